This is an optimization exercise on Yosys and OpenROAD, whose aim is small area and a short achievable clock period, not a production implementation.
At most, simulation tests tie the RTL to the original design; equivalence was not proved.
Order is by start time. A run may have started before the one above it ended, and the first run may already hold edits.
Not every run is shown, and edits may drop behaviour that the tests do not exercise.
Function not checked in runs 1, 5, 6 and 8: the RTL went through the layout flow alone.
Power is estimated from default activity; no workload was simulated.

==> design/flow/design.v <==
module Adder_Subtractor8 (
    output       Cout,
    output [7:0] Sum,
    input  [7:0] A,
    input  [7:0] B,
    input        Cin
);
    wire C1, C2, C3, C4, C5, C6, C7;
    FullAdder F0 (
        C1,
        Sum[0],
        A[0],
        B[0] ^ Cin,
        Cin
    );
    FullAdder F1 (
        C2,
        Sum[1],
        A[1],
        B[1] ^ Cin,
        C1
    );
    FullAdder F2 (
        C3,
        Sum[2],
        A[2],
        B[2] ^ Cin,
        C2
    );
    FullAdder F3 (
        C4,
        Sum[3],
        A[3],
        B[3] ^ Cin,
        C3
    );
    FullAdder F4 (
        C5,
        Sum[4],
        A[4],
        B[4] ^ Cin,
        C4
    );
    FullAdder F5 (
        C6,
        Sum[5],
        A[5],
        B[5] ^ Cin,
        C5
    );
    FullAdder F6 (
        C7,
        Sum[6],
        A[6],
        B[6] ^ Cin,
        C6
    );
    FullAdder F7 (
        Cout,
        Sum[7],
        A[7],
        B[7] ^ Cin,
        C7
    );
endmodule
module Adder_Subtractor25 (
    output        Cout,
    output [24:0] Sum,
    input  [24:0] A,
    B,
    input         Cin
);
    wire C1, C2, C3, C4, C5, C6, C7, C8, C9, C10, C11, C12, C13, 
		C14, C15, C16, C17, C18, C19, C20, C21, C22, C23, C24;
    FullAdder F0 (
        C1,
        Sum[0],
        A[0],
        B[0] ^ Cin,
        Cin
    );
    FullAdder F1 (
        C2,
        Sum[1],
        A[1],
        B[1] ^ Cin,
        C1
    );
    FullAdder F2 (
        C3,
        Sum[2],
        A[2],
        B[2] ^ Cin,
        C2
    );
    FullAdder F3 (
        C4,
        Sum[3],
        A[3],
        B[3] ^ Cin,
        C3
    );
    FullAdder F4 (
        C5,
        Sum[4],
        A[4],
        B[4] ^ Cin,
        C4
    );
    FullAdder F5 (
        C6,
        Sum[5],
        A[5],
        B[5] ^ Cin,
        C5
    );
    FullAdder F6 (
        C7,
        Sum[6],
        A[6],
        B[6] ^ Cin,
        C6
    );
    FullAdder F7 (
        C8,
        Sum[7],
        A[7],
        B[7] ^ Cin,
        C7
    );
    FullAdder F8 (
        C9,
        Sum[8],
        A[8],
        B[8] ^ Cin,
        C8
    );
    FullAdder F9 (
        C10,
        Sum[9],
        A[9],
        B[9] ^ Cin,
        C9
    );
    FullAdder F10 (
        C11,
        Sum[10],
        A[10],
        B[10] ^ Cin,
        C10
    );
    FullAdder F11 (
        C12,
        Sum[11],
        A[11],
        B[11] ^ Cin,
        C11
    );
    FullAdder F12 (
        C13,
        Sum[12],
        A[12],
        B[12] ^ Cin,
        C12
    );
    FullAdder F13 (
        C14,
        Sum[13],
        A[13],
        B[13] ^ Cin,
        C13
    );
    FullAdder F14 (
        C15,
        Sum[14],
        A[14],
        B[14] ^ Cin,
        C14
    );
    FullAdder F15 (
        C16,
        Sum[15],
        A[15],
        B[15] ^ Cin,
        C15
    );
    FullAdder F16 (
        C17,
        Sum[16],
        A[16],
        B[16] ^ Cin,
        C16
    );
    FullAdder F17 (
        C18,
        Sum[17],
        A[17],
        B[17] ^ Cin,
        C17
    );
    FullAdder F18 (
        C19,
        Sum[18],
        A[18],
        B[18] ^ Cin,
        C18
    );
    FullAdder F19 (
        C20,
        Sum[19],
        A[19],
        B[19] ^ Cin,
        C19
    );
    FullAdder F20 (
        C21,
        Sum[20],
        A[20],
        B[20] ^ Cin,
        C20
    );
    FullAdder F21 (
        C22,
        Sum[21],
        A[21],
        B[21] ^ Cin,
        C21
    );
    FullAdder F22 (
        C23,
        Sum[22],
        A[22],
        B[22] ^ Cin,
        C22
    );
    FullAdder F23 (
        C24,
        Sum[23],
        A[23],
        B[23] ^ Cin,
        C23
    );
    FullAdder F24 (
        Cout,
        Sum[24],
        A[24],
        B[24] ^ Cin,
        C24
    );
endmodule
module CarryLookaheadAdder #(
    parameter WIDTH = 32
) (
    output [WIDTH-1 : 0] Sum,
    output               Cout,
    input  [WIDTH-1 : 0] A,
    B,
    input                Cin
);
    wire [WIDTH:0] C;
    assign C[0] = Cin;
    genvar i;
    generate
        for (i = 0; i < WIDTH; i = i + 1) begin
            FullAdder FA (
                C[i+1],
                Sum[i],
                A[i],
                B[i],
                C[i]
            );
        end
    endgenerate
    assign Cout = C[WIDTH];
endmodule
module FullAdder (
    output Cout,
    Sum,
    input  A,
    B,
    Cin
);
    assign Cout = (A & B) | (A & Cin) | (B & Cin);
    assign Sum  = A ^ B ^ Cin;
endmodule
module Int_Multiplier (
    input  [23:0] a,
    input  [23:0] b,
    output [47:0] product
);
    wire [47:0] s00, c00, s01, c01, s02, c02, s03, c03, s04, c04, s05, c05, s06, c06, s07, c07;
    wire [47:0] s10, c10, s11, c11, s12, c12, s13, c13, s14, c14;
    wire [47:0] s20, c20, s21, c21, s22, c22;
    wire [47:0] s30, c30, s31, c31;
    wire [47:0] s40, c40, s41, c41;
    wire [47:0] s50, c50;
    wire [47:0] s60, c60;
    wire [47:0] 
        p0, p1, p2, p3, p4, p5, p6, p7, p8, p9, 
        p10, p11, p12, p13, p14, p15, p16, p17, p18, p19, 
        p20, p21, p22, p23;
    assign p0  = a & {24{b[0]}};
    assign p1  = a & {24{b[1]}};
    assign p2  = a & {24{b[2]}};
    assign p3  = a & {24{b[3]}};
    assign p4  = a & {24{b[4]}};
    assign p5  = a & {24{b[5]}};
    assign p6  = a & {24{b[6]}};
    assign p7  = a & {24{b[7]}};
    assign p8  = a & {24{b[8]}};
    assign p9  = a & {24{b[9]}};
    assign p10 = a & {24{b[10]}};
    assign p11 = a & {24{b[11]}};
    assign p12 = a & {24{b[12]}};
    assign p13 = a & {24{b[13]}};
    assign p14 = a & {24{b[14]}};
    assign p15 = a & {24{b[15]}};
    assign p16 = a & {24{b[16]}};
    assign p17 = a & {24{b[17]}};
    assign p18 = a & {24{b[18]}};
    assign p19 = a & {24{b[19]}};
    assign p20 = a & {24{b[20]}};
    assign p21 = a & {24{b[21]}};
    assign p22 = a & {24{b[22]}};
    assign p23 = a & {24{b[23]}};
    CarrySaveAdder48 add_00 (
        p0,
        p1 << 1,
        p2 << 2,
        s00,
        c00
    );
    CarrySaveAdder48 add_01 (
        p3 << 3,
        p4 << 4,
        p5 << 5,
        s01,
        c01
    );
    CarrySaveAdder48 add_02 (
        p6 << 6,
        p7 << 7,
        p8 << 8,
        s02,
        c02
    );
    CarrySaveAdder48 add_03 (
        p9 << 9,
        p10 << 10,
        p11 << 11,
        s03,
        c03
    );
    CarrySaveAdder48 add_04 (
        p12 << 12,
        p13 << 13,
        p14 << 14,
        s04,
        c04
    );
    CarrySaveAdder48 add_05 (
        p15 << 15,
        p16 << 16,
        p17 << 17,
        s05,
        c05
    );
    CarrySaveAdder48 add_06 (
        p18 << 18,
        p19 << 19,
        p20 << 20,
        s06,
        c06
    );
    CarrySaveAdder48 add_07 (
        p21 << 21,
        p22 << 22,
        p23 << 23,
        s07,
        c07
    );
    CarrySaveAdder48 add_10 (
        s00,
        c00 << 1,
        s01,
        s10,
        c10
    );
    CarrySaveAdder48 add_11 (
        c01 << 1,
        s02,
        c02 << 1,
        s11,
        c11
    );
    CarrySaveAdder48 add_12 (
        s03,
        c03 << 1,
        s04,
        s12,
        c12
    );
    CarrySaveAdder48 add_13 (
        c04 << 1,
        s05,
        c05 << 1,
        s13,
        c13
    );
    CarrySaveAdder48 add_14 (
        s06,
        c06 << 1,
        s07,
        s14,
        c14
    );   
    CarrySaveAdder48 add_20 (
        s10,
        c10 << 1,
        s11,
        s20,
        c20
    );
    CarrySaveAdder48 add_21 (
        c11 << 1,
        s12,
        c12 << 1,
        s21,
        c21
    );
    CarrySaveAdder48 add_22 (
        s13,
        c13 << 1,
        s14,
        s22,
        c22
    );   
    CarrySaveAdder48 add_30 (
        s20,
        c20 << 1,
        s21,
        s30,
        c30
    );
    CarrySaveAdder48 add_31 (
        c21 << 1,
        s22,
        c22 << 1,
        s31,
        c31
    );
    CarrySaveAdder48 add_40 (
        s30,
        c30 << 1,
        s31,
        s40,
        c40
    );
    CarrySaveAdder48 add_41 (
        c31 << 1,
        c07 << 1,
        c14 << 1,
        s41,
        c41
    );
    CarrySaveAdder48 add_50 (
        s40,
        c40 << 1,
        s41,
        s50,
        c50
    );   
    CarrySaveAdder48 add_60 (
        s50,
        c50 << 1,
        c41 << 1,
        s60,
        c60
    );
    CarryLookaheadAdder #(48) cla (
        product
        ,,
        s60,
        c60 << 1,
        1'b0
    );
endmodule
module CarrySaveAdder48 (
    input  [47:0] a,
    input  [47:0] b,
    input  [47:0] c,
    output [47:0] Sum,
    output [47:0] Cout
);
    assign Sum  = a ^ b ^ c;
    assign Cout = a & b | b & c | a & c;
endmodule
module LZDetector48 (
    output [ 5:0] s,
    input  [47:0] q
);
    wire result32, result16_0, result16_1;
    wire m_result04, m_result08, m_result16, m_result32;
    wire [ 3:0] r04;
    wire [ 7:0] r08;
    wire [15:0] r16;
    wire [31:0] r32;
    wire [ 5:0] s_temp;
    assign result32 = ~(|q[47:16]);
    assign result16_0 = ~(|q[47:32]);
    assign result16_1 = ~(|q[15:0]);
    assign r04 = {1'b0, ~(|q[15:8]), ~(|q[31:24]), ~(|q[47:40])};
    assign r08 = {
        2'b0, ~(|q[7:4]), ~(|q[15:12]), ~(|q[23:20]), ~(|q[31:28]), ~(|q[39:36]), ~(|q[47:44])
    };
    assign r16 = {
        4'b0,
        ~(|q[3:2]),
        ~(|q[7:6]),
        ~(|q[11:10]),
        ~(|q[15:14]),
        ~(|q[19:18]),
        ~(|q[23:22]),
        ~(|q[27:26]),
        ~(|q[31:30]),
        ~(|q[35:34]),
        ~(|q[39:38]),
        ~(|q[43:42]),
        ~(|q[47:46])
    };
    assign r32 = {
        8'b0,
        ~q[1],
        ~q[3],
        ~q[5],
        ~q[7],
        ~q[9],
        ~q[11],
        ~q[13],
        ~q[15],
        ~q[17],
        ~q[19],
        ~q[21],
        ~q[23],
        ~q[25],
        ~q[27],
        ~q[29],
        ~q[31],
        ~q[33],
        ~q[35],
        ~q[37],
        ~q[39],
        ~q[41],
        ~q[43],
        ~q[45],
        ~q[47]
    };
    assign m_result04 = r04[s_temp[5:4]];
    assign m_result08 = r08[s_temp[5:3]];
    assign m_result16 = r16[s_temp[5:2]];
    assign m_result32 = r32[s_temp[5:1]];
    assign s_temp = {
        result32,
        (s_temp[5]) ? result16_1 : result16_0,
        m_result04,
        m_result08,
        m_result16,
        m_result32
    };
    assign s = s_temp + 6'b1;
endmodule
module FP_Multiplier (
    input  [31:0] A,
    input  [31:0] B,
    output [31:0] Out
);
    wire [ 7:0] Exp_temp;
    wire [ 7:0] Exp_sum;
    wire [47:0] Mts_temp;
    wire [ 5:0] Shift_amount;
    wire [47:0] Mts_shifted;
    assign Out[31] = A[31] ^ B[31];
    Adder_Subtractor8 Sub (
        ,
        Exp_temp,
        B[30:23],
        8'd125,
        1'b1
    );
    Adder_Subtractor8 Add (
        ,
        Exp_sum,
        A[30:23],
        Exp_temp,
        1'b0
    );
    Int_Multiplier W0 (
        {1'b1, A[22:0]},
        {1'b1, B[22:0]},
        Mts_temp
    );
    LZDetector48 LZD (
        Shift_amount,
        Mts_temp
    );
    Adder_Subtractor8 NORM (
        ,
        Out[30:23],
        Exp_sum,
        {2'b0, Shift_amount},
        1'b1
    );
    assign Mts_shifted = Mts_temp << Shift_amount;
    assign Out[22 : 0] = Mts_shifted[47 : 25];
endmodule
module FP_Adder_Subtractor32 #(
    parameter EXP_IEEE754 = 8,   
    parameter MTS_IEEE754 = 23   
) (
    output [                         31:0] Out,
    output                                 isZero,
    input  [EXP_IEEE754 + MTS_IEEE754 : 0] A,
    input  [EXP_IEEE754 + MTS_IEEE754 : 0] B
);
    wire                       sign_o;
    wire [EXP_IEEE754 - 1 : 0] exp_o;
    wire [MTS_IEEE754 - 1 : 0] mts_o;
    wire [EXP_IEEE754 - 1 : 0] exp_A;
    wire [EXP_IEEE754 - 1 : 0] exp_B;
    wire                       A_greater_than_B;
    assign exp_A            = A[MTS_IEEE754+EXP_IEEE754-1 : MTS_IEEE754];
    assign exp_B            = B[MTS_IEEE754+EXP_IEEE754-1 : MTS_IEEE754];
    assign A_greater_than_B = (exp_A >= exp_B);
    wire                       sign_X;
    wire                       sign_Y;
    wire [EXP_IEEE754 - 1 : 0] exp_X;
    wire [EXP_IEEE754 - 1 : 0] exp_Y;
    wire [MTS_IEEE754 + 1 : 0] mts_X;
    wire [MTS_IEEE754 + 1 : 0] mts_Y;
    assign  sign_X = 
            (A[EXP_IEEE754 + MTS_IEEE754] & A_greater_than_B) |
            (B[EXP_IEEE754 + MTS_IEEE754] & ~A_greater_than_B);
    assign  sign_Y = 
            (A[EXP_IEEE754 + MTS_IEEE754] & ~A_greater_than_B)|
            (B[EXP_IEEE754 + MTS_IEEE754] & A_greater_than_B) ;
    assign  exp_X = 
            (A[MTS_IEEE754 + EXP_IEEE754 - 1 : MTS_IEEE754] & {8{A_greater_than_B}}) |
            (B[MTS_IEEE754 + EXP_IEEE754 - 1 : MTS_IEEE754] & {8{~A_greater_than_B}});
    assign  exp_Y = 
            (A[MTS_IEEE754 + EXP_IEEE754 - 1 : MTS_IEEE754] & {8{~A_greater_than_B}})|
            (B[MTS_IEEE754 + EXP_IEEE754 - 1 : MTS_IEEE754] & {8{A_greater_than_B}}) ;
    assign  mts_X = 
            ({2'b1, A[MTS_IEEE754 - 1 : 0]} & {25{A_greater_than_B}}) |
            ({2'b1, B[MTS_IEEE754 - 1 : 0]} & {25{~A_greater_than_B}});
    assign  mts_Y = 
            ({2'b1, A[MTS_IEEE754 - 1 : 0]} & {25{~A_greater_than_B}})|
            ({2'b1, B[MTS_IEEE754 - 1 : 0]} & {25{A_greater_than_B}}) ;
    wire [EXP_IEEE754 - 1 : 0] exp_added;
    wire [MTS_IEEE754 + 1 : 0] mts_added;
    wire                       negative;
    FP_Adder32 FPADD (
        .exp_o   (exp_added),
        .mts_o   (mts_added),
        .negative(negative),
        .sign_X  (sign_X),
        .exp_X   (exp_X),
        .mts_X   (mts_X),
        .sign_Y  (sign_Y),
        .exp_Y   (exp_Y),
        .mts_Y   (mts_Y)
    );
    wire [              5 : 0] Shift_amount;
    wire [              5 : 0] Shift_real;
    wire [MTS_IEEE754 + 1 : 0] mts_shift;
    LZDetector48 LZD (
        Shift_amount,
        {23'b0, mts_added}
    );
    assign Shift_real = Shift_amount - 5'd23;
    assign mts_shift  = mts_added << Shift_real;
    assign mts_o      = mts_shift[24:2];
    assign isZero     = ~(|mts_added);
    assign exp_o      = exp_added - Shift_real + 2;
    assign sign_o     = ((sign_X ^ sign_Y) & negative) | (sign_X & sign_Y);
    assign Out        = {sign_o, exp_o, mts_o};
endmodule
module FP_Adder32 #(
    parameter EXP_IEEE754 = 8,   
    parameter MTS_IEEE754 = 23   
) (
    output                       negative,
    output [EXP_IEEE754 - 1 : 0] exp_o,
    output [  MTS_IEEE754 + 1:0] mts_o,
    input                        sign_X,
    input  [EXP_IEEE754 - 1 : 0] exp_X,
    input  [MTS_IEEE754 + 1 : 0] mts_X,
    input                        sign_Y,
    input  [EXP_IEEE754 - 1 : 0] exp_Y,
    input  [MTS_IEEE754 + 1 : 0] mts_Y
);
    wire [EXP_IEEE754 - 1 : 0] exp_diff;
    Adder_Subtractor8 ExpSubtract (
        .Sum(exp_diff),
        .A  (exp_X),
        .B  (exp_Y),
        .Cin(1'b1)
    );
    wire [MTS_IEEE754 + 1 : 0] mts_Y_new;
    assign mts_Y_new = mts_Y >> exp_diff;
    wire [MTS_IEEE754 + 1 : 0] mts_X_compl;
    Adder_Subtractor25 Complement2_X (
        .Sum(mts_X_compl),
        .A  (25'b0),
        .B  (mts_X),
        .Cin((sign_X ^ sign_Y) & sign_X)
    );
    wire [MTS_IEEE754 + 1 : 0] mts_Y_compl;
    Adder_Subtractor25 Complement2_Y (
        .Sum(mts_Y_compl),
        .A  (25'b0),
        .B  (mts_Y_new),
        .Cin((sign_X ^ sign_Y) & sign_Y)
    );
    wire [MTS_IEEE754 + 1 : 0] mts_pre_ovf;
    Adder_Subtractor25 MTSAdd (
        .Sum(mts_pre_ovf),
        .A  (mts_X_compl),
        .B  (mts_Y_compl),
        .Cin(1'b0)
    );
    assign negative = (sign_X ^ sign_Y) & mts_pre_ovf[24];
    Adder_Subtractor25 Complement2_MTS (
        .Sum(mts_o),
        .A  (25'b0),
        .B  (mts_pre_ovf),
        .Cin(negative)
    );
    assign exp_o = exp_X;
endmodule
module P_Element (
    output reg [31:0] out,
    output     [31:0] bottom_o,
    output     [31:0] right_o,
    input      [31:0] top_i,
    input      [31:0] left_i,
    input             clk,        
    input             rst_n       
);
    reg  [31:0] REG_TOP;   
    reg  [31:0] REG_LEFT;   
    reg  [31:0] REG_MUL;   
    reg  [31:0] REG_ADD;   
    reg  [31:0] PRE_ADD;   
    wire [31:0] RESULT_MUL;
    wire [31:0] RESULT_ADD;
    wire        RESULT_isZero;
    always @(posedge clk) begin
        if (rst_n == 1'b0) begin
            REG_TOP  <= 32'b0;
            REG_LEFT <= 32'b0;
        end else begin
            REG_TOP  <= top_i;
            REG_LEFT <= left_i;
        end
    end
    assign bottom_o = REG_TOP;
    assign right_o  = REG_LEFT;
    FP_Multiplier MUL (
        REG_TOP,
        REG_LEFT,
        RESULT_MUL
    );
    always @(posedge clk) begin
        if (rst_n == 1'b0) begin
            REG_MUL <= 32'b0;
        end else if (~(|REG_TOP) | ~(|REG_LEFT)) REG_MUL <= 32'b0;
        else REG_MUL <= RESULT_MUL;
    end
    FP_Adder_Subtractor32 ADD (
        .Out   (RESULT_ADD),
        .isZero(RESULT_isZero),
        .A     (REG_MUL),
        .B     (PRE_ADD)
    );
    always @(posedge clk) begin
        if (rst_n == 1'b0) begin
            REG_ADD <= 32'b0;
            PRE_ADD <= 32'b0;
        end   
        else if ((~(|PRE_ADD) & ~(|REG_MUL)) | RESULT_isZero) begin
            REG_ADD <= 32'b0;
            PRE_ADD <= 32'b0;
        end   
        else if (~|PRE_ADD) begin
            REG_ADD <= REG_MUL;
            PRE_ADD <= REG_MUL;
        end   
        else if (~|REG_MUL) begin
            REG_ADD <= PRE_ADD;
            PRE_ADD <= PRE_ADD;
        end else begin
            REG_ADD <= RESULT_ADD;
            PRE_ADD <= RESULT_ADD;
        end
    end
    always @(posedge clk) begin
        if (rst_n == 1'b0) begin
            out <= 32'b0;
        end else begin
            out <= REG_ADD;
        end
    end
endmodule
module SystolicArray (
	output [31:0] out0_0,
	output [31:0] out0_1,
	output [31:0] out0_2,
	output [31:0] out0_3,
	output [31:0] out1_0,
	output [31:0] out1_1,
	output [31:0] out1_2,
	output [31:0] out1_3,
	output [31:0] out2_0,
	output [31:0] out2_1,
	output [31:0] out2_2,
	output [31:0] out2_3,
	output [31:0] out3_0,
	output [31:0] out3_1,
	output [31:0] out3_2,
	output [31:0] out3_3,
	input [31:0]	 W0_i,
	input [31:0]	 W1_i,
	input [31:0]	 W2_i,
	input [31:0]	 W3_i,
	input [31:0]	 N0_i,
	input [31:0]	 N1_i,
	input [31:0]	 N2_i,
	input [31:0]	 N3_i,
	input clk,
	input reset
);
	wire [31:0]
		ROW00_00, ROW00_01, ROW00_02, ROW00_03,
		ROW01_00, ROW01_01, ROW01_02, ROW01_03,
		ROW02_00, ROW02_01, ROW02_02, ROW02_03,
		ROW03_00, ROW03_01, ROW03_02, ROW03_03;
	wire [31:0]
		COL00_00, COL00_01, COL00_02, COL00_03,
		COL01_00, COL01_01, COL01_02, COL01_03,
		COL02_00, COL02_01, COL02_02, COL02_03,
		COL03_00, COL03_01, COL03_02, COL03_03;
	P_Element PE_00_00 (
		.out(out0_0),	.right_o(ROW00_00),	.bottom_o(COL00_00),
		.left_i(W0_i),	.top_i(N0_i),
		.clk(clk),	.rst_n(reset)
	);
	P_Element PE_00_01 (
		.out(out0_1),	.right_o(ROW00_01),	.bottom_o(COL00_01),
		.left_i(ROW00_00),	.top_i(N1_i),
		.clk(clk),	.rst_n(reset)
	);
	P_Element PE_00_02 (
		.out(out0_2),	.right_o(ROW00_02),	.bottom_o(COL00_02),
		.left_i(ROW00_01),	.top_i(N2_i),
		.clk(clk),	.rst_n(reset)
	);
	P_Element PE_00_03 (
		.out(out0_3),	.right_o(ROW00_03),	.bottom_o(COL00_03),
		.left_i(ROW00_02),	.top_i(N3_i),
		.clk(clk),	.rst_n(reset)
	);
	P_Element PE_01_00 (
		.out(out1_0),	.right_o(ROW01_00),	.bottom_o(COL01_00),
		.left_i(W1_i),	.top_i(COL00_00),
		.clk(clk),	.rst_n(reset)
	);
	P_Element PE_01_01 (
		.out(out1_1),	.right_o(ROW01_01),	.bottom_o(COL01_01),
		.left_i(ROW01_00),	.top_i(COL00_01),
		.clk(clk),	.rst_n(reset)
	);
	P_Element PE_01_02 (
		.out(out1_2),	.right_o(ROW01_02),	.bottom_o(COL01_02),
		.left_i(ROW01_01),	.top_i(COL00_02),
		.clk(clk),	.rst_n(reset)
	);
	P_Element PE_01_03 (
		.out(out1_3),	.right_o(ROW01_03),	.bottom_o(COL01_03),
		.left_i(ROW01_02),	.top_i(COL00_03),
		.clk(clk),	.rst_n(reset)
	);
	P_Element PE_02_00 (
		.out(out2_0),	.right_o(ROW02_00),	.bottom_o(COL02_00),
		.left_i(W2_i),	.top_i(COL01_00),
		.clk(clk),	.rst_n(reset)
	);
	P_Element PE_02_01 (
		.out(out2_1),	.right_o(ROW02_01),	.bottom_o(COL02_01),
		.left_i(ROW02_00),	.top_i(COL01_01),
		.clk(clk),	.rst_n(reset)
	);
	P_Element PE_02_02 (
		.out(out2_2),	.right_o(ROW02_02),	.bottom_o(COL02_02),
		.left_i(ROW02_01),	.top_i(COL01_02),
		.clk(clk),	.rst_n(reset)
	);
	P_Element PE_02_03 (
		.out(out2_3),	.right_o(ROW02_03),	.bottom_o(COL02_03),
		.left_i(ROW02_02),	.top_i(COL01_03),
		.clk(clk),	.rst_n(reset)
	);
	P_Element PE_03_00 (
		.out(out3_0),	.right_o(ROW03_00),	.bottom_o(COL03_00),
		.left_i(W3_i),	.top_i(COL02_00),
		.clk(clk),	.rst_n(reset)
	);
	P_Element PE_03_01 (
		.out(out3_1),	.right_o(ROW03_01),	.bottom_o(COL03_01),
		.left_i(ROW03_00),	.top_i(COL02_01),
		.clk(clk),	.rst_n(reset)
	);
	P_Element PE_03_02 (
		.out(out3_2),	.right_o(ROW03_02),	.bottom_o(COL03_02),
		.left_i(ROW03_01),	.top_i(COL02_02),
		.clk(clk),	.rst_n(reset)
	);
	P_Element PE_03_03 (
		.out(out3_3),	.right_o(ROW03_03),	.bottom_o(COL03_03),
		.left_i(ROW03_02),	.top_i(COL02_03),
		.clk(clk),	.rst_n(reset)
	);
endmodule
==> design/flow/run.sh <==
#!/bin/bash
# synth_recipe.tcl (not shown) runs the flow's synth.tcl, then flattens the netlist and writes it again
# the make line also repeats each setting of config.mk as NAME=value (left out here)
make -C /OpenROAD-flow-scripts/flow DESIGN_CONFIG=/design/flow/config.mk WORK_HOME=/design/flow/orfs CLKGATE_MAP_FILE= SYNTH_SCRIPT=/design/flow/synth_recipe.tcl finish
==> design/flow/config.mk <==
export PLATFORM = sky130hd
export DESIGN_NAME = SystolicArray
export DESIGN_NICKNAME = SystolicArray
export VERILOG_FILES = /design/flow/design.v
export SDC_FILE = /design/flow/constraint.sdc
export NUM_CORES = 8
export LEC_CHECK = 0
export CAP_MARGIN = 20
export CORE_MARGIN = 2
export CORE_UTILIZATION = 40
export SLEW_MARGIN = 20
==> design/flow/constraint.sdc <==
create_clock -name core_clock -period 25.0 [get_ports {clk}]
set_input_delay 5.0000 -clock core_clock [delete_from_list [all_inputs] [get_ports {clk}]]
set_output_delay 5.0000 -clock core_clock [all_outputs]
set_load 0.01 [all_outputs]
==> results by group, run 1 <==
Status
  – Status: no timing/DRC/antenna violations

Timing
  – Max Fclk: 0.0416 GHz
  – Final number of setup-violating endpoints: 0
  – Final Hold Fails: 0
  – Final period util: 96.1%
  – Max-slew violations: 0
  – Worst-margin pin slew: 1.24 ns
  – Fin crit period: 24.03 ns
  – Clock skew: 0.129 ns
  – WHS: 0.434 ns
  – Slew HR: 17.5%

Setup path
  – Crit path max fanout: 15
  – Setup Crit Path Kind: reg -> reg
  – R2r setup slk: 0.97 ns
  – RR Startpoint: PE_01_00.REG_MUL[30]$_SDFF_PP0_
  – Required time worst endpoint: 26.04 ns
  – Setup crit start: PE_01_00.REG_MUL[30]$_SDFF_PP0_
  – Slowest stage delay, CP: 0.48 ns
  – Crit-path slowest cell: fa_1
  – Terminus of the critical flop-to-flop path: PE_01_00.REG_ADD[30]$_SDFFE_PP0P_
  – Most frequent CP cell: ha_1
  – Worst Setup End Kind: flop
  – Critical Path Source Type: flop
  – WP data arrival: 25.07 ns
  – Worst r2r path cells: 95

Place
  – Post-DP HPWL: 1500 mm
  – Placed instance count: 77082
  – GPL Wtd Cong: 0.972
  – PortBufs: 769
  – Post-DP Area: 555000 um^2

Drt
  – # DRC: 0
  – 1st-pass router iterations: 10
  – Via count: 426011
  – Drt via density: 5.43
  – Per-cell routed wire length: 24.0 um
  – Total wire length: 1880 mm
  – Post-DRT Antenna Nets: 0
  – Initial DRC Count: 36983

Global route
  – Total global routing overflow: 0
  – Met2 Track Usage GR: 44.7%
  – First-pass GRT wire length: 2820 mm
  – GRT busiest layer: met2
  – M3 GR Usage: 5.90%
  – Pin count of the biggest net entering global routing: 128
  – Met1 usage: 36.9%
  – Vias in the first global route: 436188
  – Initial antenna violation count: 252
  – All-Layer GR Usage: 28.4%

Floorplanning
  – Core Region: 1290000 um^2
  – Die height: 1.14 mm
  – Initial Utilization: 40.1%
  – Die width: 1.14 mm
  – Die footprint: 1310000 um^2
  – IO Pins: 770
  – Std-Cell Rows: 418

Yosys
  – Cells after Synth: 60058
  – Post-Syn Nets: 72524
  – Asr flop ratio synth: 0%
  – Library cells used by synthesis: 137
  – Yosys Warn Count: 1
  – EDFF count, synth: 0
  – Post-synth top flop: dfxtp_1
  – Synth Area per Inst: 8.64 um^2
  – Flops & latches, synth: 2560
  – Post-Syn Area: 519000 um^2
  – Seq/Total Area, Yosys: 9.88%

Cells and area
  – Nets: 72964
  – Share of cells above drive strength 1: 8.73%
  – Post-route cell area: 576000 um^2
  – Final std cells w/o fill: 78387
  – Area growth syn-to-layout: 11.0%

Clock tree
  – Sink Count: 2560
  – CTS max path bufs: 5
  – Worst skew pair latency: 1.18 ns
  – CTS H-tree lvls: 5
  – Worst-path clk slew: 0.07 ns
  – CTS tree: built
  – CTS Root Cell: clkbuf_16
  – TritonCTS buffer count: 348

Power and ir drop
  – Tot Pwr: 59.0 mW
  – Leak Pwr: 252 nW
  – Peak VDD IR: 257 uV
  – Pwr/cell area: 102 nW/um^2

Min path
  – Hold crit path type: reg -> reg
  – Hold Path Depth: 1
  – Hold wc startpoint: PE_01_01.REG_LEFT[18]$_SDFF_PN0_
  – Hold path endpoint: PE_01_02.REG_LEFT[18]$_SDFF_PN0_

Job
  – Max cap viols: 0
## Yosys cell counts, drive strengths merged, types with 191 or more instances
library cell	number	area, um^2
a211oi	482	3670
a21oi	1818	9120
a22oi	409	3070
a31oi	284	1810
and2	7872	49200
and3	191	1190
buf	464	2110
clkbuf	2919	11000
dfxtp	2560	51200
fa	8976	180000
ha	3232	40400
inv	10595	39800
mux2	289	3250
mux2i	2883	28900
nand2	5265	19800
nand2b	253	1580
nand3	504	2530
nand4	221	1380
nor2	3218	12100
nor3	563	2850
nor4	709	4460
o211ai	350	2640
o21ai	1435	7220
o22ai	387	2440
xnor2	1025	9010
xor2	547	4800
## where the power goes
group	leakage, nW	switching [mW]	internal (mW)
sequential	21.1	0.889	4.76
clock	5.96	2.39	3.20
combinational	225	29.0	18.7
## kinds of logic after synthesis
kind of cell             after synthesis  share of synthesized area, %
AO/OA/AOI/OAI                       6786                          8.50
XOR/XNOR                            1572                          2.66
adder cells (fa/ha/maj)            12256                          42.5
buffers and inverters              14031                          10.2
flip-flops                          2560                          9.88
multiplexers                        3306                          6.78
AND/OR/NAND/NOR                    19547                          19.4
## metrics by stage
| stage | utilization [%] | setup slack, ns | setup TNS [ns] |
|---|---|---|---|
| finish | 44.5 | 0.970 | 0 |
| floorplan | - | -0.134 | -0.134 |
| global route | 44.5 | -0.122 | -1.32 |
| global placement | 42.9 | -0.0636 | -0.163 |
| CTS | 43.9 | -0.0609 | -0.0609 |
| detailed placement | 42.9 | -0.341 | -1.99 |
## worst max-delay path by stage
stage                                   endpoint  slack, ns  cells after the start
2_1_floorplan  PE_03_00.PRE_ADD[30]$_SDFFE_PP0P_      -0.13                    100
3_3_place_gp     PE_00_02.REG_MUL[30]$_SDFF_PP0_      -0.06                    105
3_5_place_dp   PE_03_00.PRE_ADD[30]$_SDFFE_PP0P_      -0.34                    100
4_1_cts        PE_03_00.PRE_ADD[30]$_SDFFE_PP0P_      -0.06                    100
5_1_grt        PE_03_00.PRE_ADD[30]$_SDFFE_PP0P_      -0.12                    104
6_report       PE_01_00.REG_ADD[30]$_SDFFE_PP0P_       0.97                     95
## what timing repair did
action,in CTS,in global routing
hold endpoints to repair,0,0
hold buffers,0,0
gates resized for setup,42,1338
gates cloned,0,29
setup buffers,6,251
setup endpoints to repair,25,905
pin swaps,8,311
## placed cells by master (no fill, tap or decap), types with 282 or more instances in the layout
cell type and instances:
inv_1 10478, fa_1 8671, and2_1 7855, nand2_1 5231, ha_1 3184, nor2_1 3138
mux2i_1 2813, buf_4 2550, dfxtp_1 2388, a21oi_1 1749, o21ai_0 1296, xnor2_1 946
clkdlybuf4s50_1 767, nor4_1 682, nor3_1 531, xor2_1 513, nand3_1 495, a211oi_1 419
a22oi_1 400, diode_2 389, clkbuf_16 372, o22ai_1 371, o211ai_1 348, fa_2 305
mux2_2 282
## layout make-up
| cell class | count | area [um^2] |
|---|---|---|
| fillers | 128258 | 718000 |
| multi-input cells | 43473 | 420000 |
| flip-flops and latches | 2560 | 51500 |
| inverters | 10647 | 40000 |
| repair buffers | 3467 | 29300 |
| well taps | 17220 | 21500 |
| clock buffers | 434 | 9640 |
| clock inverters | 196 | 2670 |
| diodes | 389 | 973 |
| repair inverters | 1 | 7.51 |
## routing by layer
metal	wire length, um	vias to the layer above
met3	151000	3606
met4	114000	150
met1	767000	214679
li1	-	190511
met2	848000	17065
met5	1010	-
## worst max-delay path, delay by kind of cell (launching register included)
kind | cells | cell delay [ns]
mux | 1 | 0.13
simple gates | 14 | 1.79
flops | 1 | 0.41
buf+inv | 5 | 0.65
compound gates | 18 | 3.49
xor+xnor | 5 | 0.80
fa+ha+maj | 52 | 16.54
--- run 2: outline of the changes from run 1 ---
design/flow/design.v: 932 -> 3048 lines; modules unchanged: 0
  PE_Mul: new, 1398 lines, shown in part
  PE_Acc: new, 1505 lines, not shown
  C_A222OI: new, 3 lines
  C_A22O: new, 3 lines
  C_AOI21: new, 3 lines
  C_FA: new, 4 lines
  C_HA: new, 4 lines
  C_INV: new, 3 lines
  C_MUX2I: new, 3 lines
  C_NAND2: new, 3 lines
  C_NAND2B: new, 3 lines
  C_NOR2: new, 3 lines
  C_O21AI: new, 3 lines
  C_O22A: new, 3 lines
  C_O22AI: new, 3 lines
  C_OR2: new, 3 lines
  C_XNOR2: new, 3 lines
  C_XOR2: new, 3 lines
  SystolicArray: edited, 119 -> 41 lines
  BoothEnc: new, 19 lines
  P_Element: edited, 74 -> 35 lines
  removed: Adder_Subtractor8, Adder_Subtractor25, CarryLookaheadAdder, FullAdder, Int_Multiplier, CarrySaveAdder48, LZDetector48, FP_Multiplier, FP_Adder_Subtractor32, FP_Adder32
==> module PE_Mul as of run 2, first 27 of 1398 lines <==
module PE_Mul (
    input [11:0] onen,
    input [11:0] twon,
    input [10:0] neg,
    input [22:0] xn,
    input [7:0] ea,
    input [7:0] eb,
    input sa,
    input sb,
    output [31:0] r
);
  wire n1, n2, n3, n4, n5, n6, n7, n8, n9, n10, n11, n12, n13, n14, n15, n16;
  wire n17, n18, n19, n20, n21, n22, n23, n24, n25, n26, n27, n28, n29, n30, n31, n32;
  wire n33, n34, n35, n36, n37, n38, n39, n40, n41, n42, n43, n44, n45, n46, n47, n48;
  wire n49, n50, n51, n52, n53, n54, n55, n56, n57, n58, n59, n60, n61, n62, n63, n64;
  wire n65, n66, n67, n68, n69, n70, n71, n72, n73, n74, n75, n76, n77, n78, n79, n80;
  wire n81, n82, n83, n84, n85, n86, n87, n88, n89, n90, n91, n92, n93, n94, n95, n96;
  wire n97, n98, n99, n100, n101, n102, n103, n104, n105, n106, n107, n108, n109, n110, n111, n112;
  wire n113, n114, n115, n116, n117, n118, n119, n120, n121, n122, n123, n124, n125, n126, n127, n128;
  wire n129, n130, n131, n132, n133, n134, n135, n136, n137, n138, n139, n140, n141, n142, n143, n144;
  wire n145, n146, n147, n148, n149, n150, n151, n152, n153, n154, n155, n156, n157, n158, n159, n160;
  wire n161, n162, n163, n164, n165, n166, n167, n168, n169, n170, n171, n172, n173, n174, n175, n176;
  wire n177, n178, n179, n180, n181, n182, n183, n184, n185, n186, n187, n188, n189, n190, n191, n192;
  wire n193, n194, n195, n196, n197, n198, n199, n200, n201, n202, n203, n204, n205, n206, n207, n208;
  wire n209, n210, n211, n212, n213, n214, n215, n216, n217, n218, n219, n220, n221, n222, n223, n224;
  wire n225, n226, n227, n228, n229, n230, n231, n232, n233, n234, n235, n236, n237, n238, n239, n240;
  wire n241, n242, n243, n244, n245, n246, n247, n248, n249, n250, n251, n252, n253, n254, n255, n256;
==> module C_A222OI as of run 2 <==
module C_A222OI (input a1, input a2, input b1, input b2, input c1, input c2, output y);
  assign y = ~((a1 & a2) | (b1 & b2) | (c1 & c2));
endmodule
==> module C_A22O as of run 2 <==
module C_A22O (input a1, input a2, input b1, input b2, output y);
  assign y = (a1 & a2) | (b1 & b2);
endmodule
==> module C_AOI21 as of run 2 <==
module C_AOI21 (input a1, input a2, input b, output y);
  assign y = ~((a1 & a2) | b);
endmodule
==> module C_FA as of run 2 <==
module C_FA (input a, input b, input c, output s, output co);
  assign s = a ^ b ^ c;
  assign co = (a & b) | (a & c) | (b & c);
endmodule
==> module C_HA as of run 2 <==
module C_HA (input a, input b, output s, output co);
  assign s = a ^ b;
  assign co = a & b;
endmodule
==> module C_INV as of run 2 <==
module C_INV (input a, output y);
  assign y = ~a;
endmodule
==> module C_MUX2I as of run 2 <==
module C_MUX2I (input a0, input a1, input s, output y);
  assign y = ~(s ? a1 : a0);
endmodule
==> module C_NAND2 as of run 2 <==
module C_NAND2 (input a, input b, output y);
  assign y = ~(a & b);
endmodule
==> module C_NAND2B as of run 2 <==
module C_NAND2B (input an, input b, output y);
  assign y = ~(~an & b);
endmodule
==> module C_NOR2 as of run 2 <==
module C_NOR2 (input a, input b, output y);
  assign y = ~(a | b);
endmodule
==> module C_O21AI as of run 2 <==
module C_O21AI (input a1, input a2, input b, output y);
  assign y = ~((a1 | a2) & b);
endmodule
==> module C_O22A as of run 2 <==
module C_O22A (input a1, input a2, input b1, input b2, output y);
  assign y = (a1 | a2) & (b1 | b2);
endmodule
==> module C_O22AI as of run 2 <==
module C_O22AI (input a1, input a2, input b1, input b2, output y);
  assign y = ~((a1 | a2) & (b1 | b2));
endmodule
==> module C_OR2 as of run 2 <==
module C_OR2 (input a, input b, output y);
  assign y = a | b;
endmodule
==> module C_XNOR2 as of run 2 <==
module C_XNOR2 (input a, input b, output y);
  assign y = ~(a ^ b);
endmodule
==> module C_XOR2 as of run 2 <==
module C_XOR2 (input a, input b, output y);
  assign y = a ^ b;
endmodule
==> module SystolicArray as of run 2 <==
module SystolicArray (
    output [31:0] out0_0, output [31:0] out0_1, output [31:0] out0_2, output [31:0] out0_3,
    output [31:0] out1_0, output [31:0] out1_1, output [31:0] out1_2, output [31:0] out1_3,
    output [31:0] out2_0, output [31:0] out2_1, output [31:0] out2_2, output [31:0] out2_3,
    output [31:0] out3_0, output [31:0] out3_1, output [31:0] out3_2, output [31:0] out3_3,
    input  [31:0] W0_i, input [31:0] W1_i, input [31:0] W2_i, input [31:0] W3_i,
    input  [31:0] N0_i, input [31:0] N1_i, input [31:0] N2_i, input [31:0] N3_i,
    input clk, input reset
);
    wire [44:0] v [0:4][0:3];    
    wire [32:0] h [0:3][0:4];    
    wire [31:0] o [0:3][0:3];
    wire [31:0] N [0:3];
    wire [31:0] W [0:3];
    assign N[0] = N0_i; assign N[1] = N1_i; assign N[2] = N2_i; assign N[3] = N3_i;
    assign W[0] = W0_i; assign W[1] = W1_i; assign W[2] = W2_i; assign W[3] = W3_i;
    genvar i, j;
    generate
        for (j = 0; j < 4; j = j + 1) begin : edg
            wire [11:0] onen, twon;
            wire [10:0] neg;
            BoothEnc enc (.m(N[j][22:0]), .onen(onen), .twon(twon), .neg(neg));
            assign v[0][j] = {~|N[j], N[j][31:23], neg, twon, onen};
            assign h[j][0] = {~|W[j], W[j][31:23], ~W[j][22:0]};
        end
        for (i = 0; i < 4; i = i + 1) begin : row
            for (j = 0; j < 4; j = j + 1) begin : col
                P_Element pe (
                    .clk(clk), .reset(reset),
                    .top_i(v[i][j]), .left_i(h[i][j]),
                    .bottom_o(v[i+1][j]), .right_o(h[i][j+1]),
                    .out(o[i][j])
                );
            end
        end
    endgenerate
    assign out0_0 = o[0][0]; assign out0_1 = o[0][1]; assign out0_2 = o[0][2]; assign out0_3 = o[0][3];
    assign out1_0 = o[1][0]; assign out1_1 = o[1][1]; assign out1_2 = o[1][2]; assign out1_3 = o[1][3];
    assign out2_0 = o[2][0]; assign out2_1 = o[2][1]; assign out2_2 = o[2][2]; assign out2_3 = o[2][3];
    assign out3_0 = o[3][0]; assign out3_1 = o[3][1]; assign out3_2 = o[3][2]; assign out3_3 = o[3][3];
endmodule
==> module BoothEnc as of run 2 <==
module BoothEnc (
    input  [22:0] m,
    output [11:0] onen,      
    output [11:0] twon,      
    output [10:0] neg        
);
    wire [25:0] b = {2'b01, m, 1'b0};    
    genvar k;
    generate
        for (k = 0; k < 12; k = k + 1) begin : dig
            wire b2 = b[2*k+2], b1 = b[2*k+1], b0 = b[2*k];
            assign onen[k] = ~(b1 ^ b0);
            assign twon[k] = ~((b2 & ~b1 & ~b0) | (~b2 & b1 & b0));
            if (k < 11) begin : s
                assign neg[k] = b2;
            end
        end
    endgenerate
endmodule
==> module P_Element as of run 2 <==
module P_Element (
    input             clk,
    input             reset,       
    input      [44:0] top_i,
    input      [32:0] left_i,
    output     [44:0] bottom_o,
    output     [32:0] right_o,
    output reg [31:0] out
);
    reg [43:0] tr;     
    reg        tz;
    reg [31:0] lr;     
    reg        lz;
    reg [31:0] p;      
    reg        pz;
    reg [31:0] s;      
    wire [31:0] prod, sum;
    always @(posedge clk) begin
        tr <= top_i[43:0];
        tz <= ~reset | top_i[44];
        lr <= left_i[31:0];
        lz <= ~reset | left_i[32];
        p  <= prod;
        pz <= ~reset | tz | lz;
        s  <= sum;
        out <= reset ? s : 32'd0;
    end
    assign bottom_o = {tz, tr};
    assign right_o  = {lz, lr};
    PE_Mul mul (
        .onen(tr[11:0]), .twon(tr[23:12]), .neg(tr[34:24]), .xn(lr[22:0]),
        .ea(tr[42:35]), .eb(lr[30:23]), .sa(tr[43]), .sb(lr[31]), .r(prod)
    );
    PE_Acc acc (.p(p), .pzf(pz), .s(s), .rst_n(reset), .r(sum));
endmodule
removed: design/flow/run.sh
==> design/flow/flow/run.sh (new file) <==
#!/bin/bash
# Standard ORFS layout, asking the timing repair steps (after CTS and after global routing)
# for extra setup margin, so that the achieved period is optimised and not just the 25 ns.
set -o pipefail
bash standard.sh SETUP_SLACK_MARGIN=18 finish 2>&1 | tee standard.log
==> design/flow/standard.sh (new file) <==
#!/bin/bash
# synth_recipe.tcl (not shown) runs the flow's synth.tcl, then flattens the netlist and writes it again
# the make line also repeats each setting of config.mk as NAME=value (left out here)
make -C /OpenROAD-flow-scripts/flow DESIGN_CONFIG=/design/flow/config.mk WORK_HOME=/design/flow/orfs CLKGATE_MAP_FILE= SYNTH_SCRIPT=/design/flow/synth_recipe.tcl "${@:-finish}"
--- a/design/flow/config.mk
+++ b/design/flow/config.mk
@@ -9,3 +9,4 @@
 export CORE_MARGIN = 2
 export CORE_UTILIZATION = 40
 export SLEW_MARGIN = 20
+export SYNTH_HIERARCHICAL = 1
==> results by group, run 2 <==
Timing
  – Max Fclk: 0.144 GHz (+250%)
  – RSZ-0062 raised after global routing: yes
  – Final number of setup-violating endpoints: 0 (unchanged)
  – Slew HR: 11.7% (-5.8 points)
  – Fin crit period: 6.94 ns (-17.09 ns)
  – Final Hold Fails: 0 (unchanged)
  – Max-slew violations: 0 (unchanged)
  – Total Negative Setup Slacks: 0 ns (unchanged)
  – Worst-margin pin slew: 1.32 ns (+0.0868 ns)
  – Final period util: 27.7% (-68 points)
  – Clock skew: 0.150 ns (+0.0203 ns)

Cells and area
  – Largest register FFs: 704
  – Largest register by flop count: row.col.pe.tr
  – Fin util: 46.6% (+2.1 points)
  – Most frequent cells in the layout: xor2_1 (7776), inv_1 (5292), mux2i_1 (5133), fa_1 (4208), o22ai_1 (3872)
  – Final std cells w/o fill: 64888 (-17%)
  – Area growth syn-to-layout: 16.4%
  – Number of fill cells: 102730 (-20%)
  – Share of cells above drive strength 1: 14.2% (+5.5 points)
  – Commonest non-fill, non-tap cell in the layout: xor2_1
  – Nets: 56754 (-22%)

Setup path
  – Setup Crit Path Kind: reg -> out
  – Worst r2r path cells: 31 (-67%)
  – CP Buf/Inv Count: 1 (-4)
  – Critical Path Source Type: flop
  – Terminus of the critical flop-to-flop path: row[1].col[1].pe.s[27]$_DFF_P_
  – Crit path max fanout: 1 (-14)
  – Critical path cell sequence: clkdlybuf4s50_1
  – WP data arrival: 1.94 ns (-23.13 ns)
  – Worst Setup End Kind: output pin
  – Crit-path slowest cell: clkdlybuf4s50_1
  – Required time worst endpoint: 20.00 ns (-6.04 ns)
  – Slowest stage delay, CP: 0.53 ns (+0.05 ns)
  – R2r setup slk: 18.08 ns (+17.11 ns)
  – RR Startpoint: row[1].col[1].pe.s[23]$_DFF_P_
  – Delay-heaviest family, CP: buffers and inverters

Yosys
  – Post-Syn Nets: 53338 (-26%)
  – Cells after Synth: 46948 (-22%)
  – Post-Syn Area: 426000 um^2 (-18%)
  – Yosys Warn Count: 8 (+7)
  – Synth Area per Inst: 9.08 um^2 (+5.2%)

Clock tree
  – CTS Hold Bufs: 0 (unchanged)
  – CTS max path bufs: 5 (unchanged)
  – Worst-path clk slew: 0.06 ns (about the same)
  – CTS tree: built
  – Worst skew pair latency: 1.17 ns (about the same)
  – Sink Count: 2800 (+9.4%)
  – TritonCTS buffer count: 370 (+6.3%)
  – CTS H-tree lvls: 5 (unchanged)
  – CTS Root Cell: clkbuf_16

Min path
  – Hold wc startpoint: row[1].col[1].pe.lr[27]$_DFF_P_
  – Hold Path Depth: 0 (-1)
  – Hold path endpoint: row[1].col[2].pe.lr[27]$_DFF_P_
  – Hold crit path type: reg -> reg

Floorplanning
  – Initial Utilization: 40.1% (about the same)
  – Std-Cell Rows: 379 (-9.3%)
  – IO Pins: 770 (unchanged)
  – Die width: 1.04 mm (-9.3%)
  – Die footprint: 1070000 um^2 (-18%)
  – Core Region: 1060000 um^2 (-18%)
  – Die height: 1.04 mm (-9.3%)

Global route
  – M3 GR Usage: 7.36% (+1.5 points)
  – Met1 usage: 37.5% (+0.61 points)
  – GRT busiest layer: met2
  – First-pass GRT wire length: 2380 mm (-16%)
  – Vias in the first global route: 373678 (-14%)
  – Met2 Track Usage GR: 43.1% (-1.6 points)
  – Initial antenna violation count: 152 (-40%)
  – Pin count of the biggest net entering global routing: 95 (-26%)
  – All-Layer GR Usage: 28.5% (+0.082 points)
  – Total global routing overflow: 0 (unchanged)

Drt
  – Total wire length: 1620 mm (-14%)
  – 1st-pass router iterations: 20 (+10)
  – Initial DRC Count: 49291 (+33%)
  – Post-DRT Antenna Nets: 0 (unchanged)
  – Via count: 382485 (-10%)
  – Drt via density: 5.89 (+8.5%)
  – Per-cell routed wire length: 25.0 um (+4.1%)
  – # DRC: 0 (unchanged)

Job
  – Max cap viols: 0 (unchanged)

Place
  – Post-DP HPWL: 1110 mm (-26%)
  – GPL Wtd Cong: 0.950 (-2.3%)
  – PortBufs: 769 (unchanged)
  – Placed instance count: 62782 (-19%)

Status
  – Status: no timing/DRC/antenna violations
run 2: layout make-up:
class | count | area, um^2 | share of cell area (%)
flip-flops and latches | 2800 | 56600 | 11.4
clock buffers | 465 | 10300 | 2.08
multi-input cells | 38727 | 361000 | 72.8
inverters | 5440 | 20800 | 4.20
repair inverters | 117 | 861 | 0.173
diodes | 132 | 330 | 0.0666
clock inverters | 202 | 2450 | 0.495
repair buffers | 2908 | 26000 | 5.25
well taps | 14097 | 17600 | 3.55
run 2: layer usage:
| layer | wire [um] | vias up |
|---|---|---|
| met3 | 173000 | 3749 |
| met1 | 662000 | 186588 |
| met4 | 93100 | 80 |
| li1 | - | 171160 |
| met5 | 543 | - |
| met2 | 693000 | 20908 |
run 2: worst max-delay path by stage:
stage | startpoint | cells after the start | endpoint
finish | row[0].col[3].pe.out[5]$_SDFF_PN0_ | 1 | out0_3[5]
global route | row[1].col[1].pe.p[23]$_DFF_P_ | 35 | row[1].col[1].pe.s[4]$_DFF_P_
CTS | row[1].col[1].pe.s[24]$_DFF_P_ | 34 | row[1].col[1].pe.s[28]$_DFF_P_
floorplan | row[0].col[0].pe.s[23]$_DFF_P_ | 26 | row[0].col[0].pe.s[28]$_DFF_P_
detailed placement | row[1].col[1].pe.p[23]$_DFF_P_ | 30 | row[1].col[1].pe.s[28]$_DFF_P_
global placement | row[2].col[0].pe.p[23]$_DFF_P_ | 30 | row[2].col[0].pe.s[30]$_DFF_P_
run 2: what timing repair did:
item	4_1_cts	5_1_grt
setup endpoints to repair	958	696
resized for setup	1086	1108
setup buffers	446	559
pin swaps	181	388
endpoints found under the hold margin	0	0
gates cloned	200	71
run 2: metrics by stage:
step                      hold WS (ns)  worst slack [ns]  area [um^2]
after floorplan                  0.334             17.03       430000
after global placement           0.343             15.69       464000
after detailed placement         0.343             15.51       464000
after CTS                        0.343             18.00       485000
after global routing             0.345             17.85       496000
final                            0.346             18.06       496000
Power of run 2 is left out: the tool's default activity adds up to more than one toggle a clock period on the data nets, which glitch-free logic cannot reach.
==> inputs of run 3 (changes only) <==
==> design/flow/flow/run.sh (replaced) <==
#!/bin/bash
# Standard ORFS layout, asking the timing repair steps (after CTS and after global routing)
# for extra setup margin, so that the achieved period is optimised and not just the 25 ns.
set -o pipefail
bash standard.sh SETUP_SLACK_MARGIN=18.7 finish 2>&1 | tee standard.log
==> results by group, run 3 <==
Floorplanning
  – Core Region: 1060000 um^2 (unchanged)
  – Die height: 1.04 mm (unchanged)
  – Die width: 1.04 mm (unchanged)
  – Initial Utilization: 40.1% (unchanged)
  – IO Pins: 770 (unchanged)
  – Std-Cell Rows: 379 (unchanged)
  – Die footprint: 1070000 um^2 (unchanged)

Min path
  – Hold crit path type: reg -> reg
  – Hold wc startpoint: row[1].col[1].pe.lr[31]$_DFF_P_

Timing
  – Max Fclk: 0.149 GHz (+3.2%)
  – Worst-margin pin slew: 1.35 ns (+0.0279 ns)
  – Worst Slack Setup Final: 18.28 ns (+0.216 ns)
  – Final period util: 26.9% (-0.86 points)
  – Fin crit period: 6.72 ns (-0.216 ns)
  – Clock skew: 0.169 ns (+0.0198 ns)
  – Final Hold Fails: 0 (unchanged)
  – Final number of setup-violating endpoints: 0 (unchanged)
  – Slew HR: 9.93% (-1.7 points)
  – RSZ-0062 raised after global routing: yes
  – Max-slew violations: 0 (unchanged)
  – Total Negative Setup Slacks: 0 ns (unchanged)

Setup path
  – Critical Path Source Type: flop
  – Setup Crit Path Kind: reg -> out
  – Delay-heaviest family, CP: flip-flops
  – Slowest stage delay, CP: 0.42 ns (-0.11 ns)
  – CP Buf/Inv Count: 1 (unchanged)
  – Crit path max fanout: 1 (unchanged)
  – Setup crit start: row[2].col[1].pe.out[3]$_SDFF_PN0_
  – Required time worst endpoint: 20.00 ns (about the same)
  – Crit-path slowest cell: dfxtp_4
  – Critical path cell sequence: buf_6
  – Worst Setup End Kind: output pin
  – WP data arrival: 1.72 ns (-0.22 ns)
  – RR Startpoint: row[2].col[1].pe.s[23]$_DFF_P_

Global route
  – Initial antenna violation count: 148 (-2.6%)
  – GRT busiest layer: met2
  – M3 GR Usage: 6.87% (-0.49 points)
  – Met1 usage: 37.4% (-0.12 points)
  – Vias in the first global route: 380352 (+1.8%)
  – Met2 Track Usage GR: 44.0% (+0.94 points)
  – First-pass GRT wire length: 2400 mm (+0.77%)
  – All-Layer GR Usage: 28.6% (+0.12 points)
  – Pin count of the biggest net entering global routing: 101 (+6.3%)
  – Total global routing overflow: 0 (unchanged)

Clock tree
  – TritonCTS buffer count: 373 (+0.81%)
  – Worst skew pair latency: 1.18 ns (about the same)
  – Worst-path clk slew: 0.06 ns (about the same)
  – CTS tree: built
  – CTS Root Cell: clkbuf_16
  – CTS Hold Bufs: 0 (unchanged)
  – CTS max path bufs: 5 (unchanged)
  – Sink Count: 2800 (unchanged)
  – CTS H-tree lvls: 5 (unchanged)

Drt
  – Total wire length: 1670 mm (+2.7%)
  – # DRC: 0 (unchanged)
  – Post-DRT Antenna Nets: 0 (unchanged)
  – 1st-pass router iterations: 15 (-25%)
  – Drt via density: 5.91 (+0.34%)
  – Per-cell routed wire length: 25.0 um (+0.15%)
  – Initial DRC Count: 50133 (+1.7%)
  – Via count: 393388 (+2.9%)

Cells and area
  – Nets: 58371 (+2.8%)
  – Most frequent cells in the layout: xor2_1 (7529), inv_1 (5162), mux2i_1 (4692), fa_1 (4208), o22ai_1 (3872)
  – Commonest non-fill, non-tap cell in the layout: xor2_1
  – Largest register FFs: 704 (unchanged)
  – Final std cells w/o fill: 66513 (+2.5%)
  – Largest register by flop count: row.col.pe.tr
  – Area growth syn-to-layout: 23.4%
  – Share of cells above drive strength 1: 21.4% (+7.2 points)
  – Number of fill cells: 98255 (-4.4%)

Yosys
  – Cells after Synth: 46948 (unchanged)
  – Post-Syn Area: 426000 um^2 (unchanged)
  – Synth Area per Inst: 9.08 um^2 (unchanged)
  – Yosys Warn Count: 8 (unchanged)
  – Post-Syn Nets: 53338 (unchanged)

Place
  – Dpl ws: 15.56 ns (+0.0432 ns)
  – Placed instance count: 62760 (-0.035%)
  – PortBufs: 769 (unchanged)
  – GPL Wtd Cong: 0.938 (-1.2%)
  – Post-DP HPWL: 1100 mm (-1.1%)

Job
  – Max cap viols: 0 (unchanged)

Status
  – Status: no timing/DRC/antenna violations
==> run 3: area by class of cell <==
type	instances	area, um^2	share of cell area [%]
tap	14097	17600	3.35
antenna	127	318	0.0604
clock inverter	224	3080	0.585
sequential	2800	57500	10.9
clock buffer	459	10200	1.93
timing repair buffer	4478	43900	8.34
multi-input combinational	38733	371000	70.6
timing repair inverter	155	1090	0.207
inverter	5440	20900	3.98
==> run 3: worst paths after layout <==
check | slack, ns | cells after the start | to
max | 18.28 | 1 | out2_1[3]
min | 0.31 | 0 | row[1].col[2].pe.lr[31]$_DFF_P_
max reg2reg | 18.44 | 30 | row[2].col[1].pe.s[21]$_DFF_P_
min reg2reg | 0.31 | 0 | row[1].col[2].pe.lr[31]$_DFF_P_
==> run 3: routing by layer <==
layer / vias to the layer above / part of all wire, %
met5: - / 0.062
met2: 21900 / 44
met3: 4230 / 10
met4: 98 / 6.0
met1: 192842 / 40
li1: 174318 / -
==> run 3: metrics by stage <==
stage / util [%] / area [um^2] / hold slack [ns]
floorplan: - / 431000 / 0.334
global placement: 43.6 / 464000 / 0.350
detailed placement: 43.6 / 464000 / 0.350
CTS: 46.8 / 498000 / 0.306
global route: 49.4 / 526000 / 0.308
finish: 49.5 / 526000 / 0.311
==> run 3: worst reg2reg max path: cells and delay by family (launching register included) <==
kind                       cells  cell delay [ns]
buffers and inverters          5             0.75
muxes                          5             1.32
and+or+nand+nor               10             1.21
xor gates and xnor gates       3             0.77
DFF                            1             0.41
adders and majority gates      1             0.22
AOI/OAI and AO/OA              6             1.76
==> run 3: timing repair <==
item                       in CTS  in global routing
gates cloned                  281                114
gates resized for setup      4880               2777
setup endpoints to repair    1662               1472
setup buffers                1102               1405
pin swaps                     641               1551
Power of run 3 is left out for the same reason.
==> run 4: too many edits to list; what changed since run 3 <==
design/flow/design.v: 3048 -> 2926 lines; modules unchanged: 18
  PE_Mul: edited, 1398 -> 1328 lines, shown in part
  PE_Acc: edited, 1505 -> 1446 lines, not shown
  C_AND2: new, 3 lines
  C_MUX2: new, 3 lines
  P_Element: edited, 35 -> 36 lines
==> module PE_Mul as of run 4, first 27 of 1328 lines <==
module PE_Mul (
    input [11:0] onen,
    input [11:0] twon,
    input [10:0] neg,
    input [22:0] xn,
    input [7:0] ea,
    input [7:0] eb,
    input sa,
    input sb,
    output [33:0] r
);
  wire n1, n2, n3, n4, n5, n6, n7, n8, n9, n10, n11, n12, n13, n14, n15, n16;
  wire n17, n18, n19, n20, n21, n22, n23, n24, n25, n26, n27, n28, n29, n30, n31, n32;
  wire n33, n34, n35, n36, n37, n38, n39, n40, n41, n42, n43, n44, n45, n46, n47, n48;
  wire n49, n50, n51, n52, n53, n54, n55, n56, n57, n58, n59, n60, n61, n62, n63, n64;
  wire n65, n66, n67, n68, n69, n70, n71, n72, n73, n74, n75, n76, n77, n78, n79, n80;
  wire n81, n82, n83, n84, n85, n86, n87, n88, n89, n90, n91, n92, n93, n94, n95, n97;
  wire n98, n99, n100, n101, n102, n103, n104, n105, n106, n107, n108, n109, n110, n111, n112, n113;
  wire n114, n115, n116, n117, n118, n119, n120, n121, n122, n123, n124, n125, n126, n127, n128, n129;
  wire n130, n131, n132, n133, n134, n135, n136, n137, n138, n139, n140, n141, n142, n143, n144, n145;
  wire n146, n147, n148, n149, n151, n152, n153, n154, n155, n156, n157, n158, n159, n160, n161, n162;
  wire n163, n164, n165, n166, n167, n168, n169, n170, n171, n172, n173, n174, n175, n176, n177, n178;
  wire n179, n180, n181, n182, n183, n184, n185, n186, n187, n188, n189, n190, n191, n192, n193, n194;
  wire n195, n196, n197, n198, n199, n201, n202, n203, n204, n205, n206, n207, n208, n209, n210, n211;
  wire n212, n213, n214, n215, n216, n217, n218, n219, n220, n221, n222, n223, n224, n225, n226, n227;
  wire n228, n229, n230, n231, n232, n233, n234, n235, n236, n237, n238, n239, n240, n241, n242, n243;
  wire n244, n245, n246, n247, n248, n249, n251, n252, n253, n254, n255, n256, n257, n258, n259, n260;
==> module C_AND2 as of run 4 <==
module C_AND2 (input a, input b, output y);
  assign y = a & b;
endmodule
==> module C_MUX2 as of run 4 <==
module C_MUX2 (input a0, input a1, input s, input sn, output y);
  assign y = (a1 & s) | (a0 & sn);
endmodule
==> module P_Element, changes in run 4 <==
@@ -11,10 +11,11 @@
     reg        tz;
     reg [31:0] lr;     
     reg        lz;
-    reg [31:0] p;      
+    reg [33:0] p;      
     reg        pz;
     reg [31:0] s;      
-    wire [31:0] prod, sum;
+    wire [33:0] prod;
+    wire [31:0] sum;
     always @(posedge clk) begin
         tr <= top_i[43:0];
         tz <= ~reset | top_i[44];
==> design/flow/flow/run.sh (replaced) <==
#!/bin/bash
# Standard ORFS layout with two changes: the timing repair steps (after CTS and after global
# routing) are asked for extra setup margin, so that the achieved period is optimised and not
# just the 25 ns; and the port buffers are plain buffers (buf_2) instead of the delay cells that
# buffer_ports picks by default.
set -o pipefail
bash standard.sh SETUP_SLACK_MARGIN=18.6 "BUFFER_PORTS_ARGS=-buffer_cell sky130_fd_sc_hd__buf_2" finish 2>&1 | tee standard.log
--- a/design/flow/config.mk
+++ b/design/flow/config.mk
@@ -8,5 +8,6 @@
 export CAP_MARGIN = 20
 export CORE_MARGIN = 2
 export CORE_UTILIZATION = 40
+export CTS_CLUSTER_SIZE = 20
 export SLEW_MARGIN = 20
 export SYNTH_HIERARCHICAL = 1
==> results by group, run 4 <==
Status
  – Status: no timing/DRC/antenna violations

Cells and area
  – Final std cells w/o fill: 64397 (-3.2%)
  – Most frequent cells in the layout: xor2_1 (6923), fa_1 (4208), o22ai_1 (3888), mux2i_1 (3499), inv_1 (3263)
  – Fin util: 48.8% (-0.64 points)
  – Nets: 56311 (-3.5%)
  – Share of cells above drive strength 1: 21.1% (-0.30 points)
  – Largest register FFs: 704 (unchanged)
  – Largest register by flop count: row.col.pe.tr
  – Area growth syn-to-layout: 21.7%
  – Biggest regs: row.col.pe.tr x704, row.col.pe.p x544
  – Commonest non-fill, non-tap cell in the layout: xor2_1
  – Number of fill cells: 96626 (-1.7%)

Setup path
  – Crit. path cell count: 1 (unchanged)
  – CP Buf/Inv Count: 1 (unchanged)
  – Crit-path slowest cell: dfxtp_4
  – WP data arrival: 1.79 ns (+0.07 ns)
  – Slowest stage delay, CP: 0.51 ns (+0.09 ns)
  – Crit path max fanout: 1 (unchanged)
  – Worst r2r path cells: 31 (+3.3%)
  – Critical path cell sequence: buf_6
  – Delay-heaviest family, CP: flip-flops
  – Worst Setup End Kind: output pin
  – Setup Crit Path Kind: reg -> out
  – Critical Path Source Type: flop
  – Required time worst endpoint: 20.00 ns (about the same)

Timing
  – Final Hold Fails: 0 (unchanged)
  – Final period util: 27.2% (+0.29 points)
  – Clock skew: 0.0928 ns (-0.0766 ns)
  – Max Fclk: 0.147 GHz (-1.1%)
  – Slew HR: 8.74% (-1.2 points)
  – Worst-margin pin slew: 1.36 ns (+0.0133 ns)
  – Max-slew violations: 0 (unchanged)
  – RSZ-0062 raised after global routing: yes
  – WHS: 0.350 ns (+0.0385 ns)
  – Fin crit period: 6.79 ns (+0.0724 ns)
  – Final number of setup-violating endpoints: 0 (unchanged)
  – Total Negative Setup Slacks: 0 ns (unchanged)

Global route
  – Total global routing overflow: 0 (unchanged)
  – Vias in the first global route: 400937 (+5.4%)
  – Initial antenna violation count: 159 (+7.4%)
  – All-Layer GR Usage: 30.6% (+2.0 points)
  – Pin count of the biggest net entering global routing: 101 (unchanged)
  – First-pass GRT wire length: 2510 mm (+4.5%)

Clock tree
  – Sink Count: 2832 (+1.1%)
  – CTS H-tree lvls: 5 (unchanged)
  – CTS Root Cell: clkbuf_16
  – TritonCTS buffer count: 385 (+3.2%)
  – CTS tree: built
  – CTS max path bufs: 5 (unchanged)
  – Worst-path clk slew: 0.07 ns (about the same)
  – CTS Hold Bufs: 0 (unchanged)
  – Worst skew pair latency: 1.17 ns (about the same)

Yosys
  – Post-Syn Area: 418000 um^2 (-1.9%)
  – Yosys Warn Count: 8 (unchanged)
  – Post-Syn Nets: 51434 (-3.6%)
  – Cells after Synth: 45044 (-4.1%)
  – Synth Area per Inst: 9.28 um^2 (+2.2%)

Floorplanning
  – Die footprint: 1050000 um^2 (-1.9%)
  – Core Region: 1040000 um^2 (-2.0%)
  – Initial Utilization: 40.1% (about the same)
  – Die width: 1.03 mm (-0.97%)
  – Die height: 1.03 mm (-0.97%)
  – Std-Cell Rows: 375 (-1.1%)
  – IO Pins: 770 (unchanged)

Drt
  – Per-cell routed wire length: 27.0 um (+7.8%)
  – Post-DRT Antenna Nets: 0 (unchanged)
  – # DRC: 0 (unchanged)
  – Initial DRC Count: 53121 (+6.0%)
  – Via count: 398531 (+1.3%)
  – Total wire length: 1740 mm (+4.4%)
  – 1st-pass router iterations: 22 (+7)
  – Drt via density: 6.19 (+4.6%)

Place
  – Post-DP HPWL: 1150 mm (+4.8%)
  – GPL Wtd Cong: 0.953 (+1.6%)
  – Placed instance count: 60713 (-3.3%)
  – PortBufs: 769 (unchanged)

Min path
  – Hold crit path type: reg -> reg
  – Hold Path Depth: 0 (unchanged)

Job
  – Max cap viols: 0 (unchanged)
==> run 4: metrics by stage <==
stage / cell area (um^2) / setup slack [ns]
global route: 509000 / 18.17
finish: 509000 / 18.21
floorplan: 421000 / 16.62
detailed placement: 451000 / 14.73
CTS: 486000 / 18.15
global placement: 451000 / 14.85
==> run 4: area by class of cell <==
type / instances / area [um^2] / share of cell area (%)
Multi-Input combinational cell: 38751 / 365000 / 71.8
Sequential cell: 2832 / 58100 / 11.4
Timing Repair Buffer: 4258 / 38900 / 7.64
Tap cell: 13949 / 17500 / 3.43
Inverter: 3504 / 13800 / 2.70
Clock buffer: 464 / 10500 / 2.06
Clock inverter: 240 / 2960 / 0.582
Timing Repair inverter: 189 / 1380 / 0.272
Antenna cell: 210 / 526 / 0.103
==> run 4: what timing repair did <==
| item | CTS | global route |
|---|---|---|
| endpoints found under the setup margin | 1258 | 1159 |
| resized for setup | 2409 | 2157 |
| buffers inserted | 1053 | 1296 |
| endpoints found under the hold margin | 0 | 0 |
| gates cloned | 303 | 114 |
| pin swaps | 528 | 932 |
==> run 4: worst paths after layout <==
check,slack [ns],end,startpoint
setup / recovery,18.21,out1_3[20],row[1].col[3].pe.out[20]$_SDFF_PN0_
hold / removal,0.35,row[2].col[3].pe.lr[16]$_DFF_P_,row[2].col[2].pe.lr[16]$_DFF_P_
setup reg to reg,18.42,row[1].col[2].pe.s[12]$_DFF_P_,row[1].col[2].pe.p[26]$_DFF_P_
hold reg to reg,0.35,row[2].col[3].pe.lr[16]$_DFF_P_,row[2].col[2].pe.lr[16]$_DFF_P_
==> run 4: routing by layer <==
metal  up-vias  GRT usage [%]  wire, um
met4        90           17.7    115000
met3      5289           7.28    184000
met5         -              0       615
met2     24635           47.4    761000
met1    196616           39.0    678000
li1     171901              -         -
Power of run 4 is left out for the same reason.
==> run 5: too many edits to list; what changed since run 4 <==
design/flow/design.v: 2926 -> 2944 lines; modules unchanged: 21
  PE_Mul: edited, 1328 -> 1350 lines, not shown
  PE_Acc: edited, 1446 -> 1436 lines, shown in part
  C_A21O: new, 3 lines
  C_O21A: new, 3 lines
==> module PE_Acc as of run 5, first 24 of 1436 lines <==
module PE_Acc (
    input [33:0] p,
    input pzf,
    input [31:0] s,
    input rst_n,
    output [31:0] r
);
  wire n1, n2, n3, n4, n5, n6, n7, n8, n9, n10, n11, n12, n13, n14, n15, n16;
  wire n17, n18, n19, n20, n21, n22, n23, n24, n25, n26, n27, n28, n29, n30, n31, n32;
  wire n33, n34, n35, n36, n37, n38, n39, n40, n41, n42, n43, n44, n45, n46, n47, n48;
  wire n49, n50, n51, n52, n53, n54, n55, n56, n57, n58, n59, n60, n61, n62, n63, n64;
  wire n65, n66, n67, n68, n69, n70, n71, n72, n73, n74, n75, n76, n77, n78, n79, n80;
  wire n81, n82, n83, n84, n85, n86, n87, n88, n89, n90, n91, n92, n93, n94, n95, n96;
  wire n97, n98, n99, n100, n101, n102, n103, n104, n105, n106, n107, n108, n109, n110, n111, n112;
  wire n113, n114, n115, n116, n117, n118, n119, n120, n121, n122, n123, n124, n125, n126, n127, n128;
  wire n129, n130, n131, n132, n133, n134, n135, n136, n137, n138, n139, n140, n141, n142, n143, n144;
  wire n145, n146, n147, n148, n149, n150, n151, n153, n154, n155, n156, n157, n158, n159, n162, n163;
  wire n164, n165, n166, n167, n170, n171, n172, n173, n174, n176, n177, n178, n179, n180, n181, n182;
  wire n183, n184, n185, n186, n187, n188, n189, n190, n191, n192, n193, n194, n195, n196, n197, n198;
  wire n199, n200, n201, n202, n203, n204, n205, n206, n207, n208, n209, n210, n211, n212, n213, n214;
  wire n215, n216, n217, n218, n219, n220, n221, n222, n223, n224, n225, n226, n227, n228, n229, n230;
  wire n231, n232, n233, n234, n235, n236, n237, n238, n239, n240, n241, n242, n243, n244, n246, n247;
  wire n248, n249, n250, n251, n252, n253, n254, n255, n256, n257, n258, n259, n260, n261, n262, n263;
  wire n264, n265, n266, n267, n268, n269, n270, n271, n272, n273, n274, n275, n276, n277, n278, n279;
==> module C_A21O as of run 5 <==
module C_A21O (input a1, input a2, input b, output y);
  assign y = (a1 & a2) | b;
endmodule
==> module C_O21A as of run 5 <==
module C_O21A (input a1, input a2, input b, output y);
  assign y = (a1 | a2) & b;
endmodule
==> design/flow/flow/run.sh (replaced) <==
#!/bin/bash
# Standard ORFS layout with three changes:
#  - the timing repair steps are asked for extra setup margin, so that the achieved period is
#    optimised and not just the 25 ns clock;
#  - the port buffers are plain buffers (buf_2) instead of the delay cells buffer_ports picks;
#  - after placement, each output's flip-flop and port buffer are moved next to the output pin
#    (then legalised), so the register-to-output paths are short.
set -o pipefail
ARGS=(SETUP_SLACK_MARGIN=18.4 "BUFFER_PORTS_ARGS=-buffer_cell sky130_fd_sc_hd__buf_2")
bash standard.sh "${ARGS[@]}" place 2>&1 | tee standard_place.log || exit 1
RESDIR=$PWD/orfs/results/sky130hd/SystolicArray/base openroad -no_init -exit flow/move_out.tcl 2>&1 | tee move_out.log || exit 1
bash standard.sh "${ARGS[@]}" finish 2>&1 | tee standard_finish.log
==> design/flow/flow/move_out.tcl (new file) <==
# Move each output port's buffer, and the flip-flop that drives it, next to the port's pin.
proc move_output_flops {} {
  set block [ord::get_db_block]
  set core [$block getCoreArea]
  set cx0 [$core xMin]; set cy0 [$core yMin]; set cx1 [$core xMax]; set cy1 [$core yMax]
  set moved 0
  foreach bterm [$block getBTerms] {
    if {[$bterm getIoType] ne "OUTPUT"} continue
    set net [$bterm getNet]
    if {$net eq "NULL"} continue
    set buf ""
    foreach it [$net getITerms] { if {[$it isOutputSignal]} { set buf [$it getInst] } }
    if {$buf eq ""} continue
    set src ""
    foreach it [$buf getITerms] {
      if {[$it isInputSignal]} {
        set n2 [$it getNet]
        if {$n2 ne "NULL"} { foreach it2 [$n2 getITerms] { if {[$it2 isOutputSignal]} { set src [$it2 getInst] } } }
      }
    }
    if {$src eq ""} continue
    if {![string match "*df*" [[$src getMaster] getName]]} continue
    set bb [$bterm getBBox]
    set px [expr {([$bb xMin] + [$bb xMax]) / 2}]
    set py [expr {([$bb yMin] + [$bb yMax]) / 2}]
    set px [expr {max($cx0, min($cx1 - 20000, $px))}]
    set py [expr {max($cy0, min($cy1 - 5440, $py))}]
    $buf setLocation $px $py
    $buf setPlacementStatus PLACED
    $src setLocation $px $py
    $src setPlacementStatus PLACED
    incr moved
  }
  puts "moved $moved output flip-flops"
}

# run on the placed design, between the place and cts steps of the standard flow
set R $::env(RESDIR)
read_db $R/3_place.odb
move_output_flops
detailed_placement
check_placement
write_db $R/3_place.odb
--- a/design/flow/config.mk
+++ b/design/flow/config.mk
@@ -8,6 +8,5 @@
 export CAP_MARGIN = 20
 export CORE_MARGIN = 2
 export CORE_UTILIZATION = 40
-export CTS_CLUSTER_SIZE = 20
 export SLEW_MARGIN = 20
 export SYNTH_HIERARCHICAL = 1
==> results by group, run 5 <==
Yosys
  – Post-Syn Area: 417000 um^2 (-0.20%)
  – Post-Syn Nets: 50986 (-0.87%)
  – Synth Area per Inst: 9.22 um^2 (-0.66%)
  – Cells after Synth: 45252 (+0.46%)
  – Yosys Warn Count: 8 (unchanged)

Drt
  – Via count: 399075 (+0.14%)
  – Total wire length: 1750 mm (+0.51%)
  – 1st-pass router iterations: 19 (-14%)
  – # DRC: 0 (unchanged)
  – Per-cell routed wire length: 27.4 um (+1.5%)
  – Post-DRT Antenna Nets: 0 (unchanged)
  – Drt via density: 6.26 (+1.1%)
  – Initial DRC Count: 54293 (+2.2%)

Floorplanning
  – Initial Utilization: 40.1% (about the same)
  – Core Region: 1040000 um^2 (-0.14%)
  – Std-Cell Rows: 375 (unchanged)
  – Die footprint: 1050000 um^2 (-0.20%)
  – Die width: 1.03 mm (about the same)
  – IO Pins: 770 (unchanged)
  – Die height: 1.03 mm (about the same)

Timing
  – Final Hold Fails: 0 (unchanged)
  – Final number of setup-violating endpoints: 0 (unchanged)
  – Slew HR: 18.9% (+10 points)
  – Total Negative Setup Slacks: 0 ns (unchanged)
  – Max-slew violations: 0 (unchanged)
  – Worst-margin pin slew: 1.21 ns (-0.152 ns)
  – Max Fclk: 0.147 GHz (-0.39%)
  – Final period util: 27.3% (+0.10 points)
  – RSZ-0062 raised after global routing: yes
  – Fin crit period: 6.82 ns (+0.0262 ns)
  – Clock skew: 0.113 ns (+0.0197 ns)

Cells and area
  – Number of fill cells: 97434 (+0.84%)
  – Area growth syn-to-layout: 17.8%
  – Nets: 54966 (-2.4%)
  – Most frequent cells in the layout: xor2_1 (7395), mux2i_1 (4281), fa_1 (4208), o22ai_1 (3888), nor2_1 (3397)
  – Largest register FFs: 704 (unchanged)
  – Commonest non-fill, non-tap cell in the layout: xor2_1
  – Largest register by flop count: row.col.pe.tr
  – Biggest regs: row.col.pe.tr x704, row.col.pe.p x544
  – Share of cells above drive strength 1: 17.1% (-3.9 points)

Setup path
  – Crit path max fanout: 76 (+75)
  – RR Startpoint: row[0].col[1].pe.p[25]$_DFF_P_
  – R2r setup slk: 18.38 ns (-0.04 ns)
  – Setup Crit Path Kind: in -> reg
  – WP data arrival: 7.80 ns (+6.01 ns)
  – Worst Setup End Kind: flop
  – Setup crit start: reset
  – Required time worst endpoint: 25.98 ns (+5.98 ns)
  – Worst r2r path cells: 31 (unchanged)
  – Critical Path Source Type: input pin

Place
  – Post-DP HPWL: 1170 mm (+2.0%)
  – PortBufs: 769 (unchanged)
  – GPL Wtd Cong: 0.952 (-0.13%)

Clock tree
  – Worst skew pair latency: 1.17 ns (about the same)
  – CTS max path bufs: 5 (unchanged)
  – CTS H-tree lvls: 5 (unchanged)
  – TritonCTS buffer count: 369 (-4.2%)
  – Worst-path clk slew: 0.08 ns (about the same)
  – CTS tree: built
  – Sink Count: 2832 (unchanged)
  – CTS Hold Bufs: 0 (unchanged)
  – CTS Root Cell: clkbuf_16

Global route
  – Pin count of the biggest net entering global routing: 97 (-4.0%)
  – Vias in the first global route: 397299 (-0.91%)
  – Total global routing overflow: 0 (unchanged)
  – Initial antenna violation count: 223 (+40%)
  – First-pass GRT wire length: 2530 mm (+0.95%)
  – All-Layer GR Usage: 31.0% (+0.41 points)

Job
  – Max cap viols: 0 (unchanged)

Min path
  – Hold crit path type: reg -> reg
  – Hold wc startpoint: row[3].col[0].pe.lr[30]$_DFF_P_
  – Hold Path Depth: 0 (unchanged)

Status
  – Status: no timing/DRC/antenna violations
run 5: changes by cell type in the layout (fill, tap and decap cells not counted), sizes merged, moves of 294 or more:
cell    delta
xor2     +544
a21oi    -336
inv      -789
mux2i    +295
diode    +294
nor2     +590
nand2b   +512
ha       -656
buf      -809
run 5: worst paths after layout:
path | end
worst min-delay path | row[3].col[1].pe.lr[30]$_DFF_P_
worst min register to register | row[3].col[1].pe.lr[30]$_DFF_P_
worst max register to register | row[0].col[1].pe.s[27]$_DFF_P_
worst max-delay path | row[3].col[0].pe.s[3]$_DFF_P_
run 5: timing repair:
action	in CTS	in global routing
resized for setup	1424	1518
setup buffers	508	1002
gates cloned	247	92
endpoints found under the setup margin	968	766
pin swaps	281	678
run 5: worst max-delay path: stages:
cell and delay, ns:
buf_16 0.20, buf_8 0.42, buf_8 0.25, nand2b_4 0.32, nand2b_1 0.27, clkinvlp_4 0.15, buf_12 0.16, a222oi_1 0.39
nand2_1 0.08
run 5: stage by stage:
step / utilization [%] / area (um^2) / std cells / setup WS (ns) / hold slack, ns
6_report: 47.2 / 492000 / 63790 / 18.18 / 0.331
5_1_grt: 47.2 / 491000 / 63674 / 18.20 / 0.328
4_1_cts: 45.6 / 475000 / 62186 / 18.31 / 0.328
3_5_place_dp: 43.2 / 449000 / 60766 / 15.18 / 0.362
3_3_place_gp: 43.1 / 449000 / 60759 / 15.26 / 0.352
2_1_floorplan: - / 419000 / 45252 / 17.05 / 0.334
run 5: area by class of cell:
cell class | count | area [um^2] | area share, %
diodes | 504 | 1260 | 0.257
clock buffers | 460 | 10100 | 2.06
repair inverters | 178 | 1290 | 0.263
inverters | 2720 | 10800 | 2.20
clock inverters | 205 | 2510 | 0.510
well taps | 13760 | 17200 | 3.50
repair buffers | 3430 | 28800 | 5.85
multi-input cells | 39701 | 362000 | 73.6
flip-flops and latches | 2832 | 57700 | 11.7
run 5: per-layer routing:
metal  part of all wire [%]  track usage, %  vias to the layer above
met4                    6.7            18.7                       98
met5                  0.039               0                        -
li1                       -               -                   171456
met3                     11            7.43                     5270
met2                     44            47.9                    24659
met1                     39            39.3                   197592
Power of run 5 is left out for the same reason.
==> inputs of run 6 (changes only) <==
--- a/design/flow/design.v
+++ b/design/flow/design.v
@@ -1409,36 +1409,30 @@
   wire n841, n842, n843, n844, n845, n846, n847, n848, n849, n850, n851, n852, n853, n854, n855, n856;
   wire n857, n858, n859, n860, n861, n862, n863, n864, n865, n866, n867, n868, n869, n870, n871, n872;
   wire n873, n874, n875, n876, n877, n878, n879, n880, n881, n882, n883, n884, n885, n886, n887, n888;
-  wire n889, n890, n891, n892, n893, n894, n895, n896, n897, n898, n899, n900, n901, n902, n903, n904;
-  wire n905, n906, n907, n908, n909, n910, n911, n912, n913, n914, n915, n916, n917, n918, n919, n920;
-  wire n921, n922, n923, n924, n925, n926, n927, n928, n929, n930, n931, n932, n933, n934, n935, n936;
-  wire n937, n938, n939, n940, n941, n942, n943, n944, n945, n946, n947, n948, n949, n950, n951, n952;
-  wire n953, n954, n955, n956, n957, n958, n959, n960, n962, n963, n964, n965, n966, n967, n968, n969;
-  wire n970, n971, n972, n973, n974, n975, n976, n977, n978, n979, n980, n981, n982, n983, n984, n985;
-  wire n986, n987, n988, n989, n990, n991, n992, n993, n994, n996, n997, n999, n1000, n1001, n1002, n1003;
-  wire n1004, n1005, n1006, n1007, n1008, n1009, n1010, n1011, n1012, n1013, n1014, n1015, n1017, n1018, n1020, n1021;
-  wire n1022, n1023, n1024, n1025, n1026, n1027, n1028, n1029, n1030, n1031, n1032, n1033, n1034, n1035, n1036, n1037;
-  wire n1040, n1043, n1044, n1045, n1046, n1047, n1048, n1049, n1050, n1051, n1054, n1055, n1057, n1058, n1059, n1060;
-  wire n1061, n1062, n1065, n1067, n1068, n1070, n1071, n1072, n1073, n1074, n1075, n1076, n1079, n1080, n1081, n1082;
-  wire n1083, n1084, n1085, n1086, n1088, n1089, n1090, n1091, n1092, n1093, n1094, n1095, n1096, n1097, n1098, n1099;
-  wire n1100, n1101, n1102, n1103, n1104, n1105, n1106, n1107, n1108, n1109, n1110, n1112, n1113, n1114, n1115, n1116;
-  wire n1117, n1118, n1119, n1120, n1121, n1122, n1123, n1124, n1125, n1126, n1127, n1128, n1129, n1130, n1131, n1132;
-  wire n1133, n1134, n1136, n1137, n1138, n1139, n1140, n1141, n1142, n1143, n1144, n1145, n1146, n1147, n1148, n1149;
-  wire n1150, n1151, n1152, n1153, n1154, n1155, n1156, n1157, n1158, n1160, n1161, n1162, n1163, n1164, n1165, n1166;
-  wire n1167, n1168, n1169, n1170, n1171, n1172, n1173, n1174, n1175, n1176, n1177, n1178, n1179, n1180, n1181, n1182;
-  wire n1184, n1185, n1186, n1187, n1188, n1189, n1190, n1191, n1192, n1193, n1194, n1195, n1196, n1197, n1198, n1199;
-  wire n1200, n1201, n1202, n1203, n1204, n1205, n1206, n1208, n1209, n1210, n1211, n1212, n1213, n1214, n1215, n1216;
-  wire n1217, n1218, n1219, n1220, n1221, n1222, n1223, n1224, n1225, n1226, n1229, n1230, n1231, n1232, n1233, n1234;
-  wire n1235, n1236, n1237, n1238, n1239, n1240, n1241, n1242, n1243, n1246, n1247, n1248, n1249, n1250, n1251, n1253;
-  wire n1255, n1256, n1257, n1258, n1259, n1260, n1261, n1262, n1264, n1265, n1267, n1268, n1269, n1270, n1271, n1272;
-  wire n1273, n1274, n1275, n1276, n1277, n1278, n1279, n1280, n1281, n1282, n1283, n1284, n1285, n1286, n1287, n1288;
-  wire n1289, n1291, n1292, n1293, n1295, n1296, n1297, n1299, n1300, n1302, n1303, n1304, n1306, n1307, n1309, n1310;
-  wire n1312, n1313, n1314, n1316, n1317, n1318, n1320, n1321, n1323, n1324, n1326, n1327, n1328, n1330, n1331, n1333;
-  wire n1334, n1335, n1337, n1338, n1339, n1341, n1342, n1344, n1345, n1346, n1348, n1349, n1351, n1352, n1354, n1355;
-  wire n1356, n1358, n1359, n1361, n1362, n1363, n1365, n1366, n1367, n1369, n1370, n1371, n1372, n1374, n1375, n1376;
-  wire n1377, n1378, n1380, n1381, n1382, n1383, n1384, n1386, n1387, n1388, n1390, n1391, n1392, n1393, n1395, n1396;
-  wire n1397, n1399, n1400, n1401, n1402, n1403, n1405, n1406, n1407, n1409, n1410, n1411, n1412, n1414, n1415, n1416;
-  wire n1417, n1418, n1419, n1420, n1421, n1422;
+  wire n889, n891, n892, n893, n894, n895, n897, n898, n899, n900, n901, n902, n903, n904, n905, n906;
+  wire n907, n908, n909, n911, n913, n914, n915, n917, n918, n919, n920, n921, n923, n924, n925, n926;
+  wire n927, n928, n929, n930, n931, n932, n933, n934, n935, n936, n938, n939, n941, n942, n943, n944;
+  wire n945, n946, n947, n948, n949, n950, n951, n952, n953, n954, n955, n956, n957, n958, n959, n960;
+  wire n961, n962, n963, n964, n965, n966, n967, n968, n969, n970, n971, n972, n973, n974, n975, n976;
+  wire n977, n978, n979, n980, n981, n982, n983, n984, n985, n986, n987, n988, n989, n990, n991, n992;
+  wire n993, n994, n995, n996, n997, n998, n999, n1000, n1001, n1002, n1003, n1004, n1005, n1006, n1007, n1008;
+  wire n1009, n1010, n1011, n1012, n1013, n1014, n1015, n1017, n1018, n1019, n1020, n1021, n1022, n1023, n1024, n1025;
+  wire n1026, n1027, n1028, n1029, n1030, n1031, n1032, n1033, n1034, n1035, n1036, n1037, n1038, n1039, n1041, n1042;
+  wire n1043, n1044, n1045, n1046, n1047, n1048, n1049, n1050, n1051, n1052, n1053, n1054, n1055, n1056, n1057, n1058;
+  wire n1059, n1060, n1061, n1062, n1063, n1065, n1066, n1067, n1068, n1069, n1070, n1071, n1072, n1073, n1074, n1075;
+  wire n1076, n1077, n1078, n1079, n1080, n1081, n1082, n1083, n1084, n1085, n1086, n1087, n1089, n1090, n1091, n1092;
+  wire n1093, n1094, n1095, n1096, n1097, n1098, n1099, n1100, n1101, n1102, n1103, n1104, n1105, n1106, n1107, n1108;
+  wire n1109, n1110, n1111, n1113, n1114, n1115, n1116, n1117, n1118, n1119, n1120, n1121, n1122, n1123, n1124, n1125;
+  wire n1126, n1127, n1128, n1129, n1130, n1131, n1132, n1133, n1134, n1135, n1136, n1137, n1138, n1139, n1143, n1144;
+  wire n1145, n1146, n1147, n1148, n1149, n1153, n1154, n1155, n1156, n1162, n1166, n1168, n1169, n1170, n1171, n1172;
+  wire n1173, n1174, n1175, n1176, n1177, n1178, n1179, n1180, n1181, n1182, n1183, n1184, n1185, n1186, n1187, n1188;
+  wire n1189, n1190, n1192, n1193, n1194, n1196, n1197, n1198, n1200, n1201, n1203, n1204, n1205, n1207, n1208, n1210;
+  wire n1211, n1213, n1214, n1215, n1217, n1218, n1219, n1221, n1222, n1224, n1225, n1227, n1228, n1229, n1231, n1232;
+  wire n1234, n1235, n1236, n1238, n1239, n1240, n1242, n1243, n1245, n1246, n1247, n1249, n1250, n1252, n1253, n1255;
+  wire n1256, n1257, n1259, n1260, n1262, n1263, n1264, n1266, n1267, n1268, n1270, n1271, n1272, n1273, n1275, n1276;
+  wire n1277, n1278, n1279, n1281, n1282, n1283, n1284, n1285, n1287, n1288, n1289, n1290, n1292, n1293, n1294, n1295;
+  wire n1297, n1298, n1299, n1300, n1302, n1303, n1304, n1305, n1306, n1308, n1309, n1310, n1311, n1313, n1314, n1315;
+  wire n1316, n1318, n1319;
   C_INV c0 (p[24], n1);
   C_MUX2 c1 (p[0], p[1], p[24], n1, n2);
   C_MUX2 c2 (p[1], p[2], p[24], n1, n3);
@@ -1568,7 +1562,7 @@
   C_INV c126 (n121, n127);
   C_AOI21 c127 (n127, n125, n120, n128);
   C_O21AI c128 (n123, n118, n122, n129);
-  C_INV c129 (n129, n1421);
+  C_INV c129 (n129, n1318);
   C_XOR2 c130 (n93, n107, n130);
   C_XOR2 c131 (n95, n109, n131);
   C_XOR2 c132 (n97, n117, n132);
@@ -1678,7 +1672,7 @@
   C_MUX2I c236 (s[28], p[30], n129, n242);
   C_MUX2I c237 (s[29], p[31], n129, n243);
   C_MUX2I c238 (s[30], p[32], n129, n244);
-  C_MUX2 c239 (s[31], p[33], n129, n1421, n1409);
+  C_MUX2 c239 (s[31], p[33], n129, n1318, n1313);
   C_XOR2 c240 (n2, n25, n246);
   C_XOR2 c241 (n3, n25, n247);
   C_XOR2 c242 (n4, n25, n248);
@@ -2024,46 +2018,46 @@
   C_INV c582 (n567, n589);
   C_AOI21 c583 (n589, n578, n566, n590);
   C_XOR2 c584 (n443, n25, n591);
-  C_XNOR2 c585 (n445, n489, n1284);
-  C_XNOR2 c586 (n447, n491, n1291);
-  C_XNOR2 c587 (n449, n517, n1295);
+  C_XNOR2 c585 (n445, n489, n1185);
+  C_XNOR2 c586 (n447, n491, n1192);
+  C_XNOR2 c587 (n449, n517, n1196);
   C_XOR2 c588 (n451, n518, n595);
-  C_XNOR2 c589 (n453, n545, n1302);
+  C_XNOR2 c589 (n453, n545, n1203);
   C_XOR2 c590 (n455, n547, n597);
   C_XOR2 c591 (n457, n548, n598);
-  C_XNOR2 c592 (n459, n549, n1312);
-  C_XNOR2 c593 (n461, n569, n1316);
+  C_XNOR2 c592 (n459, n549, n1213);
+  C_XNOR2 c593 (n461, n569, n1217);
   C_XOR2 c594 (n463, n570, n601);
   C_XOR2 c595 (n465, n571, n602);
-  C_XNOR2 c596 (n467, n572, n1326);
+  C_XNOR2 c596 (n467, n572, n1227);
   C_XOR2 c597 (n469, n573, n604);
-  C_XNOR2 c598 (n471, n575, n1333);
-  C_XNOR2 c599 (n473, n577, n1337);
+  C_XNOR2 c598 (n471, n575, n1234);
+  C_XNOR2 c599 (n473, n577, n1238);
   C_XOR2 c600 (n475, n578, n607);
-  C_XNOR2 c601 (n477, n579, n1344);
+  C_XNOR2 c601 (n477, n579, n1245);
   C_XOR2 c602 (n479, n581, n609);
   C_XOR2 c603 (n481, n582, n610);
-  C_XNOR2 c604 (n483, n583, n1354);
+  C_XNOR2 c604 (n483, n583, n1255);
   C_XOR2 c605 (n485, n584, n612);
-  C_XNOR2 c606 (n487, n586, n1361);
+  C_XNOR2 c606 (n487, n586, n1262);
   C_XOR2 c607 (n442, n588, n614);
   C_NOR2 c608 (n25, n590, n615);
   C_NAND2 c609 (n25, n614, n616);
   C_NAND2B c610 (n615, n616, n617);
   C_XOR2 c611 (n238, n237, n618);
   C_NOR2 c612 (n237, n238, n619);
-  C_XNOR2 c613 (n239, n619, n1380);
+  C_XNOR2 c613 (n239, n619, n1281);
   C_NAND2B c614 (n239, n619, n621);
   C_XOR2 c615 (n240, n621, n622);
   C_NOR2 c616 (n621, n240, n623);
-  C_XNOR2 c617 (n241, n623, n1390);
+  C_XNOR2 c617 (n241, n623, n1292);
   C_NAND2B c618 (n241, n623, n625);
   C_XOR2 c619 (n242, n625, n626);
   C_NOR2 c620 (n625, n242, n627);
-  C_XNOR2 c621 (n243, n627, n1399);
+  C_XNOR2 c621 (n243, n627, n1302);
   C_NAND2B c622 (n243, n627, n629);
   C_XOR2 c623 (n244, n629, n630);
-  C_XNOR2 c624 (n238, n237, n1375);
+  C_XNOR2 c624 (n238, n237, n1276);
   C_NAND2 c625 (n237, n238, n632);
   C_XOR2 c626 (n239, n632, n633);
   C_NAND2B c627 (n632, n239, n634);
@@ -2080,7 +2074,7 @@
   C_XOR2 c638 (p[26], s[24], n645);
   C_XOR2 c639 (n645, s[23], n646);
   C_NAND2B c640 (n646, n644, n647);
-  C_NAND2 c641 (n644, n646, n648);
+  C_NAND2 c641 (n644, n647, n648);
   C_INV c642 (n648, n649);
   C_MUX2 c643 (n2, s[0], n649, n648, n650);
   C_MUX2 c644 (n3, s[1], n649, n648, n651);
@@ -2299,490 +2293,391 @@
   C_NAND2B c857 (n860, n861, n886);
   C_NAND2B c858 (n862, n863, n887);
   C_NOR2 c859 (n644, n887, n888);
-  C_INV c860 (n888, n1419);
-  C_XOR2 c861 (n702, n864, n889);
-  C_XOR2 c862 (n704, n865, n890);
-  C_XOR2 c863 (n706, n866, n891);
-  C_XOR2 c864 (n708, n867, n892);
-  C_XOR2 c865 (n710, n868, n893);
-  C_XOR2 c866 (n712, n869, n894);
-  C_XOR2 c867 (n714, n870, n895);
-  C_XOR2 c868 (n716, n871, n896);
-  C_XOR2 c869 (n718, n872, n897);
-  C_XOR2 c870 (n720, n873, n898);
-  C_XOR2 c871 (n722, n874, n899);
-  C_XOR2 c872 (n724, n875, n900);
-  C_XOR2 c873 (n726, n876, n901);
-  C_XOR2 c874 (n728, n877, n902);
-  C_XOR2 c875 (n730, n878, n903);
-  C_XOR2 c876 (n732, n879, n904);
-  C_XOR2 c877 (n734, n880, n905);
-  C_XOR2 c878 (n736, n881, n906);
-  C_XOR2 c879 (n738, n882, n907);
-  C_XOR2 c880 (n740, n883, n908);
-  C_XOR2 c881 (n742, n884, n909);
-  C_XOR2 c882 (n744, n885, n910);
-  C_XOR2 c883 (n644, n886, n911);
-  C_XOR2 c884 (n702, n701, n912);
-  C_XOR2 c885 (n704, n746, n913);
-  C_XOR2 c886 (n706, n772, n914);
-  C_XOR2 c887 (n708, n774, n915);
-  C_XOR2 c888 (n710, n800, n916);
-  C_XOR2 c889 (n712, n803, n917);
-  C_XOR2 c890 (n714, n805, n918);
-  C_XOR2 c891 (n716, n807, n919);
-  C_XOR2 c892 (n718, n828, n920);
-  C_XOR2 c893 (n720, n830, n921);
-  C_XOR2 c894 (n722, n832, n922);
-  C_XOR2 c895 (n724, n834, n923);
-  C_XOR2 c896 (n726, n836, n924);
-  C_XOR2 c897 (n728, n839, n925);
-  C_XOR2 c898 (n730, n842, n926);
-  C_XOR2 c899 (n732, n844, n927);
-  C_XOR2 c900 (n734, n846, n928);
-  C_XOR2 c901 (n736, n849, n929);
-  C_XOR2 c902 (n738, n851, n930);
-  C_XOR2 c903 (n740, n853, n931);
-  C_XOR2 c904 (n742, n855, n932);
-  C_XOR2 c905 (n744, n858, n933);
-  C_XOR2 c906 (n644, n860, n934);
-  C_NAND2 c907 (n911, n910, n935);
-  C_NOR2 c908 (n909, n908, n936);
-  C_NAND2B c909 (n935, n936, n937);
-  C_INV c910 (n911, n938);
-  C_MUX2I c911 (n909, n938, n935, n939);
-  C_NOR2 c912 (n907, n906, n940);
-  C_NAND2B c913 (n905, n904, n941);
-  C_NAND2B c914 (n941, n940, n942);
-  C_MUX2I c915 (n907, n905, n940, n943);
-  C_NOR2 c916 (n937, n942, n944);
-  C_MUX2I c917 (n943, n939, n937, n945);
-  C_INV c918 (n935, n946);
-  C_MUX2I c919 (n940, n946, n937, n947);
-  C_NOR2 c920 (n903, n902, n948);
-  C_NAND2B c921 (n900, n901, n949);
-  C_NAND2B c922 (n949, n948, n950);
-  C_INV c923 (n950, n1414);
-  C_INV c924 (n901, n951);
-  C_MUX2I c925 (n903, n951, n948, n952);
-  C_NAND2 c926 (n899, n898, n953);
-  C_NOR2 c927 (n897, n896, n954);
-  C_NAND2B c928 (n953, n954, n955);
-  C_INV c929 (n899, n956);
-  C_MUX2I c930 (n897, n956, n953, n957);
-  C_NOR2 c931 (n950, n955, n958);
-  C_MUX2I c932 (n957, n952, n950, n959);
-  C_INV c933 (n948, n960);
-  C_MUX2 c934 (n953, n960, n950, n1414, n964);
-  C_NAND2 c935 (n944, n958, n962);
-  C_MUX2I c936 (n945, n959, n944, n963);
-  C_MUX2I c937 (n947, n964, n944, n965);
-  C_MUX2I c938 (n937, n950, n944, n966);
-  C_NOR2 c939 (n895, n894, n967);
-  C_NAND2B c940 (n893, n892, n968);
-  C_NAND2B c941 (n968, n967, n969);
-  C_MUX2I c942 (n895, n893, n967, n970);
-  C_NOR2 c943 (n891, n890, n971);
-  C_NAND2 c944 (n889, n700, n972);
-  C_NAND2B c945 (n972, n971, n973);
-  C_INV c946 (n889, n974);
-  C_MUX2I c947 (n891, n974, n971, n975);
-  C_NOR2 c948 (n969, n973, n976);
-  C_MUX2I c949 (n975, n970, n969, n977);
-  C_MUX2I c950 (n971, n967, n969, n978);
-  C_NOR2 c951 (n976, n977, n979);
-  C_NOR2 c952 (n976, n978, n980);
-  C_NOR2 c953 (n976, n969, n981);
-  C_MUX2I c954 (n979, n963, n962, n982);
-  C_MUX2I c955 (n980, n965, n962, n983);
-  C_MUX2I c956 (n981, n966, n962, n984);
-  C_MUX2I c957 (n976, n944, n962, n985);
-  C_NAND2B c958 (n934, n933, n986);
-  C_NAND2B c959 (n931, n932, n987);
-  C_NOR2 c960 (n986, n987, n988);
-  C_INV c961 (n988, n1416);
-  C_INV c962 (n934, n989);
-  C_MUX2I c963 (n932, n989, n986, n990);
-  C_NAND2 c964 (n930, n929, n991);
-  C_INV c965 (n991, n1415);
-  C_NAND2B c966 (n928, n927, n992);
-  C_NOR2 c967 (n991, n992, n993);
-  C_INV c968 (n930, n994);
-  C_MUX2 c969 (n928, n994, n991, n1415, n997);
-  C_NAND2 c970 (n988, n993, n996);
-  C_INV c971 (n996, n1417);
-  C_MUX2 c972 (n990, n997, n988, n1416, n1015);
-  C_MUX2I c973 (n986, n991, n988, n999);
-  C_NOR2 c974 (n926, n925, n1000);
-  C_NAND2B c975 (n923, n924, n1001);
-  C_NAND2B c976 (n1001, n1000, n1002);
-  C_INV c977 (n924, n1003);
-  C_MUX2I c978 (n926, n1003, n1000, n1004);
-  C_NAND2 c979 (n922, n921, n1005);
-  C_NOR2 c980 (n920, n919, n1006);
-  C_NAND2B c981 (n1005, n1006, n1007);
-  C_INV c982 (n922, n1008);
-  C_MUX2I c983 (n920, n1008, n1005, n1009);
-  C_NOR2 c984 (n1002, n1007, n1010);
-  C_MUX2I c985 (n1009, n1004, n1002, n1011);
-  C_INV c986 (n1000, n1012);
-  C_MUX2I c987 (n1005, n1012, n1002, n1013);
-  C_NAND2B c988 (n996, n1010, n1014);
-  C_INV c989 (n1014, n1418);
-  C_MUX2 c990 (n1011, n1015, n996, n1417, n1037);
-  C_MUX2I c991 (n1013, n999, n996, n1017);
-  C_INV c992 (n988, n1018);
-  C_MUX2 c993 (n1002, n1018, n996, n1417, n1040);
-  C_NAND2 c994 (n918, n917, n1020);
-  C_NAND2B c995 (n916, n915, n1021);
-  C_NOR2 c996 (n1020, n1021, n1022);
-  C_INV c997 (n918, n1023);
-  C_MUX2I c998 (n916, n1023, n1020, n1024);
-  C_NOR2 c999 (n914, n913, n1025);
-  C_NAND2 c1000 (n912, n700, n1026);
-  C_NAND2B c1001 (n1026, n1025, n1027);
-  C_INV c1002 (n912, n1028);
-  C_MUX2I c1003 (n914, n1028, n1025, n1029);
-  C_NAND2B c1004 (n1027, n1022, n1030);
-  C_MUX2I c1005 (n1024, n1029, n1022, n1031);
-  C_INV c1006 (n1025, n1032);
-  C_MUX2I c1007 (n1020, n1032, n1022, n1033);
-  C_NAND2B c1008 (n1031, n1030, n1034);
-  C_NAND2 c1009 (n1030, n1033, n1035);
-  C_NAND2 c1010 (n1030, n1022, n1036);
-  C_MUX2 c1011 (n1034, n1037, n1014, n1418, n1043);
-  C_MUX2 c1012 (n1035, n1017, n1014, n1418, n1045);
-  C_MUX2 c1013 (n1036, n1040, n1014, n1418, n1047);
-  C_MUX2 c1014 (n1030, n996, n1014, n1418, n1049);
-  C_MUX2I c1015 (n982, n1043, n888, n1044);
-  C_MUX2I c1016 (n983, n1045, n888, n1046);
-  C_MUX2I c1017 (n984, n1047, n888, n1048);
-  C_MUX2I c1018 (n985, n1049, n888, n1050);
-  C_MUX2I c1019 (n962, n1014, n888, n1051);
-  C_MUX2 c1020 (n700, n700, n888, n1419, n1079);
-  C_MUX2 c1021 (n889, n912, n888, n1419, n1080);
-  C_MUX2I c1022 (n890, n913, n888, n1054);
-  C_MUX2I c1023 (n891, n914, n888, n1055);
-  C_MUX2 c1024 (n892, n915, n888, n1419, n1081);
-  C_MUX2I c1025 (n893, n916, n888, n1057);
-  C_INV c1026 (n917, n1058);
-  C_MUX2I c1027 (n894, n1058, n888, n1059);
-  C_MUX2I c1028 (n895, n1023, n888, n1060);
-  C_MUX2I c1029 (n896, n919, n888, n1061);
-  C_MUX2I c1030 (n897, n920, n888, n1062);
-  C_MUX2 c1031 (n898, n921, n888, n1419, n1082);
-  C_MUX2 c1032 (n899, n922, n888, n1419, n1083);
-  C_MUX2I c1033 (n900, n923, n888, n1065);
-  C_MUX2 c1034 (n901, n924, n888, n1419, n1084);
-  C_MUX2I c1035 (n902, n925, n888, n1067);
-  C_MUX2I c1036 (n903, n926, n888, n1068);
-  C_MUX2 c1037 (n904, n927, n888, n1419, n1085);
-  C_MUX2I c1038 (n905, n928, n888, n1070);
-  C_INV c1039 (n929, n1071);
-  C_MUX2I c1040 (n906, n1071, n888, n1072);
-  C_MUX2I c1041 (n907, n994, n888, n1073);
-  C_MUX2I c1042 (n908, n931, n888, n1074);
-  C_INV c1043 (n932, n1075);
-  C_MUX2I c1044 (n909, n1075, n888, n1076);
-  C_MUX2 c1045 (n910, n933, n888, n1419, n1086);
-  C_NOR2 c1046 (n1051, n1079, n1088);
-  C_NOR2 c1047 (n1051, n1080, n1089);
-  C_NOR2 c1048 (n1051, n1054, n1090);
-  C_NOR2 c1049 (n1051, n1055, n1091);
-  C_NOR2 c1050 (n1051, n1081, n1092);
-  C_NOR2 c1051 (n1051, n1057, n1093);
-  C_NOR2 c1052 (n1051, n1059, n1094);
-  C_NOR2 c1053 (n1051, n1060, n1095);
-  C_NOR2 c1054 (n1051, n1061, n1096);
-  C_NOR2 c1055 (n1051, n1062, n1097);
-  C_NOR2 c1056 (n1051, n1082, n1098);
-  C_NOR2 c1057 (n1051, n1083, n1099);
-  C_NOR2 c1058 (n1051, n1065, n1100);
-  C_NOR2 c1059 (n1051, n1084, n1101);
-  C_NOR2 c1060 (n1051, n1067, n1102);
-  C_NOR2 c1061 (n1051, n1068, n1103);
-  C_MUX2I c1062 (n1085, n1079, n1051, n1104);
-  C_MUX2I c1063 (n1070, n1080, n1051, n1105);
-  C_MUX2I c1064 (n1072, n1054, n1051, n1106);
-  C_MUX2I c1065 (n1073, n1055, n1051, n1107);
-  C_MUX2I c1066 (n1074, n1081, n1051, n1108);
-  C_MUX2I c1067 (n1076, n1057, n1051, n1109);
-  C_MUX2I c1068 (n1086, n1059, n1051, n1110);
-  C_NAND2B c1069 (n1050, n1088, n1112);
-  C_NAND2B c1070 (n1050, n1089, n1113);
-  C_NAND2B c1071 (n1050, n1090, n1114);
-  C_NAND2B c1072 (n1050, n1091, n1115);
-  C_NAND2B c1073 (n1050, n1092, n1116);
-  C_NAND2B c1074 (n1050, n1093, n1117);
-  C_NAND2B c1075 (n1050, n1094, n1118);
-  C_NAND2B c1076 (n1050, n1095, n1119);
-  C_MUX2I c1077 (n1096, n1088, n1050, n1120);
-  C_MUX2I c1078 (n1097, n1089, n1050, n1121);
-  C_MUX2I c1079 (n1098, n1090, n1050, n1122);
-  C_MUX2I c1080 (n1099, n1091, n1050, n1123);
-  C_MUX2I c1081 (n1100, n1092, n1050, n1124);
-  C_MUX2I c1082 (n1101, n1093, n1050, n1125);
-  C_MUX2I c1083 (n1102, n1094, n1050, n1126);
-  C_MUX2I c1084 (n1103, n1095, n1050, n1127);
-  C_MUX2I c1085 (n1104, n1096, n1050, n1128);
-  C_MUX2I c1086 (n1105, n1097, n1050, n1129);
-  C_MUX2I c1087 (n1106, n1098, n1050, n1130);
-  C_MUX2I c1088 (n1107, n1099, n1050, n1131);
-  C_MUX2I c1089 (n1108, n1100, n1050, n1132);
-  C_MUX2I c1090 (n1109, n1101, n1050, n1133);
-  C_MUX2I c1091 (n1110, n1102, n1050, n1134);
-  C_NOR2 c1092 (n1048, n1112, n1136);
-  C_NOR2 c1093 (n1048, n1113, n1137);
-  C_NOR2 c1094 (n1048, n1114, n1138);
-  C_NOR2 c1095 (n1048, n1115, n1139);
-  C_MUX2I c1096 (n1116, n1112, n1048, n1140);
-  C_MUX2I c1097 (n1117, n1113, n1048, n1141);
-  C_MUX2I c1098 (n1118, n1114, n1048, n1142);
-  C_MUX2I c1099 (n1119, n1115, n1048, n1143);
-  C_MUX2I c1100 (n1120, n1116, n1048, n1144);
-  C_MUX2I c1101 (n1121, n1117, n1048, n1145);
-  C_MUX2I c1102 (n1122, n1118, n1048, n1146);
-  C_MUX2I c1103 (n1123, n1119, n1048, n1147);
-  C_MUX2I c1104 (n1124, n1120, n1048, n1148);
-  C_MUX2I c1105 (n1125, n1121, n1048, n1149);
-  C_MUX2I c1106 (n1126, n1122, n1048, n1150);
-  C_MUX2I c1107 (n1127, n1123, n1048, n1151);
-  C_MUX2I c1108 (n1128, n1124, n1048, n1152);
-  C_MUX2I c1109 (n1129, n1125, n1048, n1153);
-  C_MUX2I c1110 (n1130, n1126, n1048, n1154);
-  C_MUX2I c1111 (n1131, n1127, n1048, n1155);
-  C_MUX2I c1112 (n1132, n1128, n1048, n1156);
-  C_MUX2I c1113 (n1133, n1129, n1048, n1157);
-  C_MUX2I c1114 (n1134, n1130, n1048, n1158);
-  C_NAND2B c1115 (n1046, n1136, n1160);
-  C_NAND2B c1116 (n1046, n1137, n1161);
-  C_MUX2I c1117 (n1138, n1136, n1046, n1162);
-  C_MUX2I c1118 (n1139, n1137, n1046, n1163);
-  C_MUX2I c1119 (n1140, n1138, n1046, n1164);
-  C_MUX2I c1120 (n1141, n1139, n1046, n1165);
-  C_MUX2I c1121 (n1142, n1140, n1046, n1166);
-  C_MUX2I c1122 (n1143, n1141, n1046, n1167);
-  C_MUX2I c1123 (n1144, n1142, n1046, n1168);
-  C_MUX2I c1124 (n1145, n1143, n1046, n1169);
-  C_MUX2I c1125 (n1146, n1144, n1046, n1170);
-  C_MUX2I c1126 (n1147, n1145, n1046, n1171);
-  C_MUX2I c1127 (n1148, n1146, n1046, n1172);
-  C_MUX2I c1128 (n1149, n1147, n1046, n1173);
-  C_MUX2I c1129 (n1150, n1148, n1046, n1174);
-  C_MUX2I c1130 (n1151, n1149, n1046, n1175);
-  C_MUX2I c1131 (n1152, n1150, n1046, n1176);
-  C_MUX2I c1132 (n1153, n1151, n1046, n1177);
-  C_MUX2I c1133 (n1154, n1152, n1046, n1178);
-  C_MUX2I c1134 (n1155, n1153, n1046, n1179);
-  C_MUX2I c1135 (n1156, n1154, n1046, n1180);
-  C_MUX2I c1136 (n1157, n1155, n1046, n1181);
-  C_MUX2I c1137 (n1158, n1156, n1046, n1182);
-  C_NOR2 c1138 (n1044, n1160, n1184);
-  C_MUX2I c1139 (n1161, n1160, n1044, n1185);
-  C_MUX2I c1140 (n1162, n1161, n1044, n1186);
-  C_MUX2I c1141 (n1163, n1162, n1044, n1187);
-  C_MUX2I c1142 (n1164, n1163, n1044, n1188);
-  C_MUX2I c1143 (n1165, n1164, n1044, n1189);
-  C_MUX2I c1144 (n1166, n1165, n1044, n1190);
-  C_MUX2I c1145 (n1167, n1166, n1044, n1191);
-  C_MUX2I c1146 (n1168, n1167, n1044, n1192);
-  C_MUX2I c1147 (n1169, n1168, n1044, n1193);
-  C_MUX2I c1148 (n1170, n1169, n1044, n1194);
-  C_MUX2I c1149 (n1171, n1170, n1044, n1195);
-  C_MUX2I c1150 (n1172, n1171, n1044, n1196);
-  C_MUX2I c1151 (n1173, n1172, n1044, n1197);
-  C_MUX2I c1152 (n1174, n1173, n1044, n1198);
-  C_MUX2I c1153 (n1175, n1174, n1044, n1199);
-  C_MUX2I c1154 (n1176, n1175, n1044, n1200);
-  C_MUX2I c1155 (n1177, n1176, n1044, n1201);
-  C_MUX2I c1156 (n1178, n1177, n1044, n1202);
-  C_MUX2I c1157 (n1179, n1178, n1044, n1203);
-  C_MUX2I c1158 (n1180, n1179, n1044, n1204);
-  C_MUX2I c1159 (n1181, n1180, n1044, n1205);
-  C_MUX2I c1160 (n1182, n1181, n1044, n1206);
-  C_MUX2I c1161 (s[23], p[25], n648, n1208);
-  C_MUX2I c1162 (s[24], p[26], n648, n1209);
-  C_MUX2I c1163 (s[25], p[27], n648, n1210);
-  C_MUX2I c1164 (s[26], p[28], n648, n1211);
-  C_MUX2I c1165 (s[27], p[29], n648, n1212);
-  C_MUX2I c1166 (s[28], p[30], n648, n1213);
-  C_MUX2I c1167 (s[29], p[31], n648, n1214);
-  C_MUX2I c1168 (s[30], p[32], n648, n1215);
-  C_XOR2 c1169 (n1208, n1044, n1216);
-  C_NOR2 c1170 (n1208, n1044, n1217);
-  C_XOR2 c1171 (n1209, n1046, n1218);
-  C_NOR2 c1172 (n1209, n1046, n1219);
-  C_XOR2 c1173 (n1210, n1048, n1220);
-  C_NOR2 c1174 (n1210, n1048, n1221);
-  C_NOR2 c1175 (n1217, n1216, n1222);
-  C_INV c1176 (n1222, n1223);
-  C_AOI21 c1177 (n1218, n1223, n1219, n1224);
-  C_INV c1178 (n1224, n1225);
-  C_AOI21 c1179 (n1220, n1225, n1221, n1226);
-  C_INV c1180 (n1226, n1420);
-  C_XNOR2 c1181 (n1218, n1222, n1377);
-  C_XNOR2 c1182 (n1220, n1224, n1383);
-  C_XOR2 c1183 (n1211, n1050, n1229);
-  C_NOR2 c1184 (n1211, n1050, n1230);
-  C_XOR2 c1185 (n1212, n1051, n1231);
-  C_NOR2 c1186 (n1212, n1051, n1232);
-  C_NOR2 c1187 (n1230, n1229, n1233);
-  C_INV c1188 (n1233, n1234);
-  C_AOI21 c1189 (n1231, n1234, n1232, n1235);
-  C_INV c1190 (n1214, n1236);
-  C_O21AI c1191 (n1236, n1213, n1214, n1237);
-  C_NAND2B c1192 (n1236, n1213, n1238);
-  C_INV c1193 (n1213, n1239);
-  C_O21AI c1194 (n1239, n1235, n1213, n1240);
-  C_INV c1195 (n1235, n1241);
-  C_INV c1196 (n1238, n1242);
-  C_AOI21 c1197 (n1242, n1241, n1237, n1243);
-  C_XOR2 c1198 (n1231, n1233, n1246);
-  C_XOR2 c1199 (n1213, n1235, n1247);
-  C_XOR2 c1200 (n1214, n1240, n1248);
-  C_XOR2 c1201 (n1215, n1243, n1249);
-  C_XOR2 c1202 (n1246, n1229, n1250);
-  C_NAND2 c1203 (n1229, n1246, n1251);
-  C_XNOR2 c1204 (n1247, n1251, n1260);
-  C_NAND2B c1205 (n1251, n1247, n1253);
-  C_XNOR2 c1206 (n1248, n1253, n1262);
-  C_NOR2 c1207 (n1253, n1248, n1255);
-  C_XOR2 c1208 (n1249, n1255, n1256);
-  C_INV c1209 (n1229, n1257);
-  C_MUX2I c1210 (n1229, n1257, n1226, n1258);
-  C_MUX2I c1211 (n1246, n1250, n1226, n1259);
-  C_MUX2I c1212 (n1247, n1260, n1226, n1261);
-  C_MUX2 c1213 (n1248, n1262, n1226, n1420, n1402);
-  C_MUX2I c1214 (n1249, n1256, n1226, n1264);
-  C_NAND2B c1215 (n888, n648, n1265);
-  C_INV c1216 (n1265, n1422);
-  C_MUX2 c1217 (p[33], s[31], n1265, n1422, n1411);
-  C_NAND2B c1218 (n87, n88, n1267);
-  C_NAND2B c1219 (n1267, n207, n1268);
-  C_NAND2B c1220 (n1268, rst_n, n1269);
-  C_NOR2 c1221 (n644, n863, n1270);
-  C_NOR2 c1222 (n207, n1270, n1271);
-  C_NAND2B c1223 (n1267, n1271, n1272);
-  C_NAND2B c1224 (n1272, rst_n, n1273);
-  C_NOR2 c1225 (n87, n88, n1274);
-  C_NAND2 c1226 (n1274, n89, n1275);
-  C_NAND2B c1227 (n1275, rst_n, n1276);
-  C_NAND2 c1228 (n87, n88, n1277);
-  C_NAND2B c1229 (n1277, n90, n1278);
-  C_NAND2B c1230 (n1278, rst_n, n1279);
-  C_NAND2B c1231 (n1269, n615, n1280);
-  C_NOR2 c1232 (n1269, n617, n1281);
-  C_NOR2 c1233 (n1269, n616, n1282);
-  C_INV c1234 (n1280, n1283);
-  C_A22O c1235 (n1283, n1284, n1281, n591, n1285);
-  C_INV c1236 (n1273, n1286);
-  C_INV c1237 (n1276, n1287);
-  C_INV c1238 (n1279, n1288);
-  C_A222OI c1239 (n1286, n1184, n1287, n2, n1288, s[0], n1289);
-  C_NAND2B c1240 (n1285, n1289, r[0]);
-  C_A222OI c1241 (n1283, n1291, n1281, n1284, n1282, n591, n1292);
-  C_A222OI c1242 (n1286, n1185, n1287, n3, n1288, s[1], n1293);
-  C_NAND2 c1243 (n1292, n1293, r[1]);
-  C_A222OI c1244 (n1283, n1295, n1281, n1291, n1282, n1284, n1296);
-  C_A222OI c1245 (n1286, n1186, n1287, n4, n1288, s[2], n1297);
-  C_NAND2 c1246 (n1296, n1297, r[2]);
-  C_A222OI c1247 (n1283, n595, n1281, n1295, n1282, n1291, n1299);
-  C_A222OI c1248 (n1286, n1187, n1287, n5, n1288, s[3], n1300);
-  C_NAND2 c1249 (n1299, n1300, r[3]);
-  C_A222OI c1250 (n1283, n1302, n1281, n595, n1282, n1295, n1303);
-  C_A222OI c1251 (n1286, n1188, n1287, n6, n1288, s[4], n1304);
-  C_NAND2 c1252 (n1303, n1304, r[4]);
-  C_A222OI c1253 (n1283, n597, n1281, n1302, n1282, n595, n1306);
-  C_A222OI c1254 (n1286, n1189, n1287, n7, n1288, s[5], n1307);
-  C_NAND2 c1255 (n1306, n1307, r[5]);
-  C_A222OI c1256 (n1283, n598, n1281, n597, n1282, n1302, n1309);
-  C_A222OI c1257 (n1286, n1190, n1287, n8, n1288, s[6], n1310);
-  C_NAND2 c1258 (n1309, n1310, r[6]);
-  C_A222OI c1259 (n1283, n1312, n1281, n598, n1282, n597, n1313);
-  C_A222OI c1260 (n1286, n1191, n1287, n9, n1288, s[7], n1314);
-  C_NAND2 c1261 (n1313, n1314, r[7]);
-  C_A222OI c1262 (n1283, n1316, n1281, n1312, n1282, n598, n1317);
-  C_A222OI c1263 (n1286, n1192, n1287, n10, n1288, s[8], n1318);
-  C_NAND2 c1264 (n1317, n1318, r[8]);
-  C_A222OI c1265 (n1283, n601, n1281, n1316, n1282, n1312, n1320);
-  C_A222OI c1266 (n1286, n1193, n1287, n11, n1288, s[9], n1321);
-  C_NAND2 c1267 (n1320, n1321, r[9]);
-  C_A222OI c1268 (n1283, n602, n1281, n601, n1282, n1316, n1323);
-  C_A222OI c1269 (n1286, n1194, n1287, n12, n1288, s[10], n1324);
-  C_NAND2 c1270 (n1323, n1324, r[10]);
-  C_A222OI c1271 (n1283, n1326, n1281, n602, n1282, n601, n1327);
-  C_A222OI c1272 (n1286, n1195, n1287, n13, n1288, s[11], n1328);
-  C_NAND2 c1273 (n1327, n1328, r[11]);
-  C_A222OI c1274 (n1283, n604, n1281, n1326, n1282, n602, n1330);
-  C_A222OI c1275 (n1286, n1196, n1287, n14, n1288, s[12], n1331);
-  C_NAND2 c1276 (n1330, n1331, r[12]);
-  C_A222OI c1277 (n1283, n1333, n1281, n604, n1282, n1326, n1334);
-  C_A222OI c1278 (n1286, n1197, n1287, n15, n1288, s[13], n1335);
-  C_NAND2 c1279 (n1334, n1335, r[13]);
-  C_A222OI c1280 (n1283, n1337, n1281, n1333, n1282, n604, n1338);
-  C_A222OI c1281 (n1286, n1198, n1287, n16, n1288, s[14], n1339);
-  C_NAND2 c1282 (n1338, n1339, r[14]);
-  C_A222OI c1283 (n1283, n607, n1281, n1337, n1282, n1333, n1341);
-  C_A222OI c1284 (n1286, n1199, n1287, n17, n1288, s[15], n1342);
-  C_NAND2 c1285 (n1341, n1342, r[15]);
-  C_A222OI c1286 (n1283, n1344, n1281, n607, n1282, n1337, n1345);
-  C_A222OI c1287 (n1286, n1200, n1287, n18, n1288, s[16], n1346);
-  C_NAND2 c1288 (n1345, n1346, r[16]);
-  C_A222OI c1289 (n1283, n609, n1281, n1344, n1282, n607, n1348);
-  C_A222OI c1290 (n1286, n1201, n1287, n19, n1288, s[17], n1349);
-  C_NAND2 c1291 (n1348, n1349, r[17]);
-  C_A222OI c1292 (n1283, n610, n1281, n609, n1282, n1344, n1351);
-  C_A222OI c1293 (n1286, n1202, n1287, n20, n1288, s[18], n1352);
-  C_NAND2 c1294 (n1351, n1352, r[18]);
-  C_A222OI c1295 (n1283, n1354, n1281, n610, n1282, n609, n1355);
-  C_A222OI c1296 (n1286, n1203, n1287, n21, n1288, s[19], n1356);
-  C_NAND2 c1297 (n1355, n1356, r[19]);
-  C_A222OI c1298 (n1283, n612, n1281, n1354, n1282, n610, n1358);
-  C_A222OI c1299 (n1286, n1204, n1287, n22, n1288, s[20], n1359);
-  C_NAND2 c1300 (n1358, n1359, r[20]);
-  C_A222OI c1301 (n1283, n1361, n1281, n612, n1282, n1354, n1362);
-  C_A222OI c1302 (n1286, n1205, n1287, n23, n1288, s[21], n1363);
-  C_NAND2 c1303 (n1362, n1363, r[21]);
-  C_INV c1304 (n614, n1365);
-  C_A222OI c1305 (n1283, n1365, n1281, n1361, n1282, n612, n1366);
-  C_A222OI c1306 (n1286, n1206, n1287, n24, n1288, s[22], n1367);
-  C_NAND2 c1307 (n1366, n1367, r[22]);
-  C_INV c1308 (n237, n1369);
-  C_A222OI c1309 (n1283, n237, n1281, n1369, n1282, n237, n1370);
-  C_INV c1310 (n1216, n1371);
-  C_A222OI c1311 (n1286, n1371, n1287, p[25], n1288, s[23], n1372);
-  C_NAND2 c1312 (n1370, n1372, r[23]);
-  C_INV c1313 (n238, n1374);
-  C_A222OI c1314 (n1283, n618, n1281, n1374, n1282, n1375, n1376);
-  C_A222OI c1315 (n1286, n1377, n1287, p[26], n1288, s[24], n1378);
-  C_NAND2 c1316 (n1376, n1378, r[24]);
-  C_INV c1317 (n239, n1381);
-  C_A222OI c1318 (n1283, n1380, n1281, n1381, n1282, n633, n1382);
-  C_A222OI c1319 (n1286, n1383, n1287, p[27], n1288, s[25], n1384);
-  C_NAND2 c1320 (n1382, n1384, r[25]);
-  C_INV c1321 (n240, n1386);
-  C_A222OI c1322 (n1283, n622, n1281, n1386, n1282, n635, n1387);
-  C_A222OI c1323 (n1286, n1258, n1287, p[28], n1288, s[26], n1388);
-  C_NAND2 c1324 (n1387, n1388, r[26]);
-  C_INV c1325 (n241, n1391);
-  C_A222OI c1326 (n1283, n1390, n1281, n1391, n1282, n637, n1392);
-  C_A222OI c1327 (n1286, n1259, n1287, p[29], n1288, s[27], n1393);
-  C_NAND2 c1328 (n1392, n1393, r[27]);
-  C_INV c1329 (n242, n1395);
-  C_A222OI c1330 (n1283, n626, n1281, n1395, n1282, n639, n1396);
-  C_A222OI c1331 (n1286, n1261, n1287, p[30], n1288, s[28], n1397);
-  C_NAND2 c1332 (n1396, n1397, r[28]);
-  C_INV c1333 (n243, n1400);
-  C_A222OI c1334 (n1283, n1399, n1281, n1400, n1282, n641, n1401);
-  C_A222OI c1335 (n1286, n1402, n1287, p[31], n1288, s[29], n1403);
-  C_NAND2 c1336 (n1401, n1403, r[29]);
-  C_INV c1337 (n244, n1405);
-  C_A222OI c1338 (n1283, n630, n1281, n1405, n1282, n643, n1406);
-  C_A222OI c1339 (n1286, n1264, n1287, p[32], n1288, s[30], n1407);
-  C_NAND2 c1340 (n1406, n1407, r[30]);
-  C_A222OI c1341 (n1283, n1409, n1281, n1409, n1282, n1409, n1410);
-  C_A222OI c1342 (n1286, n1411, n1287, p[33], n1288, s[31], n1412);
-  C_NAND2 c1343 (n1410, n1412, r[31]);
+  C_MUX2I c860 (n864, n701, n888, n889);
+  C_XNOR2 c861 (n702, n889, n941);
+  C_MUX2I c862 (n865, n746, n888, n891);
+  C_XOR2 c863 (n704, n891, n892);
+  C_MUX2I c864 (n866, n772, n888, n893);
+  C_XOR2 c865 (n706, n893, n894);
+  C_MUX2I c866 (n867, n774, n888, n895);
+  C_XNOR2 c867 (n708, n895, n942);
+  C_MUX2I c868 (n868, n800, n888, n897);
+  C_XOR2 c869 (n710, n897, n898);
+  C_INV c870 (n803, n899);
+  C_MUX2I c871 (n869, n899, n888, n900);
+  C_XOR2 c872 (n712, n900, n901);
+  C_INV c873 (n805, n902);
+  C_MUX2I c874 (n870, n902, n888, n903);
+  C_XOR2 c875 (n714, n903, n904);
+  C_MUX2I c876 (n871, n807, n888, n905);
+  C_XOR2 c877 (n716, n905, n906);
+  C_MUX2I c878 (n872, n828, n888, n907);
+  C_XOR2 c879 (n718, n907, n908);
+  C_MUX2I c880 (n873, n830, n888, n909);
+  C_XNOR2 c881 (n720, n909, n943);
+  C_MUX2I c882 (n874, n832, n888, n911);
+  C_XNOR2 c883 (n722, n911, n944);
+  C_MUX2I c884 (n875, n834, n888, n913);
+  C_XOR2 c885 (n724, n913, n914);
+  C_MUX2I c886 (n876, n836, n888, n915);
+  C_XNOR2 c887 (n726, n915, n945);
+  C_MUX2I c888 (n877, n839, n888, n917);
+  C_XOR2 c889 (n728, n917, n918);
+  C_MUX2I c890 (n878, n842, n888, n919);
+  C_XOR2 c891 (n730, n919, n920);
+  C_MUX2I c892 (n879, n844, n888, n921);
+  C_XNOR2 c893 (n732, n921, n946);
+  C_MUX2I c894 (n880, n846, n888, n923);
+  C_XOR2 c895 (n734, n923, n924);
+  C_INV c896 (n849, n925);
+  C_MUX2I c897 (n881, n925, n888, n926);
+  C_XOR2 c898 (n736, n926, n927);
+  C_INV c899 (n851, n928);
+  C_MUX2I c900 (n882, n928, n888, n929);
+  C_XOR2 c901 (n738, n929, n930);
+  C_MUX2I c902 (n883, n853, n888, n931);
+  C_XOR2 c903 (n740, n931, n932);
+  C_INV c904 (n855, n933);
+  C_MUX2I c905 (n884, n933, n888, n934);
+  C_XOR2 c906 (n742, n934, n935);
+  C_MUX2I c907 (n885, n858, n888, n936);
+  C_XNOR2 c908 (n744, n936, n947);
+  C_INV c909 (n860, n938);
+  C_MUX2I c910 (n886, n938, n888, n939);
+  C_XNOR2 c911 (n644, n939, n948);
+  C_NAND2 c912 (n948, n947, n949);
+  C_NAND2 c913 (n935, n932, n950);
+  C_NOR2 c914 (n949, n950, n951);
+  C_MUX2I c915 (n935, n948, n949, n952);
+  C_NAND2 c916 (n930, n927, n953);
+  C_NAND2 c917 (n924, n946, n954);
+  C_NOR2 c918 (n953, n954, n955);
+  C_MUX2I c919 (n924, n930, n953, n956);
+  C_NAND2 c920 (n951, n955, n957);
+  C_MUX2I c921 (n952, n956, n951, n958);
+  C_MUX2I c922 (n949, n953, n951, n959);
+  C_NAND2 c923 (n920, n918, n960);
+  C_NAND2 c924 (n945, n914, n961);
+  C_NOR2 c925 (n960, n961, n962);
+  C_MUX2I c926 (n945, n920, n960, n963);
+  C_NAND2 c927 (n944, n943, n964);
+  C_NAND2 c928 (n908, n906, n965);
+  C_NOR2 c929 (n964, n965, n966);
+  C_MUX2I c930 (n908, n944, n964, n967);
+  C_NAND2 c931 (n962, n966, n968);
+  C_MUX2I c932 (n963, n967, n962, n969);
+  C_MUX2I c933 (n960, n964, n962, n970);
+  C_NOR2 c934 (n957, n968, n971);
+  C_MUX2I c935 (n969, n958, n957, n972);
+  C_MUX2I c936 (n970, n959, n957, n973);
+  C_MUX2I c937 (n962, n951, n957, n974);
+  C_NAND2 c938 (n904, n901, n975);
+  C_NAND2 c939 (n898, n942, n976);
+  C_NOR2 c940 (n975, n976, n977);
+  C_MUX2I c941 (n898, n904, n975, n978);
+  C_NAND2 c942 (n894, n892, n979);
+  C_NAND2 c943 (n941, n700, n980);
+  C_NOR2 c944 (n979, n980, n981);
+  C_MUX2I c945 (n941, n894, n979, n982);
+  C_NAND2 c946 (n977, n981, n983);
+  C_MUX2I c947 (n978, n982, n977, n984);
+  C_MUX2I c948 (n975, n979, n977, n985);
+  C_NAND2 c949 (n983, n984, n986);
+  C_NAND2 c950 (n983, n985, n987);
+  C_NAND2 c951 (n983, n977, n988);
+  C_MUX2I c952 (n972, n986, n971, n989);
+  C_MUX2I c953 (n973, n987, n971, n990);
+  C_MUX2I c954 (n974, n988, n971, n991);
+  C_MUX2I c955 (n957, n983, n971, n992);
+  C_NOR2 c956 (n971, n700, n993);
+  C_NOR2 c957 (n971, n941, n994);
+  C_NOR2 c958 (n971, n892, n995);
+  C_NOR2 c959 (n971, n894, n996);
+  C_NOR2 c960 (n971, n942, n997);
+  C_NOR2 c961 (n971, n898, n998);
+  C_NOR2 c962 (n971, n901, n999);
+  C_NOR2 c963 (n971, n904, n1000);
+  C_NOR2 c964 (n971, n906, n1001);
+  C_NOR2 c965 (n971, n908, n1002);
+  C_NOR2 c966 (n971, n943, n1003);
+  C_NOR2 c967 (n971, n944, n1004);
+  C_NOR2 c968 (n971, n914, n1005);
+  C_NOR2 c969 (n971, n945, n1006);
+  C_NOR2 c970 (n971, n918, n1007);
+  C_NOR2 c971 (n971, n920, n1008);
+  C_MUX2I c972 (n946, n700, n971, n1009);
+  C_MUX2I c973 (n924, n941, n971, n1010);
+  C_MUX2I c974 (n927, n892, n971, n1011);
+  C_MUX2I c975 (n930, n894, n971, n1012);
+  C_MUX2I c976 (n932, n942, n971, n1013);
+  C_MUX2I c977 (n935, n898, n971, n1014);
+  C_MUX2I c978 (n947, n901, n971, n1015);
+  C_NAND2B c979 (n992, n993, n1017);
+  C_NAND2B c980 (n992, n994, n1018);
+  C_NAND2B c981 (n992, n995, n1019);
+  C_NAND2B c982 (n992, n996, n1020);
+  C_NAND2B c983 (n992, n997, n1021);
+  C_NAND2B c984 (n992, n998, n1022);
+  C_NAND2B c985 (n992, n999, n1023);
+  C_NAND2B c986 (n992, n1000, n1024);
+  C_MUX2I c987 (n1001, n993, n992, n1025);
+  C_MUX2I c988 (n1002, n994, n992, n1026);
+  C_MUX2I c989 (n1003, n995, n992, n1027);
+  C_MUX2I c990 (n1004, n996, n992, n1028);
+  C_MUX2I c991 (n1005, n997, n992, n1029);
+  C_MUX2I c992 (n1006, n998, n992, n1030);
+  C_MUX2I c993 (n1007, n999, n992, n1031);
+  C_MUX2I c994 (n1008, n1000, n992, n1032);
+  C_MUX2I c995 (n1009, n1001, n992, n1033);
+  C_MUX2I c996 (n1010, n1002, n992, n1034);
+  C_MUX2I c997 (n1011, n1003, n992, n1035);
+  C_MUX2I c998 (n1012, n1004, n992, n1036);
+  C_MUX2I c999 (n1013, n1005, n992, n1037);
+  C_MUX2I c1000 (n1014, n1006, n992, n1038);
+  C_MUX2I c1001 (n1015, n1007, n992, n1039);
+  C_NOR2 c1002 (n991, n1017, n1041);
+  C_NOR2 c1003 (n991, n1018, n1042);
+  C_NOR2 c1004 (n991, n1019, n1043);
+  C_NOR2 c1005 (n991, n1020, n1044);
+  C_MUX2I c1006 (n1021, n1017, n991, n1045);
+  C_MUX2I c1007 (n1022, n1018, n991, n1046);
+  C_MUX2I c1008 (n1023, n1019, n991, n1047);
+  C_MUX2I c1009 (n1024, n1020, n991, n1048);
+  C_MUX2I c1010 (n1025, n1021, n991, n1049);
+  C_MUX2I c1011 (n1026, n1022, n991, n1050);
+  C_MUX2I c1012 (n1027, n1023, n991, n1051);
+  C_MUX2I c1013 (n1028, n1024, n991, n1052);
+  C_MUX2I c1014 (n1029, n1025, n991, n1053);
+  C_MUX2I c1015 (n1030, n1026, n991, n1054);
+  C_MUX2I c1016 (n1031, n1027, n991, n1055);
+  C_MUX2I c1017 (n1032, n1028, n991, n1056);
+  C_MUX2I c1018 (n1033, n1029, n991, n1057);
+  C_MUX2I c1019 (n1034, n1030, n991, n1058);
+  C_MUX2I c1020 (n1035, n1031, n991, n1059);
+  C_MUX2I c1021 (n1036, n1032, n991, n1060);
+  C_MUX2I c1022 (n1037, n1033, n991, n1061);
+  C_MUX2I c1023 (n1038, n1034, n991, n1062);
+  C_MUX2I c1024 (n1039, n1035, n991, n1063);
+  C_NAND2B c1025 (n990, n1041, n1065);
+  C_NAND2B c1026 (n990, n1042, n1066);
+  C_MUX2I c1027 (n1043, n1041, n990, n1067);
+  C_MUX2I c1028 (n1044, n1042, n990, n1068);
+  C_MUX2I c1029 (n1045, n1043, n990, n1069);
+  C_MUX2I c1030 (n1046, n1044, n990, n1070);
+  C_MUX2I c1031 (n1047, n1045, n990, n1071);
+  C_MUX2I c1032 (n1048, n1046, n990, n1072);
+  C_MUX2I c1033 (n1049, n1047, n990, n1073);
+  C_MUX2I c1034 (n1050, n1048, n990, n1074);
+  C_MUX2I c1035 (n1051, n1049, n990, n1075);
+  C_MUX2I c1036 (n1052, n1050, n990, n1076);
+  C_MUX2I c1037 (n1053, n1051, n990, n1077);
+  C_MUX2I c1038 (n1054, n1052, n990, n1078);
+  C_MUX2I c1039 (n1055, n1053, n990, n1079);
+  C_MUX2I c1040 (n1056, n1054, n990, n1080);
+  C_MUX2I c1041 (n1057, n1055, n990, n1081);
+  C_MUX2I c1042 (n1058, n1056, n990, n1082);
+  C_MUX2I c1043 (n1059, n1057, n990, n1083);
+  C_MUX2I c1044 (n1060, n1058, n990, n1084);
+  C_MUX2I c1045 (n1061, n1059, n990, n1085);
+  C_MUX2I c1046 (n1062, n1060, n990, n1086);
+  C_MUX2I c1047 (n1063, n1061, n990, n1087);
+  C_NOR2 c1048 (n989, n1065, n1089);
+  C_MUX2I c1049 (n1066, n1065, n989, n1090);
+  C_MUX2I c1050 (n1067, n1066, n989, n1091);
+  C_MUX2I c1051 (n1068, n1067, n989, n1092);
+  C_MUX2I c1052 (n1069, n1068, n989, n1093);
+  C_MUX2I c1053 (n1070, n1069, n989, n1094);
+  C_MUX2I c1054 (n1071, n1070, n989, n1095);
+  C_MUX2I c1055 (n1072, n1071, n989, n1096);
+  C_MUX2I c1056 (n1073, n1072, n989, n1097);
+  C_MUX2I c1057 (n1074, n1073, n989, n1098);
+  C_MUX2I c1058 (n1075, n1074, n989, n1099);
+  C_MUX2I c1059 (n1076, n1075, n989, n1100);
+  C_MUX2I c1060 (n1077, n1076, n989, n1101);
+  C_MUX2I c1061 (n1078, n1077, n989, n1102);
+  C_MUX2I c1062 (n1079, n1078, n989, n1103);
+  C_MUX2I c1063 (n1080, n1079, n989, n1104);
+  C_MUX2I c1064 (n1081, n1080, n989, n1105);
+  C_MUX2I c1065 (n1082, n1081, n989, n1106);
+  C_MUX2I c1066 (n1083, n1082, n989, n1107);
+  C_MUX2I c1067 (n1084, n1083, n989, n1108);
+  C_MUX2I c1068 (n1085, n1084, n989, n1109);
+  C_MUX2I c1069 (n1086, n1085, n989, n1110);
+  C_MUX2I c1070 (n1087, n1086, n989, n1111);
+  C_MUX2I c1071 (s[23], p[25], n648, n1113);
+  C_MUX2I c1072 (s[24], p[26], n648, n1114);
+  C_MUX2I c1073 (s[25], p[27], n648, n1115);
+  C_MUX2I c1074 (s[26], p[28], n648, n1116);
+  C_MUX2I c1075 (s[27], p[29], n648, n1117);
+  C_MUX2I c1076 (s[28], p[30], n648, n1118);
+  C_MUX2I c1077 (s[29], p[31], n648, n1119);
+  C_MUX2I c1078 (s[30], p[32], n648, n1120);
+  C_XOR2 c1079 (n1113, n989, n1121);
+  C_NOR2 c1080 (n1113, n989, n1122);
+  C_XOR2 c1081 (n1114, n990, n1123);
+  C_NOR2 c1082 (n1114, n990, n1124);
+  C_XOR2 c1083 (n1115, n991, n1125);
+  C_NOR2 c1084 (n1115, n991, n1126);
+  C_XOR2 c1085 (n1116, n992, n1127);
+  C_NOR2 c1086 (n1116, n992, n1128);
+  C_XOR2 c1087 (n1117, n971, n1129);
+  C_NOR2 c1088 (n1117, n971, n1130);
+  C_NOR2 c1089 (n1122, n1121, n1131);
+  C_INV c1090 (n1131, n1132);
+  C_AOI21 c1091 (n1123, n1132, n1124, n1133);
+  C_AOI21 c1092 (n1127, n1126, n1128, n1134);
+  C_NAND2 c1093 (n1127, n1125, n1135);
+  C_INV c1094 (n1130, n1136);
+  C_INV c1095 (n1118, n1137);
+  C_O21AI c1096 (n1137, n1136, n1118, n1138);
+  C_NAND2B c1097 (n1137, n1129, n1139);
+  C_INV c1098 (n1133, n1143);
+  C_AOI21 c1099 (n1125, n1143, n1126, n1144);
+  C_O21AI c1100 (n1135, n1133, n1134, n1145);
+  C_INV c1101 (n1138, n1146);
+  C_INV c1102 (n1119, n1147);
+  C_O21AI c1103 (n1147, n1146, n1119, n1148);
+  C_NOR2 c1104 (n1147, n1139, n1149);
+  C_AOI21 c1105 (n1129, n1145, n1130, n1153);
+  C_INV c1106 (n1139, n1154);
+  C_AOI21 c1107 (n1154, n1145, n1138, n1155);
+  C_AOI21 c1108 (n1149, n1145, n1148, n1156);
+  C_XNOR2 c1109 (n1123, n1131, n1278);
+  C_XNOR2 c1110 (n1125, n1133, n1284);
+  C_XNOR2 c1111 (n1127, n1144, n1289);
+  C_XOR2 c1112 (n1129, n1145, n1162);
+  C_XNOR2 c1113 (n1118, n1153, n1299);
+  C_XNOR2 c1114 (n1119, n1155, n1305);
+  C_XNOR2 c1115 (n1120, n1156, n1310);
+  C_NAND2B c1116 (n888, n648, n1166);
+  C_INV c1117 (n1166, n1319);
+  C_MUX2 c1118 (p[33], s[31], n1166, n1319, n1315);
+  C_NAND2B c1119 (n87, n88, n1168);
+  C_NAND2B c1120 (n1168, n207, n1169);
+  C_NAND2B c1121 (n1169, rst_n, n1170);
+  C_NOR2 c1122 (n644, n863, n1171);
+  C_NOR2 c1123 (n207, n1171, n1172);
+  C_NAND2B c1124 (n1168, n1172, n1173);
+  C_NAND2B c1125 (n1173, rst_n, n1174);
+  C_NOR2 c1126 (n87, n88, n1175);
+  C_NAND2 c1127 (n1175, n89, n1176);
+  C_NAND2B c1128 (n1176, rst_n, n1177);
+  C_NAND2 c1129 (n87, n88, n1178);
+  C_NAND2B c1130 (n1178, n90, n1179);
+  C_NAND2B c1131 (n1179, rst_n, n1180);
+  C_NAND2B c1132 (n1170, n615, n1181);
+  C_NOR2 c1133 (n1170, n617, n1182);
+  C_NOR2 c1134 (n1170, n616, n1183);
+  C_INV c1135 (n1181, n1184);
+  C_A22O c1136 (n1184, n1185, n1182, n591, n1186);
+  C_INV c1137 (n1174, n1187);
+  C_INV c1138 (n1177, n1188);
+  C_INV c1139 (n1180, n1189);
+  C_A222OI c1140 (n1187, n1089, n1188, n2, n1189, s[0], n1190);
+  C_NAND2B c1141 (n1186, n1190, r[0]);
+  C_A222OI c1142 (n1184, n1192, n1182, n1185, n1183, n591, n1193);
+  C_A222OI c1143 (n1187, n1090, n1188, n3, n1189, s[1], n1194);
+  C_NAND2 c1144 (n1193, n1194, r[1]);
+  C_A222OI c1145 (n1184, n1196, n1182, n1192, n1183, n1185, n1197);
+  C_A222OI c1146 (n1187, n1091, n1188, n4, n1189, s[2], n1198);
+  C_NAND2 c1147 (n1197, n1198, r[2]);
+  C_A222OI c1148 (n1184, n595, n1182, n1196, n1183, n1192, n1200);
+  C_A222OI c1149 (n1187, n1092, n1188, n5, n1189, s[3], n1201);
+  C_NAND2 c1150 (n1200, n1201, r[3]);
+  C_A222OI c1151 (n1184, n1203, n1182, n595, n1183, n1196, n1204);
+  C_A222OI c1152 (n1187, n1093, n1188, n6, n1189, s[4], n1205);
+  C_NAND2 c1153 (n1204, n1205, r[4]);
+  C_A222OI c1154 (n1184, n597, n1182, n1203, n1183, n595, n1207);
+  C_A222OI c1155 (n1187, n1094, n1188, n7, n1189, s[5], n1208);
+  C_NAND2 c1156 (n1207, n1208, r[5]);
+  C_A222OI c1157 (n1184, n598, n1182, n597, n1183, n1203, n1210);
+  C_A222OI c1158 (n1187, n1095, n1188, n8, n1189, s[6], n1211);
+  C_NAND2 c1159 (n1210, n1211, r[6]);
+  C_A222OI c1160 (n1184, n1213, n1182, n598, n1183, n597, n1214);
+  C_A222OI c1161 (n1187, n1096, n1188, n9, n1189, s[7], n1215);
+  C_NAND2 c1162 (n1214, n1215, r[7]);
+  C_A222OI c1163 (n1184, n1217, n1182, n1213, n1183, n598, n1218);
+  C_A222OI c1164 (n1187, n1097, n1188, n10, n1189, s[8], n1219);
+  C_NAND2 c1165 (n1218, n1219, r[8]);
+  C_A222OI c1166 (n1184, n601, n1182, n1217, n1183, n1213, n1221);
+  C_A222OI c1167 (n1187, n1098, n1188, n11, n1189, s[9], n1222);
+  C_NAND2 c1168 (n1221, n1222, r[9]);
+  C_A222OI c1169 (n1184, n602, n1182, n601, n1183, n1217, n1224);
+  C_A222OI c1170 (n1187, n1099, n1188, n12, n1189, s[10], n1225);
+  C_NAND2 c1171 (n1224, n1225, r[10]);
+  C_A222OI c1172 (n1184, n1227, n1182, n602, n1183, n601, n1228);
+  C_A222OI c1173 (n1187, n1100, n1188, n13, n1189, s[11], n1229);
+  C_NAND2 c1174 (n1228, n1229, r[11]);
+  C_A222OI c1175 (n1184, n604, n1182, n1227, n1183, n602, n1231);
+  C_A222OI c1176 (n1187, n1101, n1188, n14, n1189, s[12], n1232);
+  C_NAND2 c1177 (n1231, n1232, r[12]);
+  C_A222OI c1178 (n1184, n1234, n1182, n604, n1183, n1227, n1235);
+  C_A222OI c1179 (n1187, n1102, n1188, n15, n1189, s[13], n1236);
+  C_NAND2 c1180 (n1235, n1236, r[13]);
+  C_A222OI c1181 (n1184, n1238, n1182, n1234, n1183, n604, n1239);
+  C_A222OI c1182 (n1187, n1103, n1188, n16, n1189, s[14], n1240);
+  C_NAND2 c1183 (n1239, n1240, r[14]);
+  C_A222OI c1184 (n1184, n607, n1182, n1238, n1183, n1234, n1242);
+  C_A222OI c1185 (n1187, n1104, n1188, n17, n1189, s[15], n1243);
+  C_NAND2 c1186 (n1242, n1243, r[15]);
+  C_A222OI c1187 (n1184, n1245, n1182, n607, n1183, n1238, n1246);
+  C_A222OI c1188 (n1187, n1105, n1188, n18, n1189, s[16], n1247);
+  C_NAND2 c1189 (n1246, n1247, r[16]);
+  C_A222OI c1190 (n1184, n609, n1182, n1245, n1183, n607, n1249);
+  C_A222OI c1191 (n1187, n1106, n1188, n19, n1189, s[17], n1250);
+  C_NAND2 c1192 (n1249, n1250, r[17]);
+  C_A222OI c1193 (n1184, n610, n1182, n609, n1183, n1245, n1252);
+  C_A222OI c1194 (n1187, n1107, n1188, n20, n1189, s[18], n1253);
+  C_NAND2 c1195 (n1252, n1253, r[18]);
+  C_A222OI c1196 (n1184, n1255, n1182, n610, n1183, n609, n1256);
+  C_A222OI c1197 (n1187, n1108, n1188, n21, n1189, s[19], n1257);
+  C_NAND2 c1198 (n1256, n1257, r[19]);
+  C_A222OI c1199 (n1184, n612, n1182, n1255, n1183, n610, n1259);
+  C_A222OI c1200 (n1187, n1109, n1188, n22, n1189, s[20], n1260);
+  C_NAND2 c1201 (n1259, n1260, r[20]);
+  C_A222OI c1202 (n1184, n1262, n1182, n612, n1183, n1255, n1263);
+  C_A222OI c1203 (n1187, n1110, n1188, n23, n1189, s[21], n1264);
+  C_NAND2 c1204 (n1263, n1264, r[21]);
+  C_INV c1205 (n614, n1266);
+  C_A222OI c1206 (n1184, n1266, n1182, n1262, n1183, n612, n1267);
+  C_A222OI c1207 (n1187, n1111, n1188, n24, n1189, s[22], n1268);
+  C_NAND2 c1208 (n1267, n1268, r[22]);
+  C_INV c1209 (n237, n1270);
+  C_A222OI c1210 (n1184, n237, n1182, n1270, n1183, n237, n1271);
+  C_INV c1211 (n1121, n1272);
+  C_A222OI c1212 (n1187, n1272, n1188, p[25], n1189, s[23], n1273);
+  C_NAND2 c1213 (n1271, n1273, r[23]);
+  C_INV c1214 (n238, n1275);
+  C_A222OI c1215 (n1184, n618, n1182, n1275, n1183, n1276, n1277);
+  C_A222OI c1216 (n1187, n1278, n1188, p[26], n1189, s[24], n1279);
+  C_NAND2 c1217 (n1277, n1279, r[24]);
+  C_INV c1218 (n239, n1282);
+  C_A222OI c1219 (n1184, n1281, n1182, n1282, n1183, n633, n1283);
+  C_A222OI c1220 (n1187, n1284, n1188, p[27], n1189, s[25], n1285);
+  C_NAND2 c1221 (n1283, n1285, r[25]);
+  C_INV c1222 (n240, n1287);
+  C_A222OI c1223 (n1184, n622, n1182, n1287, n1183, n635, n1288);
+  C_A222OI c1224 (n1187, n1289, n1188, p[28], n1189, s[26], n1290);
+  C_NAND2 c1225 (n1288, n1290, r[26]);
+  C_INV c1226 (n241, n1293);
+  C_A222OI c1227 (n1184, n1292, n1182, n1293, n1183, n637, n1294);
+  C_A222OI c1228 (n1187, n1162, n1188, p[29], n1189, s[27], n1295);
+  C_NAND2 c1229 (n1294, n1295, r[27]);
+  C_INV c1230 (n242, n1297);
+  C_A222OI c1231 (n1184, n626, n1182, n1297, n1183, n639, n1298);
+  C_A222OI c1232 (n1187, n1299, n1188, p[30], n1189, s[28], n1300);
+  C_NAND2 c1233 (n1298, n1300, r[28]);
+  C_INV c1234 (n243, n1303);
+  C_A222OI c1235 (n1184, n1302, n1182, n1303, n1183, n641, n1304);
+  C_A222OI c1236 (n1187, n1305, n1188, p[31], n1189, s[29], n1306);
+  C_NAND2 c1237 (n1304, n1306, r[29]);
+  C_INV c1238 (n244, n1308);
+  C_A222OI c1239 (n1184, n630, n1182, n1308, n1183, n643, n1309);
+  C_A222OI c1240 (n1187, n1310, n1188, p[32], n1189, s[30], n1311);
+  C_NAND2 c1241 (n1309, n1311, r[30]);
+  C_A222OI c1242 (n1184, n1313, n1182, n1313, n1183, n1313, n1314);
+  C_A222OI c1243 (n1187, n1315, n1188, p[33], n1189, s[31], n1316);
+  C_NAND2 c1244 (n1314, n1316, r[31]);
 endmodule
 module C_A21O (input a1, input a2, input b, output y);
   assign y = (a1 & a2) | b;
==> results by group, run 6 <==
Status
  – Status: no timing/DRC/antenna violations

Clock tree
  – CTS Root Cell: clkbuf_16
  – CTS max path bufs: 5 (unchanged)
  – TritonCTS buffer count: 372 (+0.81%)
  – Worst-path clk slew: 0.06 ns (-0.02 ns)
  – Sink Count: 2832 (unchanged)
  – CTS tree: built
  – CTS H-tree lvls: 5 (unchanged)
  – Worst skew pair latency: 1.17 ns (about the same)

Drt
  – # DRC: 0 (unchanged)
  – Total wire length: 1730 mm (-1.1%)
  – Drt via density: 6.26 (about the same)
  – Per-cell routed wire length: 27.6 um (+0.88%)
  – Initial DRC Count: 52789 (-2.8%)
  – Post-DRT Antenna Nets: 0 (unchanged)
  – Via count: 391138 (-2.0%)
  – 1st-pass router iterations: 28 (+9)

Cells and area
  – Most frequent cells in the layout: xor2_1 (6822), fa_1 (4208), o22ai_1 (3887), mux2i_1 (3826), nor2_1 (3211)
  – Fin util: 48.3% (+1.1 points)
  – Area growth syn-to-layout: 20.6%
  – Largest register by flop count: row.col.pe.tr
  – Nets: 54004 (-1.8%)
  – Share of cells above drive strength 1: 19.5% (+2.3 points)
  – Biggest regs: row.col.pe.tr x704, row.col.pe.p x544
  – Commonest non-fill, non-tap cell in the layout: xor2_1
  – Post-route cell area: 490000 um^2 (-0.35%)
  – Largest register FFs: 704 (unchanged)

Place
  – Post-DP Area: 438000 um^2 (-2.4%)
  – PortBufs: 769 (unchanged)
  – GPL Wtd Cong: 0.966 (+1.5%)
  – Post-DP HPWL: 1140 mm (-2.6%)

Timing
  – Total Negative Setup Slacks: 0 ns (unchanged)
  – Clock skew: 0.139 ns (+0.0261 ns)
  – Max Fclk: 0.144 GHz (-2.1%)
  – Final Hold Fails: 0 (unchanged)
  – Fin crit period: 6.96 ns (+0.144 ns)
  – Slew HR: 12.8% (-6.1 points)
  – Final number of setup-violating endpoints: 0 (unchanged)
  – RSZ-0062 raised after global routing: yes
  – Worst-margin pin slew: 1.30 ns (+0.0866 ns)
  – Max-slew violations: 0 (unchanged)
  – Final period util: 27.9% (+0.58 points)

Global route
  – M3 GR Usage: 7.60% (+0.17 points)
  – Pin count of the biggest net entering global routing: 94 (-3.1%)
  – GRT busiest layer: met2
  – Total global routing overflow: 0 (unchanged)
  – Vias in the first global route: 386768 (-2.7%)
  – Met1 usage: 40.0% (+0.68 points)
  – All-Layer GR Usage: 31.3% (+0.28 points)
  – Initial antenna violation count: 240 (+7.6%)
  – First-pass GRT wire length: 2490 mm (-1.9%)
  – Met2 Track Usage GR: 48.4% (+0.49 points)

Setup path
  – Worst Setup End Kind: flop
  – Required time worst endpoint: 26.01 ns (+0.03 ns)
  – Crit path max fanout: 93 (+22%)
  – Worst r2r path cells: 33 (+6.5%)
  – R2r setup slk: 18.28 ns (-0.10 ns)
  – Critical Path Source Type: input pin
  – WP data arrival: 7.97 ns (+0.17 ns)
  – Setup Crit Path Kind: in -> reg

Min path
  – Hold Path Depth: 0 (unchanged)
  – Hold crit path type: reg -> reg

Floorplanning
  – Die footprint: 1020000 um^2 (-2.7%)
  – IO Pins: 770 (unchanged)
  – Core Region: 1010000 um^2 (-2.7%)
  – Initial Utilization: 40.1% (about the same)
  – Die height: 1.01 mm (-1.3%)
  – Std-Cell Rows: 370 (-1.3%)
  – Die width: 1.01 mm (-1.3%)

Job
  – Max cap viols: 0 (unchanged)

Yosys
  – Post-Syn Area: 406000 um^2 (-2.7%)
  – Yosys Warn Count: 8 (unchanged)
  – Post-Syn Nets: 49402 (-3.1%)
  – Cells after Synth: 43668 (-3.5%)
  – Synth Area per Inst: 9.30 um^2 (+0.84%)
-- run 6: per-layer routing --
metal	vias to the layer above	part of all wire, %
met3	5069	11
met1	193522	39
met5	-	0.032
met4	88	6.4
li1	167707	-
met2	24752	44
-- run 6: worst paths after layout --
kind / to / from
worst max-delay path: row[0].col[0].pe.s[29]$_DFF_P_ / reset
worst min register to register: row[1].col[2].pe.tr[41]$_DFF_P_ / row[0].col[2].pe.tr[41]$_DFF_P_
worst min-delay path: row[1].col[2].pe.tr[41]$_DFF_P_ / row[0].col[2].pe.tr[41]$_DFF_P_
worst max register to register: row[2].col[0].pe.s[29]$_DFF_P_ / row[2].col[0].pe.p[26]$_DFF_P_
-- run 6: critical path: stages --
cell,delay (ns)
buf_12,0.15
buf_16,0.27
buf_16,0.18
buf_16,0.31
buf_16,0.22
nand2b_1,0.34
clkinvlp_4,0.49
a222oi_1,0.51
nand2_1,0.11
-- run 6: what timing repair did --
item / CTS / global route
pin swaps: 404 / 969
setup buffers: 832 / 1240
resized for setup: 1624 / 1770
hold buffers: 0 / 0
endpoints found under the setup margin: 1161 / 834
cloned: 321 / 105
-- run 6: metrics by stage --
step                setup slack, ns  instances  hold WS, ns
CTS                           18.28      60614        0.353
floorplan                     17.05      43668        0.334
global placement              15.47      58772        0.354
detailed placement            15.28      58781        0.349
finish                        18.04      62511        0.346
global route                  17.99      62450        0.349
-- run 6: layout make-up --
type / instances / area (um^2)
Inverter: 2400 / 9520
Clock inverter: 241 / 2850
Sequential cell: 2832 / 57800
Timing Repair Buffer: 3989 / 35600
Antenna cell: 543 / 1360
Tap cell: 13392 / 16800
Multi-Input combinational cell: 38492 / 355000
Fill cell: 93754 / 523000
Clock buffer: 439 / 10000
Timing Repair inverter: 183 / 1320
Power of run 6 is left out for the same reason.
==> inputs of run 7 (changes only) <==
==> design/flow/design.v: back to that of run 4 <==
==> results by group, run 7 <==
Global route
  – Pin count of the biggest net entering global routing: 101 (+7.4%)
  – All-Layer GR Usage: 30.5% (-0.81 points)
  – Vias in the first global route: 397632 (+2.8%)
  – First-pass GRT wire length: 2500 mm (+0.60%)
  – Total global routing overflow: 0 (unchanged)
  – Initial antenna violation count: 185 (-23%)

Setup path
  – Slowest stage delay, CP: 0.31 ns (-0.20 ns)
  – Critical path cell sequence: buf_2
  – Required time worst endpoint: 20.00 ns (-6.01 ns)
  – Critical Path Source Type: flop
  – Crit-path slowest cell: dfxtp_1
  – Crit path max fanout: 1 (-99%)
  – Worst Setup End Kind: output pin
  – WP data arrival: 1.62 ns (-6.35 ns)
  – Delay-heaviest family, CP: flip-flops
  – CP Buf/Inv Count: 1 (-5)
  – Setup Crit Path Kind: reg -> out

Drt
  – Via count: 395134 (+1.0%)
  – 1st-pass router iterations: 25 (-11%)
  – Initial DRC Count: 52202 (-1.1%)
  – Post-DRT Antenna Nets: 0 (unchanged)
  – Per-cell routed wire length: 27.0 um (-2.4%)
  – Drt via density: 6.19 (-1.0%)
  – Total wire length: 1720 mm (-0.45%)
  – # DRC: 0 (unchanged)

Timing
  – Slew HR: 16.5% (+3.7 points)
  – Total Negative Setup Slacks: 0 ns (unchanged)
  – Final period util: 26.5% (-1.4 points)
  – Worst Slack Setup Final: 18.38 ns (+0.348 ns)
  – Max-slew violations: 0 (unchanged)
  – Final number of setup-violating endpoints: 0 (unchanged)
  – RSZ-0062 raised after global routing: yes
  – Max Fclk: 0.151 GHz (+5.3%)
  – Worst-margin pin slew: 1.25 ns (-0.0464 ns)
  – Clock skew: 0.101 ns (-0.0377 ns)
  – Fin crit period: 6.62 ns (-0.348 ns)
  – Final Hold Fails: 0 (unchanged)

Place
  – GPL Wtd Cong: 0.953 (-1.3%)
  – Post-DP HPWL: 1150 mm (+0.66%)
  – Placed instance count: 60713 (+3.3%)
  – PortBufs: 769 (unchanged)
  – Dpl ws: 14.73 ns (-0.556 ns)

Cells and area
  – Fin util: 47.6% (-0.70 points)
  – Commonest non-fill, non-tap cell in the layout: xor2_1
  – Number of fill cells: 97735 (+4.2%)
  – Final std cells w/o fill: 63785 (+2.0%)
  – Multi-input gate area: 362000 um^2 (+1.9%)
  – Seq. cell area: 57700 um^2 (-0.15%)
  – Nets: 55583 (+2.9%)
  – Share of cells above drive strength 1: 18.7% (-0.80 points)
  – Most frequent cells in the layout: xor2_1 (7009), fa_1 (4208), o22ai_1 (3888), mux2i_1 (3685), inv_1 (3293)
  – Largest register by flop count: row.col.pe.tr
  – Biggest regs: row.col.pe.tr x704, row.col.pe.p x544
  – Largest register FFs: 704 (unchanged)
  – Area growth syn-to-layout: 18.8%

Yosys
  – Yosys Warn Count: 8 (unchanged)
  – Post-Syn Nets: 51434 (+4.1%)
  – Cells after Synth: 45044 (+3.2%)
  – Synth Area per Inst: 9.28 um^2 (-0.18%)
  – Post-Syn Area: 418000 um^2 (+3.0%)

Clock tree
  – Sink Count: 2832 (unchanged)
  – CTS H-tree lvls: 5 (unchanged)
  – Worst-path clk slew: 0.06 ns (about the same)
  – TritonCTS buffer count: 378 (+1.6%)
  – CTS Root Cell: clkbuf_16
  – CTS max path bufs: 5 (unchanged)
  – CTS tree: built
  – Worst skew pair latency: 1.16 ns (about the same)
  – CTS Hold Bufs: 0 (unchanged)

Floorplanning
  – Die height: 1.03 mm (+1.5%)
  – Initial Utilization: 40.1% (about the same)
  – IO Pins: 770 (unchanged)
  – Std-Cell Rows: 375 (+1.4%)
  – Die width: 1.03 mm (+1.5%)
  – Core Region: 1040000 um^2 (+2.9%)
  – Die footprint: 1050000 um^2 (+3.0%)

Job
  – Max cap viols: 0 (unchanged)

Min path
  – Hold crit path type: reg -> reg

Status
  – Status: no timing/DRC/antenna violations
-- run 7: layer usage --
layer / wire, um / vias up / share of wire, % / GRT usage (%)
met5: 979 / - / 0.057 / 0
met4: 107000 / 110 / 6.2 / 17.3
met3: 183000 / 5166 / 11 / 7.43
met2: 756000 / 24394 / 44 / 47.2
met1: 672000 / 194967 / 39 / 38.9
li1: - / 170497 / - / -
-- run 7: final cells by class --
cell class,count,area share [%]
flip-flops and latches,2832,11.6
well taps,13949,3.51
repair buffers,3564,6.22
repair inverters,159,0.233
clock inverters,235,0.645
diodes,335,0.169
inverters,3504,2.76
clock buffers,453,2.06
multi-input cells,38754,72.8
-- run 7: stage by stage --
step	hold WS, ns	cell area [um^2]
floorplan	0.334	421000
global placement	0.336	451000
detailed placement	0.336	451000
CTS	0.350	480000
global route	0.354	497000
finish	0.348	497000
-- run 7: timing repair --
item                        CTS  global route
setup endpoints to repair  1075           783
gates resized for setup    1571          1559
pin swaps                   302           670
gates cloned                259           107
buffers inserted            751           927
-- run 7: final timing paths --
check | startpoint | end | slack, ns | cells past startpoint
max | row[2].col[3].pe.out[24]$_SDFF_PN0_ | out2_3[24] | 18.38 | 1
min | row[0].col[0].pe.tr[32]$_DFF_P_ | row[1].col[0].pe.tr[32]$_DFF_P_ | 0.35 | 0
max reg2reg | row[1].col[0].pe.s[23]$_DFF_P_ | row[1].col[0].pe.s[26]$_DFF_P_ | 18.48 | 35
min reg2reg | row[0].col[0].pe.tr[32]$_DFF_P_ | row[1].col[0].pe.tr[32]$_DFF_P_ | 0.35 | 0
Power of run 7 is left out for the same reason.
## Run 8: large edit since run 7, in outline
design/flow/design.v: 2926 -> 2984 lines; modules unchanged: 21
  PE_Mul: edited, 1328 -> 1373 lines, not shown
  PE_Acc: edited, 1446 -> 1453 lines, shown in part
  C_A21O: new, 3 lines
  C_O21A: new, 3 lines
==> module PE_Acc as of run 8, first 24 of 1453 lines <==
module PE_Acc (
    input [33:0] p,
    input pzf,
    input [31:0] s,
    input rst_n,
    output [31:0] r
);
  wire n1, n2, n3, n4, n5, n6, n7, n8, n9, n10, n11, n12, n13, n14, n15, n16;
  wire n17, n18, n19, n20, n21, n22, n23, n24, n25, n26, n27, n28, n29, n30, n31, n32;
  wire n33, n34, n35, n36, n37, n38, n39, n40, n41, n42, n43, n44, n45, n46, n47, n48;
  wire n49, n50, n51, n52, n53, n54, n55, n56, n57, n58, n59, n60, n61, n62, n63, n64;
  wire n65, n66, n67, n68, n69, n70, n71, n72, n73, n74, n75, n76, n77, n78, n79, n80;
  wire n81, n82, n83, n84, n85, n86, n87, n88, n89, n90, n91, n92, n93, n94, n95, n96;
  wire n97, n98, n99, n100, n101, n102, n103, n104, n105, n106, n107, n108, n109, n110, n111, n112;
  wire n113, n114, n115, n116, n117, n118, n119, n120, n121, n122, n123, n124, n125, n126, n127, n128;
  wire n129, n130, n131, n132, n133, n134, n135, n136, n137, n138, n139, n140, n141, n142, n143, n144;
  wire n145, n146, n147, n148, n149, n150, n151, n153, n154, n155, n156, n157, n158, n159, n162, n163;
  wire n164, n165, n166, n167, n170, n171, n172, n173, n174, n176, n177, n178, n179, n180, n181, n182;
  wire n183, n184, n185, n186, n187, n188, n189, n190, n191, n192, n193, n194, n195, n196, n197, n198;
  wire n199, n200, n201, n202, n203, n204, n205, n206, n207, n208, n209, n210, n211, n212, n213, n214;
  wire n215, n216, n217, n218, n219, n220, n221, n222, n223, n224, n225, n226, n227, n228, n229, n230;
  wire n231, n232, n233, n234, n235, n236, n237, n238, n239, n240, n241, n242, n243, n244, n246, n247;
  wire n248, n249, n250, n251, n252, n253, n254, n255, n256, n257, n258, n259, n260, n261, n262, n263;
  wire n264, n265, n266, n267, n268, n269, n270, n271, n272, n273, n274, n275, n276, n277, n278, n279;
==> module C_A21O as of run 8 <==
module C_A21O (input a1, input a2, input b, output y);
  assign y = (a1 & a2) | b;
endmodule
==> module C_O21A as of run 8 <==
module C_O21A (input a1, input a2, input b, output y);
  assign y = (a1 | a2) & b;
endmodule
==> results by group, run 8 <==
Status
  – Status: no timing/DRC/antenna violations

Cells and area
  – Largest register by flop count: row.col.pe.tr
  – Share of cells above drive strength 1: 18.8% (+0.16 points)
  – Number of fill cells: 98809 (+1.1%)
  – Area growth syn-to-layout: 18.4%
  – Nets: 55685 (+0.18%)
  – Commonest non-fill, non-tap cell in the layout: xor2_1
  – Biggest regs: row.col.pe.tr x704, row.col.pe.p x544
  – Most frequent cells in the layout: xor2_1 (7374), mux2i_1 (4829), fa_1 (4208), o22ai_1 (3888), nor2_1 (3381)
  – Largest register FFs: 704 (unchanged)

Timing
  – RSZ-0062 raised after global routing: yes
  – Total Negative Setup Slacks: 0 ns (unchanged)
  – Final number of setup-violating endpoints: 0 (unchanged)
  – Final period util: 26.5% (+0.060 points)
  – Worst-margin pin slew: 1.19 ns (-0.0627 ns)
  – Fin crit period: 6.63 ns (+0.0150 ns)
  – Max-slew violations: 0 (unchanged)
  – Max Fclk: 0.151 GHz (-0.23%)
  – Slew HR: 20.7% (+4.2 points)
  – Clock skew: 0.134 ns (+0.0334 ns)
  – Final Hold Fails: 0 (unchanged)

Setup path
  – Worst Setup End Kind: output pin
  – Crit path max fanout: 1 (unchanged)
  – Critical Path Source Type: flop
  – Critical path cell sequence: buf_6
  – Required time worst endpoint: 20.00 ns (about the same)
  – Crit-path slowest cell: dfxtp_2
  – CP Buf/Inv Count: 1 (unchanged)
  – Slowest stage delay, CP: 0.35 ns (+0.04 ns)
  – WP data arrival: 1.63 ns (about the same)
  – Delay-heaviest family, CP: flip-flops
  – Setup Crit Path Kind: reg -> out

Clock tree
  – CTS Hold Bufs: 0 (unchanged)
  – CTS tree: built
  – Sink Count: 2832 (unchanged)
  – CTS max path bufs: 5 (unchanged)
  – CTS Root Cell: clkbuf_16
  – Worst skew pair latency: 1.17 ns (about the same)
  – CTS H-tree lvls: 5 (unchanged)
  – TritonCTS buffer count: 374 (-1.1%)
  – Worst-path clk slew: 0.07 ns (about the same)

Yosys
  – Cells after Synth: 45860 (+1.8%)
  – Yosys Warn Count: 8 (unchanged)
  – Post-Syn Area: 425000 um^2 (+1.7%)
  – Post-Syn Nets: 51610 (+0.34%)
  – Synth Area per Inst: 9.28 um^2 (about the same)

Place
  – GPL Wtd Cong: 0.941 (-1.3%)
  – PortBufs: 769 (unchanged)
  – Post-DP HPWL: 1190 mm (+3.1%)

Drt
  – Metal3 WL: 185 mm (+0.97%)
  – Per-cell routed wire length: 27.3 um (+1.2%)
  – Initial DRC Count: 50354 (-3.5%)
  – Via count: 402713 (+1.9%)
  – Drt via density: 6.23 (+0.56%)
  – # DRC: 0 (unchanged)
  – Post-DRT Antenna Nets: 0 (unchanged)
  – Total wire length: 1760 mm (+2.6%)
  – WL met2: 777 mm (+2.7%)
  – Wl on met1: 690 mm (+2.6%)
  – 1st-pass router iterations: 19 (-24%)
  – Top layer reached by signal wires: met5

Floorplanning
  – Die footprint: 1070000 um^2 (+1.7%)
  – Core Region: 1060000 um^2 (+1.7%)
  – Die width: 1.04 mm (+0.86%)
  – Initial Utilization: 40.1% (about the same)
  – Die height: 1.04 mm (+0.86%)
  – IO Pins: 770 (unchanged)
  – Std-Cell Rows: 378 (+0.80%)

Global route
  – All-Layer GR Usage: 30.6% (+0.15 points)
  – Total global routing overflow: 0 (unchanged)
  – Pin count of the biggest net entering global routing: 94 (-6.9%)
  – First-pass GRT wire length: 2560 mm (+2.5%)
  – Vias in the first global route: 403579 (+1.5%)
  – Initial antenna violation count: 236 (+28%)

Min path
  – Hold crit path type: reg -> reg

Job
  – Max cap viols: 0 (unchanged)
run 8: per-layer routing:
metal	up-vias	track usage, %
met3	5492	8.11
met4	106	17.3
met2	24302	47.7
met1	199176	38.4
li1	173637	-
met5	-	0.0221
run 8: worst reg2reg max path, delay by kind of cell, from the launching register on:
kind	cells	cell delay (ns)
flops	1	0.41
fa+ha+maj	1	0.32
mux	4	0.68
simple gates	9	1.58
buf+inv	4	0.58
xor+xnor	6	1.17
compound gates	9	1.71
run 8: through the flow:
step           cell area (um^2)  setup slack (ns)  hold slack (ns)  cells  util, %
6_report                 504000             18.37            0.348  64646     47.5
5_1_grt                  504000             18.13            0.360  64541     47.5
4_1_cts                  486000             18.28            0.349  63163     45.8
3_5_place_dp             458000             15.40            0.338  61697     43.2
3_3_place_gp             458000             15.40            0.339  61688     43.2
2_1_floorplan            428000             16.94            0.334  45860        -
run 8: final timing paths:
kind | from | slack, ns | to | depth (start not counted)
max | row[0].col[3].pe.out[28]$_SDFF_PN0_ | 18.37 | out0_3[28] | 1
min | row[1].col[3].pe.tr[1]$_DFF_P_ | 0.35 | row[2].col[3].pe.tr[1]$_DFF_P_ | 0
max reg2reg | row[3].col[3].pe.p[26]$_DFF_P_ | 18.39 | row[3].col[3].pe.s[30]$_DFF_P_ | 33
min reg2reg | row[1].col[3].pe.tr[1]$_DFF_P_ | 0.35 | row[2].col[3].pe.tr[1]$_DFF_P_ | 0
run 8: area by class of cell:
| class | instances | area (um^2) | area share, % |
|---|---|---|---|
| antenna | 347 | 868 | 0.172 |
| clock buffer | 450 | 10100 | 2.01 |
| clock inverter | 230 | 2920 | 0.579 |
| inverter | 2832 | 11100 | 2.20 |
| multi-input combinational | 40228 | 372000 | 73.9 |
| sequential | 2832 | 57800 | 11.5 |
| tap | 14060 | 17600 | 3.49 |
| timing repair buffer | 3540 | 30300 | 6.02 |
| timing repair inverter | 127 | 936 | 0.186 |
run 8: timing repair:
action,CTS,global route
gates resized for setup,1678,1667
setup buffers,533,1042
pin swaps,285,721
cloned,253,85
setup endpoints to repair,1217,825
Power of run 8 is left out for the same reason.
==> inputs of run 9 (changes only) <==
==> design/flow/design.v: back to that of run 4 <==
--- a/design/flow/flow/run.sh
+++ b/design/flow/flow/run.sh
@@ -6,7 +6,7 @@
 #  - after placement, each output's flip-flop and port buffer are moved next to the output pin
 #    (then legalised), so the register-to-output paths are short.
 set -o pipefail
-ARGS=(SETUP_SLACK_MARGIN=18.4 "BUFFER_PORTS_ARGS=-buffer_cell sky130_fd_sc_hd__buf_2")
+ARGS=(SETUP_SLACK_MARGIN=18.3 "BUFFER_PORTS_ARGS=-buffer_cell sky130_fd_sc_hd__buf_2")
 bash standard.sh "${ARGS[@]}" place 2>&1 | tee standard_place.log || exit 1
 RESDIR=$PWD/orfs/results/sky130hd/SystolicArray/base openroad -no_init -exit flow/move_out.tcl 2>&1 | tee move_out.log || exit 1
 bash standard.sh "${ARGS[@]}" finish 2>&1 | tee standard_finish.log
==> results by group, run 9 <==
Drt
  – Drt via density: 6.18 (-0.73%)
  – Post-DRT Antenna Nets: 0 (unchanged)
  – # DRC: 0 (unchanged)
  – Total wire length: 1710 mm (-3.1%)
  – Initial DRC Count: 52092 (+3.5%)
  – Per-cell routed wire length: 26.9 um (-1.4%)
  – Via count: 392702 (-2.5%)
  – 1st-pass router iterations: 17 (-2)

Job
  – Max cap viols: 0 (unchanged)

Clock tree
  – CTS max path bufs: 5 (unchanged)
  – Worst skew pair latency: 1.16 ns (about the same)
  – CTS Root Cell: clkbuf_16
  – TritonCTS buffer count: 378 (+1.1%)
  – Worst-path clk slew: 0.07 ns (about the same)
  – CTS Hold Bufs: 0 (unchanged)
  – CTS tree: built
  – Sink Count: 2832 (unchanged)
  – CTS H-tree lvls: 5 (unchanged)

Floorplanning
  – Core Region: 1040000 um^2 (-1.6%)
  – Die footprint: 1050000 um^2 (-1.7%)
  – Die height: 1.03 mm (-0.85%)
  – Std-Cell Rows: 375 (-0.79%)
  – Initial Utilization: 40.1% (about the same)
  – IO Pins: 770 (unchanged)
  – Die width: 1.03 mm (-0.85%)

Setup path
  – RR Startpoint: row[1].col[2].pe.s[24]$_DFF_P_
  – Required time worst endpoint: 25.95 ns (+5.95 ns)
  – Crit path max fanout: 62 (+61)
  – WP data arrival: 7.69 ns (+6.06 ns)
  – Setup crit start: reset
  – Setup Crit Path Kind: in -> reg
  – Critical Path Source Type: input pin
  – Worst Setup End Kind: flop

Place
  – Post-DP HPWL: 1150 mm (-3.0%)
  – Post-DP Area: 451000 um^2 (-1.6%)
  – PortBufs: 769 (unchanged)
  – GPL Wtd Cong: 0.953 (+1.3%)

Global route
  – Pin count of the biggest net entering global routing: 101 (+7.4%)
  – First-pass GRT wire length: 2490 mm (-2.7%)
  – Total global routing overflow: 0 (unchanged)
  – Initial antenna violation count: 181 (-23%)
  – Vias in the first global route: 396627 (-1.7%)
  – All-Layer GR Usage: 30.4% (-0.24 points)

Timing
  – Total Negative Setup Slacks: 0 ns (unchanged)
  – Final number of setup-violating endpoints: 0 (unchanged)
  – Worst-margin pin slew: 1.28 ns (+0.0868 ns)
  – Fin crit period: 6.74 ns (+0.111 ns)
  – Clock skew: 0.0984 ns (-0.0360 ns)
  – Max-slew violations: 0 (unchanged)
  – Final period util: 27.0% (+0.44 points)
  – RSZ-0062 raised after global routing: yes
  – Final Hold Fails: 0 (unchanged)
  – Slew HR: 14.9% (-5.8 points)
  – Max Fclk: 0.148 GHz (-1.6%)

Yosys
  – Post-Syn Area: 418000 um^2 (-1.7%)
  – Synth Area per Inst: 9.28 um^2 (about the same)
  – Yosys Warn Count: 8 (unchanged)
  – Post-Syn Nets: 51434 (-0.34%)
  – Cells after Synth: 45044 (-1.8%)

Min path
  – Hold wc startpoint: row[0].col[0].pe.tr[32]$_DFF_P_
  – Hold crit path type: reg -> reg

Status
  – Status: no timing/DRC/antenna violations

Cells and area
  – Post-route cell area: 491000 um^2 (-2.5%)
  – Commonest non-fill, non-tap cell in the layout: xor2_1
  – Nets: 55318 (-0.66%)
  – Area growth syn-to-layout: 17.5%
  – Most frequent cells in the layout: xor2_1 (7016), fa_1 (4208), o22ai_1 (3888), mux2i_1 (3728), inv_1 (3307)
  – Largest register by flop count: row.col.pe.tr
  – Share of cells above drive strength 1: 17.4% (-1.4 points)
  – Biggest regs: row.col.pe.tr x704, row.col.pe.p x544
  – Largest register FFs: 704 (unchanged)
[run 9: final cells by class]
type	instances	area, um^2
Timing Repair Buffer	3318	27100
Clock buffer	453	10200
Sequential cell	2832	57400
Multi-Input combinational cell	38747	360000
Tap cell	13949	17500
Inverter	3504	13700
Timing Repair inverter	147	1080
Antenna cell	319	798
Clock inverter	235	3200
Fill cell	98361	551000
[run 9: metal layers]
metal / global-route usage (%) / routed length, um
met1: 38.9 / 673000
met2: 47.0 / 750000
met3: 7.35 / 179000
met4: 17.3 / 106000
met5: 0 / 732
[run 9: path summary, 6_finish.rpt]
check                                         end  slack [ns]  depth (start not counted)
setup / recovery   row[1].col[2].pe.s[18]$_DFF_P_       18.26                          8
hold / removal    row[1].col[0].pe.tr[32]$_DFF_P_        0.35                          0
setup reg to reg   row[1].col[2].pe.s[28]$_DFF_P_       18.30                         32
hold reg to reg   row[1].col[0].pe.tr[32]$_DFF_P_        0.35                          0
[run 9: repair_timing]
action | in CTS | in global routing
pin swaps | 242 | 600
resized for setup | 1135 | 1251
endpoints found under the setup margin | 712 | 582
buffers inserted | 639 | 800
cloned | 243 | 95
[run 9: worst max-delay path, cell delays in order]
cell and delay [ns]:
buf_12 0.18, buf_4 0.37, buf_4 0.31, nand2b_2 0.32
nand2b_1 0.34, clkinvlp_4 0.40, a222oi_1 0.48, nand2_1 0.08
[run 9: stage by stage]
step / util, % / hold WS (ns) / setup slack, ns / std cells
floorplan: - / 0.334 / 16.62 / 45044
global placement: 43.2 / 0.336 / 14.85 / 60700
detailed placement: 43.2 / 0.336 / 14.73 / 60713
CTS: 45.8 / 0.350 / 18.27 / 62283
global route: 47.1 / 0.354 / 18.07 / 63441
finish: 47.1 / 0.348 / 18.26 / 63504
Power of run 9 is left out for the same reason.

[afterwards: timing with drivers on the ports]
Ports are ideal in the flow. The routed layouts listed here were re-timed in OpenROAD.
Step 1: set_driving_cell puts a clkbuf_16 on clk and a buf_2 on each other input, an assumption about the parent block.
Step 2 also shifts input and output timing later by t, the mid clock arrival at the registers, as if the neighbouring blocks saw the same clock.
Slacks: ideal / step 1 / step 2; pairs: ideal / step 1.
run	t, ns	slack for setup (ns)	clock arrival spread, ns	pins driven straight from the clock port
run 1	1.305	0.970 / 0.970 / 0.970	0.185 / 0.186	1
run 2	1.265	18.063 / 17.889 / 16.944	0.154 / 0.154	1
run 3	1.272	18.280 / 18.109 / 17.237	0.175 / 0.175	1
run 4	1.287	18.207 / 18.040 / 17.305	0.102 / 0.102	1
run 5	1.270	18.181 / 18.224 / 17.020	0.133 / 0.133	1
run 6	1.267	18.037 / 18.155 / 16.888	0.152 / 0.152	1
run 7	1.291	18.385 / 18.207 / 17.234	0.122 / 0.122	1
run 8	1.286	18.370 / 18.190 / 17.077	0.153 / 0.153	1
run 9	1.294	18.259 / 18.196 / 17.095	0.120 / 0.120	1
After both steps every run listed still meets setup and hold. For run 8, which loses most, drivers alone change the setup slack by -0.180 ns; drivers and shift together by -1.293 ns.
